What follows belongs to an exercise in optimizing a design on an open flow for small area; a production flow would make more cautious choices.
At most, simulation tests tie the RTL to the original design; equivalence was not proved.
Runs are listed by start time; runs that overlapped did not see each other's results, and the first one shown may already differ from the original design.
Not every run is shown, and edits may drop behaviour that the tests do not exercise.
For runs 10 and 13, only the layout was checked, not whether the RTL still works.
The flow treats the clock pin as an ideal source, which a real chip does not have.

===== design/flow/design.v =====
module cmd_decoder
(
	md2udi, reset_, clock_m2rx24, rcvd_datareg, m2rxirqb,rst_out,load,tst_state,bit35
);
parameter word_size = 34;
parameter num_state_bits = 10;
parameter idle = 10'b0000000001;
parameter heading = 10'b0000000010;
parameter starting = 10'b0000000100;
parameter receiving = 10'b0000001000;
parameter waiting = 10'b0000010000;
parameter waiting1 = 10'b0000100000;
parameter idle1 = 10'b0001000000;
parameter heading1 = 10'b0010000000;
parameter starting1 = 10'b0100000000;
parameter receiving1 = 10'b1000000000;
parameter state_1=2'b01;
parameter state_2=2'b10;
parameter state_11=4'b01;
parameter state_22=4'b10;
	input md2udi;
	input reset_;
	input clock_m2rx24;
	output [15:0] rcvd_datareg;
	output m2rxirqb;
    output rst_out;
    output load;
    output [1:0] tst_state;
    output bit35;
reg [word_size-1:0] rcv_shftreg;
reg [23:0] sample_counter;
reg [34:0] bit_counter;
reg inc_bit_counter,clr_bit_counter;
reg inc_sample_counter,clr_sample_counter;
reg shift,load;
reg [15:0] rcvd_datareg;
reg [num_state_bits-1:0] state,next_state;
reg [1:0] state_ii,next_state_ii;
reg [6:0] headreg ;
reg headshift ;
reg headshift_clr ;
reg loaddata ;
reg m2rxirq_out;
reg m2rxirqb ;
reg [8:0] int_counter ;
reg int_counter_inc ;
reg int_counter_clr ;
reg md2udireg;
reg rst_out;
reg rst_out_en;
reg [1:0] state_iii , next_state_iii ;
reg [34:0] rst_counter ;
reg rst_counter_clr , rst_counter_inc;
reg [1:0] tst_state;
reg [1:0] tst_state_q;
wire bit35;
assign bit35=bit_counter[34];
always @(posedge clock_m2rx24)
begin
	if(reset_ == 0)
		md2udireg <= 1'b0;
	else if(state == idle || state == idle1 || state == waiting || state == waiting1)
		md2udireg <= md2udi;
end
always @(posedge clock_m2rx24, negedge reset_)
begin
     if(reset_==0)
     begin
        state<=idle;
     end       
     else
        begin
            state<=next_state;
        end
end
always @(posedge clock_m2rx24, negedge reset_)
begin
    if(reset_==0)
        tst_state_q <= 2'b00;
    else
        tst_state_q <= tst_state;
end
always @(state,md2udireg,headreg,sample_counter,bit_counter,rcv_shftreg,tst_state_q)
begin
    m2rxirq_out=0;
	clr_sample_counter=0;
	clr_bit_counter=0;
	inc_sample_counter=0;
	inc_bit_counter=0;
	shift=0;
	load=0;
	headshift = 0 ;
	headshift_clr = 0 ;
	loaddata = 0 ;
	next_state=state;
    rst_out_en = 0;
    tst_state = tst_state_q;
	case(state)
	idle:
		if(md2udireg == 1)
			begin
				next_state = heading ;
				headshift_clr = 1 ;
                tst_state=2'b00;
			end
	heading:
		if(sample_counter != 24'b000000000000001000000000)
			inc_sample_counter = 1 ;
		else
			begin
				headshift = 1 ;
				next_state = starting ;
				clr_sample_counter = 1 ;
			end
	starting:
		begin
            tst_state=2'b01;
			if(sample_counter != 24'b100000000000000000000000)
				inc_sample_counter = 1 ;
			else
				begin
				headshift = 1 ;
				clr_sample_counter = 1 ;
				end
			if( (headreg == 7'b0001001) || (headreg == 7'b0001010) || (headreg == 7'b0000101) || (headreg == 7'b0000110) ) 
                begin
					loaddata = 1 ;
					next_state = receiving ;
				end
            if(headreg == 7'b0000000)
				next_state = idle ;
		end
	receiving:
		if(sample_counter != 24'b100000000000000000000000)
        begin
			inc_sample_counter=1;
            tst_state=2'b10;
        end
		else
			begin
				clr_sample_counter=1;
				if(bit_counter!=35'b10000000000000000000000000000000000)
					begin
						shift=1;
						inc_bit_counter=1;
					end
				else
					begin					
						clr_bit_counter=1;
						load=1;
						headshift_clr = 1 ;
                        tst_state=2'b11;
                        case({rcv_shftreg[33],rcv_shftreg[31],rcv_shftreg[29],rcv_shftreg[27],rcv_shftreg[25],rcv_shftreg[23],rcv_shftreg[21],rcv_shftreg[19],rcv_shftreg[17],rcv_shftreg[15],rcv_shftreg[13],rcv_shftreg[11]})                            
                            12'b1001_1001_0011:
                            begin
                                m2rxirq_out = 1'b1; 
                                next_state = waiting1;
                            end 
                            12'b1001_1001_0010:
                            begin
                                m2rxirq_out = 1'b1; 
                                next_state = waiting1;
                            end                       
                            12'b1001_1001_0101:
                            begin
                                m2rxirq_out = 1'b1; 
                                next_state = waiting1;
                            end
                            12'b1001_1001_0110:
                            begin
                                m2rxirq_out = 1'b1; 
                                next_state = waiting1;
                            end
                            12'b1001_1001_0111:
                            begin
                                m2rxirq_out = 1'b1; 
                                next_state = waiting1;
                            end
                            12'b1001_1001_1000:
                            begin
                                m2rxirq_out = 1'b1; 
                                next_state = waiting1;
                            end
                            12'b1001_1001_1010:
                            begin
                                m2rxirq_out = 1'b1; 
                                next_state = waiting1;
                            end
                            12'b1001_1001_0001:
                            begin
                                m2rxirq_out = 1'b1; 
                                next_state = waiting;
                            end
                            12'b1001_1001_0100:
                            begin
                                m2rxirq_out = 1'b1; 
                                next_state = waiting;
                            end
                            12'b1001_1001_0000:
                            begin
                                m2rxirq_out = 1'b1; 
                                next_state = waiting;
                            end
                            12'b1001_1001_1001:
                            begin
                                m2rxirq_out = 1'b1; 
                                next_state = waiting1;
                            end
                            12'b0000_0011_0100:
                            begin
                                m2rxirq_out = 1'b1; 
                                next_state = waiting;
                            end
							default:
								next_state=waiting;
						endcase		 
                        if(({rcv_shftreg[33],rcv_shftreg[31],rcv_shftreg[29],rcv_shftreg[27],rcv_shftreg[25],rcv_shftreg[23],rcv_shftreg[21],rcv_shftreg[19],rcv_shftreg[17],rcv_shftreg[15],rcv_shftreg[13],rcv_shftreg[11],rcv_shftreg[9],rcv_shftreg[7],rcv_shftreg[5],rcv_shftreg[3]})
				        == 16'b0000_0011_0000_0000)
                            rst_out_en = 1; 
                   end
			end
	waiting:
		if(md2udireg == 1)
		   next_state = idle;
	waiting1:
		if(md2udireg == 0)
        	next_state = idle1;
	idle1:
        begin
        tst_state=2'b00;
		if(md2udireg == 1)
			begin
				next_state = heading1 ;
				headshift_clr = 1 ;
			end
        end
	heading1:
		if(sample_counter != 24'b000000000000001000000000)
        begin
			inc_sample_counter = 1 ;
        end
		else
			begin
				headshift = 1 ;
				next_state = starting1 ;
				clr_sample_counter = 1 ;
			end
	starting1:
		begin
            tst_state=2'b01;
			if(sample_counter != 24'b100000000000000000000000)
					inc_sample_counter = 1 ;
				else
					begin
					headshift = 1 ;
					clr_sample_counter = 1 ;
					end
			if(headreg == 7'b1111001 || headreg == 7'b1111010 || headreg == 7'b1110101 || headreg == 7'b1110110) 
				begin
					loaddata = 1 ;
					next_state = receiving1 ;
				end
			if((headreg == 7'b0001001) || (headreg == 7'b0001010) || (headreg == 7'b0000101) || (headreg == 7'b0000110)) 
				begin
					loaddata = 1 ;
					next_state = receiving ;
				end
            if(headreg == 7'b0000000)
				next_state = idle ;
		end
	receiving1:
		if(sample_counter != 24'b100000000000000000000000)
        begin
			inc_sample_counter=1;
            tst_state=2'b10;
        end
		else
			begin
				clr_sample_counter=1;
				if(bit_counter!=35'b10000000000000000000000000000000000)
					begin
						shift=1;
						inc_bit_counter=1;
					end
				else
					begin
						next_state = waiting1;
						clr_bit_counter=1;
						load=1;
						headshift_clr = 1 ;
						m2rxirq_out = 1'b1;
                        tst_state=2'b11;		 
					end
			end		
    default:       
           next_state = idle;
   endcase 
end
always @(posedge clock_m2rx24, negedge reset_)
begin
	if(reset_==0)
		begin
			sample_counter<=24'b000000000000000000000001;
			bit_counter<=35'b00000000000000000000000000000000001;
			rcvd_datareg<=0;
			rcv_shftreg<=0;
			headreg <= 7'b0000000 ;
		end
	else
		begin
			if(headshift_clr == 1)
				headreg <= 7'b0000000 ;
			if(clr_sample_counter==1)
				sample_counter<=24'b000000000000000000000001;
			if(inc_sample_counter==1)
				sample_counter<={sample_counter[22:0],1'b0};
			if(clr_bit_counter==1)
				bit_counter<=35'b00000000000000000000000000000000001;
			if(inc_bit_counter==1)
				bit_counter<={bit_counter[33:0],1'b0};
			if(loaddata == 1)
				begin
					bit_counter<=35'b00000000000000000000000000000010000;
					rcv_shftreg<={rcv_shftreg[29:0],headreg[3:0]};
				end
			if(shift==1)
				rcv_shftreg<={rcv_shftreg[word_size-2:0],md2udi};
			if(headshift == 1)
				headreg <= {headreg[5:0],md2udi} ;
			if(load==1)
				begin
					rcvd_datareg[15]<=rcv_shftreg[33];
					rcvd_datareg[14]<=rcv_shftreg[31];
					rcvd_datareg[13]<=rcv_shftreg[29];
					rcvd_datareg[12]<=rcv_shftreg[27];
					rcvd_datareg[11]<=rcv_shftreg[25];
					rcvd_datareg[10]<=rcv_shftreg[23];
					rcvd_datareg[9]<=rcv_shftreg[21];
					rcvd_datareg[8]<=rcv_shftreg[19];
					rcvd_datareg[7]<=rcv_shftreg[17];
					rcvd_datareg[6]<=rcv_shftreg[15];
					rcvd_datareg[5]<=rcv_shftreg[13];
					rcvd_datareg[4]<=rcv_shftreg[11];
					rcvd_datareg[3]<=rcv_shftreg[9];
					rcvd_datareg[2]<=rcv_shftreg[7];
					rcvd_datareg[1]<=rcv_shftreg[5];
					rcvd_datareg[0]<=rcv_shftreg[3];
				end
		end
end
always @(state_ii,m2rxirq_out,int_counter)
begin
	m2rxirqb=0;
	int_counter_inc = 0 ;
	int_counter_clr = 0 ;
	next_state_ii=state_ii ;
	case(state_ii)
	state_1:
		if(m2rxirq_out==1 )
			next_state_ii=state_2;
	state_2:
			if(int_counter == 9'b100000000)
				begin
					int_counter_clr = 1 ;
					m2rxirqb = 1 ;
					next_state_ii=state_1;
				end
			else
				begin
					int_counter_inc = 1 ;
					m2rxirqb = 1 ;
				end
	default:
		next_state_ii=state_1;
	endcase
end
always @(posedge clock_m2rx24, negedge reset_)
begin
	if(reset_==0)
		begin
			state_ii <= state_1 ;
			int_counter <= 9'b000000001 ;
		end
	else
		begin
			state_ii <= next_state_ii ;
			if(int_counter_inc == 1)
				int_counter <= {int_counter[7:0],1'b0} ;
			if(int_counter_clr == 1)
				int_counter <= 9'b000000001 ;
		end
end
always @(state_iii,rst_counter,rst_out_en)
begin
    rst_out = 1;
    rst_counter_clr = 0;
    rst_counter_inc = 0;
    next_state_iii = state_iii;
    case(state_iii)
    state_11:
    begin
        if(rst_out_en == 1)
            next_state_iii = state_22;
    end
    state_22:
    begin
        rst_out = 0; 
        if(rst_counter == 35'b10000000000000000000000000000000000)
        begin
            rst_counter_clr = 1 ;
			next_state_iii = state_11;
		end
        else
            rst_counter_inc = 1 ;
    end
    default:
        next_state_iii = state_11;
    endcase
end
always @(posedge clock_m2rx24)
begin
		if(rst_out_en == 0)
			begin
				state_iii<=state_11;
				rst_counter <= 35'b00000000000000000000000000000000001;
			end
		else
			begin
				state_iii<=next_state_iii;
				if(rst_counter_inc == 1)
					rst_counter <= {rst_counter[33:0],1'b0} ;
				if(rst_counter_clr == 1)
					rst_counter <= 35'b00000000000000000000000000000000001;
			end
end
endmodule

===== design/flow/run.sh =====
#!/bin/bash
# synth_recipe.tcl (not shown) runs the flow's synth.tcl, then flattens the netlist and writes it again
# the make line also repeats each setting of config.mk as NAME=value (left out here)
make -C /OpenROAD-flow-scripts/flow DESIGN_CONFIG=/design/flow/config.mk WORK_HOME=/design/flow/orfs CLKGATE_MAP_FILE= SYNTH_SCRIPT=/design/flow/synth_recipe.tcl finish

===== design/flow/config.mk =====
export PLATFORM = sky130hd
export DESIGN_NAME = cmd_decoder
export DESIGN_NICKNAME = cmd_decoder
export VERILOG_FILES = /design/flow/design.v
export SDC_FILE = /design/flow/constraint.sdc
export NUM_CORES = 4
export LEC_CHECK = 0
export CAP_MARGIN = 20
export CORE_MARGIN = 2
export CORE_UTILIZATION = 40
export PLACE_DENSITY = 0.6
export SLEW_MARGIN = 20

===== design/flow/constraint.sdc =====
create_clock -name core_clock -period 10.0 [get_ports {clock_m2rx24}]
set_input_delay 2.0000 -clock core_clock [delete_from_list [all_inputs] [get_ports {clock_m2rx24}]]
set_output_delay 2.0000 -clock core_clock [all_outputs]
set_load 0.01 [all_outputs]

==> results of run 1 <==
-- Yosys cell counts (4+ instances only) --
| cell type | number | area share |
|---|---|---|
| o22ai_1 | 5 | 0.0040 |
| a21oi_1 | 13 | 0.0084 |
| clkbuf_1 | 18 | 0.0087 |
| nand3_1 | 6 | 0.0039 |
| a22o_1 | 56 | 0.063 |
| nor3_1 | 13 | 0.0084 |
| and2_1 | 4 | 0.0032 |
| nor4_1 | 21 | 0.017 |
| dfxtp_1 | 38 | 0.098 |
| nand2_1 | 71 | 0.034 |
| o21ai_1 | 14 | 0.0091 |
| dfstp_2 | 5 | 0.017 |
| nand4_1 | 7 | 0.0057 |
| nor3_2 | 5 | 0.0065 |
| nor4b_1 | 5 | 0.0057 |
| o21ai_0 | 32 | 0.021 |
| buf_4 | 9 | 0.0087 |
| nand2b_1 | 6 | 0.0049 |
| buf_2 | 14 | 0.0091 |
| xor2_1 | 5 | 0.0057 |
| inv_1 | 13 | 0.0063 |
| dfrtp_1 | 134 | 0.43 |
| mux2i_1 | 66 | 0.085 |
| mux2_2 | 19 | 0.028 |
| nor2_1 | 49 | 0.024 |
-- metal layers --
layer | GRT usage | part of all wire | wire [um]
met4 | 0.0584 | 0.019 | 295
met5 | 0 | 0 | 0
met1 | 0.230 | 0.49 | 7400
met3 | 0.0322 | 0.030 | 451
met2 | 0.245 | 0.46 | 7000
-- layout make-up --
cell class | instances | area [um2] | share of cell area
Multi-Input combinational cell | 458 | 3240 | 0.370
Timing Repair Buffer | 28 | 272 | 0.0310
Clock buffer | 23 | 520 | 0.0595
Tap cell | 260 | 325 | 0.0372
Sequential cell | 177 | 4250 | 0.485
Inverter | 14 | 52.6 | 0.00601
Clock inverter | 9 | 100 | 0.0114
-- stage by stage --
stage           util  area (um2)  cells  setup WS (ps)
6_report       0.465        8750    969           4670
2_1_floorplan      -        7730    691           5960
4_1_cts        0.465        8750    969           4580
3_3_place_gp   0.432        8130    937           5180
3_5_place_dp   0.432        8130    937           5090
5_1_grt        0.465        8750    969           4360
-- cell usage in the layout (no fill, tap or decap), types with 5 or more instances in the layout --
cell type	instances
o21ai_0	32
mux2_2	19
nor2_1	49
nor3_1	13
nand2b_1	5
o22ai_1	5
nand4_1	7
nand2_1	71
inv_1	13
clkbuf_16	19
a21oi_1	13
mux2i_1	66
nor4_1	21
xor2_1	5
clkdlybuf4s50_1	23
nor4b_1	5
o21ai_1	14
a22o_1	56
dfrtp_1	134
nand3_1	6
dfxtp_1	38
dfstp_2	5
-- cell families after synthesis --
family | synth area share
simple gates | 0.147
flops | 0.549
buf+inv | 0.0343
mux | 0.119
xor+xnor | 0.00793
compound gates | 0.143
-- registers in the layout (all words and copies together) (netlist names), 7 cells and up --
name and cells:
headreg 7, int_counter 9, sample_counter 24, rcv_shftreg 34
rst_counter 35, rcvd_datareg 16, state 10, bit_counter 35
-- critical path: cells and delay by family, from the launching register on --
kind | cells | cell delay, ps
simple gates | 5 | 1550
buf+inv | 2 | 820
flops | 1 | 410
compound gates | 1 | 110
-- worst paths after layout --
| kind | from | endpoint | cells past startpoint |
|---|---|---|---|
| setup / recovery | bit_counter[15] | tst_state[0] | 8 |
| hold / removal | rst_counter[11] | rst_counter[12] | 2 |
| setup reg to reg | state[1] | rcv_shftreg[8] | 6 |
| hold reg to reg | rst_counter[11] | rst_counter[12] | 2 |
| max in group asynchronous | reset_ | sample_counter[18] | 2 |
| min in group asynchronous | reset_ | rcvd_datareg[7] | 1 |
==> results.yml, run 1 <==
setup_path:
  path_max_fanout: 19
  worstSetupStartpointType: "flip-flop"
  crit_type: "flip-flop to output pin"
  r2r_setup_slack_ps: 6640
  crit_path_end_kind: "output pin"
  cp_slowest_stage_delay_ps: 550
  required_ps: 8000
  cp_slowest_cell: "clkdlybuf4s50_1"
  cp.arrival_ps: 3330
  worstPathCellList: "nor4_1 > nand4_1 > nor3_2 > nand3_2 > inv_1 > o22ai_1 > nand2_1 > clkdlybuf4s50_1"
sta:
  slew_violations: 0
  relSlewSlack: 0.293
  setup_violations: 0
  holdWs_ps: 468
  skew_ps: 11.4
  fin_crit_ps: 5330
  final_hold_viol_count: 0
  tns_ps: 0
  worstMarginPinSlew_ps: 1060
  fmax_mhz: 188
  final.period_utilization: 0.533
  rsz0062_at_grt: "false"
routing:
  vias: 5203
  routed_wl_mm: 15.1
  wire_per_inst_um: 15.6
  avgViaCountPerCell: 5.37
  dr.pass1.iters: 4
  ant_nets: 0
  drt_iter0_drc: 427
  post-route-drc-count: 0
synthesis:
  yosysWarnings: 1
  syn_inst: 691
  netlist-cell-type-count: 66
  synth-async-reset-ratio: 0.785
  syn_area_per_cell_um2: 11.2
  ys.flop_type: "dfrtp_1"
  syn_area_um2: 7730
  synth_seq_cells: 177
  synth_edf_count: 0
  synth_seq_area_share: 0.549
  synthesis.nets: 694
clock_tree:
  clkLatencyLatePin_ps: 420
  root_buffer: "clkbuf_16"
  cts_tree: "built"
  cts_buffers: 17
  clock_sinks: 177
  postCtsSetupRepairBufs: 0
  postCtsResizedCells: 0
  hold_buffers: 0
  cts_max_level: 4
  path_clk_slew_ps: 70
  clockBufferDepth: 2
status:
  outcome: "complete, no violations"
floorplanning:
  core_area_um2: 18800
  die_x_um: 143
  die_h_um: 143
  fp.dieArea_um2: 20500
  core.rowCount: 50
  initial_core_util: 0.410
  io_pins: 25
final_layout:
  drive_above_1_share: 0.127
  n_antenna_cell: 0
  fillers: 1718
  area_delta_synth_final_pct: 13.2
  nets: 699
worst_hold_path:
  holdCritPathClass: "flip-flop to flip-flop"
grt:
  grt_overflow: 0
  grt_usage: 0.161
  grt_pass1_vias: 5231
  grt_start_max_net_pins: 81
  antenna_found_initial: 0
  grt_pass1_wl_mm: 26.6
placed_design:
  globalplace.congestion: 0.866
  portBuffers: 24
  dpl.hpwl_mm: 10.0
run:
  cap_viol_max_count: 0
Power of run 1 is not shown: the default activity estimate is doubtful for this run.
==> inputs of run 2 (changes only) <==
==> design/flow/design.v (replaced) <==
module cmd_decoder
(
	md2udi, reset_, clock_m2rx24, rcvd_datareg, m2rxirqb,rst_out,load,tst_state,bit35
);
	input md2udi;
	input reset_;
	input clock_m2rx24;
	output [15:0] rcvd_datareg;
	output m2rxirqb;
	output rst_out;
	output load;
	output [1:0] tst_state;
	output bit35;
localparam [3:0] IDLE_00 = 4'd0,
                 IDLE_01 = 4'd1,
                 IDLE_11 = 4'd2,
                 HEAD    = 4'd3,
                 START   = 4'd4,
                 RECV    = 4'd5,
                 WAIT    = 4'd6,
                 WAIT1   = 4'd7,
                 IDLE1   = 4'd8,
                 HEAD1   = 4'd9,
                 START1  = 4'd10,
                 RECV1   = 4'd11;
reg [3:0] state, next_state;
reg [4:0] scnt;         
reg [4:0] bcnt;         
reg [6:0] hr;           
reg [8:0] sr;           
reg [15:0] rcvd_datareg;
reg md2udireg;
reg rst_out;
wire in_idle  = (state == IDLE_00) | (state == IDLE_01) | (state == IDLE_11);
wire in_head  = (state == HEAD)  | (state == HEAD1);
wire in_start = (state == START) | (state == START1);
wire in_recv  = (state == RECV)  | (state == RECV1);
wire upd_md   = in_idle | (state == IDLE1) | (state == WAIT) | (state == WAIT1);
wire s9   = scnt[3] & scnt[0];
wire s23  = scnt[4] & scnt[2] & scnt[1] & scnt[0];
wire term = in_head ? s9 : s23;
wire blast = &bcnt;
wire tick  = in_recv & s23;
wire ld    = tick & blast;
wire [15:0] word = {hr[3], hr[1], sr[8:0], hr[6], hr[5], hr[4], hr[2], hr[0]};
wire h_cmd  = (hr == 7'b0001001) | (hr == 7'b0001010) | (hr == 7'b0000101) | (hr == 7'b0000110);
wire h_data = (hr == 7'b1111001) | (hr == 7'b1111010) | (hr == 7'b1110101) | (hr == 7'b1110110);
wire h_zero = (hr == 7'b0000000);
wire c99    = (word[15:8] == 8'h99);
wire c_irq  = (c99 & (word[7:4] <= 4'ha)) | (word[15:4] == 12'h034);
wire c_w1   = c99 & (word[7:4] != 4'h0) & (word[7:4] != 4'h1) & (word[7:4] != 4'h4) & (word[7:4] <= 4'ha);
wire irq    = ld & ((state == RECV1) | c_irq);
wire rst_en = ld & (state == RECV) & (word == 16'h0300);
wire loaddata = (state == START & h_cmd) | (state == START1 & (h_cmd | h_data));
wire hs = in_head | (in_start & s23);
wire ss = tick & bcnt[0] & ~(bcnt[4] & bcnt[3] & bcnt[2]);
wire sh = hs | ss;
wire din = md2udi & term;
assign load = ld;
assign bit35 = in_recv & blast;
assign m2rxirqb = ~in_recv & (|bcnt);
assign tst_state[1] = in_recv | (state == WAIT) | (state == WAIT1) | ((state == IDLE_11) & ~md2udireg);
assign tst_state[0] = in_start | ld | (state == WAIT) | (state == WAIT1) |
                      (((state == IDLE_01) | (state == IDLE_11)) & ~md2udireg);
always @(*)
begin
	next_state = state;
	case (state)
	IDLE_00, IDLE_01, IDLE_11:
		if (md2udireg) next_state = HEAD;
	HEAD:
		if (s9) next_state = START;
	START:
		if (h_cmd) next_state = RECV;
		else if (h_zero) next_state = IDLE_01;
	RECV:
		if (ld) next_state = (c_w1 ? WAIT1 : WAIT);
	WAIT:
		if (md2udireg) next_state = IDLE_11;
	WAIT1:
		if (!md2udireg) next_state = IDLE1;
	IDLE1:
		if (md2udireg) next_state = HEAD1;
	HEAD1:
		if (s9) next_state = START1;
	START1:
		if (h_cmd) next_state = RECV;
		else if (h_data) next_state = RECV1;
		else if (h_zero) next_state = IDLE_01;
	RECV1:
		if (ld) next_state = WAIT1;
	default:
		next_state = 4'bxxxx;
	endcase
end
always @(posedge clock_m2rx24, negedge reset_)
begin
	if (reset_ == 0)
	begin
		state <= IDLE_00;
		scnt <= 5'd0;
		bcnt <= 5'd0;
		rcvd_datareg <= 16'd0;
	end
	else
	begin
		state <= next_state;
		if (in_head | in_start | in_recv)
			scnt <= term ? 5'd0 : scnt + 5'd1;
		if (in_recv ? s23 : (loaddata | (|bcnt)))
			bcnt <= (bcnt + 5'd1) | {irq, 1'b0, irq, irq, irq};
		if (ld)
			rcvd_datareg <= word;
	end
end
always @(posedge clock_m2rx24)
begin
	if (upd_md)
		md2udireg <= md2udi & reset_;
	rst_out <= ~rst_en;
	if (sh)
		hr[0] <= din;
	if (hs)
	begin
		hr[1] <= hr[0];
		hr[3] <= hr[2];
	end
	if (hs)
	begin
		hr[2] <= hr[1];
		hr[4] <= hr[3];
	end
	else if (ss)
	begin
		hr[2] <= hr[0];
		hr[4] <= hr[2];
	end
	if (sh)
	begin
		hr[6:5] <= hr[5:4];
		sr <= {sr[7:0], hr[6]};
	end
end
endmodule
==> run 2 against run 1 <==
  * Utilization grew 1.2 points
  * First-iteration DRC count is 66% lower
  * Synthesized area decreased by 67%
  * Via count fell by 66%
  * Critical path depth decreased by 1
  * Register-to-register slack improved by 940 ps
  * Sequential share of layout area down 5.5 points
  * Routed wire length fell by 67%
  * Final area decreased by 66%
  * Die area decreased by 66%
  * Worst hold slack better by 26 ps
  * Fmax rose by 12%
  * Largest cell class unchanged
  * Highest routed layer unchanged
==> results.yml, run 2 <==
status:
  outcome: "complete, no violations"
grt:
  grt_start_max_net_pins: 32
  met1_usage: 0.222
  grt_use_met2: 0.227
  grt_pass1_vias: 1706
  grt.busiest_layer: "met2"
  grt_overflow: 0
  antenna_found_initial: 0
  grt_usage: 0.153
  use_met3: 0.0326
  grt_pass1_wl_mm: 8.58
worst_hold_path:
  holdCritPathClass: "flip-flop to flip-flop"
  hold_end: "sr[4]"
  hold_start: "sr[3]"
  hold_depth: 0
routing:
  ant_nets: 0
  wire_per_inst_um: 15.5
  routed_wl_mm: 5.03
  post-route-drc-count: 0
  dr.pass1.iters: 5
  vias: 1785
  drt_iter0_drc: 146
  avgViaCountPerCell: 5.49
synthesis:
  netlist-cell-type-count: 50
  syn_area_um2: 2540
  synth-async-reset-ratio: 0.625
  synth_top_area_share: 0.296
  yosysMostFrequentCell: "dfrtp_1"
  synth_edf_count: 17
  ys.flop_type: "dfrtp_1"
  syn_area_per_cell_um2: 11.5
  ys_top_cells_by_area: "dfrtp_1 30%, edfxtp_1 20%, mux2_2 9.8%, ha_1 3.4%, nand2_1 2.4%"
  synthesis.nets: 231
  yosysWarnings: 1
  synth_seq_cells: 48
  synth_seq_area_share: 0.505
  yosys-top-cells-count: "30 x dfrtp_1, 22 x mux2_2, 17 x edfxtp_1"
  yosysTopAreaCell: "dfrtp_1"
  syn_inst: 221
final_layout:
  nets: 257
  largest-register: "rcvd_datareg"
  final_cell_mix: "30 x dfrtp_1, 24 x clkdlybuf4s50_1, 22 x mux2_2, 17 x edfxtp_1, 16 x nand2_1"
  area_delta_synth_final_pct: 17.3
  drive_above_1_share: 0.173
  mostFrequentLayoutCell: "dfrtp_1"
  largest_registers: "rcvd_datareg x16, sr x9, hr x7"
  fillers: 578
  largest_reg_flops: 16
  n_antenna_cell: 0
clock_tree:
  clkLatencyLatePin_ps: 300
  hold_buffers: 0
  cts_buffers: 5
  root_buffer: "clkbuf_8"
  path_clk_slew_ps: 90
  postCtsSetupRepairBufs: 0
  cts_tree: "built"
  cts_max_level: 2
  postCtsResizedCells: 0
  clockBufferDepth: 2
  clock_sinks: 48
sta:
  worstMarginPinSlew_ps: 699
  skew_ps: 8.17
  fmax_mhz: 210
  setup_violations: 0
  fin_crit_ps: 4770
  relSlewSlack: 0.534
  final.period_utilization: 0.477
  final_hold_viol_count: 0
  rsz0062_at_grt: "false"
  tns_ps: 0
  slew_violations: 0
  holdWs_ps: 494
setup_path:
  r2r_cells: 9
  timing.rr.start: "state[2]"
  crit_type: "flip-flop to output pin"
  rr_endpoint: "bcnt[0]"
  path_max_fanout: 18
  cp.arrival_ps: 2770
  r2r_setup_slack_ps: 7580
  worstSetupStartpointType: "flip-flop"
  crit_path_end_kind: "output pin"
  required_ps: 8000
placed_design:
  globalplace.congestion: 0.839
  portBuffers: 24
  dpl.hpwl_mm: 3.58
floorplanning:
  core.rowCount: 29
  initial_core_util: 0.407
  io_pins: 25
  die_h_um: 83.7
  die_x_um: 83.7
  fp.dieArea_um2: 7000
  core_area_um2: 6240
run:
  cap_viol_max_count: 0
==> run 2: cell types whose count changed after synthesis, sizes merged, moves of 19 or more <==
cell | before | now
nor4 | 26 | 2
nor2 | 49 | 12
o21ai | 46 | 11
dfrtp | 134 | 30
dfxtp | 38 | 1
nand2 | 72 | 17
clkbuf | 19 | 0
mux2i | 66 | 3
a22o | 58 | 2
==> run 2: stage by stage <==
| stage | area, um2 | worst slack (ps) | util | std cells |
|---|---|---|---|---|
| 2_1_floorplan | 2540 | 6580 | - | 221 |
| 3_3_place_gp | 2840 | 5660 | 0.455 | 317 |
| 3_5_place_dp | 2840 | 5560 | 0.455 | 317 |
| 4_1_cts | 2980 | 5210 | 0.477 | 325 |
| 5_1_grt | 2980 | 5000 | 0.477 | 325 |
| 6_report | 2980 | 5230 | 0.477 | 325 |
==> run 2: area by class of cell <==
cell class	count	area (um2)	area share
Clock buffer	5	68.8	0.0231
Timing Repair Buffer	26	255	0.0857
Inverter	13	48.8	0.0164
Tap cell	77	96.3	0.0324
Sequential cell	48	1280	0.430
Clock inverter	3	68.8	0.0231
Multi-Input combinational cell	153	1160	0.389
==> run 2: cells by family (layout without fill, tap and decap cells) <==
| group | Yosys count | count (layout) | synth area share |
|---|---|---|---|
| AOI/OAI and AO/OA | 49 | 49 | 0.150 |
| buffers and inverters | 20 | 47 | 0.0389 |
| muxes | 25 | 25 | 0.114 |
| DFF | 48 | 48 | 0.505 |
| and+or+nand+nor | 68 | 68 | 0.144 |
| adders and majority gates | 7 | 7 | 0.0345 |
| xor gates and xnor gates | 4 | 4 | 0.0138 |
==> run 2: layer usage <==
layer / vias to the layer above / routed length (um)
met5: - / 0
met4: 0 / 87
met3: 8 / 178
met2: 50 / 2340
met1: 855 / 2420
li1: 872 / -
==> run 2: worst max-delay path by stage <==
stage / endpoint / slack [ps] / depth (start not counted) / from
floorplan: load / 6580 / 8 / state[3]
global placement: load / 5660 / 7 / state[2]
detailed placement: load / 5560 / 7 / state[2]
CTS: load / 5210 / 7 / state[2]
global route: load / 5000 / 7 / state[2]
finish: load / 5230 / 7 / state[2]
==> run 2: critical path, cell delays in order, from the launching register on <==
cell,delay (ps)
dfrtp_1,410
inv_1,110
ha_1,490
mux2i_4,170
nor2_1,200
nand2_1,150
inv_2,320
clkdlybuf4s50_1,610
Power of run 2 is not shown: the default activity estimate is doubtful for this run.
==> inputs of run 3 (changes only) <==
==> design/flow/flow/run.sh (new file) <==
#!/bin/bash
# Layout flow: the standard synthesis, then an area-oriented re-mapping of the
# combinational logic only (every register instance is kept as synthesised),
# then the standard ORFS floorplan..finish with the smallest port buffers.
set -euo pipefail
HERE=$(pwd)
FD=$HERE/flow
R=$HERE/orfs/results/$FLOW_PLATFORM/cmd_decoder/base
LIB=$FLOW_HOME/platforms/$FLOW_PLATFORM/lib/sky130_fd_sc_hd__tt_025C_1v80.lib

# 1. standard synthesis
bash standard.sh synth > synth_std.log 2>&1
cp $R/1_2_yosys.v $HERE/netlist_std.v

# 2. re-map the combinational logic for area
python3 $FD/mkmodels.py $LIB $HERE/cell_models.v > mkmodels.log 2>&1
DU=$(sed -n '/DONT_USE_CELLS/,/^$/p' $FLOW_HOME/platforms/$FLOW_PLATFORM/config.mk | grep -o 'sky130_fd_sc_hd__[A-Za-z0-9_]*' | sed 's/^/-dont_use /' | tr '\n' ' ')
cat > $HERE/resyn.ys <<EOT
read_liberty -lib $LIB
read_verilog -overwrite $HERE/cell_models.v
read_verilog $HERE/netlist_std.v
hierarchy -top $FLOW_TOP
flatten
opt -purge
techmap
opt -fast -purge
abc -liberty $LIB $DU -script $FD/area.abc
opt_clean -purge
hilomap -singleton -hicell sky130_fd_sc_hd__conb_1 HI -locell sky130_fd_sc_hd__conb_1 LO
setundef -zero
splitnets
opt_clean -purge
stat -liberty $LIB
write_verilog -noattr -noexpr -nohex -nodec $HERE/netlist_resyn.v
EOT
yosys -l resyn.log -q $HERE/resyn.ys > /dev/null 2>&1
grep -q "^module $FLOW_TOP" $HERE/netlist_resyn.v
cp $HERE/netlist_resyn.v $R/1_2_yosys.v
rm -f $R/1_synth.odb $R/1_synth.sdc
bash standard.sh synth > synth_odb.log 2>&1

# 3. layout
export BUFFER_PORTS_ARGS="-buffer_cell sky130_fd_sc_hd__buf_1"
bash standard.sh > layout.log 2>&1
==> design/flow/flow/area.abc (new file) <==
strash
&get -n
&deepsyn -T 20
&put
dch
map -a
topo
==> design/flow/flow/mkmodels.py (new file) <==
# Write Verilog models of the comb cells of the sky130hd liberty (function attributes)
import re, sys
lib = open(sys.argv[1]).read()
out = open(sys.argv[2], 'w')
# split into cells
parts = re.split(r'\n\s*cell\s*\(\s*"?([\w]+)"?\s*\)\s*\{', lib)
n = 0
for i in range(1, len(parts), 2):
    name, body = parts[i], parts[i+1]
    if re.search(r'\b(ff|latch|statetable|ff_bank)\s*\(', body):
        continue
    pins = re.findall(r'\bpin\s*\(\s*"?(\w+)"?\s*\)\s*\{(.*?)(?=\n\s*pin\s*\(|\Z)', body, re.S)
    ins, outs = [], []
    for p, pb in pins:
        d = re.search(r'direction\s*:\s*"?(\w+)"?', pb)
        if not d: continue
        if d.group(1) == 'input': ins.append(p)
        elif d.group(1) == 'output':
            f = re.search(r'function\s*:\s*"([^"]*)"', pb)
            if not f: outs = None; break
            outs.append((p, f.group(1)))
    if not outs: continue
    ports = ins + [o for o, _ in outs]
    out.write('module %s(%s);\n' % (name, ', '.join(ports)))
    for p in ins: out.write('  input %s;\n' % p)
    for o, f in outs:
        e = f.replace('!', '~')
        out.write('  output %s;\n  assign %s = %s;\n' % (o, o, e))
    out.write('endmodule\n')
    n += 1
print(n, 'models')
==> design/flow/standard.sh (new file) <==
#!/bin/bash
# synth_recipe.tcl (not shown) runs the flow's synth.tcl, then flattens the netlist and writes it again
# the make line also repeats each setting of config.mk as NAME=value (left out here)
make -C /OpenROAD-flow-scripts/flow DESIGN_CONFIG=/design/flow/config.mk WORK_HOME=/design/flow/orfs CLKGATE_MAP_FILE= SYNTH_SCRIPT=/design/flow/synth_recipe.tcl "${@:-finish}"
removed: design/flow/run.sh
==> run 3 against run 2 <==
  * First-iteration DRC count down 41%
  * Final area down 18%
  * Clock skew up 2.2 ps
  * Via count down 8.0%
  * Synthesized cell count up 7.7%
  * Synthesized area down 16%
  * Utilization about the same
  * Sequential share of layout area up 9.5 points
  * Die area down 16%
  * Worst setup slack better by 16 ps
  * Critical endpoint is now tst_state[0]
  * Highest routed layer unchanged
==> results.yml, run 3 <==
status:
  outcome: "complete, no violations"
final_layout:
  fillers: 535
  largest-register: "rcvd_datareg"
  seq_area_um2: 1280
  largest_registers: "rcvd_datareg x16, sr x9, hr x7"
  multi_input_area_um2: 688
  design_area_um2: 2440
  drive_above_1_share: 0.0478
  final_util: 0.477
  largest_reg_flops: 16
  final_cell_mix: "55 x nor2_1, 41 x clkinv_1, 30 x dfrtp_1, 26 x nand2_1, 23 x buf_1"
  area_delta_synth_final_pct: 15.0
  nets: 274
  n_antenna_cell: 0
  mostFrequentLayoutCell: "nor2_1"
setup_path:
  r2r_setup_slack_ps: 6690
  required_ps: 8000
  cp_slowest_stage_delay_ps: 410
  worstSetupStartpointType: "flip-flop"
  worstPathCellList: "clkinv_1 > nor3_1 > a21oi_1 > nor2_1 > nand4_1 > nor2_2 > buf_4 > nor2_1 > a21oi_1 > buf_1"
  rr_endpoint: "hr[2]"
  critPathTopFamily: "simple AND/OR/NAND/NOR gates"
  timing.rr.start: "state[1]"
  r2r_cells: 11
  cp_slowest_cell: "nor3_1"
  path_max_fanout: 31
  crit_type: "flip-flop to output pin"
  critPathBufInv: 3
  cp.arrival_ps: 2750
  crit_path_end_kind: "output pin"
worst_hold_path:
  hold_depth: 2
  holdCritPathClass: "flip-flop to flip-flop"
  hold_start: "rcvd_datareg[13]"
  hold_end: "rcvd_datareg[13]"
floorplanning:
  die_h_um: 76.8
  io_pins: 25
  core.rowCount: 26
  die_x_um: 76.8
  fp.dieArea_um2: 5900
  initial_core_util: 0.415
  core_area_um2: 5110
sta:
  setup_violations: 0
  tns_ps: 0
  final.period_utilization: 0.475
  relSlewSlack: 0.470
  rsz0062_at_grt: "false"
  slew_violations: 0
  final_hold_viol_count: 0
  fin_crit_ps: 4750
  skew_ps: 10.4
  holdWs_ps: 478
  worstMarginPinSlew_ps: 789
  fmax_mhz: 210
synthesis:
  syn_area_per_cell_um2: 8.91
  synthesis.nets: 241
  yosysWarnings: 1
  syn_inst: 238
  syn_area_um2: 2120
routing:
  ant_nets: 0
  wire_per_inst_um: 12.5
  avgViaCountPerCell: 4.80
  post-route-drc-count: 0
  dr.pass1.iters: 4
  routed_wl_mm: 4.28
  drt_iter0_drc: 86
  vias: 1642
clock_tree:
  clockBufferDepth: 2
  clock_sinks: 48
  postCtsSetupRepairBufs: 0
  cts_buffers: 5
  path_clk_slew_ps: 90
  hold_buffers: 0
  cts_tree: "built"
  root_buffer: "clkbuf_8"
  cts_max_level: 2
  postCtsResizedCells: 0
  clkLatencyLatePin_ps: 310
placed_design:
  dpl_cell_area_um2: 2320
  globalplace.congestion: 0.837
  portBuffers: 24
  dpl.hpwl_mm: 3.17
grt:
  grt_start_max_net_pins: 32
  grt_pass1_wl_mm: 7.47
  grt_overflow: 0
  antenna_found_initial: 0
  grt_usage: 0.161
  grt_pass1_vias: 1631
run:
  cap_viol_max_count: 0
-- run 3: how the worst max path moves through the flow --
stage	start	end	slack, ps	cells after the start
after global placement	state[1]	tst_state[0]	5720	10
after global routing	state[1]	tst_state[0]	4880	10
after floorplan	state[1]	tst_state[0]	5200	8
after CTS	state[1]	tst_state[0]	5200	10
final	state[1]	tst_state[0]	5250	10
after detailed placement	state[1]	tst_state[0]	5530	10
-- run 3: layout make-up --
cell class / count / area share
Sequential cell: 48 / 0.525
Multi-Input combinational cell: 149 / 0.282
Inverter: 41 / 0.0631
Timing Repair Buffer: 26 / 0.0436
Tap cell: 70 / 0.0359
Clock buffer: 6 / 0.0339
Clock inverter: 2 / 0.0159
-- run 3: metrics by stage --
step                instances  setup WS, ps
floorplan                 238          5200
global placement          334          5720
detailed placement        334          5530
CTS                       342          5200
global route              342          4880
finish                    342          5250
-- run 3: routing by layer --
metal / GRT usage / wire, um / vias to the layer above / share of wire
li1: - / - / 857 / -
met1: 0.218 / 2190 / 761 / 0.51
met2: 0.241 / 1890 / 18 / 0.44
met3: 0.0482 / 121 / 6 / 0.028
met4: 0.0655 / 72 / 0 / 0.017
met5: 0 / 0 / - / 0
-- run 3: tightest hold or removal path, stage by stage, from the launching register on --
cell and delay (ps):
dfrtp_1 350, nand2_1 50, nand2_1 50
Power of run 3 is not shown: the default activity estimate is doubtful for this run.
==> inputs of run 4 (changes only) <==
--- a/design/flow/design.v
+++ b/design/flow/design.v
@@ -98,15 +98,12 @@
 	if (reset_ == 0)
 	begin
 		state <= IDLE_00;
-		scnt <= 5'd0;
 		bcnt <= 5'd0;
 		rcvd_datareg <= 16'd0;
 	end
 	else
 	begin
 		state <= next_state;
-		if (in_head | in_start | in_recv)
-			scnt <= term ? 5'd0 : scnt + 5'd1;
 		if (in_recv ? s23 : (loaddata | (|bcnt)))
 			bcnt <= (bcnt + 5'd1) | {irq, 1'b0, irq, irq, irq};
 		if (ld)
@@ -115,6 +112,10 @@
 end
 always @(posedge clock_m2rx24)
 begin
+	if (state == IDLE_00)
+		scnt <= 5'd0;
+	else if (in_head | in_start | in_recv)
+		scnt <= term ? 5'd0 : scnt + 5'd1;
 	if (upd_md)
 		md2udireg <= md2udi & reset_;
 	rst_out <= ~rst_en;
--- a/design/flow/flow/run.sh
+++ b/design/flow/flow/run.sh
@@ -26,6 +26,7 @@
 opt -fast -purge
 abc -liberty $LIB $DU -script $FD/area.abc
 opt_clean -purge
+rename -hide w:*.*
 hilomap -singleton -hicell sky130_fd_sc_hd__conb_1 HI -locell sky130_fd_sc_hd__conb_1 LO
 setundef -zero
 splitnets
@@ -40,5 +41,6 @@
 bash standard.sh synth > synth_odb.log 2>&1
 
 # 3. layout
+export CTS_ARGS="-sink_clustering_enable -sink_clustering_size 50 -sink_clustering_max_diameter 500 -buf_list sky130_fd_sc_hd__clkbuf_8 -root_buf sky130_fd_sc_hd__clkbuf_8 -dont_use_dummy_load -repair_clock_nets"
 export BUFFER_PORTS_ARGS="-buffer_cell sky130_fd_sc_hd__buf_1"
 bash standard.sh > layout.log 2>&1
==> run 4 against run 3 <==
  * Highest routed layer unchanged
  * Die area decreased by 1.2%
  * Clock-buffer cell count decreased by 1
  * Sequential share of layout area increased by 0.47 points
  * Flip-flop and latch count unchanged
  * Global-route usage decreased by 0.60 points
  * Via count increased by 1.1%
  * Synthesized area decreased by 1.3%
  * First-iteration DRC count unchanged
==> results.yml, run 4 <==
floorplanning:
  core_area_um2: 5070
  fp.dieArea_um2: 5830
  core.rowCount: 26
  die_h_um: 76.3
  io_pins: 25
  initial_core_util: 0.412
  die_x_um: 76.3
routing:
  wire_per_inst_um: 12.7
  routed_wl_mm: 4.28
  avgViaCountPerCell: 4.94
  dr.pass1.iters: 4
  ant_nets: 0
  vias: 1660
  post-route-drc-count: 0
  drt_iter0_drc: 86
final_layout:
  n_antenna_cell: 0
  largest-register: "rcvd_datareg"
  nets: 271
  largest_registers: "rcvd_datareg x16, sr x9, hr x7"
  area_delta_synth_final_pct: 13.2
  mostFrequentLayoutCell: "nor2_1"
  drive_above_1_share: 0.0489
  fillers: 507
  largest_reg_flops: 16
  final_cell_mix: "45 x nor2_1, 41 x clkinv_1, 28 x nand2_1, 26 x a21oi_1, 25 x dfrtp_1"
setup_path:
  cp.arrival_ps: 3160
  path_max_fanout: 31
  crit_top_cell: "clkinv_1"
  rr_endpoint: "state[3]"
  crit_end: "tst_state[0]"
  r2r_cells: 21
  cp_slowest_stage_delay_ps: 410
  crit_path_end_kind: "output pin"
  worstSetupStartpointType: "flip-flop"
  worstPathCellList: "clkinv_1 > nor2_1 > nor2_1 > clkinv_1 > a21oi_1 > clkinv_1 > nor2_1 > clkinv_1 > nor2_1 > clkinv_1 > nor2_2 > buf_4 > clkinv_1 > o2111ai_1 > buf_1"
  r2r_setup_slack_ps: 6710
  timing.rr.start: "state[1]"
  cp_slowest_cell: "dfrtp_1"
  required_ps: 8000
  critPathLaunch: "state[1]"
  crit_type: "flip-flop to output pin"
sta:
  final_hold_viol_count: 0
  skew_ps: 26.2
  fin_crit_ps: 5160
  tns_ps: 0
  relSlewSlack: 0.685
  rsz0062_at_grt: "false"
  worstMarginPinSlew_ps: 468
  setup_violations: 0
  slew_violations: 0
  fmax_mhz: 194
  final.period_utilization: 0.516
clock_tree:
  postCtsSetupRepairBufs: 0
  clockBufferDepth: 2
  cts_max_level: 2
  clkLatencyLatePin_ps: 310
  cts_buffers: 5
  path_clk_slew_ps: 80
  postCtsResizedCells: 0
  cts_tree: "built"
  root_buffer: "clkbuf_8"
  hold_buffers: 0
  clock_sinks: 48
worst_hold_path:
  holdCritPathClass: "flip-flop to flip-flop"
grt:
  grt_pass1_wl_mm: 7.10
  grt_overflow: 0
  use_met3: 0.0367
  met1_usage: 0.227
  grt_usage: 0.155
  grt_pass1_vias: 1506
  grt.busiest_layer: "met1"
  grt_use_met2: 0.222
  antenna_found_initial: 0
  grt_start_max_net_pins: 32
synthesis:
  synthesis.nets: 237
  syn_inst: 234
  yosysWarnings: 1
  syn_area_per_cell_um2: 8.95
  syn_area_um2: 2090
placed_design:
  globalplace.congestion: 0.889
  dpl.hpwl_mm: 3.19
  portBuffers: 24
run:
  cap_viol_max_count: 0
status:
  outcome: "complete, no violations"
[run 4: routing by layer]
layer / up-vias / part of all wire
met5: - / 0
met4: 0 / 0.016
met3: 7 / 0.044
met2: 36 / 0.44
met1: 764 / 0.50
li1: 853 / -
[run 4: critical path: cells and delay by family, from the launching register on]
family / cells / cell delay (ps)
AO/OA/AOI/OAI: 2 / 440
buffers and inverters: 8 / 1320
flip-flops: 1 / 410
AND/OR/NAND/NOR: 5 / 670
[run 4: worst min-delay path by stage]
| stage | startpoint | to | slack, ps | depth (start not counted) |
|---|---|---|---|---|
| global placement | scnt[4] | scnt[4] | 440 | 2 |
| finish | scnt[4] | scnt[4] | 470 | 2 |
| CTS | sr[3] | sr[4] | 470 | 0 |
| global route | hr[5] | hr[6] | 480 | 0 |
| floorplan | scnt[4] | scnt[4] | 420 | 2 |
| detailed placement | sr[3] | sr[4] | 450 | 0 |
[run 4: layout make-up]
class	instances	area, um2	area share
Clock buffer	5	68.8	0.0290
Multi-Input combinational cell	145	691	0.291
Timing Repair Buffer	27	113	0.0475
Sequential cell	48	1260	0.530
Tap cell	70	87.6	0.0370
Inverter	41	154	0.0649
[run 4: metrics by stage]
step | util | hold slack [ps] | instance area (um2) | cells | setup WS [ps]
6_report | 0.467 | 468 | 2370 | 336 | 4840
5_1_grt | 0.467 | 482 | 2370 | 336 | 4470
4_1_cts | 0.467 | 471 | 2370 | 336 | 4850
3_5_place_dp | 0.453 | 446 | 2300 | 331 | 5190
3_3_place_gp | 0.453 | 436 | 2300 | 331 | 5340
2_1_floorplan | - | 425 | 2090 | 234 | 4690
Power of run 4 is not shown: the default activity estimate is doubtful for this run.
==> inputs of run 5 (changes only) <==
--- a/design/flow/flow/run.sh
+++ b/design/flow/flow/run.sh
@@ -34,9 +34,34 @@
 stat -liberty $LIB
 write_verilog -noattr -noexpr -nohex -nodec $HERE/netlist_resyn.v
 EOT
-yosys -l resyn.log -q $HERE/resyn.ys > /dev/null 2>&1
-grep -q "^module $FLOW_TOP" $HERE/netlist_resyn.v
-cp $HERE/netlist_resyn.v $R/1_2_yosys.v
+yosys -l resyn.log -q $HERE/resyn.ys > /dev/null 2>&1 || true
+# prove the re-mapped netlist equal to the standard one (registers paired by name);
+# fall back to the standard netlist if the proof fails
+cat > $HERE/equiv.ys <<EOT
+read_verilog $HERE/cell_models.v $FD/ffmodels.v
+read_verilog $HERE/netlist_std.v
+rename $FLOW_TOP gold
+read_verilog $HERE/netlist_resyn.v
+rename $FLOW_TOP gate
+hierarchy -check
+flatten gold gate
+rename -hide gold/w:_* gate/w:_*
+proc
+async2sync
+opt_clean
+equiv_make gold gate equiv
+hierarchy -top equiv
+equiv_simple -seq 2
+equiv_induct
+equiv_status -assert
+EOT
+if [[ -s $HERE/netlist_resyn.v ]] && yosys -l equiv.log -q $HERE/equiv.ys > /dev/null 2>&1; then
+  echo "re-mapped netlist proven equal" > resyn_status.log
+  cp $HERE/netlist_resyn.v $R/1_2_yosys.v
+else
+  echo "re-mapped netlist NOT used" > resyn_status.log
+  cp $HERE/netlist_std.v $R/1_2_yosys.v
+fi
 rm -f $R/1_synth.odb $R/1_synth.sdc
 bash standard.sh synth > synth_odb.log 2>&1
 
==> design/flow/flow/area.abc (replaced) <==
strash
&get -n
&deepsyn -T 20
&put
dch
amap
topo
==> design/flow/flow/ffmodels.v (new file) <==
module sky130_fd_sc_hd__dfrtp_1(CLK, D, RESET_B, Q); input CLK, D, RESET_B; output reg Q;
  always @(posedge CLK or negedge RESET_B) if (!RESET_B) Q <= 1'b0; else Q <= D; endmodule
module sky130_fd_sc_hd__dfstp_1(CLK, D, SET_B, Q); input CLK, D, SET_B; output reg Q;
  always @(posedge CLK or negedge SET_B) if (!SET_B) Q <= 1'b1; else Q <= D; endmodule
module sky130_fd_sc_hd__dfxtp_1(CLK, D, Q); input CLK, D; output reg Q;
  always @(posedge CLK) Q <= D; endmodule
module sky130_fd_sc_hd__edfxtp_1(CLK, D, DE, Q); input CLK, D, DE; output reg Q;
  always @(posedge CLK) if (DE) Q <= D; endmodule
module sky130_fd_sc_hd__dfrtn_1(CLK_N, D, RESET_B, Q); input CLK_N, D, RESET_B; output reg Q;
  always @(negedge CLK_N or negedge RESET_B) if (!RESET_B) Q <= 1'b0; else Q <= D; endmodule
module sky130_fd_sc_hd__dfbbp_1(CLK, D, RESET_B, SET_B, Q, Q_N); input CLK, D, RESET_B, SET_B; output reg Q; output Q_N; assign Q_N = ~Q;
  always @(posedge CLK or negedge RESET_B or negedge SET_B) if (!RESET_B) Q <= 1'b0; else if (!SET_B) Q <= 1'b1; else Q <= D; endmodule
==> run 5 against run 4 <==
  * Cell count down 7.4%
  * Utilization down 0.79 points
  * Worst setup slack worse by 640 ps
  * Routed wire length down 1.8%
  * Final area down 2.3%
  * Global-route usage up 0.68 points
  * Sequential share of layout area up 1.3 points
  * Die area down 1.5%
  * Critical endpoint unchanged
  * Highest routed layer unchanged
==> results.yml, run 5 <==
status:
  outcome: "complete, no violations"
final_layout:
  mostFrequentLayoutCell: "nor2_1"
  largest-register: "rcvd_datareg"
  n_antenna_cell: 0
  drive_above_1_share: 0.0249
  largest_registers: "rcvd_datareg x16, sr x9, hr x7"
  multi_input_area_um2: 703
  final_cell_mix: "35 x nor2_1, 27 x clkinv_1, 25 x dfrtp_1, 24 x buf_1"
  final_util: 0.459
  design_area_um2: 2310
  largest_reg_flops: 16
  seq_area_um2: 1260
  fillers: 487
  nets: 246
  area_delta_synth_final_pct: 12.3
floorplanning:
  core_area_um2: 5040
  die_x_um: 75.8
  fp.dieArea_um2: 5740
  core.rowCount: 26
  initial_core_util: 0.409
  io_pins: 25
  die_h_um: 75.8
grt:
  grt_pass1_vias: 1435
  grt_usage: 0.162
  grt_pass1_wl_mm: 6.89
  antenna_found_initial: 0
  grt_start_max_net_pins: 30
  grt_overflow: 0
clock_tree:
  cts_max_level: 2
  clock_sinks: 48
  cts_tree: "built"
  clkLatencyLatePin_ps: 310
  postCtsResizedCells: 0
  root_buffer: "clkbuf_8"
  clockBufferDepth: 2
  postCtsSetupRepairBufs: 0
  hold_buffers: 0
  cts_buffers: 5
  path_clk_slew_ps: 80
setup_path:
  crit_path_end_kind: "output pin"
  crit_type: "flip-flop to output pin"
  worstPathCellList: "nor2_1 > a21oi_1 > o21ai_0 > nor2_1 > clkinv_1 > nor3_1 > clkinv_1 > nand4_1 > buf_1"
  cp_slowest_cell: "clkinv_1"
  cp_slowest_stage_delay_ps: 850
  critPathTopFamily: "simple AND/OR/NAND/NOR gates"
  critPathBufInv: 3
  worstSetupStartpointType: "flip-flop"
  cp.arrival_ps: 3800
  path_max_fanout: 29
  r2r_setup_slack_ps: 5310
  required_ps: 8000
sta:
  slew_violations: 0
  final.period_utilization: 0.580
  skew_ps: 26.5
  rsz0062_at_grt: "false"
  setup_violations: 0
  tns_ps: 0
  holdWs_ps: 463
  fin_crit_ps: 5800
  relSlewSlack: 0.404
  final_hold_viol_count: 0
  fmax_mhz: 172
  worstMarginPinSlew_ps: 887
placed_design:
  dpl_cell_area_um2: 2250
  dpl.hpwl_mm: 3.18
  portBuffers: 24
  globalplace.congestion: 0.856
worst_hold_path:
  holdCritPathClass: "flip-flop to flip-flop"
routing:
  dr.pass1.iters: 5
  ant_nets: 0
  routed_wl_mm: 4.20
  post-route-drc-count: 0
  vias: 1604
  wire_per_inst_um: 13.5
  drt_iter0_drc: 86
  avgViaCountPerCell: 5.16
synthesis:
  syn_area_per_cell_um2: 9.77
  yosysWarnings: 1
  syn_inst: 211
  syn_area_um2: 2060
  synthesis.nets: 214
run:
  cap_viol_max_count: 0
run 5: metrics by stage:
step,setup slack (ps),cells
finish,4200,311
CTS,4180,311
global placement,4870,306
global route,3810,311
floorplan,5270,211
detailed placement,4510,306
run 5: worst paths after layout:
kind / to / from / depth (start not counted)
worst max-delay path: tst_state[0] / state[3] / 9
worst min-delay path: hr[5] / hr[4] / 0
worst max register to register: state[3] / state[3] / 11
worst min register to register: hr[5] / hr[4] / 0
max in group asynchronous: state[2] / reset_ / 2
min in group asynchronous: rcvd_datareg[8] / reset_ / 2
run 5: area by class of cell:
cell class,instances,area share
clock buffers,5,0.0297
inverters,27,0.0438
multi-input cells,136,0.304
flip-flops and latches,48,0.543
well taps,70,0.0378
repair buffers,25,0.0422
run 5: per-layer routing:
| layer | GRT usage | routed length, um |
|---|---|---|
| met1 | 0.221 | 2030 |
| met2 | 0.248 | 1940 |
| met3 | 0.0384 | 173 |
| met4 | 0.0643 | 55 |
| met5 | 0 | 0 |
Power of run 5 is not shown: the default activity estimate is doubtful for this run.
==> inputs of run 6 (changes only) <==
==> design/flow/design.v (replaced) <==
module cmd_decoder
(
	md2udi, reset_, clock_m2rx24, rcvd_datareg, m2rxirqb,rst_out,load,tst_state,bit35
);
	input md2udi;
	input reset_;
	input clock_m2rx24;
	output [15:0] rcvd_datareg;
	output m2rxirqb;
	output rst_out;
	output load;
	output [1:0] tst_state;
	output bit35;
localparam [3:0] IDLE_00 = 4'b0000,
                 IDLE1   = 4'b0001,
                 IDLE_01 = 4'b0010,
                 IDLE_11 = 4'b0100,
                 WAIT    = 4'b0110,
                 WAIT1   = 4'b0111,
                 HEAD    = 4'b1000,
                 HEAD1   = 4'b1001,
                 START   = 4'b1010,
                 START1  = 4'b1011,
                 RECV    = 4'b1100,
                 RECV1   = 4'b1101;
reg [3:0] state, next_state;
reg [4:0] scnt;         
reg [4:0] bcnt;         
reg [6:0] hr;           
reg [8:0] sr;           
reg [15:0] rcvd_datareg;
reg md2udireg;
reg rst_out;
wire in_head  = state[3] & ~state[2] & ~state[1];
wire in_start = state[3] & state[1];
wire in_recv  = state[3] & state[2];
wire upd_md   = ~state[3];
wire in_wait  = ~state[3] & state[2] & state[1];
wire s9   = scnt[3] & scnt[2];
wire s23  = scnt[3] & scnt[2] & scnt[0];
wire term = in_head ? s9 : s23;
wire blast = &bcnt;
wire tick  = in_recv & s23;
wire ld    = tick & blast;
wire [15:0] word = {hr[3], hr[1], sr[8:0], hr[6], hr[5], hr[4], hr[2], hr[0]};
wire h_cmd  = (hr == 7'b0001001) | (hr == 7'b0001010) | (hr == 7'b0000101) | (hr == 7'b0000110);
wire h_data = (hr == 7'b1111001) | (hr == 7'b1111010) | (hr == 7'b1110101) | (hr == 7'b1110110);
wire h_zero = (hr == 7'b0000000);
wire c99    = (word[15:8] == 8'h99);
wire c_irq  = (c99 & (word[7:4] <= 4'ha)) | (word[15:4] == 12'h034);
wire c_w1   = c99 & (word[7:4] != 4'h0) & (word[7:4] != 4'h1) & (word[7:4] != 4'h4) & (word[7:4] <= 4'ha);
wire irq    = ld & (state[0] | c_irq);
wire rst_en = ld & ~state[0] & (word == 16'h0300);
wire loaddata = in_start & (h_cmd | (state[0] & h_data));
wire hs = in_head | (in_start & s23);
wire ss = tick & bcnt[0] & ~(bcnt[4] & bcnt[3] & bcnt[2]);
wire sh = hs | ss;
wire din = md2udi & term;
assign load = ld;
assign bit35 = in_recv & blast;
assign m2rxirqb = ~in_recv & (|bcnt);
assign tst_state[1] = state[2] & (state[3] | state[1] | ~md2udireg);
assign tst_state[0] = (state[1] & (state[3] | state[2])) | ld |
                      (~state[3] & (state[2] ^ state[1]) & ~md2udireg);
wire sa = state[3], sp1 = state[2], sp0 = state[1], sm = state[0];
always @(*)
begin
	next_state[3] = sa ? ~(sp0 & h_zero) & ~ld : md2udireg & ~(sp1 & sp0);
	next_state[2] = sa ? (sp1 | loaddata) : sp1 & (sp0 ? (~sm | md2udireg) : ~md2udireg);
	next_state[1] = sa ? (sp1 ? ld : (sp0 ? ~loaddata : s9)) : sp0 & ~(sm ^ md2udireg);
	next_state[0] = (sa & sp1) ? (sm | (ld & c_w1)) : (sa & sp0) ? (sm & ~h_cmd & ~h_zero) : sm;
end
always @(posedge clock_m2rx24, negedge reset_)
begin
	if (reset_ == 0)
	begin
		state <= IDLE_00;
		bcnt <= 5'd0;
		rcvd_datareg <= 16'd0;
	end
	else
	begin
		state <= next_state;
		if (in_recv ? s23 : (loaddata | (|bcnt)))
			bcnt <= (bcnt + 5'd1) | {irq, 1'b0, irq, irq, irq};
		if (ld)
			rcvd_datareg <= word;
	end
end
always @(posedge clock_m2rx24)
begin
	if (~state[3] & ~state[1])
		scnt <= 5'b01010;
	else if (state[3])
		scnt <= term ? 5'b01010 : {scnt[3:0], ~(scnt[4] ^ scnt[1])};
	if (upd_md)
		md2udireg <= md2udi & reset_;
	rst_out <= ~rst_en;
	if (sh)
		hr[0] <= din;
	if (hs)
	begin
		hr[1] <= hr[0];
		hr[3] <= hr[2];
	end
	if (hs)
	begin
		hr[2] <= hr[1];
		hr[4] <= hr[3];
	end
	else if (ss)
	begin
		hr[2] <= hr[0];
		hr[4] <= hr[2];
	end
	if (sh)
	begin
		hr[6:5] <= hr[5:4];
		sr <= {sr[7:0], hr[6]};
	end
end
endmodule
==> design/flow/flow/run.sh (replaced) <==
#!/bin/bash
# Layout flow: the standard synthesis, then an area-oriented re-mapping of the
# combinational logic only (every register instance is kept as synthesised and
# the result is proven equal to the standard netlist), then the standard ORFS
# floorplan..finish with the smallest port buffers and a two-level clock tree
# built before CTS.
set -euo pipefail
HERE=$(pwd)
FD=$HERE/flow
R=$HERE/orfs/results/$FLOW_PLATFORM/cmd_decoder/base
LIB=$FLOW_HOME/platforms/$FLOW_PLATFORM/lib/sky130_fd_sc_hd__tt_025C_1v80.lib

# 1. standard synthesis
bash standard.sh synth > synth_std.log 2>&1
cp $R/1_2_yosys.v $HERE/netlist_std.v

# 2. re-map the combinational logic for area, several ABC seeds in parallel
python3 $FD/mkmodels.py $LIB $HERE/cell_models.v > mkmodels.log 2>&1
DU=$(sed -n '/DONT_USE_CELLS/,/^$/p' $FLOW_HOME/platforms/$FLOW_PLATFORM/config.mk | grep -o 'sky130_fd_sc_hd__[A-Za-z0-9_]*' | sed 's/^/-dont_use /' | tr '\n' ' ')
resyn() {
  local S=$1
  printf 'strash\n&get -n\n&deepsyn -T 30 -S %s\n&put\ndch\namap\ntopo\n' $S > $HERE/area_$S.abc
  cat > $HERE/resyn_$S.ys <<EOT
read_liberty -lib $LIB
read_verilog -overwrite $HERE/cell_models.v
read_verilog $HERE/netlist_std.v
hierarchy -top $FLOW_TOP
flatten
opt -purge
techmap
opt -fast -purge
abc -liberty $LIB $DU -script $HERE/area_$S.abc
opt_clean -purge
rename -hide w:*.*
hilomap -singleton -hicell sky130_fd_sc_hd__conb_1 HI -locell sky130_fd_sc_hd__conb_1 LO
setundef -zero
splitnets
opt_clean -purge
tee -o $HERE/resyn_$S.stat stat -liberty $LIB
write_verilog -noattr -noexpr -nohex -nodec $HERE/netlist_resyn_$S.v
EOT
  yosys -l resyn_$S.log -q $HERE/resyn_$S.ys > /dev/null 2>&1 || return 0
  # prove it equal to the standard netlist (registers paired by name)
  cat > $HERE/equiv_$S.ys <<EOT
read_verilog $HERE/cell_models.v $FD/ffmodels.v
read_verilog $HERE/netlist_std.v
rename $FLOW_TOP gold
read_verilog $HERE/netlist_resyn_$S.v
rename $FLOW_TOP gate
hierarchy -check
flatten gold gate
rename -hide gold/w:_* gate/w:_*
proc
async2sync
opt_clean
equiv_make gold gate equiv
hierarchy -top equiv
equiv_simple -seq 2
equiv_induct
equiv_status -assert
EOT
  if yosys -l equiv_$S.log -q $HERE/equiv_$S.ys > /dev/null 2>&1; then
    grep "Chip area" $HERE/resyn_$S.stat | awk -v s=$S '{print $NF, s}' > $HERE/resyn_$S.ok
  fi
}
for S in 0 1 2 3; do resyn $S & done
wait
cp $HERE/netlist_std.v $R/1_2_yosys.v
if ls $HERE/resyn_*.ok > /dev/null 2>&1; then
  best=$(cat $HERE/resyn_*.ok | sort -g | head -1 | awk '{print $2}')
  cat $HERE/resyn_*.ok > resyn_status.log
  echo "using seed $best" >> resyn_status.log
  cp $HERE/netlist_resyn_$best.v $R/1_2_yosys.v
else
  echo "no re-mapped netlist proven equal; standard netlist used" > resyn_status.log
fi
rm -f $R/1_synth.odb $R/1_synth.sdc
bash standard.sh synth > synth_odb.log 2>&1

# 3. layout
export CLK_PORT_NAME=clock_m2rx24
export CLK_LEAVES=3
export CLK_LEAF_CELL=sky130_fd_sc_hd__clkbuf_8
export CLK_ROOT_CELL=sky130_fd_sc_hd__clkbuf_2
export PRE_CTS_TCL=$FD/pre_cts.tcl
export BUFFER_PORTS_ARGS="-buffer_cell sky130_fd_sc_hd__buf_1"
bash standard.sh > layout.log 2>&1
==> design/flow/flow/pre_cts.tcl (new file) <==
# Clock distribution for a small design: the clock port drives one root
# buffer, which drives CLK_LEAVES leaf buffers, each feeding an equal share of
# the flip-flops (grouped by position). CTS then finds the net already buffered.
set leaf_cell $::env(CLK_LEAF_CELL)
set root_cell $::env(CLK_ROOT_CELL)
set k $::env(CLK_LEAVES)
set clk_port [get_ports $::env(CLK_PORT_NAME)]
set clk_net [get_nets -of_objects $clk_port]
set sinks {}
foreach p [get_pins -of_objects $clk_net] {
  set inst [[sta::sta_to_db_pin $p] getInst]
  set loc [$inst getLocation]
  lappend sinks [list [lindex $loc 0] [lindex $loc 1] $p]
}
set n [llength $sinks]
puts "pre_cts: $n clock sinks, $k leaf buffers ($leaf_cell), root $root_cell"
# split into k groups of consecutive x, then each group is one leaf
set sinks [lsort -integer -index 0 $sinks]
for {set i 0} {$i < $k} {incr i} {
  set grp {}
  foreach e [lrange $sinks [expr {$i * $n / $k}] [expr {($i + 1) * $n / $k - 1}]] {
    lappend grp [lindex $e 2]
  }
  insert_buffer -buffer_cell $leaf_cell -net [get_name $clk_net] -load_pins $grp
}
insert_buffer -buffer_cell $root_cell -net [get_name $clk_net]
removed: design/flow/flow/area.abc
==> run 6 against run 5 <==
  * The run now fails in clock tree synthesis (4_1_cts)
  * Synthesized cell count shrank 14%
  * Synthesized area decreased by 6.1%
==> results.yml, run 6 <==
synthesis:
  syn_inst: 181
  synthesis.nets: 184
  syn_area_per_cell_um2: 10.7
  yosysWarnings: 1
  syn_area_um2: 1940
placed_design:
  pre_cts_slack_ps: 5630
  globalplace.congestion: 0.796
  portBuffers: 24
  dp_cells: 261
  dpl.hpwl_mm: 2.63
floorplanning:
  io_pins: 25
  die_x_um: 73.6
  core.rowCount: 25
  die_h_um: 73.6
  initial_core_util: 0.413
status:
  outcome: "stopped before the end"
  tool.error: "[ERROR STA-0100] unsupported object type Port."
  lastStage: "clock tree synthesis (4_1_cts)"
## run 6: metrics by stage
step	util	cell area, um2	hold slack, ps
global placement	0.449	2110	443
detailed placement	0.449	2110	446
floorplan	-	1940	435
## run 6: worst max path at each step
stage,slack (ps),endpoint
after floorplan,5870,tst_state[0]
after detailed placement,5630,tst_state[0]
after global placement,5660,tst_state[0]
==> inputs of run 7 (changes only) <==
--- a/design/flow/flow/pre_cts.tcl
+++ b/design/flow/flow/pre_cts.tcl
@@ -4,8 +4,7 @@
 set leaf_cell $::env(CLK_LEAF_CELL)
 set root_cell $::env(CLK_ROOT_CELL)
 set k $::env(CLK_LEAVES)
-set clk_port [get_ports $::env(CLK_PORT_NAME)]
-set clk_net [get_nets -of_objects $clk_port]
+set clk_net [get_nets $::env(CLK_PORT_NAME)]
 set sinks {}
 foreach p [get_pins -of_objects $clk_net] {
   set inst [[sta::sta_to_db_pin $p] getInst]
==> run 7 against run 6 <==
  * Now clean on timing, DRC and antenna
  * Synthesized area did not move
  * Synthesized cell count did not move
==> results.yml, run 7 <==
synthesis:
  yosysWarnings: 1
  syn_inst: 181
  syn_area_per_cell_um2: 10.7
  synthesis.nets: 184
  syn_area_um2: 1940
final_layout:
  nets: 216
  largest-register: "rcvd_datareg"
  largest_reg_flops: 16
  final_cell_mix: "30 x clkinv_1, 25 x dfrtp_1, 24 x buf_1, 18 x nand2_1"
  largest_registers: "rcvd_datareg x16, sr x9, hr x7"
  stdcell_count: 265
  final_util: 0.459
  drive_above_1_share: 0.0284
  n_antenna_cell: 0
  area_delta_synth_final_pct: 11.3
  mostFrequentLayoutCell: "clkinv_1"
floorplanning:
  core_area_um2: 4690
  core.rowCount: 25
  io_pins: 25
  die_h_um: 73.6
  fp.dieArea_um2: 5410
  initial_core_util: 0.413
  die_x_um: 73.6
run:
  cap_viol_max_count: 0
setup_path:
  crit_path_end_kind: "output pin"
  cp.arrival_ps: 2780
  critPathBufInv: 3
  worstSetupStartpointType: "flip-flop"
  cp_slowest_stage_delay_ps: 620
  critPathTopFamily: "simple AND/OR/NAND/NOR gates"
  cp_slowest_cell: "nand2_1"
  required_ps: 8000
  path_max_fanout: 29
  crit_type: "flip-flop to output pin"
  worstPathCellList: "nand3_1 > clkinv_1 > nand2_1 > clkinv_1 > o21a_1 > nor2_1 > nor2_1 > buf_1"
routing:
  dr.pass1.iters: 4
  avgViaCountPerCell: 5.12
  ant_nets: 0
  drt_iter0_drc: 69
  wire_per_inst_um: 13.4
  routed_wl_mm: 3.56
  vias: 1358
  post-route-drc-count: 0
clock_tree:
  clkLatencyLatePin_ps: 370
  hold_buffers: 0
  postCtsResizedCells: 0
  path_clk_slew_ps: 100
  postCtsSetupRepairBufs: 0
sta:
  fmax_mhz: 209
  setup_violations: 0
  fin_crit_ps: 4780
  relSlewSlack: 0.448
  tns_ps: 0
  final.period_utilization: 0.478
  skew_ps: 8.49
  slew_violations: 0
  rsz0062_at_grt: "false"
  final_hold_viol_count: 0
  worstMarginPinSlew_ps: 826
grt:
  antenna_found_initial: 0
  grt_overflow: 0
  grt_usage: 0.142
  grt_pass1_vias: 1301
  grt_pass1_wl_mm: 6.27
  grt_start_max_net_pins: 30
worst_hold_path:
  holdCritPathClass: "flip-flop to flip-flop"
placed_design:
  dp_cells: 261
  portBuffers: 24
  globalplace.congestion: 0.796
  dpl.hpwl_mm: 2.63
status:
  outcome: "complete, no violations"
==> run 7: final timing paths <==
kind                            slack [ps]     start         endpoint  cells after the start
worst min register to register         470   scnt[2]          scnt[3]                      2
worst max-delay path                  5220  state[3]     tst_state[0]                      8
worst max register to register        6670  state[3]          bcnt[1]                     10
max in group asynchronous             8140    reset_         state[2]                      2
worst min-delay path                   470   scnt[2]          scnt[3]                      2
min in group asynchronous             1600    reset_  rcvd_datareg[8]                      2
==> run 7: final cells by class, clock buffers not listed <==
cell class / count / area (um2)
fill: 481 / 2540
sequential: 48 / 1260
multi-input combinational: 103 / 567
inverter: 30 / 113
timing repair buffer: 26 / 105
tap: 54 / 67.6
==> run 7: layer usage <==
| metal | GRT usage | share of wire |
|---|---|---|
| met5 | 0 | 0 |
| met4 | 0.0101 | 0.0093 |
| met3 | 0.0110 | 0.029 |
| met2 | 0.234 | 0.43 |
| met1 | 0.216 | 0.53 |
==> run 7: stage by stage <==
step | hold WS (ps) | setup slack, ps | cell area, um2
after detailed placement | 446 | 5630 | 2110
final | 472 | 5220 | 2150
after CTS | 446 | 5620 | 2150
after floorplan | 435 | 5870 | 1940
after global routing | 491 | 4910 | 2150
after global placement | 443 | 5660 | 2110
==> run 7: tightest hold or removal path: stages, from the launching register on <==
cell,delay (ps)
dfxtp_1,310
clkinv_1,60
a21oi_1,60
Power of run 7 is not shown: the default activity estimate is doubtful for this run.
==> inputs of run 8 (changes only) <==
--- a/design/flow/flow/run.sh
+++ b/design/flow/flow/run.sh
@@ -79,9 +79,9 @@
 
 # 3. layout
 export CLK_PORT_NAME=clock_m2rx24
-export CLK_LEAVES=3
-export CLK_LEAF_CELL=sky130_fd_sc_hd__clkbuf_8
-export CLK_ROOT_CELL=sky130_fd_sc_hd__clkbuf_2
+export CLK_SLEW_TARGET=0.112
+C=sky130_fd_sc_hd__clkbuf
+export CLK_CANDIDATES="{1 ${C}_16 -} {3 ${C}_4 ${C}_2} {2 ${C}_8 ${C}_2} {4 ${C}_4 ${C}_2} {5 ${C}_4 ${C}_2} {3 ${C}_8 ${C}_2} {6 ${C}_4 ${C}_2} {2 ${C}_16 ${C}_2} {4 ${C}_8 ${C}_2}"
 export PRE_CTS_TCL=$FD/pre_cts.tcl
 export BUFFER_PORTS_ARGS="-buffer_cell sky130_fd_sc_hd__buf_1"
 bash standard.sh > layout.log 2>&1
==> design/flow/flow/pre_cts.tcl (replaced) <==
# Clock distribution for a small design, built before CTS (which then finds
# the clock net already buffered): the clock port drives one root buffer,
# which drives k leaf buffers, each feeding a compact group of flip-flops.
# Candidate trees are tried from the smallest cell area up; the first whose
# estimated flip-flop clock slew stays under CLK_SLEW_TARGET (ns) is kept.
set clk_name $::env(CLK_PORT_NAME)
set target $::env(CLK_SLEW_TARGET)
set cands $::env(CLK_CANDIDATES)

proc split_groups {sinks k} {
  if {$k <= 1} { return [list $sinks] }
  set xs {}; set ys {}
  foreach e $sinks { lappend xs [lindex $e 0]; lappend ys [lindex $e 1] }
  set xs [lsort -integer $xs]; set ys [lsort -integer $ys]
  set axis [expr {([lindex $xs end] - [lindex $xs 0]) >= ([lindex $ys end] - [lindex $ys 0]) ? 0 : 1}]
  set sinks [lsort -integer -index $axis $sinks]
  set k1 [expr {$k / 2}]
  set n [llength $sinks]
  set cut [expr {($n * $k1 + $k / 2) / $k}]
  return [concat [split_groups [lrange $sinks 0 [expr {$cut - 1}]] $k1] \
                 [split_groups [lrange $sinks $cut end] [expr {$k - $k1}]]]
}

proc clk_sinks {clk_name} {
  set sinks {}
  foreach p [get_pins -of_objects [get_nets $clk_name]] {
    set inst [[sta::sta_to_db_pin $p] getInst]
    set loc [$inst getLocation]
    lappend sinks [list [lindex $loc 0] [lindex $loc 1] [get_full_name $p]]
  }
  return $sinks
}

proc max_clk_slew {} {
  estimate_parasitics -placement
  set mx 0
  foreach p [get_pins -hierarchical */CLK] {
    set s [get_property $p slew_max]
    if {$s > $mx} { set mx $s }
  }
  return $mx
}

proc inst_names {} {
  set l {}
  foreach i [[ord::get_db_block] getInsts] { lappend l [$i getName] }
  return $l
}

set sinks [clk_sinks $clk_name]
puts "pre_cts: [llength $sinks] clock sinks"
set_propagated_clock [all_clocks]
set done 0
foreach cand $cands {
  lassign $cand k leaf root
  set before [inst_names]
  foreach grp [split_groups $sinks $k] {
    set pins {}
    foreach e $grp { lappend pins [get_pins [lindex $e 2]] }
    insert_buffer -buffer_cell $leaf -net $clk_name -load_pins $pins
  }
  if {$root ne "-"} { insert_buffer -buffer_cell $root -net $clk_name }
  set slew [max_clk_slew]
  puts "pre_cts: $k x $leaf, root $root: max clock slew [format %.1f [expr {$slew * 1e3}]] ps"
  if {$slew <= $target} { set done 1; break }
  set added {}
  foreach n [inst_names] { if {[lsearch -exact $before $n] < 0} { lappend added [get_cells $n] } }
  remove_buffers $added
}
if {!$done} { puts "pre_cts: no candidate met the target; CTS builds the tree" }
unset_propagated_clock [all_clocks]
==> design/flow/config.mk (replaced) <==
export PLATFORM = sky130hd
export DESIGN_NAME = cmd_decoder
export DESIGN_NICKNAME = cmd_decoder
export VERILOG_FILES = /design/flow/design.v
export SDC_FILE = /design/flow/constraint.sdc
export NUM_CORES = 4
export LEC_CHECK = 0
export CAP_MARGIN = 0
export CORE_MARGIN = 2
export CORE_UTILIZATION = 55
export PLACE_DENSITY = 0.7000000000000001
export SLEW_MARGIN = 0
==> run 8 against run 7 <==
  * Sequential share of layout area increased by 3.5 points
  * Worst setup slack worse by 95 ps
  * Utilization grew 15 points
  * Critical path depth decreased by 3
  * Synthesized area down 0.32%
  * Register-to-register slack better by 150 ps
  * Clock skew down 1.4 ps
  * Via count decreased by 2.3%
  * Final area shrank 5.6%
  * Routed wire length is 0.14% lower
  * Die area decreased by 26%
==> results.yml, run 8 <==
floorplanning:
  fp.dieArea_um2: 4000
  die_x_um: 63.2
  core.rowCount: 21
  io_pins: 25
  core_area_um2: 3360
  initial_core_util: 0.574
  die_h_um: 63.2
routing:
  met3WireLength_um: 182
  dr_wl_met2_mm: 1.62
  top_layer: "met4"
  vias: 1327
  avgViaCountPerCell: 5.65
  dr.pass1.iters: 4
  drt_iter0_drc: 62
  wl_met1_mm: 1.72
  ant_nets: 0
  routed_wl_mm: 3.55
  post-route-drc-count: 0
  wire_per_inst_um: 15.1
setup_path:
  worstPathCellList: "clkinv_1 > nor4_1 > nand2_1 > clkinv_1 > a221o_1"
  crit_top_cell: "clkinv_1"
  crit_path_end_kind: "output pin"
  path_max_fanout: 29
  critPathTopFamily: "simple AND/OR/NAND/NOR gates"
  required_ps: 8000
  cp_slowest_cell: "nor4_1"
  cp_slowest_stage_delay_ps: 690
  crit_type: "flip-flop to output pin"
  cp.arrival_ps: 2880
  critPathBufInv: 2
  worstSetupStartpointType: "flip-flop"
worst_hold_path:
  holdCritPathClass: "flip-flop to flip-flop"
sta:
  skew_ps: 7.07
  setup_violations: 0
  final.period_utilization: 0.488
  fin_crit_ps: 4880
  rsz0062_at_grt: "false"
  relSlewSlack: 0.138
  slew_violations: 0
  fmax_mhz: 205
  tns_ps: 0
  final_hold_viol_count: 0
  worstMarginPinSlew_ps: 1280
grt:
  grt_usage: 0.187
  antenna_found_initial: 0
  grt_overflow: 0
  grt_pass1_vias: 1287
  grt_pass1_wl_mm: 6.14
  grt_start_max_net_pins: 30
final_layout:
  largest-register: "rcvd_datareg"
  drive_above_1_share: 0.0212
  n_antenna_cell: 0
  area_delta_synth_final_pct: 5.38
  nets: 194
  largest_reg_flops: 16
  mostFrequentLayoutCell: "clkinv_1"
  fillers: 306
  largest_registers: "rcvd_datareg x16, sr x9, hr x7"
  final_cell_mix: "27 x clkinv_1, 25 x dfrtp_1, 23 x nand2_1, 21 x nor2_1, 18 x o21ai_0"
clock_tree:
  path_clk_slew_ps: 100
  postCtsResizedCells: 0
  postCtsSetupRepairBufs: 0
  hold_buffers: 0
  clkLatencyLatePin_ps: 360
placed_design:
  globalplace.congestion: 0.905
  portBuffers: 24
  dpl.hpwl_mm: 2.68
synthesis:
  yosysWarnings: 1
  syn_area_per_cell_um2: 10.4
  syn_inst: 185
  syn_area_um2: 1930
  synthesis.nets: 188
run:
  cap_viol_max_count: 0
status:
  outcome: "complete, no violations"
-- run 8: cell count changes in the layout (fill, tap and decap cells not counted), moves of 3 or more --
cell,before,now
buf_1,24,0
nand2_1,18,23
nor2_1,17,21
clkinv_1,30,27
o21ai_0,15,18
-- run 8: layer usage --
| layer | up-vias | track usage |
|---|---|---|
| li1 | 666 | - |
| met1 | 625 | 0.285 |
| met2 | 32 | 0.301 |
| met3 | 4 | 0.0232 |
| met4 | 0 | 0.0217 |
| met5 | - | 0 |
-- run 8: final cells by class, clock buffers not listed --
cell class / count / area, um2 / share of cell area
Inverter: 27 / 101 / 0.0498
Multi-Input combinational cell: 110 / 572 / 0.281
Tap cell: 46 / 57.6 / 0.0283
Sequential cell: 48 / 1260 / 0.618
-- run 8: path summary, 6_finish.rpt --
| kind | startpoint | endpoint | slack (ps) | cells past startpoint |
|---|---|---|---|---|
| worst max-delay path | bcnt[0] | tst_state[0] | 5120 | 5 |
| worst min-delay path | hr[2] | hr[3] | 470 | 0 |
| worst max register to register | bcnt[0] | bcnt[1] | 6820 | 9 |
| worst min register to register | hr[2] | hr[3] | 470 | 0 |
| max in group asynchronous | reset_ | rcvd_datareg[2] | 8590 | 0 |
| min in group asynchronous | reset_ | rcvd_datareg[5] | 1320 | 0 |
-- run 8: through the flow --
step | cells | setup WS, ps | utilization | hold slack (ps) | area [um2]
after detailed placement | 257 | 5750 | 0.622 | 450 | 2090
after CTS | 235 | 5520 | 0.605 | 450 | 2030
after global routing | 235 | 4860 | 0.605 | 491 | 2030
after global placement | 257 | 5810 | 0.622 | 440 | 2090
final | 235 | 5120 | 0.605 | 474 | 2030
after floorplan | 185 | 6020 | - | 435 | 1930
Power of run 8 is not shown: the default activity estimate is doubtful for this run.
==> inputs of run 9 (changes only) <==
--- a/design/flow/config.mk
+++ b/design/flow/config.mk
@@ -7,6 +7,6 @@
 export LEC_CHECK = 0
 export CAP_MARGIN = 0
 export CORE_MARGIN = 2
-export CORE_UTILIZATION = 55
-export PLACE_DENSITY = 0.7000000000000001
+export CORE_UTILIZATION = 75
+export PLACE_DENSITY = 0.9
 export SLEW_MARGIN = 0
==> run 9 against run 8 <==
  * Still clean on timing, DRC and antenna
  * Sequential share of layout area grew 0.73 points
  * Critical endpoint unchanged
  * Critical path depth is the same
  * Die area shrank 25%
  * Largest cell class unchanged
  * Register-to-register slack lost 120 ps
==> results.yml, run 9 <==
status:
  outcome: "complete, no violations"
setup_path:
  cp_slowest_stage_delay_ps: 680
  r2r_setup_slack_ps: 6700
  path_max_fanout: 29
  cp_slowest_cell: "nor4_1"
  worstPathCellList: "clkinv_1 > nor4_1 > nand2_1 > clkinv_1 > a221o_1"
  crit_type: "flip-flop to output pin"
  cp.arrival_ps: 2920
  crit_path_end_kind: "output pin"
  crit_top_cell: "clkinv_1"
  r2r_cells: 8
  worstSetupStartpointType: "flip-flop"
  rr_endpoint: "bcnt[2]"
  required_ps: 8000
  timing.rr.start: "bcnt[0]"
final_layout:
  drive_above_1_share: 0.0314
  n_antenna_cell: 0
  area_delta_synth_final_pct: 4.15
  final_cell_mix: "27 x clkinv_1, 25 x dfrtp_1, 23 x nand2_1, 21 x nor2_1, 18 x o21ai_0"
  final_util: 0.819
  largest_reg_flops: 16
  mostFrequentLayoutCell: "clkinv_1"
  stdcell_count: 221
  largest-register: "rcvd_datareg"
  nets: 196
  largest_registers: "rcvd_datareg x16, sr x9, hr x7"
  design_area_um2: 2010
routing:
  avgViaCountPerCell: 6.36
  routed_wl_mm: 3.66
  post-route-drc-count: 0
  drt_iter0_drc: 45
  vias: 1406
  dr.pass1.iters: 5
  wire_per_inst_um: 16.5
  ant_nets: 0
grt:
  grt_pass1_vias: 1334
  grt_usage: 0.273
  use_met3: 0.0546
  grt_overflow: 0
  antenna_found_initial: 0
  grt.busiest_layer: "met2"
  met1_usage: 0.381
  grt_start_max_net_pins: 30
  grt_use_met2: 0.444
  grt_pass1_wl_mm: 5.91
synthesis:
  syn_area_per_cell_um2: 10.4
  yosysWarnings: 1
  syn_inst: 185
  synthesis.nets: 188
  syn_area_um2: 1930
floorplanning:
  io_pins: 25
  core_area_um2: 2450
  initial_core_util: 0.786
  die_h_um: 54.7
  die_x_um: 54.7
  fp.dieArea_um2: 2990
  core.rowCount: 18
clock_tree:
  path_clk_slew_ps: 90
  clkLatencyLatePin_ps: 400
  postCtsSetupRepairBufs: 0
  postCtsResizedCells: 0
  hold_buffers: 0
sta:
  tns_ps: 0
  final.period_utilization: 0.492
  setup_violations: 0
  worstMarginPinSlew_ps: 1260
  rsz0062_at_grt: "false"
  fin_crit_ps: 4920
  fmax_mhz: 203
  relSlewSlack: 0.153
  skew_ps: 8.30
  slew_violations: 0
  final_hold_viol_count: 0
placed_design:
  dpl_cell_area_um2: 2070
  dp_cells: 241
  portBuffers: 24
  dpl.hpwl_mm: 2.80
  globalplace.congestion: 0.901
run:
  cap_viol_max_count: 0
worst_hold_path:
  hold_start: "scnt[2]"
  hold_end: "scnt[3]"
  holdCritPathClass: "flip-flop to flip-flop"
  hold_depth: 2
-- run 9: routing by layer --
| metal | up-vias | wire (um) | share of wire |
|---|---|---|---|
| li1 | 665 | - | - |
| met1 | 654 | 1530 | 0.42 |
| met2 | 80 | 1760 | 0.48 |
| met3 | 7 | 301 | 0.082 |
| met4 | 0 | 68 | 0.019 |
| met5 | - | 0 | 0 |
-- run 9: layout make-up, clock buffers not listed --
type	count	area, um2
tap	30	37.5
fill	134	445
inverter	27	101
multi-input combinational	110	572
sequential	48	1260
-- run 9: critical path: cells and delay by family (launching register included) --
family / cells / cell delay, ps
buf+inv: 2 / 590
simple gates: 2 / 1360
flops: 1 / 340
compound gates: 1 / 230
-- run 9: stage by stage --
stage,setup slack (ps),hold WS [ps]
floorplan,6020,435
global placement,5890,439
global route,4840,491
finish,5080,473
detailed placement,5730,455
CTS,5540,455
-- run 9: how the worst max path moves through the flow --
stage,startpoint,endpoint,slack (ps)
after detailed placement,state[3],tst_state[0],5730
after floorplan,bcnt[0],tst_state[0],6020
final,bcnt[0],tst_state[0],5080
after global routing,bcnt[0],tst_state[0],4840
after CTS,bcnt[0],tst_state[0],5540
after global placement,state[3],tst_state[0],5890
Power of run 9 is not shown: the default activity estimate is doubtful for this run.
==> inputs of run 10 (changes only) <==
--- a/design/flow/design.v
+++ b/design/flow/design.v
@@ -14,15 +14,15 @@
 localparam [3:0] IDLE_00 = 4'b0000,
                  IDLE1   = 4'b0001,
                  IDLE_01 = 4'b0010,
-                 IDLE_11 = 4'b0100,
-                 WAIT    = 4'b0110,
-                 WAIT1   = 4'b0111,
+                 IDLE_11 = 4'b0110,
                  HEAD    = 4'b1000,
                  HEAD1   = 4'b1001,
                  START   = 4'b1010,
                  START1  = 4'b1011,
                  RECV    = 4'b1100,
-                 RECV1   = 4'b1101;
+                 RECV1   = 4'b1101,
+                 WAIT    = 4'b1110,
+                 WAIT1   = 4'b1111;
 reg [3:0] state, next_state;
 reg [4:0] scnt;         
 reg [4:0] bcnt;         
@@ -31,11 +31,12 @@
 reg [15:0] rcvd_datareg;
 reg md2udireg;
 reg rst_out;
-wire in_head  = state[3] & ~state[2] & ~state[1];
-wire in_start = state[3] & state[1];
-wire in_recv  = state[3] & state[2];
-wire upd_md   = ~state[3];
-wire in_wait  = ~state[3] & state[2] & state[1];
+wire sa = state[3], sp1 = state[2], sp0 = state[1], sm = state[0];
+wire in_head  = sa & ~sp1 & ~sp0;
+wire in_start = sa & ~sp1 & sp0;
+wire in_recv  = sa & sp1 & ~sp0;
+wire in_wait  = sa & sp1 & sp0;
+wire upd_md   = ~sa | in_wait;
 wire s9   = scnt[3] & scnt[2];
 wire s23  = scnt[3] & scnt[2] & scnt[0];
 wire term = in_head ? s9 : s23;
@@ -59,16 +60,14 @@
 assign load = ld;
 assign bit35 = in_recv & blast;
 assign m2rxirqb = ~in_recv & (|bcnt);
-assign tst_state[1] = state[2] & (state[3] | state[1] | ~md2udireg);
-assign tst_state[0] = (state[1] & (state[3] | state[2])) | ld |
-                      (~state[3] & (state[2] ^ state[1]) & ~md2udireg);
-wire sa = state[3], sp1 = state[2], sp0 = state[1], sm = state[0];
+assign tst_state[1] = sp1 & (sa | ~md2udireg);
+assign tst_state[0] = (sp0 & (sa | ~md2udireg)) | ld;
 always @(*)
 begin
-	next_state[3] = sa ? ~(sp0 & h_zero) & ~ld : md2udireg & ~(sp1 & sp0);
-	next_state[2] = sa ? (sp1 | loaddata) : sp1 & (sp0 ? (~sm | md2udireg) : ~md2udireg);
-	next_state[1] = sa ? (sp1 ? ld : (sp0 ? ~loaddata : s9)) : sp0 & ~(sm ^ md2udireg);
-	next_state[0] = (sa & sp1) ? (sm | (ld & c_w1)) : (sa & sp0) ? (sm & ~h_cmd & ~h_zero) : sm;
+	next_state[3] = ~sa ? md2udireg : (sp1 & sp0) ? ~(sm ^ md2udireg) : ~(sp0 & ~sp1 & h_zero);
+	next_state[2] = ~sa ? (sp1 & ~md2udireg) : sp1 ? (~(sp0 & sm) | md2udireg) : loaddata;
+	next_state[1] = ~sa ? (sp0 & ~md2udireg) : sp1 ? (sp0 ? (~sm | md2udireg) : ld) : (sp0 ? ~loaddata : s9);
+	next_state[0] = in_start ? (sm & ~h_cmd & ~h_zero) : in_recv ? (sm | (ld & c_w1)) : sm;
 end
 always @(posedge clock_m2rx24, negedge reset_)
 begin
@@ -89,9 +88,9 @@
 end
 always @(posedge clock_m2rx24)
 begin
-	if (~state[3] & ~state[1])
+	if (~sa & ~sp0)
 		scnt <= 5'b01010;
-	else if (state[3])
+	else if (sa & ~in_wait)
 		scnt <= term ? 5'b01010 : {scnt[3:0], ~(scnt[4] ^ scnt[1])};
 	if (upd_md)
 		md2udireg <= md2udi & reset_;
--- a/design/flow/flow/run.sh
+++ b/design/flow/flow/run.sh
@@ -65,6 +65,8 @@
 }
 for S in 0 1 2 3; do resyn $S & done
 wait
+for S in 4 5 6 7; do resyn $S & done
+wait
 cp $HERE/netlist_std.v $R/1_2_yosys.v
 if ls $HERE/resyn_*.ok > /dev/null 2>&1; then
   best=$(cat $HERE/resyn_*.ok | sort -g | head -1 | awk '{print $2}')
--- a/design/flow/flow/pre_cts.tcl
+++ b/design/flow/flow/pre_cts.tcl
@@ -64,8 +64,10 @@
   puts "pre_cts: $k x $leaf, root $root: max clock slew [format %.1f [expr {$slew * 1e3}]] ps"
   if {$slew <= $target} { set done 1; break }
   set added {}
-  foreach n [inst_names] { if {[lsearch -exact $before $n] < 0} { lappend added [get_cells $n] } }
-  remove_buffers $added
+  set names {}
+  foreach n [inst_names] { if {[lsearch -exact $before $n] < 0} { lappend names $n } }
+  puts "pre_cts: removing $names"
+  foreach n $names { remove_buffers [get_cells $n] }
 }
 if {!$done} { puts "pre_cts: no candidate met the target; CTS builds the tree" }
 unset_propagated_clock [all_clocks]
--- a/design/flow/config.mk
+++ b/design/flow/config.mk
@@ -7,6 +7,6 @@
 export LEC_CHECK = 0
 export CAP_MARGIN = 0
 export CORE_MARGIN = 2
-export CORE_UTILIZATION = 75
-export PLACE_DENSITY = 0.9
+export CORE_UTILIZATION = 70
+export PLACE_DENSITY = 0.85
 export SLEW_MARGIN = 0
==> run 10 against run 9 <==
  * Cell count increased by 9.5%
  * First-iteration DRC count rose by 27%
  * Still clean
  * Critical endpoint is now load
  * Sequential share of layout area shrank 2.7 points
==> results.yml, run 10 <==
status:
  outcome: "complete, no violations"
sta:
  skew_ps: 17.6
  relSlewSlack: 0.450
  rsz0062_at_grt: "false"
  fin_crit_ps: 4500
  worstMarginPinSlew_ps: 823
  fmax_mhz: 222
  slew_violations: 0
  setup_violations: 0
  final.period_utilization: 0.450
  tns_ps: 0
  final_hold_viol_count: 0
  setup_slack_ps: 5500
final_layout:
  stdcell_count: 242
  final_util: 0.825
  largest_registers: "rcvd_datareg x16, sr x9, hr x7"
  seq_area_um2: 1260
  drive_above_1_share: 0.0330
  largest-register: "rcvd_datareg"
  n_antenna_cell: 0
  multi_input_area_um2: 572
  nets: 217
  fillers: 149
  area_delta_synth_final_pct: 9.24
  largest_reg_flops: 16
  final_cell_mix: "25 x clkinv_1, 25 x dfrtp_1, 24 x buf_1, 20 x nor2_1, 19 x nand2_1"
routing:
  routed_wl_mm: 3.81
  wire_per_inst_um: 15.7
  post-route-drc-count: 0
  dr.pass1.iters: 4
  drt_iter0_drc: 57
  vias: 1465
  avgViaCountPerCell: 6.05
  ant_nets: 0
setup_path:
  crit_type: "flip-flop to output pin"
  cp.arrival_ps: 2500
  required_ps: 8000
  timing.rr.start: "state[1]"
  r2r_setup_slack_ps: 7190
  r2r_cells: 7
  path_max_fanout: 28
  crit_path_end_kind: "output pin"
  critPathLaunch: "state[1]"
  worstSetupStartpointType: "flip-flop"
  rr_endpoint: "bcnt[0]"
synthesis:
  syn_inst: 181
  syn_area_per_cell_um2: 10.6
  synthesis.nets: 184
  yosysWarnings: 1
  syn_area_um2: 1920
grt:
  grt_overflow: 0
  grt_usage: 0.263
  grt_pass1_wl_mm: 6.73
  grt_pass1_vias: 1455
  antenna_found_initial: 0
  grt_start_max_net_pins: 29
worst_hold_path:
  hold_start: "sr[3]"
  holdCritPathClass: "flip-flop to flip-flop"
  hold_depth: 0
  hold_end: "sr[4]"
placed_design:
  globalplace.congestion: 0.928
  dpl.hpwl_mm: 2.87
  pre_cts_slack_ps: 5980
  portBuffers: 24
  dp_cells: 236
floorplanning:
  die_x_um: 56.4
  core_area_um2: 2540
  die_h_um: 56.4
  core.rowCount: 18
  initial_core_util: 0.755
  io_pins: 25
  fp.dieArea_um2: 3180
clock_tree:
  postCtsResizedCells: 0
  clkLatencyLatePin_ps: 390
  postCtsSetupRepairBufs: 0
  path_clk_slew_ps: 110
  hold_buffers: 0
run:
  cap_viol_max_count: 0
==> run 10: area by class of cell, clock buffers not listed <==
| cell class | instances | area share |
|---|---|---|
| Sequential cell | 48 | 0.598 |
| Multi-Input combinational cell | 108 | 0.272 |
| Inverter | 25 | 0.0447 |
| Timing Repair Buffer | 25 | 0.0465 |
| Tap cell | 30 | 0.0179 |
==> run 10: metrics by stage <==
step	hold slack [ps]	instance area, um2
after global routing	485	2100
after global placement	443	2060
final	462	2100
after CTS	449	2100
after floorplan	435	1920
after detailed placement	449	2060
==> run 10: how the worst max path moves through the flow <==
stage	end	cells after the start	slack, ps
after detailed placement	load	6	5980
after global routing	load	6	5270
after floorplan	load	5	6340
final	load	6	5500
after CTS	load	6	5950
after global placement	load	6	6070
==> run 10: worst max-delay path: stages (launching register included) <==
cell and delay (ps):
dfrtp_1 440, clkinv_1 100, nand3_1 130, nor3_1 90, nand2_1 620, clkinv_1 490, buf_1 230
==> run 10: layer usage <==
metal	global-route usage	up-vias	wire length, um	share of wire
met1	0.348	695	1550	0.41
met5	0	-	0	0
li1	-	704	-	-
met3	0.0184	10	202	0.053
met4	0.0510	0	63	0.017
met2	0.479	56	1990	0.52
Power of run 10 is not shown: the default activity estimate is doubtful for this run.
==> inputs of run 11 (changes only) <==
--- a/design/flow/design.v
+++ b/design/flow/design.v
@@ -59,7 +59,7 @@
 wire din = md2udi & term;
 assign load = ld;
 assign bit35 = in_recv & blast;
-assign m2rxirqb = ~in_recv & (|bcnt);
+assign m2rxirqb = ~in_recv & bcnt[4];
 assign tst_state[1] = sp1 & (sa | ~md2udireg);
 assign tst_state[0] = (sp0 & (sa | ~md2udireg)) | ld;
 always @(*)
@@ -80,7 +80,7 @@
 	else
 	begin
 		state <= next_state;
-		if (in_recv ? s23 : (loaddata | (|bcnt)))
+		if (in_recv ? s23 : (loaddata | bcnt[4]))
 			bcnt <= (bcnt + 5'd1) | {irq, 1'b0, irq, irq, irq};
 		if (ld)
 			rcvd_datareg <= word;
--- a/design/flow/flow/run.sh
+++ b/design/flow/flow/run.sh
@@ -18,8 +18,9 @@
 python3 $FD/mkmodels.py $LIB $HERE/cell_models.v > mkmodels.log 2>&1
 DU=$(sed -n '/DONT_USE_CELLS/,/^$/p' $FLOW_HOME/platforms/$FLOW_PLATFORM/config.mk | grep -o 'sky130_fd_sc_hd__[A-Za-z0-9_]*' | sed 's/^/-dont_use /' | tr '\n' ' ')
 resyn() {
+  # $1: run name, $2: deepsyn options
   local S=$1
-  printf 'strash\n&get -n\n&deepsyn -T 30 -S %s\n&put\ndch\namap\ntopo\n' $S > $HERE/area_$S.abc
+  printf 'strash\n&get -n\n&deepsyn %s\n&put\ndch\namap\ntopo\n' "$2" > $HERE/area_$S.abc
   cat > $HERE/resyn_$S.ys <<EOT
 read_liberty -lib $LIB
 read_verilog -overwrite $HERE/cell_models.v
@@ -63,9 +64,12 @@
     grep "Chip area" $HERE/resyn_$S.stat | awk -v s=$S '{print $NF, s}' > $HERE/resyn_$S.ok
   fi
 }
-for S in 0 1 2 3; do resyn $S & done
-wait
-for S in 4 5 6 7; do resyn $S & done
+# deterministic short runs over seeds, then longer timed runs
+for J in 10 20 40; do
+  for S in 0 1 2 3 4 5 6 7; do resyn j${J}s$S "-J $J -S $S -T 100" & done
+  wait
+done
+for S in 0 1 2 3; do resyn t$S "-T 30 -S $S" & done
 wait
 cp $HERE/netlist_std.v $R/1_2_yosys.v
 if ls $HERE/resyn_*.ok > /dev/null 2>&1; then
--- a/design/flow/config.mk
+++ b/design/flow/config.mk
@@ -7,6 +7,6 @@
 export LEC_CHECK = 0
 export CAP_MARGIN = 0
 export CORE_MARGIN = 2
-export CORE_UTILIZATION = 70
-export PLACE_DENSITY = 0.85
+export CORE_UTILIZATION = 55
+export PLACE_DENSITY = 0.75
 export SLEW_MARGIN = 0
==> run 11 against run 10 <==
  * Critical endpoint unchanged
  * Still clean
  * Register-to-register slack better by 180 ps
  * Synthesized area did not move
  * Synthesized cell count down 0.55%
  * Critical path type unchanged
==> results.yml, run 11 <==
clock_tree:
  hold_buffers: 0
  postCtsResizedCells: 0
  path_clk_slew_ps: 110
  clkLatencyLatePin_ps: 400
  postCtsSetupRepairBufs: 0
routing:
  drt_iter0_drc: 94
  wire_per_inst_um: 14.7
  vias: 1449
  post-route-drc-count: 0
  avgViaCountPerCell: 5.62
  ant_nets: 0
  dr.pass1.iters: 4
  routed_wl_mm: 3.80
grt:
  antenna_found_initial: 0
  grt_start_max_net_pins: 27
  grt_pass1_vias: 1444
  grt_overflow: 0
  grt_pass1_wl_mm: 6.44
  grt_usage: 0.199
floorplanning:
  core.rowCount: 21
  core_area_um2: 3340
  fp.dieArea_um2: 3980
  die_x_um: 63.1
  io_pins: 25
  die_h_um: 63.1
  initial_core_util: 0.576
synthesis:
  syn_inst: 180
  syn_area_per_cell_um2: 10.7
  syn_area_um2: 1920
  yosysWarnings: 1
  synthesis.nets: 183
sta:
  final_hold_viol_count: 0
  skew_ps: 21.7
  rsz0062_at_grt: "false"
  final.period_utilization: 0.479
  tns_ps: 0
  fin_crit_ps: 4790
  setup_violations: 0
  slew_violations: 0
  worstMarginPinSlew_ps: 730
  relSlewSlack: 0.512
  fmax_mhz: 209
final_layout:
  largest-register: "rcvd_datareg"
  n_antenna_cell: 0
  seq_area_um2: 1260
  largest_reg_flops: 16
  multi_input_area_um2: 568
  mostFrequentLayoutCell: "clkinv_1"
  drive_above_1_share: 0.0425
  largest_registers: "rcvd_datareg x16, sr x9, hr x7"
  area_delta_synth_final_pct: 11.1
  final_cell_mix: "28 x clkinv_1, 25 x dfrtp_1, 24 x buf_1, 23 x nor2_1, 17 x edfxtp_1"
  fillers: 288
  nets: 217
setup_path:
  crit_type: "flip-flop to output pin"
  required_ps: 8000
  r2r_cells: 12
  crit_end: "load"
  cp.arrival_ps: 2790
  critPathBufInv: 4
  crit_top_cell: "clkinv_1"
  cp_num_cells: 7
  r2r_setup_slack_ps: 7370
  crit_path_end_kind: "output pin"
  path_max_fanout: 26
  timing.rr.start: "state[3]"
  worstPathCellList: "clkinv_1 > and3_1 > nand4_1 > clkinv_1 > nand2_1 > clkinv_1 > buf_1"
  cp_slowest_cell: "nand2_1"
  critPathLaunch: "state[1]"
  critPathTopFamily: "buffers and inverters"
  worstSetupStartpointType: "flip-flop"
  cp_slowest_stage_delay_ps: 560
  rr_endpoint: "bcnt[4]"
status:
  outcome: "complete, no violations"
run:
  cap_viol_max_count: 0
placed_design:
  portBuffers: 24
  globalplace.congestion: 0.909
  dpl.hpwl_mm: 2.82
worst_hold_path:
  holdCritPathClass: "flip-flop to flip-flop"
run 11: stage by stage:
step,instance area [um2],worst slack [ps],utilization,hold slack (ps),instances
final,2130,5210,0.640,474,258
after global routing,2130,4970,0.640,495,258
after CTS,2130,5640,0.640,462,258
after detailed placement,2090,5660,0.627,462,252
after global placement,2090,5770,0.627,456,252
after floorplan,1920,6240,-,435,180
run 11: cell type report, clock buffers not listed:
cell class                 count  share of cell area
inverter                      28              0.0492
multi-input combinational    104               0.266
sequential                    48               0.589
tap                           46              0.0270
timing repair buffer          26              0.0492
run 11: how the worst min path moves through the flow:
stage / start / endpoint / slack (ps) / cells past startpoint
after floorplan: sr[3] / sr[4] / 430 / 0
after global placement: sr[3] / sr[4] / 460 / 0
after detailed placement: sr[3] / sr[4] / 460 / 0
after CTS: sr[3] / sr[4] / 460 / 0
after global routing: sr[7] / sr[8] / 490 / 0
final: sr[7] / sr[8] / 470 / 0
run 11: routing by layer:
metal,part of all wire,track usage,up-vias
li1,-,-,713
met5,0,0,-
met4,0.027,0.0444,0
met1,0.43,0.256,672
met2,0.49,0.363,55
met3,0.052,0.0196,9
Power of run 11 is not shown: the default activity estimate is doubtful for this run.
==> inputs of run 12 (changes only) <==
--- a/design/flow/flow/run.sh
+++ b/design/flow/flow/run.sh
@@ -89,5 +89,7 @@
 C=sky130_fd_sc_hd__clkbuf
 export CLK_CANDIDATES="{1 ${C}_16 -} {3 ${C}_4 ${C}_2} {2 ${C}_8 ${C}_2} {4 ${C}_4 ${C}_2} {5 ${C}_4 ${C}_2} {3 ${C}_8 ${C}_2} {6 ${C}_4 ${C}_2} {2 ${C}_16 ${C}_2} {4 ${C}_8 ${C}_2}"
 export PRE_CTS_TCL=$FD/pre_cts.tcl
+export PRE_RESIZE_TCL=$FD/pre_resize.tcl
+export PORT_BUF_STRONG=sky130_fd_sc_hd__buf_2
 export BUFFER_PORTS_ARGS="-buffer_cell sky130_fd_sc_hd__buf_1"
 bash standard.sh > layout.log 2>&1
==> design/flow/flow/pre_resize.tcl (new file) <==
# An input port buffer that drives many pins (the reset) gets a cell whose
# maximum load covers them, instead of a second buffer added by repair.
foreach inst [get_cells input*] {
  set out [get_pins -of_objects $inst -filter "direction==output"]
  set net [get_nets -of_objects $out]
  set n [llength [get_pins -of_objects $net -filter "direction==input"]]
  if {$n > 8} {
    puts "pre_resize: [get_full_name $inst] drives $n pins, now $::env(PORT_BUF_STRONG)"
    replace_cell $inst $::env(PORT_BUF_STRONG)
  }
}
--- a/design/flow/config.mk
+++ b/design/flow/config.mk
@@ -8,5 +8,6 @@
 export CAP_MARGIN = 0
 export CORE_MARGIN = 2
 export CORE_UTILIZATION = 55
+export GPL_TIMING_DRIVEN = 0
 export PLACE_DENSITY = 0.75
 export SLEW_MARGIN = 0
==> run 12 against run 11 <==
  * Still clean
  * First-iteration DRC count unchanged
  * Die area unchanged
  * Via count down 1.3%
  * Global-route usage up 0.20 points
  * Critical path depth unchanged
  * Flip-flop and latch count unchanged
  * Final area down 0.29%
  * Synthesized cell count unchanged
  * Routed wire length up 0.45%
  * Worst hold slack worse by 1.7 ps
  * Synthesized area unchanged
  * Critical endpoint unchanged
==> results.yml, run 12 <==
placed_design:
  portBuffers: 24
  dpl.hpwl_mm: 2.73
  dpl_cell_area_um2: 2090
  globalplace.congestion: 0.817
sta:
  fmax_mhz: 205
  fin_crit_ps: 4880
  relSlewSlack: 0.477
  skew_ps: 13.5
  rsz0062_at_grt: "false"
  setup_violations: 0
  final_hold_viol_count: 0
  slew_violations: 0
  final.period_utilization: 0.488
  tns_ps: 0
  worstMarginPinSlew_ps: 775
final_layout:
  design_area_um2: 2130
  drive_above_1_share: 0.0427
  final_cell_mix: "28 x clkinv_1, 25 x dfrtp_1, 23 x nor2_1, 23 x buf_1, 17 x edfxtp_1"
  largest-register: "rcvd_datareg"
  nets: 216
  largest_reg_flops: 16
  largest_registers: "rcvd_datareg x16, sr x9, hr x7"
  mostFrequentLayoutCell: "clkinv_1"
  n_antenna_cell: 0
  area_delta_synth_final_pct: 10.7
worst_hold_path:
  hold_start: "sr[7]"
  hold_depth: 0
  holdCritPathClass: "flip-flop to flip-flop"
  hold_end: "sr[8]"
clock_tree:
  path_clk_slew_ps: 110
  postCtsSetupRepairBufs: 0
  hold_buffers: 0
  clkLatencyLatePin_ps: 390
  postCtsResizedCells: 0
setup_path:
  required_ps: 8000
  worstSetupStartpointType: "flip-flop"
  r2r_setup_slack_ps: 7290
  r2r_cells: 7
  path_max_fanout: 26
  rr_endpoint: "rcvd_datareg[10]"
  crit_type: "flip-flop to output pin"
  crit_path_end_kind: "output pin"
  timing.rr.start: "state[1]"
  cp.arrival_ps: 2880
grt:
  grt_overflow: 0
  antenna_found_initial: 0
  grt_usage: 0.201
  grt_pass1_wl_mm: 6.53
  met1_usage: 0.264
  grt.busiest_layer: "met2"
  use_met3: 0.0161
  grt_start_max_net_pins: 27
  grt_pass1_vias: 1433
  grt_use_met2: 0.368
routing:
  drt_iter0_drc: 94
  routed_wl_mm: 3.81
  post-route-drc-count: 0
  avgViaCountPerCell: 5.56
  wire_per_inst_um: 14.8
  ant_nets: 0
  vias: 1430
  dr.pass1.iters: 4
floorplanning:
  die_x_um: 63.1
  core.rowCount: 21
  core_area_um2: 3340
  die_h_um: 63.1
  initial_core_util: 0.576
  io_pins: 25
  fp.dieArea_um2: 3980
synthesis:
  yosysWarnings: 1
  syn_area_per_cell_um2: 10.7
  synthesis.nets: 183
  syn_area_um2: 1920
  syn_inst: 180
status:
  outcome: "complete, no violations"
run:
  cap_viol_max_count: 0
run 12: how the worst max path moves through the flow:
stage,cells past startpoint,end,slack [ps],startpoint
global placement,7,load,5630,state[1]
detailed placement,7,load,5540,state[1]
CTS,7,load,5520,state[1]
global route,7,load,4830,state[1]
floorplan,6,load,6240,state[1]
finish,7,load,5120,state[1]
run 12: stage by stage:
stage | hold slack, ps | util | std cells | setup slack, ps
floorplan | 435 | - | 180 | 6240
global route | 483 | 0.638 | 257 | 4830
detailed placement | 451 | 0.625 | 251 | 5540
global placement | 441 | 0.620 | 250 | 5630
CTS | 451 | 0.638 | 257 | 5520
finish | 472 | 0.638 | 257 | 5120
run 12: layout make-up, clock buffers not listed:
class	instances	area, um2
fill	300	1210
inverter	28	105
multi-input combinational	104	568
sequential	48	1260
tap	46	57.6
timing repair buffer	25	98.8
run 12: metal layers:
metal | routed length (um) | share of wire
met1 | 1650 | 0.43
met2 | 1910 | 0.50
met3 | 222 | 0.058
met4 | 38 | 0.010
met5 | 0 | 0
run 12: critical path: stages (launching register included):
cell      delay (ps)
dfrtp_1          410
clkinv_1         170
and3_1           220
nand4_1          160
clkinv_1         110
nand2_1          590
clkinv_1         580
buf_1            260
Power of run 12 is not shown: the default activity estimate is doubtful for this run.
==> inputs of run 13 (changes only) <==
--- a/design/flow/design.v
+++ b/design/flow/design.v
@@ -113,9 +113,8 @@
 		hr[4] <= hr[2];
 	end
 	if (sh)
-	begin
 		hr[6:5] <= hr[5:4];
+	if (~in_recv | ss)
 		sr <= {sr[7:0], hr[6]};
-	end
 end
 endmodule
==> run 13 against run 12 <==
  * Global-route usage down 1.6 points
  * Final area increased by 0.59%
  * Worst hold slack improved by 0.71 ps
  * Critical path type unchanged
==> results.yml, run 13 <==
status:
  outcome: "complete, no violations"
sta:
  final.period_utilization: 0.454
  holdWs_ps: 473
  final_hold_viol_count: 0
  fin_crit_ps: 4540
  rsz0062_at_grt: "false"
  setup_violations: 0
  fmax_mhz: 220
  relSlewSlack: 0.523
  tns_ps: 0
  skew_ps: 3.54
  slew_violations: 0
  worstMarginPinSlew_ps: 711
routing:
  avgViaCountPerCell: 5.44
  routed_wl_mm: 3.53
  vias: 1424
  ant_nets: 0
  dr.pass1.iters: 4
  wire_per_inst_um: 13.5
  post-route-drc-count: 0
  drt_iter0_drc: 53
floorplanning:
  initial_core_util: 0.578
  die_x_um: 63.5
  core_area_um2: 3360
  die_h_um: 63.5
  io_pins: 25
  core.rowCount: 21
  fp.dieArea_um2: 4030
final_layout:
  multi_input_area_um2: 566
  mostFrequentLayoutCell: "clkinv_1"
  largest_registers: "rcvd_datareg x16, sr x9, hr x7"
  seq_area_um2: 1260
  nets: 221
  fillers: 301
  largest_reg_flops: 16
  area_delta_synth_final_pct: 10.0
  largest-register: "rcvd_datareg"
  final_cell_mix: "33 x clkinv_1, 26 x nor2_1, 25 x dfrtp_1, 23 x buf_1"
  design_area_um2: 2140
  n_antenna_cell: 0
  drive_above_1_share: 0.0231
synthesis:
  syn_area_per_cell_um2: 10.3
  synthesis.nets: 191
  yosysWarnings: 1
  syn_inst: 188
  syn_area_um2: 1950
setup_path:
  r2r_cells: 13
  critPathTopFamily: "simple AND/OR/NAND/NOR gates"
  worstSetupStartpointType: "flip-flop"
  cp_num_cells: 7
  path_max_fanout: 30
  cp.arrival_ps: 2540
  crit_path_end_kind: "output pin"
  worstPathCellList: "clkinv_1 > nor2_1 > nand2_1 > nor3_1 > nand2_1 > clkinv_1 > buf_1"
  cp_slowest_cell: "clkinv_1"
  crit_type: "flip-flop to output pin"
  critPathBufInv: 3
  cp_slowest_stage_delay_ps: 480
  required_ps: 8000
worst_hold_path:
  holdCritPathClass: "flip-flop to flip-flop"
  hold_depth: 0
placed_design:
  globalplace.congestion: 0.834
  portBuffers: 24
  dpl_cell_area_um2: 2090
  dpl.hpwl_mm: 2.69
clock_tree:
  path_clk_slew_ps: 100
  clkLatencyLatePin_ps: 350
  postCtsSetupRepairBufs: 0
  hold_buffers: 0
  postCtsResizedCells: 0
grt:
  grt_start_max_net_pins: 31
  grt_pass1_vias: 1416
  grt_overflow: 0
  grt_pass1_wl_mm: 6.12
  antenna_found_initial: 0
  grt_usage: 0.185
run:
  cap_viol_max_count: 0
## run 13: cell count changes in the layout (fill, tap and decap cells not counted), sizes merged, moves of 2 or more
cell,before,now
o22a,2,5
a21oi,6,17
o22ai,8,11
o21ai,14,7
o41ai,2,0
clkbuf,6,4
nor2,23,26
a22o,7,0
nor3,5,10
clkinv,28,33
o221ai,2,0
nand2,16,9
## run 13: final cells by class, clock buffers not listed
type / count / area share
Sequential cell: 48 / 0.587
Multi-Input combinational cell: 107 / 0.264
Inverter: 33 / 0.0579
Timing Repair Buffer: 24 / 0.0427
Tap cell: 46 / 0.0269
## run 13: worst register-to-register path: stages (launching register included)
cell and delay [ps]:
dfrtp_1 380, clkinv_1 130, nor2_1 260, nand2_1 120, nor3_1 230, o21ai_0 190
clkinv_1 110, a211oi_1 70, nor2_1 230, and2_0 220, nand2_1 110, nor2_1 130
nor2_1 60, o22ai_1 130
## run 13: path summary, 6_finish.rpt
check / start / endpoint / slack (ps)
worst min-delay path: sr[3] / sr[4] / 470
worst max-delay path: state[3] / load / 5460
worst min register to register: sr[3] / sr[4] / 470
max in group asynchronous: reset_ / rcvd_datareg[6] / 7990
min in group asynchronous: reset_ / rcvd_datareg[4] / 1630
worst max register to register: state[3] / bcnt[4] / 7580
## run 13: stage by stage
stage                     instances  setup slack [ps]  utilization
after floorplan                 188              6290            -
after global placement          258              5990        0.622
after detailed placement        258              5870        0.623
after CTS                       262              5870        0.637
after global routing            262              5250        0.637
final                           262              5460        0.637
## run 13: routing by layer
metal / GRT usage / vias to the layer above / wire length, um
met1: 0.257 / 666 / 1640
li1: - / 714 / -
met5: 0 / - / 0
met2: 0.332 / 38 / 1710
met3: 0.0107 / 6 / 139
met4: 0.0217 / 0 / 42
Power of run 13 is not shown: the default activity estimate is doubtful for this run.
==> inputs of run 14 (changes only) <==
--- a/design/flow/design.v
+++ b/design/flow/design.v
@@ -113,8 +113,9 @@
 		hr[4] <= hr[2];
 	end
 	if (sh)
+	begin
 		hr[6:5] <= hr[5:4];
-	if (~in_recv | ss)
 		sr <= {sr[7:0], hr[6]};
+	end
 end
 endmodule
--- a/design/flow/flow/run.sh
+++ b/design/flow/flow/run.sh
@@ -77,6 +77,15 @@
   cat $HERE/resyn_*.ok > resyn_status.log
   echo "using seed $best" >> resyn_status.log
   cp $HERE/netlist_resyn_$best.v $R/1_2_yosys.v
+  # buffer nets whose load exceeds what their driving cell may carry
+  python3 $FD/capfix.py $LIB $HERE/netlist_resyn_$best.v $HERE/netlist_capfix.v > capfix.log 2>&1 || true
+  if [[ -s $HERE/netlist_capfix.v ]]; then
+    sed "s#netlist_resyn_$best.v#netlist_capfix.v#" $HERE/equiv_$best.ys > $HERE/equiv_capfix.ys
+    if yosys -l equiv_capfix.log -q $HERE/equiv_capfix.ys > /dev/null 2>&1; then
+      echo "capfix netlist proven equal, used" >> resyn_status.log
+      cp $HERE/netlist_capfix.v $R/1_2_yosys.v
+    fi
+  fi
 else
   echo "no re-mapped netlist proven equal; standard netlist used" > resyn_status.log
 fi
==> design/flow/flow/capfix.py (new file) <==
# Give a buffer to every net whose pin load is too much for its driving cell.
# usage: capfix.py liberty.lib in.v out.v
# The loads of such a net move behind the smallest buffer that can drive them
# (the driver then sees one buffer input), so the layout's repair need not
# upsize the driver and add its own buffer. Registers are left as they are.
import re, sys
lib, src, dst = sys.argv[1:4]
WIRE = 0.0015          # pF of wire assumed per load pin
LIMIT = 0.8            # use at most this share of a cell's max_capacitance
txt = open(lib).read()
cap, maxcap, outpins = {}, {}, {}
for m in re.finditer(r'\n\s*cell\s*\(\s*"?(\w+)"?\s*\)\s*\{', txt):
    name = m.group(1)
    end = txt.find('\n    cell (', m.end())
    body = txt[m.end(): end if end > 0 else len(txt)]
    for pm in re.finditer(r'\bpin\s*\(\s*"?(\w+)"?\s*\)\s*\{', body):
        nxt = body.find(' pin (', pm.end())
        pb = body[pm.end(): nxt if nxt > 0 else len(body)]
        d = re.search(r'direction\s*:\s*"?(\w+)"?', pb)
        if not d:
            continue
        if d.group(1) == 'input':
            c = re.search(r'\bcapacitance\s*:\s*([\d.eE+-]+)', pb)
            if c:
                cap[(name, pm.group(1))] = float(c.group(1))
        elif d.group(1) == 'output':
            c = re.search(r'max_capacitance\s*:\s*([\d.eE+-]+)', pb)
            outpins.setdefault(name, set()).add(pm.group(1))
            if c:
                maxcap[(name, pm.group(1))] = float(c.group(1))
v = open(src).read()
cells = list(re.finditer(r'^(\s*)(sky130_fd_sc_hd__\w+)\s+(\S+)\s*\((.*?)\);', v, re.M | re.S))
drivers, loads = {}, {}
for ci, m in enumerate(cells):
    t = m.group(2)
    for pm in re.finditer(r'\.(\w+)\(([^()]*)\)', m.group(4)):
        pin, net = pm.group(1), pm.group(2).strip()
        if pin in outpins.get(t, ()):
            drivers[net] = (ci, t, pin)
        else:
            loads.setdefault(net, []).append((ci, t, pin))
bufs = [('sky130_fd_sc_hd__buf_1', 0.130015), ('sky130_fd_sc_hd__buf_2', 0.315867),
        ('sky130_fd_sc_hd__buf_4', 0.561228)]
fix = {}
for net, (ci, t, pin) in drivers.items():
    if '__df' in t or '__edf' in t or net not in loads:
        continue
    ls = loads[net]
    load = sum(cap.get((lt, lp), 0.002) + WIRE for _, lt, lp in ls)
    mc = maxcap.get((t, pin))
    if mc is None or load <= LIMIT * mc:
        continue
    for b, bmc in bufs:
        if load <= LIMIT * bmc:
            fix[net] = b
            break
print('nets buffered:', len(fix))
# rewrite load connections
edits = {}
newdecl, newcells = [], []
for k, (net, b) in enumerate(sorted(fix.items())):
    nn = 'capfix_net_%d' % k
    print(' ', net, '->', b, len(loads[net]), 'loads')
    newdecl.append('  wire %s;\n' % nn)
    newcells.append('  %s capfix_buf_%d (\n    .A(%s),\n    .X(%s)\n  );\n' % (b, k, net if not net.startswith('\\') else net + ' ', nn))
    for ci, lt, lp in loads[net]:
        edits.setdefault(ci, []).append((lp, nn))
out, pos = [], 0
for ci, m in enumerate(cells):
    if ci not in edits:
        continue
    body = m.group(0)
    for lp, nn in edits[ci]:
        body = re.sub(r'\.%s\(([^()]*)\)' % lp, '.%s(%s)' % (lp, nn), body, count=1)
    out.append(v[pos:m.start()]); out.append(body); pos = m.end()
out.append(v[pos:])
v = ''.join(out)
i = v.index('endmodule')
j = v.index(';', v.index('module ')) + 2
v = v[:j] + ''.join(newdecl) + v[j:i] + ''.join(newcells) + v[i:]
open(dst, 'w').write(v)
==> run 14 against run 13 <==
  * Still clean
  * Worst hold slack worse by 2.8 ps
  * Synthesized area is 1.0% lower
  * Final area is 0.94% lower
  * Clock skew is 2.2 ps higher
  * Utilization is 0.099 points lower
  * Via count is 0.63% lower
  * Sequential share of layout area is 0.55 points higher
  * Synthesized cell count is 3.7% lower
  * Largest cell class unchanged
==> results.yml, run 14 <==
setup_path:
  crit_type: "flip-flop to output pin"
  critPathBufInv: 4
  required_ps: 8000
  path_max_fanout: 26
  r2r_setup_slack_ps: 7380
  crit_top_cell: "clkinv_1"
  rr_endpoint: "rcvd_datareg[7]"
  cp.arrival_ps: 2780
  crit_path_end_kind: "output pin"
  timing.rr.start: "state[1]"
  r2r_cells: 7
  cp_slowest_stage_delay_ps: 580
  worstSetupStartpointType: "flip-flop"
  worstPathCellList: "clkinv_1 > and3_1 > nand4_1 > clkinv_1 > nand2_1 > clkinv_1 > buf_1"
  cp_slowest_cell: "nand2_1"
  critPathTopFamily: "buffers and inverters"
grt:
  grt_usage: 0.197
  grt_start_max_net_pins: 27
  grt_pass1_wl_mm: 6.46
  grt_pass1_vias: 1449
  antenna_found_initial: 0
  grt_overflow: 0
floorplanning:
  initial_core_util: 0.577
  fp.dieArea_um2: 3990
  die_x_um: 63.2
  io_pins: 25
  core_area_um2: 3340
  core.rowCount: 21
  die_h_um: 63.2
sta:
  worstMarginPinSlew_ps: 831
  tns_ps: 0
  final_hold_viol_count: 0
  slew_violations: 0
  setup_violations: 0
  rsz0062_at_grt: "false"
  fin_crit_ps: 4780
  final.period_utilization: 0.478
  fmax_mhz: 209
  relSlewSlack: 0.446
  skew_ps: 5.74
final_layout:
  n_antenna_cell: 0
  largest_reg_flops: 16
  area_delta_synth_final_pct: 10.1
  largest-register: "rcvd_datareg"
  drive_above_1_share: 0.0239
  final_util: 0.636
  mostFrequentLayoutCell: "clkinv_1"
  final_cell_mix: "28 x clkinv_1, 25 x dfrtp_1, 24 x buf_1, 23 x nor2_1, 17 x edfxtp_1"
  largest_registers: "rcvd_datareg x16, sr x9, hr x7"
  nets: 214
run:
  cap_viol_max_count: 0
clock_tree:
  postCtsResizedCells: 0
  path_clk_slew_ps: 90
  hold_buffers: 0
  postCtsSetupRepairBufs: 0
  clkLatencyLatePin_ps: 370
worst_hold_path:
  hold_depth: 0
  holdCritPathClass: "flip-flop to flip-flop"
  hold_end: "sr[4]"
  hold_start: "sr[3]"
synthesis:
  synthesis.nets: 184
  yosysWarnings: 1
  syn_area_um2: 1930
  syn_inst: 181
  syn_area_per_cell_um2: 10.6
routing:
  drt_iter0_drc: 79
  avgViaCountPerCell: 5.55
  ant_nets: 0
  vias: 1415
  post-route-drc-count: 0
  routed_wl_mm: 3.69
  dr.pass1.iters: 4
  wire_per_inst_um: 14.5
placed_design:
  portBuffers: 24
  globalplace.congestion: 0.863
  dpl.hpwl_mm: 2.74
status:
  outcome: "complete, no violations"
-- run 14: worst max path at each step --
stage / startpoint / cells past startpoint / end
after floorplan: state[1] / 6 / load
after global placement: state[1] / 7 / load
after detailed placement: state[1] / 7 / load
after CTS: state[1] / 7 / load
after global routing: state[1] / 7 / load
final: state[1] / 7 / load
-- run 14: routing by layer --
metal  routed length, um  part of all wire  vias up  GRT usage
met1                1670              0.45      686      0.275
met4                  38             0.010        0     0.0217
met5                   0                 0        -          0
li1                    -                 -      695          -
met3                 134             0.036        5     0.0125
met2                1840              0.50       29      0.354
-- run 14: area by class of cell, clock buffers not listed --
class                   instances  area (um2)
plain buffers                   1        3.75
fillers                       303        1220
inverters                      28         105
multi-input cells             104         561
flip-flops and latches         48        1260
well taps                      46        57.6
repair buffers                 24        91.3
-- run 14: stage by stage --
stage	worst slack [ps]	hold WS [ps]	area (um2)	std cells
2_1_floorplan	6240	435	1930	181
3_3_place_gp	5610	441	2070	251
3_5_place_dp	5600	450	2070	251
4_1_cts	5580	451	2120	255
5_1_grt	4890	492	2120	255
6_report	5220	470	2120	255
Power of run 14 is not shown: the default activity estimate is doubtful for this run.
==> inputs of run 15 (changes only) <==
--- a/design/flow/flow/run.sh
+++ b/design/flow/flow/run.sh
@@ -18,9 +18,9 @@
 python3 $FD/mkmodels.py $LIB $HERE/cell_models.v > mkmodels.log 2>&1
 DU=$(sed -n '/DONT_USE_CELLS/,/^$/p' $FLOW_HOME/platforms/$FLOW_PLATFORM/config.mk | grep -o 'sky130_fd_sc_hd__[A-Za-z0-9_]*' | sed 's/^/-dont_use /' | tr '\n' ' ')
 resyn() {
-  # $1: run name, $2: deepsyn options
+  # $1: run name, $2: deepsyn options, $3: mapping command (default amap)
   local S=$1
-  printf 'strash\n&get -n\n&deepsyn %s\n&put\ndch\namap\ntopo\n' "$2" > $HERE/area_$S.abc
+  printf 'strash\n&get -n\n&deepsyn %s\n&put\ndch\n%s\ntopo\n' "$2" "${3:-amap}" > $HERE/area_$S.abc
   cat > $HERE/resyn_$S.ys <<EOT
 read_liberty -lib $LIB
 read_verilog -overwrite $HERE/cell_models.v
@@ -71,6 +71,9 @@
 done
 for S in 0 1 2 3; do resyn t$S "-T 30 -S $S" & done
 wait
+# the same with a longer area recovery in the mapper
+for S in 0 1 2 3 4 5 6 7; do resyn a$S "-J 20 -S $S -T 100" "amap -F 3 -A 8 -C 2000" & done
+wait
 cp $HERE/netlist_std.v $R/1_2_yosys.v
 if ls $HERE/resyn_*.ok > /dev/null 2>&1; then
   best=$(cat $HERE/resyn_*.ok | sort -g | head -1 | awk '{print $2}')
@@ -94,9 +97,10 @@
 
 # 3. layout
 export CLK_PORT_NAME=clock_m2rx24
-export CLK_SLEW_TARGET=0.112
+export CLK_SLEW_TARGET=0.108
 C=sky130_fd_sc_hd__clkbuf
-export CLK_CANDIDATES="{1 ${C}_16 -} {3 ${C}_4 ${C}_2} {2 ${C}_8 ${C}_2} {4 ${C}_4 ${C}_2} {5 ${C}_4 ${C}_2} {3 ${C}_8 ${C}_2} {6 ${C}_4 ${C}_2} {2 ${C}_16 ${C}_2} {4 ${C}_8 ${C}_2}"
+B=sky130_fd_sc_hd__buf
+export CLK_CANDIDATES="{1 ${C}_16 -} {3 ${B}_4 ${C}_1} {3 ${C}_4 ${C}_1} {4 ${B}_4 ${C}_1} {3 ${B}_6 ${C}_1} {5 ${B}_4 ${C}_1} {3 ${C}_8 ${C}_1} {4 ${B}_6 ${C}_1} {6 ${B}_4 ${C}_1} {3 ${C}_8 ${C}_2} {4 ${C}_8 ${C}_2} {5 ${C}_8 ${C}_2}"
 export PRE_CTS_TCL=$FD/pre_cts.tcl
 export PRE_RESIZE_TCL=$FD/pre_resize.tcl
 export PORT_BUF_STRONG=sky130_fd_sc_hd__buf_2
==> run 15 against run 14 <==
  * Still clean
  * Critical path depth is the same
  * Routed wire length increased by 3.8%
  * Fmax is 3.4% lower
  * Register-to-register slack worse by 650 ps
  * Die area did not move
  * First-iteration DRC count up 28%
  * Synthesized area unchanged
  * Final area rose by 7.4%
  * Cell count increased by 7.8%
  * Critical endpoint is now tst_state[0]
==> results.yml, run 15 <==
final_layout:
  design_area_um2: 2280
  fillers: 284
  mostFrequentLayoutCell: "clkinv_1"
  largest_reg_flops: 16
  largest_registers: "rcvd_datareg x16, sr x9, hr x7"
  largest-register: "rcvd_datareg"
  seq_area_um2: 1260
  drive_above_1_share: 0.105
  area_delta_synth_final_pct: 18.3
  final_cell_mix: "29 x clkinv_1, 25 x dfrtp_1, 24 x buf_1, 17 x o21ai_0, 17 x edfxtp_1"
  multi_input_area_um2: 557
  n_antenna_cell: 0
  final_util: 0.682
  nets: 229
setup_path:
  timing.rr.start: "scnt[2]"
  path_max_fanout: 12
  required_ps: 8000
  crit_path_end_kind: "output pin"
  critPathBufInv: 4
  worstSetupStartpointType: "flip-flop"
  r2r_setup_slack_ps: 6730
  cp.arrival_ps: 2940
  rr_endpoint: "bcnt[4]"
  crit_top_cell: "clkinv_1"
  crit_type: "flip-flop to output pin"
  critPathTopFamily: "simple AND/OR/NAND/NOR gates"
  r2r_cells: 7
  worstPathCellList: "clkinv_1 > nor3_1 > clkinv_1 > nor2_1 > nor2_1 > clkinv_1 > buf_1"
  cp_slowest_stage_delay_ps: 740
  cp_slowest_cell: "nor2_1"
floorplanning:
  fp.dieArea_um2: 3990
  die_h_um: 63.2
  core_area_um2: 3340
  die_x_um: 63.2
  io_pins: 25
  core.rowCount: 21
  initial_core_util: 0.577
clock_tree:
  clkLatencyLatePin_ps: 730
  cts_tree: "built"
  postCtsResizedCells: 0
  hold_buffers: 0
  clock_sinks: 48
  path_clk_slew_ps: 70
  postCtsSetupRepairBufs: 0
worst_hold_path:
  hold_end: "rcvd_datareg[0]"
  hold_start: "rcvd_datareg[0]"
  holdCritPathClass: "flip-flop to flip-flop"
  hold_depth: 2
sta:
  rsz0062_at_grt: "false"
  slew_violations: 0
  tns_ps: 0
  fmax_mhz: 202
  fin_crit_ps: 4940
  setup_slack_ps: 5060
  final_hold_viol_count: 0
  worstMarginPinSlew_ps: 918
  setup_violations: 0
  skew_ps: 20.6
  final.period_utilization: 0.494
  relSlewSlack: 0.386
status:
  outcome: "complete, no violations"
synthesis:
  syn_inst: 179
  syn_area_um2: 1930
  yosysWarnings: 1
  syn_area_per_cell_um2: 10.8
  synthesis.nets: 182
routing:
  avgViaCountPerCell: 5.53
  wire_per_inst_um: 13.9
  ant_nets: 0
  post-route-drc-count: 0
  drt_iter0_drc: 101
  routed_wl_mm: 3.83
  dr.pass1.iters: 6
  vias: 1521
placed_design:
  pre_cts_slack_ps: 5880
  portBuffers: 24
  globalplace.congestion: 0.924
  dpl_cell_area_um2: 2070
  dpl.hpwl_mm: 2.59
grt:
  grt_usage: 0.228
  grt_start_max_net_pins: 27
  grt_pass1_vias: 1633
  antenna_found_initial: 0
  grt_overflow: 0
  grt_pass1_wl_mm: 6.76
run:
  cap_viol_max_count: 0
-- run 15: layout make-up, clock buffers not listed --
class / count / area share
multi-input combinational: 101 / 0.245
buffer: 1 / 0.00165
tap: 46 / 0.0253
timing repair buffer: 24 / 0.0401
sequential: 48 / 0.552
inverter: 29 / 0.0478
-- run 15: how the worst max path moves through the flow --
stage                 start  cells after the start            to
global placement    scnt[3]                      7  tst_state[0]
global route        scnt[2]                      7  tst_state[0]
finish              scnt[2]                      7  tst_state[0]
floorplan           scnt[3]                      6  tst_state[0]
detailed placement  scnt[3]                      7  tst_state[0]
CTS                 scnt[2]                      7  tst_state[0]
-- run 15: worst min-delay path: cells and delay by family (launching register included) --
| family | cells | cell delay, ps |
|---|---|---|
| flops | 1 | 340 |
| simple gates | 1 | 50 |
| compound gates | 1 | 60 |
-- run 15: through the flow --
step,std cells,hold WS (ps)
detailed placement,249,457
global route,275,492
global placement,249,441
floorplan,179,435
CTS,275,481
finish,275,478
-- run 15: routing by layer --
metal,up-vias,routed length [um],track usage
met5,-,0,0
met2,57,1820,0.356
met1,721,1650,0.248
li1,734,-,-
met3,9,272,0.114
met4,0,83,0.136
Power of run 15 is not shown: the default activity estimate is doubtful for this run.
==> inputs of run 16 (changes only) <==
--- a/design/flow/design.v
+++ b/design/flow/design.v
@@ -40,7 +40,7 @@
 wire s9   = scnt[3] & scnt[2];
 wire s23  = scnt[3] & scnt[2] & scnt[0];
 wire term = in_head ? s9 : s23;
-wire blast = &bcnt;
+wire blast = (bcnt == 5'd1);
 wire tick  = in_recv & s23;
 wire ld    = tick & blast;
 wire [15:0] word = {hr[3], hr[1], sr[8:0], hr[6], hr[5], hr[4], hr[2], hr[0]};
@@ -54,12 +54,12 @@
 wire rst_en = ld & ~state[0] & (word == 16'h0300);
 wire loaddata = in_start & (h_cmd | (state[0] & h_data));
 wire hs = in_head | (in_start & s23);
-wire ss = tick & bcnt[0] & ~(bcnt[4] & bcnt[3] & bcnt[2]);
+wire ss = tick & bcnt[0] & (bcnt[4] | bcnt[3] | bcnt[2]);
 wire sh = hs | ss;
 wire din = md2udi & term;
 assign load = ld;
 assign bit35 = in_recv & blast;
-assign m2rxirqb = ~in_recv & bcnt[4];
+assign m2rxirqb = ~in_recv & (|bcnt[3:0]);
 assign tst_state[1] = sp1 & (sa | ~md2udireg);
 assign tst_state[0] = (sp0 & (sa | ~md2udireg)) | ld;
 always @(*)
@@ -80,8 +80,8 @@
 	else
 	begin
 		state <= next_state;
-		if (in_recv ? s23 : (loaddata | bcnt[4]))
-			bcnt <= (bcnt + 5'd1) | {irq, 1'b0, irq, irq, irq};
+		if (in_recv ? s23 : (loaddata | (|bcnt[3:0])))
+			bcnt <= (bcnt - 5'd1) | {1'b0, irq, 1'b0, 1'b0, irq};
 		if (ld)
 			rcvd_datareg <= word;
 	end
--- a/design/flow/flow/run.sh
+++ b/design/flow/flow/run.sh
@@ -99,8 +99,7 @@
 export CLK_PORT_NAME=clock_m2rx24
 export CLK_SLEW_TARGET=0.108
 C=sky130_fd_sc_hd__clkbuf
-B=sky130_fd_sc_hd__buf
-export CLK_CANDIDATES="{1 ${C}_16 -} {3 ${B}_4 ${C}_1} {3 ${C}_4 ${C}_1} {4 ${B}_4 ${C}_1} {3 ${B}_6 ${C}_1} {5 ${B}_4 ${C}_1} {3 ${C}_8 ${C}_1} {4 ${B}_6 ${C}_1} {6 ${B}_4 ${C}_1} {3 ${C}_8 ${C}_2} {4 ${C}_8 ${C}_2} {5 ${C}_8 ${C}_2}"
+export CLK_CANDIDATES="{1 ${C}_16 -} {3 ${C}_4 ${C}_1} {2 ${C}_8 ${C}_1} {4 ${C}_4 ${C}_1} {5 ${C}_4 ${C}_1} {3 ${C}_8 ${C}_1} {6 ${C}_4 ${C}_1} {2 ${C}_16 ${C}_1} {4 ${C}_8 ${C}_2} {5 ${C}_8 ${C}_2}"
 export PRE_CTS_TCL=$FD/pre_cts.tcl
 export PRE_RESIZE_TCL=$FD/pre_resize.tcl
 export PORT_BUF_STRONG=sky130_fd_sc_hd__buf_2
==> run 16 against run 15 <==
  * Worst setup slack gained 210 ps
  * Critical path type unchanged
  * Worst hold slack got worse by 0.55 ps
  * Utilization fell by 5.5 points
  * Largest cell class unchanged
  * Clock skew is 16 ps lower
==> results.yml, run 16 <==
floorplanning:
  initial_core_util: 0.569
  core.rowCount: 21
  io_pins: 25
  fp.dieArea_um2: 3940
  die_x_um: 62.8
  die_h_um: 62.8
  core_area_um2: 3340
grt:
  grt_overflow: 0
  grt_usage: 0.195
  grt_pass1_vias: 1319
  grt_use_met2: 0.333
  met1_usage: 0.290
  grt_start_max_net_pins: 29
  use_met3: 0.00901
  grt_pass1_wl_mm: 6.33
  antenna_found_initial: 0
  grt.busiest_layer: "met2"
final_layout:
  nets: 204
  n_antenna_cell: 0
  largest_reg_flops: 16
  drive_above_1_share: 0.0201
  final_cell_mix: "25 x dfrtp_1, 23 x buf_1, 22 x clkinv_1, 17 x o21ai_0, 17 x edfxtp_1"
  mostFrequentLayoutCell: "dfrtp_1"
  largest-register: "rcvd_datareg"
  largest_registers: "rcvd_datareg x16, sr x9, hr x7"
  area_delta_synth_final_pct: 10.2
  fillers: 298
sta:
  skew_ps: 4.86
  fin_crit_ps: 4730
  worstMarginPinSlew_ps: 809
  relSlewSlack: 0.459
  slew_violations: 0
  setup_violations: 0
  final.period_utilization: 0.473
  rsz0062_at_grt: "false"
  fmax_mhz: 211
  final_hold_viol_count: 0
  tns_ps: 0
synthesis:
  syn_area_per_cell_um2: 11.1
  syn_inst: 171
  yosysWarnings: 1
  synthesis.nets: 174
  syn_area_um2: 1900
routing:
  vias: 1391
  wire_per_inst_um: 14.8
  routed_wl_mm: 3.62
  dr.pass1.iters: 4
  drt_iter0_drc: 68
  ant_nets: 0
  avgViaCountPerCell: 5.68
  post-route-drc-count: 0
clock_tree:
  hold_buffers: 0
  postCtsSetupRepairBufs: 0
  postCtsResizedCells: 0
  path_clk_slew_ps: 100
  clkLatencyLatePin_ps: 480
setup_path:
  required_ps: 8000
  crit_type: "flip-flop to output pin"
  crit_path_end_kind: "output pin"
  worstSetupStartpointType: "flip-flop"
  cp.arrival_ps: 2730
  path_max_fanout: 28
run:
  cap_viol_max_count: 0
placed_design:
  globalplace.congestion: 0.977
  portBuffers: 24
  dpl.hpwl_mm: 2.68
status:
  outcome: "complete, no violations"
worst_hold_path:
  holdCritPathClass: "flip-flop to flip-flop"
## run 16: cell type report, clock buffers not listed
| class | instances | area [um2] | area share |
|---|---|---|---|
| Sequential cell | 48 | 1260 | 0.600 |
| Multi-Input combinational cell | 101 | 561 | 0.268 |
| Timing Repair Buffer | 24 | 91.3 | 0.0436 |
| Inverter | 22 | 82.6 | 0.0395 |
| Tap cell | 46 | 57.6 | 0.0275 |
## run 16: path summary, 6_finish.rpt
check / from / to / slack, ps / cells past startpoint
max: state[1] / load / 5270 / 7
min: scnt[3] / scnt[4] / 480 / 2
max reg2reg: bcnt[3] / bcnt[3] / 6780 / 10
min reg2reg: scnt[3] / scnt[4] / 480 / 2
max in group asynchronous: reset_ / rcvd_datareg[8] / 8120 / 1
min in group asynchronous: reset_ / state[1] / 1510 / 1
## run 16: routing by layer
layer / share of wire / vias up
met2: 0.49 / 52
met4: 0.0058 / 0
li1: - / 675
met5: 0 / -
met1: 0.45 / 662
met3: 0.061 / 2
## run 16: worst max-delay path, stage by stage, from the launching register on
cell      delay, ps
dfrtp_1         430
clkinv_1        110
and3_1          210
nand2_1          80
nor3_1           60
nand2_1         600
clkinv_1        510
buf_1           230
## run 16: through the flow
stage	setup slack, ps	std cells	area (um2)	utilization	hold slack (ps)
floorplan	6140	171	1900	-	435
global placement	5860	241	2050	0.613	439
detailed placement	5790	241	2050	0.614	464
CTS	5780	245	2090	0.627	464
global route	4990	245	2090	0.627	503
finish	5270	245	2090	0.627	477
Power of run 16 is not shown: the default activity estimate is doubtful for this run.
==> inputs of run 17 (changes only) <==
--- a/design/flow/design.v
+++ b/design/flow/design.v
@@ -43,7 +43,7 @@
 wire blast = (bcnt == 5'd1);
 wire tick  = in_recv & s23;
 wire ld    = tick & blast;
-wire [15:0] word = {hr[3], hr[1], sr[8:0], hr[6], hr[5], hr[4], hr[2], hr[0]};
+wire [15:0] word = {~hr[2], hr[1], sr[8:0], hr[6], hr[5], hr[4], hr[3], hr[0]};
 wire h_cmd  = (hr == 7'b0001001) | (hr == 7'b0001010) | (hr == 7'b0000101) | (hr == 7'b0000110);
 wire h_data = (hr == 7'b1111001) | (hr == 7'b1111010) | (hr == 7'b1110101) | (hr == 7'b1110110);
 wire h_zero = (hr == 7'b0000000);
@@ -100,21 +100,15 @@
 	if (hs)
 	begin
 		hr[1] <= hr[0];
-		hr[3] <= hr[2];
+		hr[2] <= hr[1];
 	end
 	if (hs)
-	begin
-		hr[2] <= hr[1];
-		hr[4] <= hr[3];
-	end
+		hr[3] <= hr[2];
 	else if (ss)
-	begin
-		hr[2] <= hr[0];
-		hr[4] <= hr[2];
-	end
+		hr[3] <= hr[0];
 	if (sh)
 	begin
-		hr[6:5] <= hr[5:4];
+		hr[6:4] <= hr[5:3];
 		sr <= {sr[7:0], hr[6]};
 	end
 end
==> run 17 against run 16 <==
  * Still clean on timing, DRC and antenna
  * Clock skew grew 1.8 ps
  * Final area up 0.54%
  * Via count down 1.5%
  * Worst hold slack worse by 15 ps
  * Highest routed layer unchanged
==> results.yml, run 17 <==
status:
  outcome: "complete, no violations"
synthesis:
  syn_area_um2: 1910
  syn_inst: 177
  syn_area_per_cell_um2: 10.8
  yosysWarnings: 1
  synthesis.nets: 180
routing:
  routed_wl_mm: 3.48
  dr.pass1.iters: 4
  vias: 1370
  wire_per_inst_um: 13.8
  avgViaCountPerCell: 5.46
  drt_iter0_drc: 67
  post-route-drc-count: 0
  ant_nets: 0
final_layout:
  fillers: 296
  largest_registers: "rcvd_datareg x16, sr x9, hr x7"
  area_delta_synth_final_pct: 10.2
  largest_reg_flops: 16
  n_antenna_cell: 0
  nets: 210
  mostFrequentLayoutCell: "nor2_1"
  final_cell_mix: "26 x nor2_1, 25 x dfrtp_1, 25 x buf_1, 24 x clkinv_1, 17 x edfxtp_1"
  design_area_um2: 2100
  drive_above_1_share: 0.0195
  largest-register: "rcvd_datareg"
placed_design:
  dpl.hpwl_mm: 2.57
  dpl_cell_area_um2: 2060
  globalplace.congestion: 0.916
  portBuffers: 24
  pre_cts_slack_ps: 4880
sta:
  setup_slack_ps: 4310
  rsz0062_at_grt: "false"
  slew_violations: 0
  final_hold_viol_count: 0
  relSlewSlack: 0.335
  tns_ps: 0
  fin_crit_ps: 5690
  final.period_utilization: 0.569
  worstMarginPinSlew_ps: 997
  fmax_mhz: 176
  skew_ps: 6.70
  setup_violations: 0
  holdWs_ps: 462
grt:
  grt_overflow: 0
  grt_usage: 0.190
  grt_pass1_vias: 1401
  grt_start_max_net_pins: 27
  grt_pass1_wl_mm: 6.28
  antenna_found_initial: 0
clock_tree:
  clkLatencyLatePin_ps: 490
  postCtsResizedCells: 0
  path_clk_slew_ps: 100
  hold_buffers: 0
  postCtsSetupRepairBufs: 0
setup_path:
  cp_slowest_cell: "buf_1"
  worstSetupStartpointType: "flip-flop"
  crit_top_cell: "clkinv_1"
  rr_endpoint: "bcnt[0]"
  crit_type: "flip-flop to output pin"
  r2r_cells: 11
  path_max_fanout: 24
  timing.rr.start: "scnt[3]"
  required_ps: 8000
  critPathBufInv: 5
  critPathTopFamily: "buffers and inverters"
  cp_slowest_stage_delay_ps: 780
  worstPathCellList: "clkinv_1 > nor3_1 > clkinv_1 > nor3_1 > buf_1 > clkinv_1 > o21ai_0 > buf_1"
  cp.arrival_ps: 3690
  critPathLaunch: "scnt[3]"
  crit_path_end_kind: "output pin"
  r2r_setup_slack_ps: 6260
floorplanning:
  core_area_um2: 3340
  core.rowCount: 21
  initial_core_util: 0.573
  io_pins: 25
  die_h_um: 62.9
  fp.dieArea_um2: 3960
  die_x_um: 62.9
run:
  cap_viol_max_count: 0
worst_hold_path:
  hold_start: "sr[3]"
  hold_end: "sr[4]"
  hold_depth: 0
  holdCritPathClass: "flip-flop to flip-flop"
## run 17: layout make-up, clock buffers not listed
class / count / area (um2) / area share
plain buffers: 2 / 7.51 / 0.00357
flip-flops and latches: 48 / 1260 / 0.597
multi-input cells: 103 / 557 / 0.265
inverters: 24 / 90.1 / 0.0428
well taps: 46 / 57.6 / 0.0273
repair buffers: 24 / 91.3 / 0.0434
## run 17: worst max-delay path by stage
| stage | end | slack [ps] | depth (start not counted) |
|---|---|---|---|
| 2_1_floorplan | tst_state[0] | 5520 | 7 |
| 3_3_place_gp | tst_state[0] | 5010 | 8 |
| 3_5_place_dp | tst_state[0] | 4880 | 8 |
| 4_1_cts | tst_state[0] | 4870 | 8 |
| 5_1_grt | tst_state[0] | 3950 | 8 |
| 6_report | tst_state[0] | 4310 | 8 |
## run 17: worst reg2reg max path: cells and delay by family (launching register included)
family                 cells  cell delay, ps
AOI/OAI and AO/OA          1             110
and+or+nand+nor            6            1500
DFF                        1             340
buffers and inverters      4            1710
## run 17: metal layers
layer / vias to the layer above / global-route usage / share of wire
li1: 682 / - / -
met1: 657 / 0.265 / 0.45
met2: 27 / 0.340 / 0.51
met3: 4 / 0.0108 / 0.031
met4: 0 / 0.0167 / 0.0098
met5: - / 0 / 0
## run 17: through the flow
stage,std cells,utilization
after floorplan,177,-
after CTS,251,0.631
after global placement,247,0.617
after global routing,251,0.631
after detailed placement,247,0.617
final,251,0.631
Power of run 17 is not shown: the default activity estimate is doubtful for this run.
==> inputs of run 18 (changes only) <==
--- a/design/flow/design.v
+++ b/design/flow/design.v
@@ -88,9 +88,11 @@
 end
 always @(posedge clock_m2rx24)
 begin
-	if (~sa & ~sp0)
+	if (~sa)
+		scnt <= (sp0 & ~sp1) ? 5'b10100 : 5'b01010;
+	else if (in_wait)
 		scnt <= 5'b01010;
-	else if (sa & ~in_wait)
+	else
 		scnt <= term ? 5'b01010 : {scnt[3:0], ~(scnt[4] ^ scnt[1])};
 	if (upd_md)
 		md2udireg <= md2udi & reset_;
--- a/design/flow/flow/run.sh
+++ b/design/flow/flow/run.sh
@@ -65,8 +65,10 @@
   fi
 }
 # deterministic short runs over seeds, then longer timed runs
-for J in 10 20 40; do
-  for S in 0 1 2 3 4 5 6 7; do resyn j${J}s$S "-J $J -S $S -T 100" & done
+for J in 10 20 40 80; do
+  for S in 0 1 2 3 4 5; do resyn j${J}s$S "-J $J -S $S -T 100" & done
+  wait
+  for S in 6 7 8 9 10 11; do resyn j${J}s$S "-J $J -S $S -T 100" & done
   wait
 done
 for S in 0 1 2 3; do resyn t$S "-T 30 -S $S" & done
==> run 18 against run 17 <==
  * Via count down 1.6%
  * Synthesized area down 1.5%
  * Cell count down 3.2%
  * Critical path depth down 1
  * Fmax up 21%
  * Routed wire length down 0.35%
  * Sequential share of layout area up 0.83 points
  * Utilization down 0.37 points
  * Highest routed layer unchanged
==> results.yml, run 18 <==
floorplanning:
  core.rowCount: 21
  io_pins: 25
  die_x_um: 62.5
  core_area_um2: 3310
  initial_core_util: 0.568
  die_h_um: 62.5
  fp.dieArea_um2: 3910
placed_design:
  dpl.hpwl_mm: 2.55
  portBuffers: 24
  globalplace.congestion: 0.868
routing:
  drt_iter0_drc: 75
  avgViaCountPerCell: 5.55
  wire_per_inst_um: 14.3
  vias: 1348
  dr.pass1.iters: 4
  post-route-drc-count: 0
  ant_nets: 0
  routed_wl_mm: 3.46
sta:
  setup_violations: 0
  worstMarginPinSlew_ps: 943
  skew_ps: 2.67
  relSlewSlack: 0.369
  fin_crit_ps: 4710
  final_hold_viol_count: 0
  tns_ps: 0
  slew_violations: 0
  fmax_mhz: 212
  rsz0062_at_grt: "false"
  final.period_utilization: 0.471
grt:
  grt_pass1_wl_mm: 6.04
  antenna_found_initial: 0
  grt_start_max_net_pins: 27
  grt_pass1_vias: 1374
  grt_usage: 0.187
  grt_overflow: 0
setup_path:
  timing.rr.start: "state[3]"
  critPathBufInv: 3
  r2r_setup_slack_ps: 6440
  cp_slowest_cell: "nor2_1"
  required_ps: 8000
  crit_top_cell: "nor2_1"
  cp_slowest_stage_delay_ps: 750
  crit_type: "flip-flop to output pin"
  worstSetupStartpointType: "flip-flop"
  worstPathCellList: "clkinv_1 > nor2_1 > nand3_1 > nor2_1 > nor2_1 > clkinv_1 > buf_1"
  crit_path_end_kind: "output pin"
  critPathTopFamily: "simple AND/OR/NAND/NOR gates"
  r2r_cells: 10
  path_max_fanout: 13
  rr_endpoint: "bcnt[4]"
  cp.arrival_ps: 2710
final_layout:
  nets: 202
  fillers: 286
  mostFrequentLayoutCell: "dfrtp_1"
  final_cell_mix: "25 x dfrtp_1, 24 x buf_1, 22 x clkinv_1, 21 x nor2_1, 18 x o21ai_0"
  largest-register: "rcvd_datareg"
  area_delta_synth_final_pct: 10.3
  n_antenna_cell: 0
  drive_above_1_share: 0.0203
  largest_registers: "rcvd_datareg x16, sr x9, hr x7"
  largest_reg_flops: 16
synthesis:
  synthesis.nets: 172
  syn_area_um2: 1880
  syn_inst: 169
  yosysWarnings: 1
  syn_area_per_cell_um2: 11.1
clock_tree:
  postCtsSetupRepairBufs: 0
  postCtsResizedCells: 0
  path_clk_slew_ps: 90
  hold_buffers: 0
  clkLatencyLatePin_ps: 490
worst_hold_path:
  hold_start: "scnt[4]"
  hold_end: "scnt[0]"
  hold_depth: 1
  holdCritPathClass: "flip-flop to flip-flop"
run:
  cap_viol_max_count: 0
status:
  outcome: "complete, no violations"
==> run 18: worst max path at each step <==
stage | slack (ps) | startpoint | to | cells after the start
after global placement | 5940 | state[3] | tst_state[0] | 7
after floorplan | 6310 | state[3] | tst_state[0] | 6
after detailed placement | 5850 | state[3] | tst_state[0] | 7
final | 5290 | state[3] | tst_state[0] | 7
after global routing | 4940 | state[3] | tst_state[0] | 7
after CTS | 5840 | state[3] | tst_state[0] | 7
==> run 18: stage by stage <==
stage           util  cells  setup slack, ps  instance area (um2)  hold WS, ps
2_1_floorplan      -    169             6310                 1880          418
3_3_place_gp   0.613    239             5940                 2030          425
3_5_place_dp   0.613    239             5850                 2030          439
4_1_cts        0.627    243             5840                 2080          446
5_1_grt        0.627    243             4940                 2080          469
6_report       0.627    243             5290                 2080          455
==> run 18: cell type report, clock buffers not listed <==
class / instances / area (um2) / share of cell area
buffer: 1 / 3.75 / 0.00181
inverter: 22 / 82.6 / 0.0398
multi-input combinational: 98 / 539 / 0.260
sequential: 48 / 1260 / 0.605
tap: 46 / 57.6 / 0.0277
timing repair buffer: 24 / 91.3 / 0.0440
==> run 18: layer usage <==
metal / global-route usage / wire length, um
met4: 0.0361 / 42
met5: 0 / 0
met2: 0.337 / 1800
met1: 0.255 / 1510
met3: 0.00901 / 117
Power of run 18 is not shown: the default activity estimate is doubtful for this run.
==> inputs of run 19 (changes only) <==
--- a/design/flow/flow/run.sh
+++ b/design/flow/flow/run.sh
@@ -99,7 +99,7 @@
 
 # 3. layout
 export CLK_PORT_NAME=clock_m2rx24
-export CLK_SLEW_TARGET=0.108
+export CLK_SLEW_TARGET=0.112
 C=sky130_fd_sc_hd__clkbuf
 export CLK_CANDIDATES="{1 ${C}_16 -} {3 ${C}_4 ${C}_1} {2 ${C}_8 ${C}_1} {4 ${C}_4 ${C}_1} {5 ${C}_4 ${C}_1} {3 ${C}_8 ${C}_1} {6 ${C}_4 ${C}_1} {2 ${C}_16 ${C}_1} {4 ${C}_8 ${C}_2} {5 ${C}_8 ${C}_2}"
 export PRE_CTS_TCL=$FD/pre_cts.tcl
==> run 19 against run 18 <==
  * Still clean on timing, DRC and antenna
  * Via count increased by 0.30%
  * Global-route usage increased by 0.20 points
  * Utilization decreased by 0.11 points
  * First-iteration DRC count decreased by 23%
  * Die area unchanged
  * Worst hold slack got worse by 4.2 ps
  * Register-to-register slack about the same
  * Critical path depth unchanged
  * Cell count increased by 0.82%
  * Final area decreased by 0.18%
  * Critical path type unchanged
  * Critical endpoint unchanged
  * Largest cell class unchanged
==> results.yml, run 19 <==
clock_tree:
  postCtsResizedCells: 0
  path_clk_slew_ps: 100
  clkLatencyLatePin_ps: 540
  hold_buffers: 0
  postCtsSetupRepairBufs: 0
setup_path:
  worstPathCellList: "clkinv_1 > nor2_1 > nand3_1 > nor2_1 > nor2_1 > clkinv_1 > buf_1"
  cp_slowest_cell: "nor2_1"
  worstSetupStartpointType: "flip-flop"
  timing.rr.start: "state[3]"
  crit_top_cell: "nor2_1"
  crit_type: "flip-flop to output pin"
  path_max_fanout: 13
  r2r_setup_slack_ps: 6450
  crit_path_end_kind: "output pin"
  critPathBufInv: 3
  r2r_cells: 10
  cp_slowest_stage_delay_ps: 740
  rr_endpoint: "bcnt[4]"
  required_ps: 8000
  cp.arrival_ps: 2750
  critPathTopFamily: "simple AND/OR/NAND/NOR gates"
worst_hold_path:
  holdCritPathClass: "flip-flop to flip-flop"
  hold_end: "scnt[0]"
  hold_depth: 1
  hold_start: "scnt[4]"
sta:
  slew_violations: 0
  relSlewSlack: 0.376
  fin_crit_ps: 4750
  tns_ps: 0
  worstMarginPinSlew_ps: 933
  fmax_mhz: 210
  setup_violations: 0
  skew_ps: 10.4
  final.period_utilization: 0.475
  rsz0062_at_grt: "false"
  final_hold_viol_count: 0
grt:
  grt_overflow: 0
  grt_usage: 0.189
  grt_pass1_wl_mm: 6.10
  grt_pass1_vias: 1389
  grt_start_max_net_pins: 27
  antenna_found_initial: 0
placed_design:
  portBuffers: 24
  globalplace.congestion: 0.868
  dpl.hpwl_mm: 2.55
synthesis:
  synthesis.nets: 172
  syn_area_per_cell_um2: 11.1
  yosysWarnings: 1
  syn_inst: 169
  syn_area_um2: 1880
floorplanning:
  die_h_um: 62.5
  io_pins: 25
  die_x_um: 62.5
  fp.dieArea_um2: 3910
  core.rowCount: 21
  core_area_um2: 3310
  initial_core_util: 0.568
final_layout:
  largest_reg_flops: 16
  final_cell_mix: "25 x dfrtp_1, 24 x buf_1, 22 x clkinv_1, 21 x nor2_1, 18 x o21ai_0"
  nets: 204
  mostFrequentLayoutCell: "dfrtp_1"
  n_antenna_cell: 0
  largest-register: "rcvd_datareg"
  area_delta_synth_final_pct: 10.1
  largest_registers: "rcvd_datareg x16, sr x9, hr x7"
  drive_above_1_share: 0.0302
routing:
  drt_iter0_drc: 58
  routed_wl_mm: 3.48
  ant_nets: 0
  avgViaCountPerCell: 5.52
  wire_per_inst_um: 14.2
  dr.pass1.iters: 4
  post-route-drc-count: 0
  vias: 1352
run:
  cap_viol_max_count: 0
status:
  outcome: "complete, no violations"
==> run 19: cell count changes in the layout (fill, tap and decap cells not counted) <==
cell,previous run,this run
clkbuf_4,0,5
clkbuf_8,3,0
==> run 19: worst max-delay path by stage <==
stage	cells past startpoint	slack [ps]	from	end
floorplan	6	6310	state[3]	tst_state[0]
global route	7	4860	state[3]	tst_state[0]
CTS	7	5840	state[3]	tst_state[0]
global placement	7	5940	state[3]	tst_state[0]
detailed placement	7	5850	state[3]	tst_state[0]
finish	7	5250	state[3]	tst_state[0]
==> run 19: layout make-up, clock buffers not listed <==
class,instances,area [um2]
well taps,46,57.6
flip-flops and latches,48,1260
plain buffers,1,3.75
multi-input cells,98,539
repair buffers,24,91.3
fillers,287,1240
inverters,22,82.6
==> run 19: worst reg2reg max path: stages (launching register included) <==
cell and delay, ps:
dfrtp_1 390, clkinv_1 180, nor2_1 350, nand3_1 150, nor2_1 740, clkinv_1 800, o221ai_1 520, nor2_1 100
nand2_1 100, nand2_1 60, o21ai_0 70
==> run 19: through the flow <==
step                hold slack (ps)  cell area [um2]   util  cells  setup WS [ps]
floorplan                       418             1880      -    169           6310
global placement                425             2030  0.613    239           5940
detailed placement              439             2030  0.613    239           5850
CTS                             438             2070  0.626    245           5840
global route                    475             2070  0.626    245           4860
finish                          450             2070  0.626    245           5250
==> run 19: metal layers <==
metal,up-vias,share of wire,GRT usage
met3,5,0.043,0.0144
met4,0,0.014,0.0444
met1,637,0.43,0.255
li1,672,-,-
met2,38,0.51,0.336
met5,-,0,0
Power of run 19 is not shown: the default activity estimate is doubtful for this run.

[re-timing with driven ports]
No port has a modelled driver above. Below, the same layouts with a new extraction and two added sets of constraints.
Step 1 (the two cells are an assumption about what drives the block):
set clk [get_ports {clock_m2rx24}]
set_driving_cell -lib_cell sky130_fd_sc_hd__clkbuf_16 $clk
set_driving_cell -lib_cell sky130_fd_sc_hd__buf_2 [delete_from_list [all_inputs] $clk]
Step 2 also shifts input and output timing later by t, the mid clock arrival at the registers, as if the neighbouring blocks saw the same clock.
Slacks: ideal / step 1 / step 2; pairs: ideal / step 1.
run | t, ns | setup slack, ns | clock arrival spread, ns | worst slew at a driven data input, ns
run 1 | 0.464 | 4.672 / 4.626 / 5.090 | 0.011 / 0.011 | 0.04
run 2 | 0.327 | 5.230 / 5.201 / 5.528 | 0.008 / 0.008 | 0.04
run 3 | 0.334 | 5.246 / 5.215 / 5.549 | 0.011 / 0.010 | 0.03
run 4 | 0.326 | 4.839 / 4.811 / 5.137 | 0.027 / 0.026 | 0.03
run 5 | 0.319 | 4.195 / 4.169 / 4.488 | 0.027 / 0.027 | 0.03
run 7 | 0.382 | 5.218 / 5.206 / 5.588 | 0.009 / 0.008 | 0.03
run 8 | 0.371 | 5.123 / 5.110 / 5.482 | 0.007 / 0.007 | 0.58
run 9 | 0.404 | 5.082 / 5.069 / 5.473 | 0.008 / 0.008 | 0.56
run 10 | 0.394 | 5.498 / 5.485 / 5.879 | 0.017 / 0.018 | 0.03
run 11 | 0.405 | 5.211 / 5.198 / 5.603 | 0.023 / 0.022 | 0.03
run 12 | 0.392 | 5.122 / 5.109 / 5.500 | 0.013 / 0.013 | 0.03
run 13 | 0.365 | 5.456 / 5.443 / 5.808 | 0.004 / 0.004 | 0.03
run 14 | 0.383 | 5.224 / 5.211 / 5.594 | 0.006 / 0.006 | 0.03
run 15 | 0.735 | 5.057 / 5.044 / 5.779 | 0.021 / 0.020 | 0.03
run 16 | 0.490 | 5.272 / 5.259 / 5.749 | 0.005 / 0.004 | 0.03
run 17 | 0.502 | 4.310 / 4.297 / 4.799 | 0.007 / 0.007 | 0.03
run 18 | 0.500 | 5.294 / 5.281 / 5.782 | 0.003 / 0.003 | 0.03
run 19 | 0.550 | 5.245 / 5.232 / 5.782 | 0.011 / 0.011 | 0.03
After both steps every run listed still meets setup and hold.
